What follows belongs to an exercise in optimizing a design on an open flow for small area and a short achievable clock period; a production flow would make more cautious choices. At most, simulation tests tie the RTL to the original design; equivalence was not proved. The runs stand in the order in which they began. Some may have run side by side, so a run need not build on the results above it, and the first need not be the original design. Some runs may be left out. An edit can pass the tests and still lose a function that they never use. The RTL of runs 1 to 5 was laid out without a check of its function. Power figures rest on the tool's default switching activity, not on a simulated workload.

==> flow/design.v <==
module agree_core (
    input  logic        clk_i,
    input  logic        rst_ni,
    output logic [31:0] imem_addr_o,
    input  logic [31:0] imem_rdata_i,
    output logic [13:0] dmem_addr_o,
    output logic [3:0]  dmem_wren_o,
    output logic [31:0] dmem_wdata_o,
    input  logic [31:0] dmem_rdata_i,
    input  logic [31:0] io_sw_i,
    input  logic [3:0]  io_btn_i,
    output logic [31:0] pc_debug_o,
    output logic        insn_vld_o,
    output logic        wb_wren_o,
    output logic [4:0]  wb_rd_o,
    output logic [31:0] wb_data_o,
    output logic [31:0] io_ledr_o,
    output logic [6:0]  io_hex0_o,
                        io_hex1_o,
                        io_hex2_o,
                        io_hex3_o,
                        io_hex4_o,
                        io_hex5_o,
    output logic [31:0] io_lcd_o
);
    localparam logic [6:0] OP_LUI = 7'b0110111, OP_AUIPC = 7'b0010111, OP_JAL = 7'b1101111,
                           OP_JALR = 7'b1100111, OP_BR = 7'b1100011, OP_LD = 7'b0000011,
                           OP_ST = 7'b0100011, OP_IMM = 7'b0010011, OP_REG = 7'b0110011;
    logic [31:2] pc_f;
    logic        fd_v;
    logic [31:0] fd_ir;
    logic [31:2] fd_pc;
    logic        dx_v, dx_we, dx_ld, dx_st, dx_br, dx_jalr, dx_link, dx_pred;
    logic [4:0]  dx_rd;
    logic [2:0]  dx_f3;
    logic        dx_sub, dx_sra;
    logic        dx_s_add, dx_s_slt, dx_s_sltu, dx_s_xor, dx_s_or, dx_s_and, dx_s_sll, dx_s_srl;
    logic        dx_fa_m, dx_fa_w, dx_fb_m, dx_fb_w, dx_fs_m, dx_fs_w;
    logic [31:0] dx_a, dx_b, dx_sd;
    logic [31:2] dx_alt, dx_pc;
    logic        xm_v, xm_we, xm_ld, xm_dwe, xm_iowe;
    logic [3:0]  xm_lanes;
    logic [2:0]  xm_f3;
    logic [4:0]  xm_rd;
    logic [31:0] xm_res, xm_sd;
    logic [31:2] xm_pc;
    logic        mw_v, mw_we;
    logic [4:0]  mw_rd;
    logic [31:0] mw_data;
    logic [31:2] mw_pc;
    logic        stall, d_redir, x_redir;
    logic [31:2] d_target, x_target;
    assign imem_addr_o = {pc_f, 2'b00};
    always_ff @(posedge clk_i or negedge rst_ni) begin
        if (!rst_ni) pc_f <= '0;
        else if (x_redir) pc_f <= x_target;
        else if (!stall) pc_f <= d_redir ? d_target : pc_f + 30'd1;
    end
    always_ff @(posedge clk_i or negedge rst_ni) begin
        if (!rst_ni) fd_v <= 1'b0;
        else if (x_redir || d_redir) fd_v <= 1'b0;
        else if (!stall) fd_v <= 1'b1;
    end
    always_ff @(posedge clk_i) begin
        if (!stall) begin
            fd_ir <= imem_rdata_i;
            fd_pc <= pc_f;
        end
    end
    logic [6:0] op;
    logic [2:0] f3;
    logic [4:0] rs1, rs2, rd;
    logic       f7_zero, f7_alt;
    assign op  = fd_ir[6:0];
    assign f3  = fd_ir[14:12];
    assign rd  = fd_ir[11:7];
    assign rs1 = fd_ir[19:15];
    assign rs2 = fd_ir[24:20];
    assign f7_zero = (fd_ir[31:25] == 7'b0000000);
    assign f7_alt  = (fd_ir[31:25] == 7'b0100000);
    logic i_lui, i_auipc, i_jal, i_jalr, i_br, i_ld, i_st, i_imm, i_reg;
    assign i_lui   = (op == OP_LUI);
    assign i_auipc = (op == OP_AUIPC);
    assign i_jal   = (op == OP_JAL);
    assign i_jalr  = (op == OP_JALR);
    assign i_br    = (op == OP_BR);
    assign i_ld    = (op == OP_LD);
    assign i_st    = (op == OP_ST);
    assign i_imm   = (op == OP_IMM);
    assign i_reg   = (op == OP_REG);
    logic legal;
    always_comb begin
        legal = i_lui | i_auipc | i_jal | i_jalr | i_br | i_ld | i_st;
        if (i_reg) legal = f7_zero | f7_alt;
        if (i_imm) legal = (f3 == 3'b001) ? f7_zero : (f3 == 3'b101) ? (f7_zero | f7_alt) : 1'b1;
    end
    logic writes, uses1, uses2;
    assign writes = i_lui | i_auipc | i_jal | i_jalr | i_ld | i_imm | i_reg;
    assign uses1  = ~(i_lui | i_auipc | i_jal);
    assign uses2  = i_reg | i_br | i_st;
    logic [31:0] imm;
    always_comb begin
        if (i_st)                 imm = {{20{fd_ir[31]}}, fd_ir[31:25], fd_ir[11:7]};
        else if (i_br)            imm = {{20{fd_ir[31]}}, fd_ir[7], fd_ir[30:25], fd_ir[11:8], 1'b0};
        else if (i_jal)           imm = {{12{fd_ir[31]}}, fd_ir[19:12], fd_ir[20], fd_ir[30:21], 1'b0};
        else if (i_lui | i_auipc) imm = {fd_ir[31:12], 12'b0};
        else                      imm = {{20{fd_ir[31]}}, fd_ir[31:20]};
    end
    logic [31:0] rf_q [1:31];
    logic [31:1] rf_ok;
    logic        rf_we;
    assign rf_we = mw_v & mw_we;
    for (genvar i = 1; i < 32; i++) begin : g_rf
        always_ff @(posedge clk_i) begin
            if (rf_we && mw_rd == i) rf_q[i] <= mw_data;
        end
    end
    always_ff @(posedge clk_i or negedge rst_ni) begin
        if (!rst_ni) rf_ok <= '0;
        else if (rf_we) rf_ok[mw_rd] <= 1'b1;
    end
    logic [31:0] rv1, rv2;
    always_comb begin
        rv1 = '0;
        rv2 = '0;
        for (int i = 1; i < 32; i++) begin
            if (rs1 == i && rf_ok[i]) rv1 = rf_q[i];
            if (rs2 == i && rf_ok[i]) rv2 = rf_q[i];
        end
        if (rf_we && mw_rd == rs1) rv1 = mw_data;
        if (rf_we && mw_rd == rs2) rv2 = mw_data;
    end
    assign stall   = fd_v & dx_v & dx_ld & dx_we &
                     ((uses1 & (dx_rd == rs1)) | (uses2 & (dx_rd == rs2)));
    logic pred;
    assign pred     = i_br & fd_ir[31];
    assign d_redir  = fd_v & (i_jal | pred) & ~stall;
    assign d_target = fd_pc + imm[31:2];
    logic m1, m2, w1, w2;
    assign m1 = dx_v & dx_we & (dx_rd == rs1);
    assign m2 = dx_v & dx_we & (dx_rd == rs2);
    assign w1 = xm_v & xm_we & (xm_rd == rs1);
    assign w2 = xm_v & xm_we & (xm_rd == rs2);
    logic go;
    assign go = fd_v & ~stall & ~x_redir;
    always_ff @(posedge clk_i or negedge rst_ni) begin
        if (!rst_ni) begin
            dx_v <= 1'b0; dx_we <= 1'b0; dx_ld <= 1'b0; dx_st <= 1'b0;
            dx_br <= 1'b0; dx_jalr <= 1'b0;
        end else begin
            dx_v    <= go & legal;
            dx_we   <= go & legal & writes & (rd != 5'd0);
            dx_ld   <= go & i_ld;
            dx_st   <= go & i_st;
            dx_br   <= go & i_br;
            dx_jalr <= go & i_jalr;
        end
    end
    always_ff @(posedge clk_i) begin
        dx_rd   <= rd;
        dx_f3   <= f3;
        dx_link <= i_jal | i_jalr;
        dx_pred <= pred;
        dx_pc   <= fd_pc;
        dx_alt  <= (i_br & ~fd_ir[31]) ? d_target : pc_f;
        dx_a    <= i_auipc ? {fd_pc, 2'b00} : i_lui ? 32'd0 : rv1;
        dx_b    <= (i_reg | i_br) ? rv2 : imm;
        dx_sd   <= rv2;
        dx_fa_m <= uses1 & m1;
        dx_fa_w <= uses1 & w1 & ~m1;
        dx_fb_m <= (i_reg | i_br) & m2;
        dx_fb_w <= (i_reg | i_br) & w2 & ~m2;
        dx_fs_m <= i_st & m2;
        dx_fs_w <= i_st & w2 & ~m2;
        dx_sub  <= i_br | ((i_reg | i_imm) & (f3 == 3'b010 | f3 == 3'b011)) | (i_reg & f3 == 3'b000 & fd_ir[30]);
        dx_sra  <= fd_ir[30];
        dx_s_add  <= ~(i_reg | i_imm) | f3 == 3'b000;
        dx_s_slt  <= (i_reg | i_imm) & f3 == 3'b010;
        dx_s_sltu <= (i_reg | i_imm) & f3 == 3'b011;
        dx_s_xor  <= (i_reg | i_imm) & f3 == 3'b100;
        dx_s_or   <= (i_reg | i_imm) & f3 == 3'b110;
        dx_s_and  <= (i_reg | i_imm) & f3 == 3'b111;
        dx_s_sll  <= (i_reg | i_imm) & f3 == 3'b001;
        dx_s_srl  <= (i_reg | i_imm) & f3 == 3'b101;
    end
    logic [31:0] a, b, sd;
    assign a  = dx_fa_m ? xm_res : dx_fa_w ? mw_data : dx_a;
    assign b  = dx_fb_m ? xm_res : dx_fb_w ? mw_data : dx_b;
    assign sd = dx_fs_m ? xm_res : dx_fs_w ? mw_data : dx_sd;
    logic [31:0] sum;
    logic        cout;
    assign {cout, sum} = {1'b0, a} + {1'b0, b ^ {32{dx_sub}}} + {32'd0, dx_sub};
    logic lt, ltu, eq;
    assign ltu = ~cout;
    assign lt  = (a[31] ^ b[31]) ? a[31] : sum[31];
    assign eq  = (a == b);
    logic [31:0] sh_in, sh_out, sh_r;
    logic        sh_fill;
    always_comb begin
        for (int i = 0; i < 32; i++) sh_in[i] = dx_s_sll ? a[31-i] : a[i];
    end
    assign sh_fill = dx_sra & a[31] & ~dx_s_sll;
    assign sh_r = $signed({sh_fill, sh_in}) >>> b[4:0];
    always_comb begin
        for (int i = 0; i < 32; i++) sh_out[i] = dx_s_sll ? sh_r[31-i] : sh_r[i];
    end
    logic [31:0] res;
    assign res = ({32{dx_s_add}}  & sum)
               | ({32{dx_s_slt}}  & {31'd0, lt})
               | ({32{dx_s_sltu}} & {31'd0, ltu})
               | ({32{dx_s_xor}}  & (a ^ b))
               | ({32{dx_s_or}}   & (a | b))
               | ({32{dx_s_and}}  & (a & b))
               | ({32{dx_s_sll | dx_s_srl}} & sh_out);
    logic taken;
    always_comb begin
        case (dx_f3)
            3'b000:  taken = eq;
            3'b001:  taken = ~eq;
            3'b100:  taken = lt;
            3'b101:  taken = ~lt;
            3'b110:  taken = ltu;
            3'b111:  taken = ~ltu;
            default: taken = 1'b0;
        endcase
    end
    assign x_redir  = dx_jalr | (dx_br & (taken ^ dx_pred));
    assign x_target = dx_jalr ? sum[31:2] : dx_alt;
    logic [3:0] lanes;
    always_comb begin
        case (dx_f3[1:0])
            2'b00:   lanes = 4'b0001 << sum[1:0];
            2'b01:   lanes = sum[1] ? 4'b1100 : 4'b0011;
            default: lanes = 4'b1111;
        endcase
    end
    always_ff @(posedge clk_i or negedge rst_ni) begin
        if (!rst_ni) begin
            xm_v <= 1'b0; xm_we <= 1'b0; xm_dwe <= 1'b0; xm_iowe <= 1'b0;
        end else begin
            xm_v    <= dx_v;
            xm_we   <= dx_we;
            xm_dwe  <= dx_st & (sum[17:16] == 2'b01);
            xm_iowe <= dx_st & (sum[17:16] == 2'b10);
        end
    end
    always_ff @(posedge clk_i) begin
        xm_ld    <= dx_ld;
        xm_f3    <= dx_f3;
        xm_rd    <= dx_rd;
        xm_pc    <= dx_pc;
        xm_lanes <= lanes;
        xm_res   <= dx_link ? {dx_alt, 2'b00} : res;
        case (dx_f3[1:0])
            2'b00:   xm_sd <= {4{sd[7:0]}};
            2'b01:   xm_sd <= {2{sd[15:0]}};
            default: xm_sd <= sd;
        endcase
    end
    assign dmem_addr_o  = xm_res[15:2];
    assign dmem_wren_o  = xm_lanes & {4{xm_dwe}};
    assign dmem_wdata_o = xm_sd;
    logic [31:0] oreg [0:3];
    logic [31:0] sw_q;
    logic [3:0]  btn_q;
    for (genvar w = 0; w < 4; w++) begin : g_oreg
        for (genvar l = 0; l < 4; l++) begin : g_lane
            always_ff @(posedge clk_i or negedge rst_ni) begin
                if (!rst_ni) oreg[w][8*l +: 8] <= 8'd0;
                else if (xm_iowe && xm_lanes[l] && xm_res[3:2] == w) oreg[w][8*l +: 8] <= xm_sd[8*l +: 8];
            end
        end
    end
    always_ff @(posedge clk_i) begin
        sw_q  <= io_sw_i;
        btn_q <= io_btn_i;
    end
    assign io_ledr_o = oreg[0];
    assign io_hex0_o = oreg[1][6:0];
    assign io_hex1_o = oreg[1][14:8];
    assign io_hex2_o = oreg[1][22:16];
    assign io_hex3_o = oreg[1][30:24];
    assign io_hex4_o = oreg[2][6:0];
    assign io_hex5_o = oreg[2][14:8];
    assign io_lcd_o  = oreg[3];
    logic [31:0] ld_word, ld_data;
    logic [7:0]  ld_byte;
    logic [15:0] ld_half;
    always_comb begin
        case (xm_res[17:16])
            2'b10:   ld_word = oreg[xm_res[3:2]];
            2'b11:   ld_word = xm_res[2] ? {24'd0, 4'h4, btn_q} : sw_q;
            default: ld_word = dmem_rdata_i;
        endcase
        ld_half = xm_res[1] ? ld_word[31:16] : ld_word[15:0];
        ld_byte = xm_res[0] ? ld_half[15:8] : ld_half[7:0];
        case (xm_f3)
            3'b000:  ld_data = {{24{ld_byte[7]}}, ld_byte};
            3'b001:  ld_data = {{16{ld_half[15]}}, ld_half};
            3'b100:  ld_data = {24'd0, ld_byte};
            3'b101:  ld_data = {16'd0, ld_half};
            default: ld_data = ld_word;
        endcase
    end
    always_ff @(posedge clk_i or negedge rst_ni) begin
        if (!rst_ni) begin
            mw_v <= 1'b0; mw_we <= 1'b0;
        end else begin
            mw_v  <= xm_v;
            mw_we <= xm_we;
        end
    end
    always_ff @(posedge clk_i) begin
        mw_rd   <= xm_rd;
        mw_pc   <= xm_pc;
        mw_data <= xm_ld ? ld_data : xm_res;
    end
    assign insn_vld_o = mw_v;
    assign wb_wren_o  = mw_we;
    assign wb_rd_o    = mw_rd;
    assign wb_data_o  = mw_data;
    assign pc_debug_o = {mw_pc, 2'b00};
endmodule
==> flow/run.sh <==
#!/bin/bash
# synth_recipe.tcl (not shown) runs the flow's synth.tcl, then flattens the netlist and writes it again
# the make line also repeats each setting of config.mk as NAME=value (left out here)
make -C /OpenROAD-flow-scripts/flow DESIGN_CONFIG=/design/flow/config.mk WORK_HOME=/design/flow/orfs CLKGATE_MAP_FILE= SYNTH_SCRIPT=/design/flow/synth_recipe.tcl finish
==> flow/config.mk <==
export PLATFORM = sky130hd
export DESIGN_NAME = agree_core
export DESIGN_NICKNAME = agree_core
export VERILOG_FILES = /design/flow/design.v
export SDC_FILE = /design/flow/constraint.sdc
export NUM_CORES = 4
export LEC_CHECK = 0
export CAP_MARGIN = 20
export CORE_MARGIN = 2
export CORE_UTILIZATION = 25
export PLACE_DENSITY = 0.45
export SLEW_MARGIN = 20
==> flow/constraint.sdc <==
create_clock -name core_clock -period 11.0 [get_ports {clk_i}]
set_input_delay 2.2000 -clock core_clock [delete_from_list [all_inputs] [get_ports {clk_i}]]
set_output_delay 2.2000 -clock core_clock [all_outputs]
set_load 0.01 [all_outputs]
==> run_results.csv, run 1 <==
group,metric,value,unit
run_status,outcome,"timing/DRC/antenna clean",
synthesis,synth.ff_latch_count,1648,
sta,fin_crit,6.686,ns
floorplan,start_util,0.2509,
critical_path,critPathMaxFanout,50,
detailed_routing,wl_per_cell,37.25,um
critical_path,ff2ff_path_depth,19,
synthesis,ys_types,89,
synthesis,netlist_top_cells_area,"edfxtp_1 41%, dfxtp_1 10%, dfrtp_1 6.6%, mux2_2 3.0%, a22oi_1 2.7%",
detailed_routing,ant_nets,0,
power_and_ir_drop,power.share.sequential,0.474,
synthesis,yosysTopAreaCellShare,0.4132,
floorplan,coreArea,305300,um2
synthesis,yosysSeqAreaShare,0.5817,
sta,finalSetupViolations,0,
synthesis,synth-simple-area-share,0.08377,
sta,fin_setup_tns,0,ns
synthesis,syn_inst,6416,
synthesis,synth-edff-count,1054,
critical_path,startpoint_type,"register",
power_and_ir_drop,p_clk_frac,0.411,
sta,period_share,0.6078,
cts,ctsResizeCount,0,
min_path,holdCritPathClass,"reg2reg",
global_routing,overflow,0,
min_path,whs_path_depth,0,
critical_path,arrival,7.46,ns
cts,clock_latency,0.91,ns
power_and_ir_drop,swShare,0.2798,
synthesis,synth_top_family_by_area,"compound AO/OA/AOI/OAI gates",
power_and_ir_drop,powerDensity,172.4,nW/um2
synthesis,synth_commonest_cells,"1,054 x edfxtp_1, 418 x clkbuf_1, 392 x dfxtp_1",
detailed_routing,viasPerCell,5.869,
layout,nNetsFinal,6925,
critical_path,r2r_slack,4.31,ns
cts,path_clk_slew,0.06,ns
cts,hold_buffers,0,
synthesis,synth.yosys.warnings,3,
cts,clock_sinks,1648,
cts,cts_setup_buffers,0,
floorplan,io_pins,361,
sta,hold_viol_final,0,
flow_run,maxCapViolations,0,
critical_path,crit_path_end_kind,"register",
floorplan,fp-row-count,203,
synthesis,synthMuxAreaShare,0.07026,
global_routing,grt_antenna_before_repair,44,
layout,largest_register_ffs,992,
detailed_routing,wl,408.3,mm
sta,maxSlewViolCount,0,
sta,max_freq,149.6,MHz
synthesis,syn_area_per_cell,11.94,um2
synthesis,synth_fa_ha_area_frac,0.02303,
placement,portBuffers,356,
floorplan,die_w,557.5,um
placement,hpwl,271.7,mm
global_routing,grt_pass1_vias,61180,
power_and_ir_drop,p_sw,4421,uW
synthesis,synth_compound_area_frac,0.1860,
power_and_ir_drop,p_comb_frac,0.115,
cts,cts_tree,"done",
synthesis,ys.flop_type,"edfxtp_1",
synthesis,async_flop_share,0.1226,
placement,place_congestion,0.9510,
sta,slew_headroom,0.1892,
power_and_ir_drop,ir_drop,0.1158,mV
layout,regMostFlops,"rf_q",
critical_path,worstSetupPathType,"reg2reg",
synthesis,syn_area,76590,um2
sta,fin_worst_skew,0.07681,ns
floorplan,die_area,310800,um2
cts,clock-root-buffer,"clkbuf_16",
cts,cts_inserted_buffers,194,
detailed_routing,drt_pass1_iterations,9,
global_routing,grt_max_degree,94,
synthesis,yosysTopAreaCell,"edfxtp_1",
sta,rsz0062_at_grt,"no",
detailed_routing,drtIter0Drc,11470,
power_and_ir_drop,p_leak,0.03273,uW
detailed_routing,vias,64320,
layout,fin_util,0.3001,
layout,layout_top_registers,"rf_q (992), oreg (128)",
cts,htree_levels,4,
layout,layout-drive-gt1-share,0.1362,
floorplan,fp.dieH,557.5,um
synthesis,synthXorXnorAreaFrac,0.01772,
power_and_ir_drop,intPower,11380,uW
critical_path,crit_required,11.77,ns
layout,area_delta_synth_final,19.63,%
cts,cts_max_path_buffers,4,
synthesis,yosysMostFrequentCell,"edfxtp_1",
detailed_routing,drc,0,
global_routing,grt_pass1_wl,542.0,mm
sta,worst_pin_slew,1.201,ns
global_routing,grtUsageTotal,0.2528,
==> metrics by stage <==
step / instances / hold slack [ns] / power [uW] / cell area [um2] / worst slack, ns
global placement: 10590 / 0.3136 / 9413 / 85290 / 4.357
detailed placement: 10590 / 0.3121 / 9416 / 85300 / 4.406
floorplan: 6419 / 0.3096 / 8216 / 76610 / 5.697
finish: 10960 / 0.3219 / 15800 / 91630 / 4.314
CTS: 10940 / 0.3259 / 15880 / 91540 / 4.349
global route: 10940 / 0.3302 / 16280 / 91590 / 3.773
==> power by group through the flow <==
stage,logic [uW],registers (uW),clock network [uW]
2_1_floorplan,830,7390,0
3_3_place_gp,1800,7620,0
3_5_place_dp,1800,7610,0
4_1_cts,1810,7490,6580
5_1_grt,1950,7520,6820
6_report,1820,7490,6490
==> layout by cell type (no fill, tap or decap), drive strengths merged, types with 55 or more instances in the layout <==
| cell type | Yosys | routed |
|---|---|---|
| a21oi | 328 | 328 |
| a221oi | 233 | 233 |
| a222oi | 61 | 61 |
| a22o | 185 | 185 |
| a22oi | 272 | 272 |
| a31oi | 75 | 75 |
| and3 | 112 | 112 |
| buf | 121 | 253 |
| clkbuf | 418 | 251 |
| clkdlybuf4s50 | 0 | 355 |
| clkinv | 6 | 80 |
| dfrtp | 202 | 202 |
| dfxtp | 392 | 392 |
| edfxtp | 1054 | 1054 |
| ha | 137 | 137 |
| inv | 151 | 160 |
| mux2 | 204 | 204 |
| mux2i | 167 | 167 |
| mux4 | 62 | 62 |
| nand2 | 374 | 374 |
| nand3 | 191 | 191 |
| nand4 | 94 | 94 |
| nor2 | 346 | 346 |
| nor3 | 67 | 67 |
| o211ai | 55 | 55 |
| o21ai | 284 | 284 |
| o22ai | 104 | 104 |
| xnor2 | 103 | 103 |
==> worst paths after layout <==
| path | startpoint | end |
|---|---|---|
| max in group asynchronous | rst_ni | pc_f[30] |
| setup / recovery | dx_fb_w | dx_ld |
| hold reg to reg | xm_pc[4] | mw_pc[4] |
| setup reg to reg | dx_fb_w | dx_ld |
| hold / removal | xm_pc[4] | mw_pc[4] |
| min in group asynchronous | rst_ni | rf_ok[11] |
==> cell type report <==
type	count	area [um2]
Sequential cell	1648	44600
Multi-Input combinational cell	4075	29550
Clock buffer	251	5278
Timing Repair Buffer	608	5473
Tap cell	4100	5130
Fill cell	31080	213700
Antenna cell	18	45.04
Clock inverter	102	960.9
Inverter	157	591.8
==> cell families after synthesis <==
group,count (synthesis)
compound gates,1993
fa+ha+maj,140
flops,1648
buf+inv,696
mux,433
xor+xnor,155
simple gates,1350
other cells,1
==> metal layers <==
metal / GRT usage / share of wire / vias up
li1: - / - / 25650
met1: 0.3419 / 0.41 / 32960
met2: 0.3643 / 0.41 / 4791
met3: 0.07960 / 0.13 / 892
met4: 0.1184 / 0.054 / 16
met5: 0 / 0.00027 / -
==> worst max-delay path, stage by stage, from the launching register on <==
cell      delay [ns]
dfxtp_2         0.31
buf_4           0.47
mux2_4          0.38
mux2i_4         0.13
buf_4           0.35
o21ai_0         0.18
fa_1            0.52
a211oi_1        0.37
o21ai_0         0.29
a211oi_1        0.50
a211oi_1        0.20
or4_1           0.49
nand4b_1        0.21
mux2i_1         0.13
nand4_2         0.11
buf_4           0.49
and3_1          0.60
buf_4           0.40
nand2_2         0.15
nor3_1          0.20
==> run 2: changes to the inputs <==
==> flow/design.v (replaced) <==
module agree_rf_sel (
    input  logic [30:0] d,
    input  logic [30:0] s,
    output logic        y
);
    assign y = |(d & s);
endmodule
module agree_core (
    input  logic        clk_i,
    input  logic        rst_ni,
    output logic [31:0] imem_addr_o,
    input  logic [31:0] imem_rdata_i,
    output logic [13:0] dmem_addr_o,
    output logic [3:0]  dmem_wren_o,
    output logic [31:0] dmem_wdata_o,
    input  logic [31:0] dmem_rdata_i,
    input  logic [31:0] io_sw_i,
    input  logic [3:0]  io_btn_i,
    output logic [31:0] pc_debug_o,
    output logic        insn_vld_o,
    output logic        wb_wren_o,
    output logic [4:0]  wb_rd_o,
    output logic [31:0] wb_data_o,
    output logic [31:0] io_ledr_o,
    output logic [6:0]  io_hex0_o,
                        io_hex1_o,
                        io_hex2_o,
                        io_hex3_o,
                        io_hex4_o,
                        io_hex5_o,
    output logic [31:0] io_lcd_o
);
    localparam logic [6:0] OP_LUI = 7'b0110111, OP_AUIPC = 7'b0010111, OP_JAL = 7'b1101111,
                           OP_JALR = 7'b1100111, OP_BR = 7'b1100011, OP_LD = 7'b0000011,
                           OP_ST = 7'b0100011, OP_IMM = 7'b0010011, OP_REG = 7'b0110011;
    logic [31:2] pc_f;
    logic        fd_v;
    logic [31:0] fd_ir;
    logic [31:2] fd_pc;
    logic        dx_v, dx_we, dx_ld, dx_br, dx_dwe, dx_iowe, dx_pred;
    logic [4:0]  dx_rd;
    logic [2:0]  dx_f3;
    logic [3:0]  dx_lanes;
    logic        dx_sub, dx_sra;
    logic        dx_s_add, dx_s_slt, dx_s_sltu, dx_s_xor, dx_s_or, dx_s_and, dx_s_sll, dx_s_srl;
    logic [31:0] dx_a, dx_b;
    logic [31:2] dx_alt, dx_pc;
    logic        mw_v, mw_we;
    logic [4:0]  mw_rd;
    logic [31:0] mw_data;
    logic [31:2] mw_pc;
    logic        stall, d_redir, x_redir;
    logic [31:0] x_res;
    logic [31:0] dsum;
    assign imem_addr_o = {pc_f, 2'b00};
    always_ff @(posedge clk_i or negedge rst_ni) begin
        if (!rst_ni) pc_f <= '0;
        else if (x_redir) pc_f <= dx_alt;
        else if (!stall) pc_f <= d_redir ? dsum[31:2] : pc_f + 30'd1;
    end
    always_ff @(posedge clk_i or negedge rst_ni) begin
        if (!rst_ni) fd_v <= 1'b0;
        else if (x_redir || d_redir) fd_v <= 1'b0;
        else if (!stall) fd_v <= 1'b1;
    end
    always_ff @(posedge clk_i) begin
        if (!stall) begin
            fd_ir <= imem_rdata_i;
            fd_pc <= pc_f;
        end
    end
    logic [6:0] op;
    logic [2:0] f3;
    logic [4:0] rs1, rs2, rd;
    logic       f7_zero, f7_alt;
    assign op  = fd_ir[6:0];
    assign f3  = fd_ir[14:12];
    assign rd  = fd_ir[11:7];
    assign rs1 = fd_ir[19:15];
    assign rs2 = fd_ir[24:20];
    assign f7_zero = (fd_ir[31:25] == 7'b0000000);
    assign f7_alt  = (fd_ir[31:25] == 7'b0100000);
    logic i_lui, i_auipc, i_jal, i_jalr, i_br, i_ld, i_st, i_imm, i_reg, i_alu;
    assign i_lui   = (op == OP_LUI);
    assign i_auipc = (op == OP_AUIPC);
    assign i_jal   = (op == OP_JAL);
    assign i_jalr  = (op == OP_JALR);
    assign i_br    = (op == OP_BR);
    assign i_ld    = (op == OP_LD);
    assign i_st    = (op == OP_ST);
    assign i_imm   = (op == OP_IMM);
    assign i_reg   = (op == OP_REG);
    assign i_alu   = i_imm | i_reg;
    logic legal;
    always_comb begin
        legal = i_lui | i_auipc | i_jal | i_jalr | i_br | i_ld | i_st;
        if (i_reg) legal = f7_zero | f7_alt;
        if (i_imm) legal = (f3 == 3'b001) ? f7_zero : (f3 == 3'b101) ? (f7_zero | f7_alt) : 1'b1;
    end
    logic writes;
    assign writes = i_lui | i_auipc | i_jal | i_jalr | i_ld | i_alu;
    logic [31:0] imm;
    always_comb begin
        if (i_st)                 imm = {{20{fd_ir[31]}}, fd_ir[31:25], fd_ir[11:7]};
        else if (i_br)            imm = {{20{fd_ir[31]}}, fd_ir[7], fd_ir[30:25], fd_ir[11:8], 1'b0};
        else if (i_jal)           imm = {{12{fd_ir[31]}}, fd_ir[19:12], fd_ir[20], fd_ir[30:21], 1'b0};
        else if (i_lui | i_auipc) imm = {fd_ir[31:12], 12'b0};
        else                      imm = {{20{fd_ir[31]}}, fd_ir[31:20]};
    end
    logic [31:0] rf_q [1:31];
    logic [31:1] rf_ok, sel1, sel2;
    for (genvar i = 1; i < 32; i++) begin : g_rf
        always_ff @(posedge clk_i) begin
            if (dx_we && dx_rd == i) rf_q[i] <= x_res;
        end
        always_ff @(posedge clk_i or negedge rst_ni) begin
            if (!rst_ni) rf_ok[i] <= 1'b0;
            else if (dx_we && dx_rd == i) rf_ok[i] <= 1'b1;
        end
        assign sel1[i] = rf_ok[i] & (rs1 == i);
        assign sel2[i] = rf_ok[i] & (rs2 == i);
    end
    logic [31:0] rv1, rv2;
    for (genvar b = 0; b < 32; b++) begin : g_rd
        logic [30:0] col;
        for (genvar i = 1; i < 32; i++) begin : g_col
            assign col[i-1] = rf_q[i][b];
        end
        agree_rf_sel u_rd1 (.d(col), .s(sel1), .y(rv1[b]));
        agree_rf_sel u_rd2 (.d(col), .s(sel2), .y(rv2[b]));
    end
    logic hx1, hx2;
    assign hx1 = dx_we & (dx_rd == rs1);
    assign hx2 = dx_we & (dx_rd == rs2);
    logic [31:0] fv1, fv2;
    assign fv1 = hx1 ? x_res : rv1;
    assign fv2 = hx2 ? x_res : rv2;
    logic        use_pc, use_rs1;
    logic [31:0] dop;
    assign use_pc  = i_jal | i_br | i_auipc;
    assign use_rs1 = i_ld | i_st | i_jalr;
    assign dop  = use_pc ? {fd_pc, 2'b00} : use_rs1 ? rv1 : 32'd0;
    assign dsum = dop + imm;
    logic pred;
    assign pred    = i_br & fd_ir[31];
    assign stall   = fd_v & use_rs1 & hx1;
    assign d_redir = fd_v & (i_jal | i_jalr | pred) & ~stall;
    logic go;
    assign go = fd_v & ~stall & ~x_redir;
    logic [3:0] lanes;
    always_comb begin
        case (f3[1:0])
            2'b00:   lanes = 4'b0001 << dsum[1:0];
            2'b01:   lanes = dsum[1] ? 4'b1100 : 4'b0011;
            default: lanes = 4'b1111;
        endcase
    end
    always_ff @(posedge clk_i or negedge rst_ni) begin
        if (!rst_ni) begin
            dx_v <= 1'b0; dx_we <= 1'b0; dx_ld <= 1'b0; dx_br <= 1'b0;
            dx_dwe <= 1'b0; dx_iowe <= 1'b0;
        end else begin
            dx_v    <= go & legal;
            dx_we   <= go & legal & writes & (rd != 5'd0);
            dx_ld   <= go & i_ld;
            dx_br   <= go & i_br;
            dx_dwe  <= go & i_st & (dsum[17:16] == 2'b01);
            dx_iowe <= go & i_st & (dsum[17:16] == 2'b10);
        end
    end
    always_ff @(posedge clk_i) begin
        dx_rd    <= rd;
        dx_f3    <= f3;
        dx_lanes <= lanes;
        dx_pred  <= pred;
        dx_pc    <= fd_pc;
        dx_alt   <= (i_br & ~fd_ir[31]) ? dsum[31:2] : pc_f;
        if (i_alu | i_br)       dx_a <= fv1;
        else if (i_jal | i_jalr) dx_a <= {pc_f, 2'b00};
        else                    dx_a <= dsum;
        if (i_st) begin
            case (f3[1:0])
                2'b00:   dx_b <= {4{fv2[7:0]}};
                2'b01:   dx_b <= {2{fv2[15:0]}};
                default: dx_b <= fv2;
            endcase
        end
        else if (i_reg | i_br) dx_b <= fv2;
        else if (i_imm)        dx_b <= imm;
        else                   dx_b <= 32'd0;
        dx_sub  <= i_br | (i_alu & (f3 == 3'b010 | f3 == 3'b011)) | (i_reg & f3 == 3'b000 & fd_ir[30]);
        dx_sra  <= fd_ir[30];
        dx_s_add  <= ~i_alu | f3 == 3'b000;
        dx_s_slt  <= i_alu & f3 == 3'b010;
        dx_s_sltu <= i_alu & f3 == 3'b011;
        dx_s_xor  <= i_alu & f3 == 3'b100;
        dx_s_or   <= i_alu & f3 == 3'b110;
        dx_s_and  <= i_alu & f3 == 3'b111;
        dx_s_sll  <= i_alu & f3 == 3'b001;
        dx_s_srl  <= i_alu & f3 == 3'b101;
    end
    logic [31:0] a, b;
    assign a = dx_a;
    assign b = dx_b;
    logic [31:0] sum;
    logic        cout;
    assign {cout, sum} = {1'b0, a} + {1'b0, b ^ {32{dx_sub}}} + {32'd0, dx_sub};
    logic lt, ltu, eq;
    assign ltu = ~cout;
    assign lt  = (a[31] ^ b[31]) ? a[31] : sum[31];
    assign eq  = (a == b);
    logic [31:0] sh_in, sh_out, sh_r;
    logic        sh_fill;
    always_comb begin
        for (int i = 0; i < 32; i++) sh_in[i] = dx_s_sll ? a[31-i] : a[i];
    end
    assign sh_fill = dx_sra & a[31] & ~dx_s_sll;
    assign sh_r = $signed({sh_fill, sh_in}) >>> b[4:0];
    always_comb begin
        for (int i = 0; i < 32; i++) sh_out[i] = dx_s_sll ? sh_r[31-i] : sh_r[i];
    end
    logic [31:0] res;
    assign res = ({32{dx_s_add}}  & sum)
               | ({32{dx_s_slt}}  & {31'd0, lt})
               | ({32{dx_s_sltu}} & {31'd0, ltu})
               | ({32{dx_s_xor}}  & (a ^ b))
               | ({32{dx_s_or}}   & (a | b))
               | ({32{dx_s_and}}  & (a & b))
               | ({32{dx_s_sll | dx_s_srl}} & sh_out);
    logic taken;
    always_comb begin
        case (dx_f3)
            3'b000:  taken = eq;
            3'b001:  taken = ~eq;
            3'b100:  taken = lt;
            3'b101:  taken = ~lt;
            3'b110:  taken = ltu;
            3'b111:  taken = ~ltu;
            default: taken = 1'b0;
        endcase
    end
    assign x_redir = dx_br & (taken ^ dx_pred);
    assign dmem_addr_o  = dx_a[15:2];
    assign dmem_wren_o  = dx_lanes & {4{dx_dwe}};
    assign dmem_wdata_o = dx_b;
    logic [31:0] oreg [0:3];
    logic [31:0] sw_q;
    logic [3:0]  btn_q;
    for (genvar w = 0; w < 4; w++) begin : g_oreg
        for (genvar l = 0; l < 4; l++) begin : g_lane
            always_ff @(posedge clk_i or negedge rst_ni) begin
                if (!rst_ni) oreg[w][8*l +: 8] <= 8'd0;
                else if (dx_iowe && dx_lanes[l] && dx_a[3:2] == w) oreg[w][8*l +: 8] <= dx_b[8*l +: 8];
            end
        end
    end
    always_ff @(posedge clk_i) begin
        sw_q  <= io_sw_i;
        btn_q <= io_btn_i;
    end
    assign io_ledr_o = oreg[0];
    assign io_hex0_o = oreg[1][6:0];
    assign io_hex1_o = oreg[1][14:8];
    assign io_hex2_o = oreg[1][22:16];
    assign io_hex3_o = oreg[1][30:24];
    assign io_hex4_o = oreg[2][6:0];
    assign io_hex5_o = oreg[2][14:8];
    assign io_lcd_o  = oreg[3];
    logic [31:0] ld_word, ld_data;
    logic [7:0]  ld_byte;
    logic [15:0] ld_half;
    always_comb begin
        case (dx_a[17:16])
            2'b10:   ld_word = oreg[dx_a[3:2]];
            2'b11:   ld_word = dx_a[2] ? {24'd0, 4'h4, btn_q} : sw_q;
            default: ld_word = dmem_rdata_i;
        endcase
        ld_half = dx_a[1] ? ld_word[31:16] : ld_word[15:0];
        ld_byte = dx_a[0] ? ld_half[15:8] : ld_half[7:0];
        case (dx_f3)
            3'b000:  ld_data = {{24{ld_byte[7]}}, ld_byte};
            3'b001:  ld_data = {{16{ld_half[15]}}, ld_half};
            3'b100:  ld_data = {24'd0, ld_byte};
            3'b101:  ld_data = {16'd0, ld_half};
            default: ld_data = ld_word;
        endcase
    end
    assign x_res = dx_ld ? ld_data : res;
    always_ff @(posedge clk_i or negedge rst_ni) begin
        if (!rst_ni) begin
            mw_v <= 1'b0; mw_we <= 1'b0;
        end else begin
            mw_v  <= dx_v;
            mw_we <= dx_we;
        end
    end
    always_ff @(posedge clk_i) begin
        mw_rd   <= dx_rd;
        mw_pc   <= dx_pc;
        mw_data <= x_res;
    end
    assign insn_vld_o = mw_v;
    assign wb_wren_o  = mw_we;
    assign wb_rd_o    = mw_rd;
    assign wb_data_o  = mw_data;
    assign pc_debug_o = {mw_pc, 2'b00};
endmodule
--- a/flow/config.mk
+++ b/flow/config.mk
@@ -10,3 +10,4 @@
 export CORE_UTILIZATION = 25
 export PLACE_DENSITY = 0.45
 export SLEW_MARGIN = 20
+export SYNTH_HIERARCHICAL = 1
==> run 2 against run 1 <==
Net effect: setup slack worse by 0.16 ns; clock power is 8.9% lower; synthesized cell count is 14% lower; fmax is 2.4% lower.
==> run_results.csv, run 2 <==
group,metric,value,unit
sta,maxSlewViolCount,0,
min_path,hp-start,"dx_pc[17]",
cts,ctsResizeCount,0,
cts,cts_tree,"done",
power_and_ir_drop,p_leak,0.02998,uW
critical_path,critPathMaxFanout,26,
layout,nNetsFinal,6268,
cts,hold_buffers,0,
critical_path,rr_endpoint,"dx_a[30]",
sta,hold_viol_final,0,
sta,fin_crit,6.849,ns
synthesis,yosysTopAreaCell,"edfxtp_1",
critical_path,path_cells,"and3_1, and3_1, buf_4, a22oi_1, nand4_1, or4_1, and2_1, ha_1, fa_1, a211oi_1, o21ai_0, nand4b_1, o211ai_1, a311oi_1, o211ai_1, and3_1, mux2i_1, a21oi_1, a211oi_1, a211oi_1",
synthesis,syn_area_per_cell,12.54,um2
layout,regMostFlops,"rf_q",
cts,cts_setup_buffers,0,
sta,fin_setup_tns,0,ns
critical_path,r2r-start,"fd_ir[19]",
synthesis,synth-edff-count,1054,
cts,cts_inserted_buffers,180,
sta,period_share,0.6227,
synthesis,yosysSeqAreaShare,0.5981,
flow_run,maxCapViolations,0,
layout,layout_top_registers,"rf_q (992), oreg (128)",
layout,layout.cells.most_common_list,"1,054 x edfxtp_1, 792 x a22oi_1, 419 x nand2_1",
cts,cts_max_path_buffers,4,
global_routing,overflow,0,
floorplan,fp-row-count,193,
power_and_ir_drop,power.share.sequential,0.482,
power_and_ir_drop,intPower,10310,uW
layout,largest_register_ffs,992,
global_routing,grtUsageTotal,0.2379,
critical_path,slowest_delay,0.73,ns
min_path,hold_end,"mw_pc[17]",
global_routing,grt_pass1_vias,53580,
min_path,holdCritPathClass,"reg2reg",
global_routing,grt_pass1_wl,470.9,mm
sta,rsz0062_at_grt,"no",
layout,layout-drive-gt1-share,0.1348,
critical_path,worstSetupPathType,"reg2reg",
layout,fillers,27980,
cts,clock-root-buffer,"clkbuf_16",
layout,stdcell_count,9916,
synthesis,syn_area,69570,um2
cts,clock_latency,0.93,ns
critical_path,r2r_slack,4.15,ns
detailed_routing,viasPerCell,5.684,
floorplan,fp.dieH,531.5,um
sta,fin_worst_skew,0.1099,ns
synthesis,netlist_top_cells_area,"edfxtp_1 45%, a22oi_1 8.6%, dfxtp_1 7.2%, dfrtp_1 7.1%, ha_1 2.3%",
run_status,outcome,"timing/DRC/antenna clean",
power_and_ir_drop,p_clk_frac,0.423,
layout,layout_commonest_cell,"edfxtp_1",
detailed_routing,drtIter0Drc,7952,
min_path,whs_path_depth,0,
sta,max_freq,146.0,MHz
power_and_ir_drop,p_comb_frac,0.095,
placement,portBuffers,356,
floorplan,die_area,282500,um2
cts,path_clk_slew,0.07,ns
critical_path,worst_path_max_delay_cell,"a311oi_1",
cts,clock_sinks,1502,
detailed_routing,wl,349.7,mm
global_routing,grt_max_degree,91,
sta,slew_headroom,0.1892,
synthesis,syn_inst,5546,
synthesis,ys.flop_type,"edfxtp_1",
synthesis,yosysMostFrequentCell,"edfxtp_1",
power_and_ir_drop,swShare,0.2620,
synthesis,synth.ff_latch_count,1502,
detailed_routing,drt_pass1_iterations,9,
sta,worst_pin_slew,1.186,ns
detailed_routing,wl_per_cell,35.26,um
floorplan,start_util,0.2514,
critical_path,crit_path_end_kind,"register",
critical_path,ff2ff_path_depth,20,
floorplan,coreArea,276700,um2
placement,dp_cells,9560,
critical_path,startpoint_type,"register",
power_and_ir_drop,powerDensity,165.3,nW/um2
placement,hpwl,240.8,mm
floorplan,io_pins,361,
placement,place_congestion,0.9779,
detailed_routing,ant_nets,0,
critical_path,crit_required,11.72,ns
synthesis,ys_types,90,
detailed_routing,vias,56370,
cts,htree_levels,4,
layout,area_delta_synth_final,21.47,%
synthesis,synth.yosys.warnings,9,
synthesis,async_flop_share,0.1318,
detailed_routing,drc,0,
floorplan,die_w,531.5,um
power_and_ir_drop,p_sw,3660,uW
critical_path,arrival,7.57,ns
power_and_ir_drop,ir_drop,0.1124,mV
synthesis,yosysTopAreaCellShare,0.4549,
sta,finalSetupViolations,0,
global_routing,grt_antenna_before_repair,66,
synthesis,synth_commonest_cells,"1,054 x edfxtp_1, 796 x a22oi_1, 420 x nand2_1",
run 2: critical path: cells and delay by family (launching register included):
kind / cells / cell delay (ns)
buffers and inverters: 1 / 0.37
muxes: 1 / 0.21
and+or+nand+nor: 7 / 2.30
DFF: 1 / 0.60
AOI/OAI and AO/OA: 9 / 2.38
adders and majority gates: 2 / 0.74
run 2: how the worst max path moves through the flow:
stage,cells after the start,start,slack [ns],endpoint
detailed placement,20,fd_ir[16],4.45,dx_a[30]
global route,20,fd_ir[16],3.89,dx_a[30]
finish,20,fd_ir[19],4.15,dx_a[30]
floorplan,20,fd_ir[18],5.59,pc_f[30]
CTS,20,fd_ir[16],4.38,dx_a[30]
global placement,20,fd_ir[16],4.34,pc_f[30]
run 2: per-stage QoR:
stage                     cell area, um2  setup WS (ns)  power, uW  hold slack (ns)  utilization
after floorplan                    69580          5.590       7217           0.3096            -
after global placement             78650          4.344       8159           0.3162       0.2842
after detailed placement           78670          4.447       8164           0.3121       0.2843
after CTS                          84410          4.379      14080           0.3274       0.3050
after global routing               84440          3.895      14370           0.3326       0.3051
final                              84510          4.151      13970           0.3247       0.3054
run 2: Yosys stat by module, one instance, submodules excluded:
module / copies in the design / flip-flops and latches
agree_core: 1 / 1502
agree_rf_sel: 64 / 0
run 2: logic make-up (layout without fill, tap and decap cells):
kind of cell	after synthesis	in the layout	share of synthesized area
other cells	1	41	0.00005390
simple gates	1345	1345	0.09528
flops	1502	1502	0.5981
mux	234	234	0.04822
fa+ha+maj	129	129	0.02342
buf+inv	379	1004	0.02467
compound gates	1858	1858	0.1979
xor+xnor	98	98	0.01234
run 2: area by class of cell:
cell class                      instances  area [um2]  area share
Inverter                              119       449.2    0.005315
Tap cell                             3705        4636     0.05486
Clock inverter                         89       842.1    0.009964
Sequential cell                      1502       41620      0.4925
Antenna cell                           37       92.59    0.001096
Multi-Input combinational cell       3668       26810      0.3173
Timing Repair Buffer                  566        5152     0.06097
Clock buffer                          230        4898     0.05796
run 2: routing by layer:
metal / GRT usage / vias to the layer above / wire length [um]
li1: - / 23430 / -
met5: 0 / - / 146
met3: 0.05024 / 677 / 32000
met2: 0.3641 / 3376 / 154400
met1: 0.3128 / 28860 / 141600
met4: 0.1300 / 22 / 21560
run 2: power by group through the flow:
stage,clock network [uW],logic (uW),registers [uW]
after floorplan,0,536,6680
after global placement,0,1310,6850
after detailed placement,0,1310,6850
after CTS,6020,1320,6740
after global routing,6230,1390,6750
final,5910,1320,6740
==> run 3: changes to the inputs <==
--- a/flow/config.mk
+++ b/flow/config.mk
@@ -7,7 +7,8 @@
 export LEC_CHECK = 0
 export CAP_MARGIN = 20
 export CORE_MARGIN = 2
-export CORE_UTILIZATION = 25
-export PLACE_DENSITY = 0.45
+export CORE_UTILIZATION = 50
+export PLACE_DENSITY = 0.6
+export SETUP_SLACK_MARGIN = 5
 export SLEW_MARGIN = 20
 export SYNTH_HIERARCHICAL = 1
==> run 3 against run 2 <==
Net effect: critical path depth increased by 2; routed wire length decreased by 12%; clock-buffer cell count decreased by 18; first-iteration DRC count increased by 20%; largest cell class unchanged; via count increased by 1.9%; sequential power decreased by 0.9%; sequential share of layout area increased by 1.5 points; global-route usage increased by 19 points; clock skew decreased by 0.065 ns.
==> run_results.csv, run 3 <==
group,metric,value,unit
run_status,outcome,"timing/DRC/antenna clean",
sta,rsz0062_at_grt,"no",
sta,hold_viol_final,0,
critical_path,ff2ff_path_depth,22,
layout,area_delta_synth_final,17.77,%
synthesis,yosysTopAreaCell,"edfxtp_1",
synthesis,ys.flop_type,"edfxtp_1",
layout,largest_register_ffs,992,
layout,layout-drive-gt1-share,0.1358,
global_routing,grt_max_degree,109,
critical_path,crit_start,"fd_ir[17]",
synthesis,syn_area,69570,um2
detailed_routing,viasPerCell,7.199,
synthesis,synth.yosys.warnings,9,
global_routing,overflow,0,
layout,regArea,41620,um2
global_routing,grt_pass1_wl,419.6,mm
layout,regMostFlops,"rf_q",
sta,fin_crit,5.893,ns
placement,portBuffers,356,
critical_path,critPathMaxFanout,32,
detailed_routing,drtIter0Drc,9528,
layout,design_area,81930,um2
synthesis,synth.ff_latch_count,1502,
synthesis,syn_inst,5546,
power_and_ir_drop,powerDensity,166.1,nW/um2
sta,fin_setup_tns,0,ns
min_path,hp-start,"dx_pc[10]",
critical_path,worstSetupPathType,"reg2reg",
sta,worst_pin_slew,1.233,ns
floorplan,start_util,0.5047,
global_routing,grt_antenna_before_repair,41,
placement,place_area,76130,um2
floorplan,die_w,377.0,um
detailed_routing,drc,0,
synthesis,synth_commonest_cells,"1,054 x edfxtp_1, 796 x a22oi_1, 420 x nand2_1",
synthesis,async_flop_share,0.1318,
layout,layout_commonest_cell,"edfxtp_1",
cts,clock-root-buffer,"clkbuf_16",
critical_path,path_cells,"buf_4, and3b_1, and3_1, buf_4, a22oi_1, nand4_1, or4_4, a22o_1, ha_1, a21oi_1, o21ai_0, nand4_1, o211ai_1, buf_4, a311oi_2, buf_4, o211ai_1, and3_1, mux2i_1, o221ai_1, a21oi_1, mux2i_1",
min_path,whs_path_depth,0,
floorplan,fp-row-count,136,
detailed_routing,wl,307.3,mm
placement,hpwl,208.6,mm
synthesis,yosysMostFrequentCell,"edfxtp_1",
cts,cts_inserted_buffers,159,
power_and_ir_drop,ir_drop,0.1665,mV
sta,fin_worst_skew,0.04453,ns
cts,cts_tree,"done",
critical_path,worst_path_max_delay_cell,"or4_4",
floorplan,io_pins,361,
synthesis,syn_area_per_cell,12.54,um2
cts,clock_sinks,1502,
layout,nNetsFinal,6243,
sta,slew_headroom,0.1777,
synthesis,yosysTopAreaCellShare,0.4549,
placement,pre_cts_slack,4.419,ns
cts,path_clk_slew,0.06,ns
synthesis,ys_types,90,
global_routing,grtUsageTotal,0.4229,
sta,maxSlewViolCount,0,
critical_path,arrival,6.57,ns
synthesis,synth-edff-count,1054,
cts,clock_latency,0.82,ns
sta,worst_slack,5.107,ns
sta,finalSetupViolations,0,
detailed_routing,drt_pass1_iterations,9,
layout,multiInputGateArea,26900,um2
critical_path,crit_required,11.67,ns
cts,hold_buffers,0,
critical_path,slowest_delay,0.76,ns
critical_path,startpoint_type,"register",
cts,htree_levels,4,
min_path,holdCritPathClass,"reg2reg",
layout,fillers,11170,
critical_path,r2r-start,"fd_ir[17]",
floorplan,die_area,142100,um2
detailed_routing,wl_per_cell,38.51,um
critical_path,crit_path_end_kind,"register",
floorplan,coreArea,137800,um2
detailed_routing,ant_nets,0,
layout,layout_top_registers,"rf_q (992), oreg (128)",
flow_run,maxCapViolations,0,
synthesis,netlist_top_cells_area,"edfxtp_1 45%, a22oi_1 8.6%, dfxtp_1 7.2%, dfrtp_1 7.1%, ha_1 2.3%",
global_routing,grt_pass1_vias,52650,
layout,layout.cells.most_common_list,"1,054 x edfxtp_1, 792 x a22oi_1, 420 x nand2_1",
placement,place_congestion,1.050,
cts,cts_max_path_buffers,3,
power_and_ir_drop,p_leak,0.02987,uW
sta,period_share,0.5357,
sta,max_freq,169.7,MHz
floorplan,fp.dieH,377.0,um
critical_path,path_common_cell,"buf_4",
detailed_routing,vias,57440,
synthesis,yosysSeqAreaShare,0.5981,
[run 3: cell types whose count changed in the layout (fill, tap and decap cells not counted), sizes merged]
cell      previous run  this run
inv                123       118
diode               37        38
clkbuf             230       214
clkinv              65        60
clkinvlp             8         5
bufinv              12        20
buf                211       205
[run 3: routing by layer]
metal	track usage	vias to the layer above	routed length [um]
li1	-	23390	-
met3	0.1581	826	45150
met5	0.01338	-	232
met4	0.2188	22	19010
met2	0.5843	4491	125400
met1	0.5774	28710	117500
[run 3: critical path: cells and delay by family (launching register included)]
kind	cells	cell delay, ns
simple gates	6	2.24
compound gates	9	1.55
buf+inv	4	0.83
flops	1	0.38
fa+ha+maj	1	0.35
mux	2	0.34
[run 3: per-module statistics from Yosys, one instance, submodules excluded]
module        cells  flip-flops and latches
agree_core     4266                    1502
agree_rf_sel     20                       0
[run 3: final cells by class]
class                   instances  share of cell area
clock buffers                 212             0.05313
inverters                     119            0.005467
multi-input cells            3668              0.3284
well taps                    1794             0.02740
clock inverters                84             0.01368
diodes                         38            0.001161
repair buffers                562             0.06283
flip-flops and latches       1502              0.5080
[run 3: cell families (layout without fill, tap and decap cells)]
| group | Yosys count | after routing | synth area share |
|---|---|---|---|
| and+or+nand+nor | 1345 | 1345 | 0.09528 |
| buffers and inverters | 379 | 977 | 0.02467 |
| xor gates and xnor gates | 98 | 98 | 0.01234 |
| other | 1 | 42 | 0.00005390 |
| muxes | 234 | 234 | 0.04822 |
| adders and majority gates | 129 | 129 | 0.02342 |
| DFF | 1502 | 1502 | 0.5981 |
| AOI/OAI and AO/OA | 1858 | 1858 | 0.1979 |
[run 3: where the power goes]
part | total [uW] | internal (uW) | switching [uW]
Clock | 5650 | 3280 | 2360
Sequential | 6680 | 6400 | 277
Combinational | 1280 | 479 | 805
Total | 13600 | 10200 | 3450
[run 3: timing repair]
action	4_1_cts	5_1_grt
buffers inserted	1	11
endpoints found under the setup margin	22	32
pin swaps	3	8
endpoints found under the hold margin	0	0
resized for setup	14	20
[run 3: path summary, 6_finish.rpt]
check / slack [ns] / endpoint
setup / recovery: 5.11 / pc_f[30]
hold / removal: 0.32 / mw_pc[10]
setup reg to reg: 5.11 / pc_f[30]
hold reg to reg: 0.32 / mw_pc[10]
max in group asynchronous: 7.91 / pc_f[26]
min in group asynchronous: 1.44 / oreg[3][22]
[run 3: per-stage QoR]
stage / power, uW / instances / util / hold WS, ns
final: 13610 / 7979 / 0.5944 / 0.3224
after global routing: 13930 / 7956 / 0.5940 / 0.3317
after CTS: 13600 / 7928 / 0.5926 / 0.3254
after detailed placement: 8030 / 7631 / 0.5524 / 0.3121
after global placement: 8015 / 7629 / 0.5521 / 0.3098
after floorplan: 7217 / 5549 / - / 0.3096
==> run 4: changes to the inputs <==
--- a/flow/design.v
+++ b/flow/design.v
@@ -35,7 +35,7 @@
                            OP_ST = 7'b0100011, OP_IMM = 7'b0010011, OP_REG = 7'b0110011;
     logic [31:2] pc_f;
     logic        fd_v;
-    logic [31:0] fd_ir;
+    logic [31:0] fd_ir, fd_rv1;
     logic [31:2] fd_pc;
     logic        dx_v, dx_we, dx_ld, dx_br, dx_dwe, dx_iowe, dx_pred;
     logic [4:0]  dx_rd;
@@ -63,10 +63,14 @@
         else if (x_redir || d_redir) fd_v <= 1'b0;
         else if (!stall) fd_v <= 1'b1;
     end
+    logic [31:0] rv1_f, rv1;
     always_ff @(posedge clk_i) begin
         if (!stall) begin
-            fd_ir <= imem_rdata_i;
-            fd_pc <= pc_f;
+            fd_ir  <= imem_rdata_i;
+            fd_pc  <= pc_f;
+            fd_rv1 <= rv1_f;
+        end else begin
+            fd_rv1 <= rv1;
         end
     end
     logic [6:0] op;
@@ -109,6 +113,8 @@
     end
     logic [31:0] rf_q [1:31];
     logic [31:1] rf_ok, sel1, sel2;
+    logic [4:0]  rs1_f;
+    assign rs1_f = imem_rdata_i[19:15];
     for (genvar i = 1; i < 32; i++) begin : g_rf
         always_ff @(posedge clk_i) begin
             if (dx_we && dx_rd == i) rf_q[i] <= x_res;
@@ -117,19 +123,21 @@
             if (!rst_ni) rf_ok[i] <= 1'b0;
             else if (dx_we && dx_rd == i) rf_ok[i] <= 1'b1;
         end
-        assign sel1[i] = rf_ok[i] & (rs1 == i);
+        assign sel1[i] = rf_ok[i] & (rs1_f == i);
         assign sel2[i] = rf_ok[i] & (rs2 == i);
     end
-    logic [31:0] rv1, rv2;
+    logic [31:0] rv2;
     for (genvar b = 0; b < 32; b++) begin : g_rd
         logic [30:0] col;
         for (genvar i = 1; i < 32; i++) begin : g_col
             assign col[i-1] = rf_q[i][b];
         end
-        agree_rf_sel u_rd1 (.d(col), .s(sel1), .y(rv1[b]));
+        agree_rf_sel u_rd1 (.d(col), .s(sel1), .y(rv1_f[b]));
         agree_rf_sel u_rd2 (.d(col), .s(sel2), .y(rv2[b]));
     end
-    logic hx1, hx2;
+    logic hx1, hx2, hw1;
+    assign hw1 = mw_we & (mw_rd == rs1);
+    assign rv1 = hw1 ? mw_data : fd_rv1;
     assign hx1 = dx_we & (dx_rd == rs1);
     assign hx2 = dx_we & (dx_rd == rs2);
     logic [31:0] fv1, fv2;
==> run 4 against run 3 <==
Net effect: first-iteration DRC count decreased by 4.0%; area after synthesis increased by 2.5%; register-to-register slack improved by 0.24 ns; highest routed layer unchanged; design area increased by 2.0%.
==> run_results.csv, run 4 <==
group,metric,value,unit
critical_path,crit_start,"fd_ir[16]",
floorplan,die_w,381.6,um
layout,layout-drive-gt1-share,0.1269,
cts,clock_sinks,1534,
run_status,outcome,"timing/DRC/antenna clean",
power_and_ir_drop,p_leak,0.03035,uW
synthesis,synth_commonest_cells,"1,054 x edfxtp_1, 787 x a22oi_1, 440 x nand2_1",
layout,layout_top_registers,"rf_q (992), oreg (128)",
power_and_ir_drop,ir_drop,0.1707,mV
synthesis,synth.ff_latch_count,1534,
critical_path,worstSetupPathType,"reg2reg",
critical_path,crit_path_end_kind,"register",
critical_path,critPathMaxFanout,32,
synthesis,async_flop_share,0.1291,
synthesis,synth-edff-count,1054,
cts,clock-root-buffer,"clkbuf_16",
flow_run,maxCapViolations,0,
critical_path,r2r-start,"fd_ir[16]",
sta,period_share,0.5139,
synthesis,syn_area_per_cell,12.35,um2
layout,nNetsFinal,6435,
detailed_routing,drtIter0Drc,9151,
layout,fin_util,0.5903,
sta,hold_viol_final,0,
detailed_routing,wl_per_cell,38.84,um
synthesis,ys.flop_type,"edfxtp_1",
synthesis,syn_inst,5771,
power_and_ir_drop,powerDensity,163.8,nW/um2
detailed_routing,vias,59150,
critical_path,arrival,6.36,ns
critical_path,path_common_cell,"nor4_1",
min_path,hp-start,"dx_pc[20]",
floorplan,die_area,145600,um2
global_routing,overflow,0,
global_routing,grt_pass1_vias,54950,
min_path,whs_path_depth,0,
synthesis,synth.yosys.warnings,9,
cts,path_clk_slew,0.07,ns
layout,layout.cells.most_common_list,"1,054 x edfxtp_1, 787 x a22oi_1, 440 x nand2_1",
cts,htree_levels,4,
critical_path,crit_required,11.71,ns
global_routing,grtUsageTotal,0.4305,
synthesis,yosysTopAreaCellShare,0.4440,
synthesis,yosysMostFrequentCell,"edfxtp_1",
sta,finalSetupViolations,0,
cts,cts_setup_buffers,0,
layout,design_area,83580,um2
layout,fillers,11600,
sta,maxSlewViolCount,0,
critical_path,slowest_delay,0.68,ns
cts,cts_inserted_buffers,163,
min_path,holdCritPathClass,"reg2reg",
synthesis,ys_types,84,
sta,fin_worst_skew,0.08995,ns
sta,worst_pin_slew,1.229,ns
synthesis,syn_area,71290,um2
critical_path,ff2ff_path_depth,16,
critical_path,startpoint_type,"register",
sta,fin_crit,5.652,ns
layout,area_delta_synth_final,17.25,%
floorplan,io_pins,361,
global_routing,grt_pass1_wl,438.9,mm
global_routing,grt_max_degree,83,
detailed_routing,drt_pass1_iterations,9,
floorplan,fp-row-count,138,
synthesis,netlist_top_cells_area,"edfxtp_1 44%, a22oi_1 8.3%, dfxtp_1 7.9%, dfrtp_1 7.0%, nand2_1 2.3%",
placement,hpwl,211.9,mm
placement,portBuffers,356,
synthesis,yosysTopAreaCell,"edfxtp_1",
layout,regMostFlops,"rf_q",
layout,stdcell_count,8266,
placement,dp_cells,7926,
floorplan,fp.dieH,381.6,um
sta,max_freq,176.9,MHz
cts,cts_tree,"done",
placement,place_area,77920,um2
detailed_routing,ant_nets,0,
detailed_routing,viasPerCell,7.155,
detailed_routing,wl,321.1,mm
global_routing,grt_antenna_before_repair,40,
synthesis,yosysSeqAreaShare,0.5927,
layout,layout_commonest_cell,"edfxtp_1",
cts,clock_latency,0.84,ns
sta,rsz0062_at_grt,"yes",
sta,fin_setup_tns,0,ns
critical_path,path_cells,"xor2_1, nor4_1, and3_2, buf_6, mux2i_2, o21ai_0, ha_1, a21oi_1, nor4_1, o2111ai_1, o211ai_1, o31a_1, or4b_2, o311ai_0, o221ai_1, mux2i_1",
floorplan,coreArea,141600,um2
critical_path,worst_path_max_delay_cell,"mux2i_2",
layout,largest_register_ffs,992,
sta,slew_headroom,0.1806,
placement,place_congestion,1.072,
cts,cts_max_path_buffers,3,
floorplan,start_util,0.5035,
detailed_routing,drc,0,
==> run 4: cells by family (layout without fill, tap and decap cells) <==
| group | count (synthesis) | after routing | share of synthesized area |
|---|---|---|---|
| DFF | 1534 | 1534 | 0.5927 |
| xor gates and xnor gates | 96 | 96 | 0.01179 |
| and+or+nand+nor | 1397 | 1397 | 0.09668 |
| AOI/OAI and AO/OA | 1944 | 1944 | 0.1990 |
| adders and majority gates | 129 | 129 | 0.02285 |
| buffers and inverters | 388 | 956 | 0.02399 |
| muxes | 282 | 282 | 0.05290 |
| other | 1 | 38 | 0.00005261 |
==> run 4: metrics by stage <==
step | total power, uW | setup slack, ns | hold WS, ns
after floorplan | 7350 | 5.234 | 0.3096
after global placement | 8147 | 4.893 | 0.3100
after detailed placement | 8156 | 4.881 | 0.3121
after CTS | 13680 | 5.167 | 0.3004
after global routing | 14030 | 4.991 | 0.3041
final | 13690 | 5.348 | 0.3070
==> run 4: worst paths after layout <==
kind                       slack, ns          to
setup / recovery                5.35    pc_f[29]
hold / removal                  0.31   mw_pc[20]
setup reg to reg                5.35    pc_f[29]
hold reg to reg                 0.31   mw_pc[20]
max in group asynchronous       7.46   rf_ok[18]
min in group asynchronous       1.36  oreg[1][8]
==> run 4: metal layers <==
layer | wire length, um | global-route usage | vias to the layer above
met5 | 196 | 0.001653 | -
met4 | 28470 | 0.3166 | 30
met3 | 39060 | 0.1168 | 1034
met2 | 139700 | 0.6370 | 4563
met1 | 113600 | 0.5433 | 29390
li1 | - | - | 24130
==> run 4: final cells by class <==
cell class	count	area (um2)	area share
Sequential cell	1534	42260	0.5056
Multi-Input combinational cell	3852	27950	0.3344
Timing Repair Buffer	545	5034	0.06022
Clock buffer	221	4526	0.05415
Tap cell	1890	2365	0.02829
Clock inverter	82	954.7	0.01142
Inverter	108	405.4	0.004850
Antenna cell	34	85.08	0.001018
==> run 4: per-module statistics from Yosys (local to each module, per instance) <==
| module | cell area, um2 | times used | cells inside | flops+latches |
|---|---|---|---|---|
| agree_rf_sel | 153.9 | 64 | 20 | 0 |
| agree_core | 61440 | 1 | 4491 | 1534 |
==> run 4: what timing repair did <==
| action | 4_1_cts | 5_1_grt |
|---|---|---|
| gates resized for setup | 3 | 3 |
| setup endpoints to repair | 7 | 7 |
| hold buffers | 0 | 0 |
==> run 4: power breakdown <==
part	leakage [uW]	internal (uW)	switching, uW
clock network	0.00265	3170	2440
logic	0.0131	490	771
registers	0.0146	6520	307
total	0.0303	10200	3510
==> run 4: critical path, delay by kind of cell, from the launching register on <==
| family | cells | cell delay, ns |
|---|---|---|
| compound gates | 7 | 1.98 |
| xor+xnor | 1 | 0.19 |
| fa+ha+maj | 1 | 0.37 |
| buf+inv | 1 | 0.39 |
| flops | 1 | 0.46 |
| mux | 2 | 0.84 |
| simple gates | 4 | 1.27 |
==> run 5: changes to the inputs <==
==> flow/design.v (replaced) <==
module agree_rf_sel (
    input  logic [30:0] d,
    input  logic [30:0] s,
    output logic        y
);
    assign y = |(d & s);
endmodule
module agree_add32 (
    input  logic [31:0] a,
    input  logic [31:0] b,
    input  logic        ci,
    output logic [31:0] s,
    output logic        co
);
    logic lo;
    assign {co, s, lo} = {1'b0, a, 1'b1} + {1'b0, b, ci};
endmodule
module agree_core (
    input  logic        clk_i,
    input  logic        rst_ni,
    output logic [31:0] imem_addr_o,
    input  logic [31:0] imem_rdata_i,
    output logic [13:0] dmem_addr_o,
    output logic [3:0]  dmem_wren_o,
    output logic [31:0] dmem_wdata_o,
    input  logic [31:0] dmem_rdata_i,
    input  logic [31:0] io_sw_i,
    input  logic [3:0]  io_btn_i,
    output logic [31:0] pc_debug_o,
    output logic        insn_vld_o,
    output logic        wb_wren_o,
    output logic [4:0]  wb_rd_o,
    output logic [31:0] wb_data_o,
    output logic [31:0] io_ledr_o,
    output logic [6:0]  io_hex0_o,
                        io_hex1_o,
                        io_hex2_o,
                        io_hex3_o,
                        io_hex4_o,
                        io_hex5_o,
    output logic [31:0] io_lcd_o
);
    localparam logic [6:0] OP_LUI = 7'b0110111, OP_AUIPC = 7'b0010111, OP_JAL = 7'b1101111,
                           OP_JALR = 7'b1100111, OP_BR = 7'b1100011, OP_LD = 7'b0000011,
                           OP_ST = 7'b0100011, OP_IMM = 7'b0010011, OP_REG = 7'b0110011;
    logic [31:2] pc_f;
    logic        fd_v;
    logic [31:0] fd_ir, fd_rv1;
    logic [31:2] fd_pc;
    logic        fd_lui, fd_auipc, fd_jal, fd_jalr, fd_br, fd_ld, fd_st, fd_imm, fd_reg;
    logic        dx_v, dx_we, dx_ld, dx_br, dx_dwe, dx_iowe, dx_kill, x_we;
    logic [4:0]  dx_sh;
    logic [4:0]  dx_rd;
    logic [2:0]  dx_f3;
    logic [3:0]  dx_lanes;
    logic        dx_sub, dx_sra, dx_c_eq, dx_c_lt, dx_c_ltu, dx_inv;
    logic        dx_s_add, dx_s_slt, dx_s_sltu, dx_s_xor, dx_s_or, dx_s_and, dx_s_sll, dx_s_srl;
    logic [31:0] dx_a, dx_b;
    logic [31:2] dx_alt, dx_pc;
    logic        mw_v, mw_we;
    logic [4:0]  mw_rd;
    logic [31:0] mw_data;
    logic [31:2] mw_pc;
    logic        stall, d_redir, x_redir;
    logic [31:0] x_res, dsum;
    logic [31:0] rf_q [1:31];
    logic [31:1] rf_ok, sel1, sel2;
    logic [4:0]  rs1_f, rs2;
    logic [31:0] rv1_f, rv2;
    for (genvar i = 1; i < 32; i++) begin : g_rf
        always_ff @(posedge clk_i) begin
            if (mw_we && mw_rd == i) rf_q[i] <= mw_data;
        end
        always_ff @(posedge clk_i or negedge rst_ni) begin
            if (!rst_ni) rf_ok[i] <= 1'b0;
            else if (mw_we && mw_rd == i) rf_ok[i] <= 1'b1;
        end
        assign sel1[i] = rf_ok[i] & (rs1_f == i);
        assign sel2[i] = rf_ok[i] & (rs2 == i);
    end
    for (genvar b = 0; b < 32; b++) begin : g_rd
        logic [30:0] col;
        for (genvar i = 1; i < 32; i++) begin : g_col
            assign col[i-1] = rf_q[i][b];
        end
        agree_rf_sel u_rd1 (.d(col), .s(sel1), .y(rv1_f[b]));
        agree_rf_sel u_rd2 (.d(col), .s(sel2), .y(rv2[b]));
    end
    assign imem_addr_o = {pc_f, 2'b00};
    always_ff @(posedge clk_i or negedge rst_ni) begin
        if (!rst_ni) pc_f <= '0;
        else if (x_redir) pc_f <= dx_alt;
        else if (!stall) pc_f <= d_redir ? dsum[31:2] : pc_f + 30'd1;
    end
    always_ff @(posedge clk_i or negedge rst_ni) begin
        if (!rst_ni) fd_v <= 1'b0;
        else if (x_redir || d_redir) fd_v <= 1'b0;
        else if (!stall) fd_v <= 1'b1;
    end
    logic [31:0] fd_rv1_d;
    logic        hxf1, hwf1, hx1;
    assign rs1_f = imem_rdata_i[19:15];
    assign hxf1  = x_we & (dx_rd == rs1_f);
    assign hwf1  = mw_we & (mw_rd == rs1_f);
    always_ff @(posedge clk_i) begin
        if (!stall) begin
            fd_ir    <= imem_rdata_i;
            fd_pc    <= pc_f;
            fd_rv1   <= hxf1 ? x_res : hwf1 ? mw_data : rv1_f;
            fd_lui   <= imem_rdata_i[6:0] == OP_LUI;
            fd_auipc <= imem_rdata_i[6:0] == OP_AUIPC;
            fd_jal   <= imem_rdata_i[6:0] == OP_JAL;
            fd_jalr  <= imem_rdata_i[6:0] == OP_JALR;
            fd_br    <= imem_rdata_i[6:0] == OP_BR;
            fd_ld    <= imem_rdata_i[6:0] == OP_LD;
            fd_st    <= imem_rdata_i[6:0] == OP_ST;
            fd_imm   <= imem_rdata_i[6:0] == OP_IMM;
            fd_reg   <= imem_rdata_i[6:0] == OP_REG;
        end else begin
            fd_rv1   <= hx1 ? x_res : fd_rv1;
        end
    end
    logic [2:0] f3;
    logic [4:0] rd;
    logic       f7_zero, f7_alt;
    assign f3  = fd_ir[14:12];
    assign rd  = fd_ir[11:7];
    assign rs2 = fd_ir[24:20];
    assign f7_zero = (fd_ir[31:25] == 7'b0000000);
    assign f7_alt  = (fd_ir[31:25] == 7'b0100000);
    logic i_alu;
    assign i_alu = fd_imm | fd_reg;
    logic legal;
    always_comb begin
        legal = fd_lui | fd_auipc | fd_jal | fd_jalr | fd_br | fd_ld | fd_st;
        if (fd_reg) legal = f7_zero | f7_alt;
        if (fd_imm) legal = (f3 == 3'b001) ? f7_zero : (f3 == 3'b101) ? (f7_zero | f7_alt) : 1'b1;
    end
    logic writes;
    assign writes = fd_lui | fd_auipc | fd_jal | fd_jalr | fd_ld | i_alu;
    logic [31:0] imm;
    always_comb begin
        if (fd_st)                  imm = {{20{fd_ir[31]}}, fd_ir[31:25], fd_ir[11:7]};
        else if (fd_br)             imm = {{20{fd_ir[31]}}, fd_ir[7], fd_ir[30:25], fd_ir[11:8], 1'b0};
        else if (fd_jal)            imm = {{12{fd_ir[31]}}, fd_ir[19:12], fd_ir[20], fd_ir[30:21], 1'b0};
        else if (fd_lui | fd_auipc) imm = {fd_ir[31:12], 12'b0};
        else                        imm = {{20{fd_ir[31]}}, fd_ir[31:20]};
    end
    logic hx2, hw2;
    assign hx1 = x_we & (dx_rd == fd_ir[19:15]);
    assign hx2 = x_we & (dx_rd == rs2);
    assign hw2 = mw_we & (mw_rd == rs2);
    logic [31:0] fv1, fv2;
    assign fv1 = hx1 ? x_res : fd_rv1;
    assign fv2 = hx2 ? x_res : hw2 ? mw_data : rv2;
    logic        use_pc, use_rs1;
    logic [31:0] dop;
    assign use_pc  = fd_jal | fd_br | fd_auipc;
    assign use_rs1 = fd_ld | fd_st | fd_jalr;
    assign dop  = ({32{use_pc}} & {fd_pc, 2'b00}) | ({32{use_rs1}} & fd_rv1);
    logic dsum_co;
    agree_add32 u_dadd (.a(dop), .b(imm), .ci(1'b0), .s(dsum), .co(dsum_co));
    logic pred;
    assign pred    = fd_br & fd_ir[31];
    assign stall   = fd_v & use_rs1 & hx1;
    assign d_redir = fd_v & (fd_jal | fd_jalr | pred) & ~stall;
    logic go;
    assign go = fd_v & ~stall;
    logic [3:0] lanes;
    always_comb begin
        case (f3[1:0])
            2'b00:   lanes = 4'b0001 << dsum[1:0];
            2'b01:   lanes = dsum[1] ? 4'b1100 : 4'b0011;
            default: lanes = 4'b1111;
        endcase
    end
    logic sub;
    assign sub = fd_br | (i_alu & (f3 == 3'b010 | f3 == 3'b011)) | (fd_reg & f3 == 3'b000 & fd_ir[30]);
    logic [31:0] b_d;
    always_comb begin
        if (fd_st) begin
            case (f3[1:0])
                2'b00:   b_d = {4{fv2[7:0]}};
                2'b01:   b_d = {2{fv2[15:0]}};
                default: b_d = fv2;
            endcase
        end
        else if (fd_reg | fd_br) b_d = fv2;
        else if (fd_imm)         b_d = imm;
        else                     b_d = 32'd0;
    end
    always_ff @(posedge clk_i or negedge rst_ni) begin
        if (!rst_ni) begin
            dx_v <= 1'b0; dx_we <= 1'b0; dx_ld <= 1'b0; dx_br <= 1'b0;
            dx_dwe <= 1'b0; dx_iowe <= 1'b0; dx_kill <= 1'b0;
        end else begin
            dx_kill <= x_redir;
            dx_v    <= go & legal;
            dx_we   <= go & legal & writes & (rd != 5'd0);
            dx_ld   <= go & fd_ld;
            dx_br   <= go & fd_br;
            dx_dwe  <= go & fd_st & (dsum[17:16] == 2'b01);
            dx_iowe <= go & fd_st & (dsum[17:16] == 2'b10);
        end
    end
    always_ff @(posedge clk_i) begin
        dx_rd    <= rd;
        dx_sh    <= b_d[4:0];
        dx_f3    <= f3;
        dx_lanes <= lanes;
        dx_pc    <= fd_pc;
        dx_alt   <= (fd_br & ~fd_ir[31]) ? dsum[31:2] : pc_f;
        if (i_alu | fd_br)         dx_a <= fv1;
        else if (fd_jal | fd_jalr) dx_a <= {pc_f, 2'b00};
        else                       dx_a <= dsum;
        dx_b     <= b_d ^ {32{sub}};
        dx_c_eq  <= f3[2:1] == 2'b00;
        dx_c_lt  <= f3[2:1] == 2'b10;
        dx_c_ltu <= f3[2:1] == 2'b11;
        dx_inv   <= (f3[0] & (f3[2] | ~f3[1])) ^ pred;
        dx_sub  <= sub;
        dx_sra  <= fd_ir[30];
        dx_s_add  <= ~i_alu | f3 == 3'b000;
        dx_s_slt  <= i_alu & f3 == 3'b010;
        dx_s_sltu <= i_alu & f3 == 3'b011;
        dx_s_xor  <= i_alu & f3 == 3'b100;
        dx_s_or   <= i_alu & f3 == 3'b110;
        dx_s_and  <= i_alu & f3 == 3'b111;
        dx_s_sll  <= i_alu & f3 == 3'b001;
        dx_s_srl  <= i_alu & f3 == 3'b101;
    end
    logic [31:0] a, b;
    assign a = dx_a;
    assign b = dx_b;
    logic [31:0] sum;
    logic        cout;
    agree_add32 u_xadd (.a(a), .b(b), .ci(dx_sub), .s(sum), .co(cout));
    logic lt, ltu, eq;
    assign ltu = ~cout;
    assign lt  = (a[31] ^ ~b[31]) ? a[31] : sum[31];
    assign eq  = &(a ^ b);
    logic [31:0] sh_in, sh_out, sh_r;
    logic        sh_fill;
    always_comb begin
        for (int i = 0; i < 32; i++) sh_in[i] = dx_s_sll ? a[31-i] : a[i];
    end
    assign sh_fill = dx_sra & a[31] & ~dx_s_sll;
    assign sh_r = $signed({sh_fill, sh_in}) >>> dx_sh;
    always_comb begin
        for (int i = 0; i < 32; i++) sh_out[i] = dx_s_sll ? sh_r[31-i] : sh_r[i];
    end
    logic [31:0] res;
    assign res = ({32{dx_s_add}}  & sum)
               | ({32{dx_s_slt}}  & {31'd0, lt})
               | ({32{dx_s_sltu}} & {31'd0, ltu})
               | ({32{dx_s_xor}}  & (a ^ b))
               | ({32{dx_s_or}}   & (a | b))
               | ({32{dx_s_and}}  & (a & b))
               | ({32{dx_s_sll | dx_s_srl}} & sh_out);
    logic cond;
    assign cond    = (dx_c_eq & eq) | (dx_c_lt & lt) | (dx_c_ltu & ltu);
    assign x_redir = dx_br & ~dx_kill & (cond ^ dx_inv);
    assign x_we    = dx_we & ~dx_kill;
    assign dmem_addr_o  = dx_a[15:2];
    assign dmem_wren_o  = dx_lanes & {4{dx_dwe & ~dx_kill}};
    assign dmem_wdata_o = dx_b;
    logic [31:0] oreg [0:3];
    logic [31:0] sw_q;
    logic [3:0]  btn_q;
    for (genvar w = 0; w < 4; w++) begin : g_oreg
        for (genvar l = 0; l < 4; l++) begin : g_lane
            always_ff @(posedge clk_i or negedge rst_ni) begin
                if (!rst_ni) oreg[w][8*l +: 8] <= 8'd0;
                else if (dx_iowe && !dx_kill && dx_lanes[l] && dx_a[3:2] == w) oreg[w][8*l +: 8] <= dx_b[8*l +: 8];
            end
        end
    end
    always_ff @(posedge clk_i) begin
        sw_q  <= io_sw_i;
        btn_q <= io_btn_i;
    end
    assign io_ledr_o = oreg[0];
    assign io_hex0_o = oreg[1][6:0];
    assign io_hex1_o = oreg[1][14:8];
    assign io_hex2_o = oreg[1][22:16];
    assign io_hex3_o = oreg[1][30:24];
    assign io_hex4_o = oreg[2][6:0];
    assign io_hex5_o = oreg[2][14:8];
    assign io_lcd_o  = oreg[3];
    logic [31:0] ld_word, ld_data;
    logic [7:0]  ld_byte;
    logic [15:0] ld_half;
    always_comb begin
        case (dx_a[17:16])
            2'b10:   ld_word = oreg[dx_a[3:2]];
            2'b11:   ld_word = dx_a[2] ? {24'd0, 4'h4, btn_q} : sw_q;
            default: ld_word = dmem_rdata_i;
        endcase
        ld_half = dx_a[1] ? ld_word[31:16] : ld_word[15:0];
        ld_byte = dx_a[0] ? ld_half[15:8] : ld_half[7:0];
        case (dx_f3)
            3'b000:  ld_data = {{24{ld_byte[7]}}, ld_byte};
            3'b001:  ld_data = {{16{ld_half[15]}}, ld_half};
            3'b100:  ld_data = {24'd0, ld_byte};
            3'b101:  ld_data = {16'd0, ld_half};
            default: ld_data = ld_word;
        endcase
    end
    assign x_res = dx_ld ? ld_data : res;
    always_ff @(posedge clk_i or negedge rst_ni) begin
        if (!rst_ni) begin
            mw_v <= 1'b0; mw_we <= 1'b0;
        end else begin
            mw_v  <= dx_v & ~dx_kill;
            mw_we <= x_we;
        end
    end
    always_ff @(posedge clk_i) begin
        mw_rd   <= dx_rd;
        mw_pc   <= dx_pc;
        mw_data <= x_res;
    end
    assign insn_vld_o = mw_v;
    assign wb_wren_o  = mw_we;
    assign wb_rd_o    = mw_rd;
    assign wb_data_o  = mw_data;
    assign pc_debug_o = {mw_pc, 2'b00};
endmodule
==> run 5 against run 4 <==
Net effect: total power is 3.2% higher; utilization fell by 0.65 points; sequential cell count is 11 higher; sequential power up 1%; area after synthesis is 4.4% higher; combinational power increased by 26%; die area up 4.4%; first-iteration DRC count up 7.4%; clock skew fell by 0.030 ns; sequential share of layout area shrank 1.3 points.
==> run_results.csv, run 5 <==
group,metric,value,unit
sta,fin_worst_skew,0.05968,ns
layout,layout_commonest_cell,"edfxtp_1",
cts,htree_levels,4,
sta,slew_headroom,0.1526,
layout,layout-drive-gt1-share,0.1246,
global_routing,grt_pass1_vias,59040,
detailed_routing,wl,334.4,mm
sta,period_share,0.5129,
run_status,outcome,"timing/DRC/antenna clean",
synthesis,syn_inst,6205,
floorplan,die_w,389.9,um
sta,maxSlewViolCount,0,
critical_path,crit_path_end_kind,"register",
placement,place_area,80820,um2
floorplan,fp-row-count,141,
detailed_routing,drt_pass1_iterations,10,
sta,worst_pin_slew,1.258,ns
detailed_routing,ant_nets,0,
cts,cts_inserted_buffers,161,
flow_run,maxCapViolations,0,
synthesis,synth.yosys.warnings,9,
layout,design_area,86310,um2
sta,rsz0062_at_grt,"no",
floorplan,die_area,152000,um2
critical_path,r2r_slack,5.36,ns
cts,cts_tree,"done",
layout,fillers,12170,
cts,hold_buffers,0,
critical_path,startpoint_type,"register",
critical_path,rr_endpoint,"dx_b[8]",
layout,layout_top_registers,"rf_q (992), oreg (128)",
layout,nNetsFinal,6870,
cts,clock_latency,0.84,ns
cts,cts_setup_buffers,0,
sta,fin_setup_tns,0,ns
floorplan,start_util,0.5036,
sta,hold_viol_final,0,
placement,portBuffers,356,
critical_path,arrival,6.28,ns
global_routing,grt_pass1_wl,459.8,mm
global_routing,grt_antenna_before_repair,25,
critical_path,crit_required,11.64,ns
detailed_routing,drtIter0Drc,9827,
placement,hpwl,224.8,mm
layout,layout.cells.most_common_list,"1,056 x edfxtp_1, 800 x a22oi_1, 486 x nand2_1",
cts,clock-root-buffer,"clkbuf_16",
cts,clock_sinks,1545,
floorplan,coreArea,147800,um2
cts,cts_max_path_buffers,3,
sta,finalSetupViolations,0,
synthesis,syn_area,74450,um2
power_and_ir_drop,p_leak,0.03103,uW
critical_path,critPathMaxFanout,59,
global_routing,grtUsageTotal,0.4292,
layout,largest_register_ffs,992,
min_path,hold_end,"mw_pc[24]",
detailed_routing,viasPerCell,7.206,
min_path,hp-start,"dx_pc[24]",
layout,fin_util,0.5838,
synthesis,syn_area_per_cell,12.00,um2
cts,path_clk_slew,0.07,ns
cts,ctsResizeCount,0,
min_path,holdCritPathClass,"reg2reg",
min_path,whs_path_depth,0,
detailed_routing,drc,0,
floorplan,fp.dieH,389.9,um
detailed_routing,wl_per_cell,38.36,um
layout,regArea,42510,um2
critical_path,r2r-start,"dx_a[17]",
sta,fin_crit,5.641,ns
sta,worst_slack,5.359,ns
placement,pre_cts_slack,5.155,ns
critical_path,ff2ff_path_depth,11,
global_routing,overflow,0,
floorplan,io_pins,361,
layout,multiInputGateArea,30190,um2
sta,max_freq,177.3,MHz
global_routing,grt_max_degree,132,
placement,place_congestion,1.061,
layout,area_delta_synth_final,15.93,%
detailed_routing,vias,62820,
power_and_ir_drop,ir_drop,0.1882,mV
critical_path,worstSetupPathType,"reg2reg",
layout,regMostFlops,"rf_q",
power_and_ir_drop,powerDensity,163.8,nW/um2
## run 5: critical path: stages, from the launching register on
cell and delay (ns):
dfxtp_2 0.48, buf_4 0.61, nor3b_2 0.86, a22oi_1 0.34, nand2_1 0.28, o211ai_1 0.17, nor2_1 0.54, a32o_1 0.72
inv_1 0.30, o211ai_1 0.25, a31oi_1 0.14, xnor2_1 0.70
## run 5: how the worst max path moves through the flow
stage	startpoint	end	slack (ns)
after CTS	dx_a[3]	pc_f[26]	5.58
final	dx_a[17]	dx_b[8]	5.36
after global routing	dx_a[3]	pc_f[27]	5.30
after floorplan	imem_rdata_i[18]	fd_rv1[2]	6.24
after global placement	dmem_rdata_i[23]	dx_b[8]	5.09
after detailed placement	dmem_rdata_i[23]	dx_b[8]	5.15
## run 5: final cells by class
type | count | share of cell area
tap | 1930 | 0.02798
timing repair buffer | 583 | 0.06125
sequential | 1545 | 0.4926
antenna | 15 | 0.0004349
inverter | 115 | 0.005016
clock buffer | 221 | 0.05203
clock inverter | 78 | 0.01096
multi-input combinational | 4231 | 0.3498
## run 5: report_power, final
| part | internal (uW) | total [uW] | switching, uW |
|---|---|---|---|
| Combinational | 590 | 1590 | 997 |
| Clock | 3200 | 5640 | 2440 |
| Sequential | 6620 | 6910 | 296 |
## run 5: metrics by stage
step / std cells / hold WS (ns) / power, uW
6_report: 8718 / 0.2949 / 14140
5_1_grt: 8706 / 0.3059 / 14460
4_1_cts: 8702 / 0.2929 / 14110
3_5_place_dp: 8403 / 0.3121 / 8553
3_3_place_gp: 8402 / 0.3107 / 8542
2_1_floorplan: 6211 / 0.3096 / 7615
## run 5: metal layers
layer  share of wire  track usage
met1            0.36       0.5444
met2            0.44       0.6478
met3            0.12       0.1229
met4           0.077       0.2714
met5         0.00028            0
==> run 6: changes to the inputs <==
--- a/flow/design.v
+++ b/flow/design.v
@@ -245,7 +245,11 @@
         for (int i = 0; i < 32; i++) sh_in[i] = dx_s_sll ? a[31-i] : a[i];
     end
     assign sh_fill = dx_sra & a[31] & ~dx_s_sll;
-    assign sh_r = $signed({sh_fill, sh_in}) >>> dx_sh;
+    always_comb begin
+        sh_r = sh_in;
+        for (int k = 0; k < 5; k++)
+            if (dx_sh[k]) sh_r = (sh_r >> (1 << k)) | ({32{sh_fill}} << (32 - (1 << k)));
+    end
     always_comb begin
         for (int i = 0; i < 32; i++) sh_out[i] = dx_s_sll ? sh_r[31-i] : sh_r[i];
     end
--- a/flow/config.mk
+++ b/flow/config.mk
@@ -7,8 +7,11 @@
 export LEC_CHECK = 0
 export CAP_MARGIN = 20
 export CORE_MARGIN = 2
-export CORE_UTILIZATION = 50
-export PLACE_DENSITY = 0.6
+export CORE_UTILIZATION = 55
+export CTS_BUF_LIST = sky130_fd_sc_hd__clkbuf_16
+export CTS_CLUSTER_DIAMETER = 100
+export CTS_CLUSTER_SIZE = 20
+export PLACE_DENSITY = 0.65
 export SETUP_SLACK_MARGIN = 5
 export SLEW_MARGIN = 20
 export SYNTH_HIERARCHICAL = 1
==> run 6 against run 5 <==
Net effect: critical endpoint is now dx_b[31]; non-clock buffer count shrank 2; combinational power is essentially flat; clock-buffer cell count shrank 131.
==> run_results.csv, run 6 <==
group,metric,value,unit
critical_path,arrival,6.15,ns
run_status,outcome,"timing/DRC/antenna clean",
critical_path,crit_required,11.54,ns
layout,design_area,83360,um2
placement,place_congestion,1.083,
global_routing,grt_pass1_wl,443.1,mm
power_and_ir_drop,p_leak,0.03024,uW
critical_path,critPathMaxFanout,33,
detailed_routing,viasPerCell,7.511,
sta,worst_pin_slew,1.333,ns
cts,clock-root-buffer,"clkbuf_16",
sta,hold_viol_final,0,
layout,layout_top_registers,"rf_q (992), oreg (128)",
detailed_routing,drtIter0Drc,10410,
floorplan,io_pins,361,
synthesis,syn_inst,6061,
cts,hold_buffers,0,
sta,period_share,0.5099,
cts,cts_setup_buffers,0,
global_routing,grt_pass1_vias,58070,
synthesis,syn_area_per_cell,12.26,um2
sta,slew_headroom,0.1050,
synthesis,synth.yosys.warnings,9,
detailed_routing,ant_nets,0,
global_routing,grtUsageTotal,0.4563,
layout,fillers,10320,
cts,cts_inserted_buffers,90,
flow_run,maxCapViolations,0,
cts,ctsResizeCount,0,
floorplan,die_area,138000,um2
cts,path_clk_slew,0.09,ns
min_path,holdCritPathClass,"reg2reg",
layout,layout.cells.most_common_list,"1,056 x edfxtp_1, 797 x a22oi_1, 355 x clkdlybuf4s50_1",
floorplan,start_util,0.5552,
critical_path,crit_path_end_kind,"register",
layout,nNetsFinal,6666,
global_routing,grt_antenna_before_repair,19,
detailed_routing,wl_per_cell,39.00,um
detailed_routing,drc,0,
layout,layout-drive-gt1-share,0.1196,
synthesis,syn_area,74280,um2
sta,maxSlewViolCount,0,
global_routing,grt_max_degree,121,
cts,clock_sinks,1545,
floorplan,fp-row-count,134,
layout,layout_commonest_cell,"edfxtp_1",
floorplan,die_w,371.5,um
placement,hpwl,219.2,mm
placement,place_area,80560,um2
floorplan,coreArea,133800,um2
floorplan,fp.dieH,371.5,um
detailed_routing,vias,62240,
sta,max_freq,178.3,MHz
detailed_routing,drt_pass1_iterations,10,
sta,fin_setup_tns,0,ns
layout,largest_register_ffs,992,
cts,cts_max_path_buffers,3,
sta,fin_worst_skew,0.07066,ns
cts,cts_tree,"done",
placement,portBuffers,356,
sta,finalSetupViolations,0,
power_and_ir_drop,powerDensity,145.5,nW/um2
cts,clock_latency,0.79,ns
cts,htree_levels,3,
power_and_ir_drop,ir_drop,0.1451,mV
sta,rsz0062_at_grt,"no",
critical_path,startpoint_type,"register",
sta,fin_crit,5.609,ns
critical_path,worstSetupPathType,"reg2reg",
detailed_routing,wl,323.2,mm
layout,regMostFlops,"rf_q",
layout,area_delta_synth_final,12.23,%
global_routing,overflow,0,
[run 6: final cells by class]
class | instances | area [um2] | share of cell area
flip-flops and latches | 1545 | 42510 | 0.5099
well taps | 1768 | 2212 | 0.02654
diodes | 8 | 20.02 | 0.0002401
inverters | 120 | 451.7 | 0.005418
repair buffers | 581 | 5270 | 0.06322
clock inverters | 80 | 528.0 | 0.006334
clock buffers | 90 | 2252 | 0.02702
multi-input cells | 4095 | 30120 | 0.3613
[run 6: per-layer routing]
layer  track usage  share of wire  up-vias
li1              -              -    25110
met1        0.5654           0.34    30470
met2        0.6946           0.44     5422
met3        0.1466           0.14     1221
met4        0.2833          0.079       22
met5      0.002448        0.00064        -
[run 6: path summary, 6_finish.rpt]
check	start	endpoint	slack (ns)	cells after the start
worst max-delay path	dx_a[3]	dx_b[31]	5.39	18
worst min-delay path	dx_pc[2]	mw_pc[2]	0.33	0
worst max register to register	dx_a[3]	dx_b[31]	5.39	18
worst min register to register	dx_pc[2]	mw_pc[2]	0.33	0
max in group asynchronous	rst_ni	rf_ok[7]	8.31	2
min in group asynchronous	rst_ni	oreg[1][27]	1.41	1
[run 6: metrics by stage]
stage,worst slack [ns],std cells,util,hold WS (ns),total power (uW)
2_1_floorplan,6.234,6067,-,0.3096,7642
3_3_place_gp,5.242,8109,0.6021,0.3105,8570
3_5_place_dp,5.204,8109,0.6021,0.3121,8591
4_1_cts,5.730,8279,0.6229,0.3253,12040
5_1_grt,5.372,8280,0.6229,0.3328,12370
6_report,5.391,8287,0.6231,0.3285,12130
[run 6: power by group]
part / switching, uW / internal [uW]
Sequential: 310 / 6610
Clock: 2050 / 1540
Combinational: 1030 / 586
Total: 3390 / 8740
[run 6: worst max-delay path, stage by stage (launching register included)]
cell and delay [ns]:
dfxtp_4 0.71, ha_1 0.40, a21o_1 0.21, a21oi_1 0.19
nand2_1 0.12, o21ai_2 0.41, o21ai_0 0.28, o211ai_1 0.31
a21oi_1 0.14, xor2_1 0.22, a22oi_1 0.10, o211ai_1 0.20
a21oi_1 0.09, a32oi_1 0.20, buf_4 0.27, o21ai_0 0.11
o21ai_0 0.14, o221ai_1 0.19, xnor2_1 1.06
==> run 7: changes to the inputs <==
--- a/flow/design.v
+++ b/flow/design.v
@@ -50,6 +50,8 @@
     logic        fd_lui, fd_auipc, fd_jal, fd_jalr, fd_br, fd_ld, fd_st, fd_imm, fd_reg;
     logic        dx_v, dx_we, dx_ld, dx_br, dx_dwe, dx_iowe, dx_kill, x_we;
     logic [4:0]  dx_sh;
+    logic        dx_rg_out, dx_rg_in, dx_rg_ram, dx_l_mid1, dx_l_mid3, dx_l_byte, dx_l_word, dx_l_sgn;
+    logic [3:0]  dx_l_lo;
     logic [4:0]  dx_rd;
     logic [2:0]  dx_f3;
     logic [3:0]  dx_lanes;
@@ -208,6 +210,16 @@
         dx_sh    <= b_d[4:0];
         dx_f3    <= f3;
         dx_lanes <= lanes;
+        dx_rg_out <= fd_ld & (dsum[17:16] == 2'b10);
+        dx_rg_in  <= fd_ld & (dsum[17:16] == 2'b11);
+        dx_rg_ram <= fd_ld & ~dsum[17];
+        for (int k = 0; k < 4; k++)
+            dx_l_lo[k] <= fd_ld & (f3[1] ? (k == 0) : f3[0] ? (k == {dsum[1], 1'b0}) : (k == dsum[1:0]));
+        dx_l_mid1 <= fd_ld & (f3[1] | (f3[0] & ~dsum[1]));
+        dx_l_mid3 <= fd_ld & ~f3[1] & f3[0] & dsum[1];
+        dx_l_byte <= fd_ld & ~f3[1] & ~f3[0];
+        dx_l_word <= fd_ld & f3[1];
+        dx_l_sgn  <= fd_ld & ~f3[2] & ~f3[1];
         dx_pc    <= fd_pc;
         dx_alt   <= (fd_br & ~fd_ir[31]) ? dsum[31:2] : pc_f;
         if (i_alu | fd_br)         dx_a <= fv1;
@@ -292,25 +304,21 @@
     assign io_hex5_o = oreg[2][14:8];
     assign io_lcd_o  = oreg[3];
     logic [31:0] ld_word, ld_data;
-    logic [7:0]  ld_byte;
-    logic [15:0] ld_half;
+    logic [7:0]  ld_lo, ld_mid;
+    logic        ld_ext;
     always_comb begin
-        case (dx_a[17:16])
-            2'b10:   ld_word = oreg[dx_a[3:2]];
-            2'b11:   ld_word = dx_a[2] ? {24'd0, 4'h4, btn_q} : sw_q;
-            default: ld_word = dmem_rdata_i;
-        endcase
-        ld_half = dx_a[1] ? ld_word[31:16] : ld_word[15:0];
-        ld_byte = dx_a[0] ? ld_half[15:8] : ld_half[7:0];
-        case (dx_f3)
-            3'b000:  ld_data = {{24{ld_byte[7]}}, ld_byte};
-            3'b001:  ld_data = {{16{ld_half[15]}}, ld_half};
-            3'b100:  ld_data = {24'd0, ld_byte};
-            3'b101:  ld_data = {16'd0, ld_half};
-            default: ld_data = ld_word;
-        endcase
+        ld_word = ({32{dx_rg_ram}} & dmem_rdata_i)
+                | ({32{dx_rg_out}} & oreg[dx_a[3:2]])
+                | ({32{dx_rg_in}}  & (dx_a[2] ? {24'd0, 4'h4, btn_q} : sw_q));
+        ld_lo = '0;
+        for (int k = 0; k < 4; k++) ld_lo = ld_lo | ({8{dx_l_lo[k]}} & ld_word[8*k +: 8]);
+        ld_mid = ({8{dx_l_mid1}} & ld_word[15:8]) | ({8{dx_l_mid3}} & ld_word[31:24]);
+        ld_ext = dx_l_sgn & (dx_l_byte ? ld_lo[7] : ld_mid[7]);
+        ld_data[7:0]   = ld_lo;
+        ld_data[15:8]  = ld_mid | {8{ld_ext & dx_l_byte}};
+        ld_data[31:16] = dx_l_word ? ld_word[31:16] : {16{ld_ext}};
     end
-    assign x_res = dx_ld ? ld_data : res;
+    assign x_res = ld_data | (res & {32{~dx_ld}});
     always_ff @(posedge clk_i or negedge rst_ni) begin
         if (!rst_ni) begin
             mw_v <= 1'b0; mw_we <= 1'b0;
==> run 7 against run 6 <==
Net effect: clock skew is 0.017 ns lower; clock-buffer cell count is 3 higher; utilization barely moved; first-iteration DRC count increased by 0.12%; total power down 0.16%; sequential power up 0.6%; critical path type is now in2reg; largest cell class unchanged.
==> run_results.csv, run 7 <==
group,metric,value,unit
detailed_routing,drtIter0Drc,10420,
sta,fin_worst_skew,0.05389,ns
layout,layout.cells.most_common_list,"1,056 x edfxtp_1, 820 x a22oi_1, 451 x nand2_1",
detailed_routing,route.met3.wl,42.96,mm
detailed_routing,vias,61870,
cts,cts_inserted_buffers,90,
global_routing,grt_antenna_before_repair,21,
floorplan,coreArea,133500,um2
min_path,hold_end,"mw_pc[15]",
synthesis,synth.yosys.warnings,9,
power_and_ir_drop,p_clk_frac,0.297,
sta,fin_setup_tns,0,ns
cts,ctsResizeCount,0,
power_and_ir_drop,p_leak,0.03013,uW
cts,cts_tree,"done",
layout,layout_commonest_cell,"edfxtp_1",
detailed_routing,wl,321.2,mm
global_routing,grt_pass1_vias,57080,
layout,nNetsFinal,6703,
floorplan,die_w,370.8,um
critical_path,crit_start,"imem_rdata_i[18]",
layout,regMostFlops,"rf_q",
sta,hold_viol_final,0,
placement,place_area,80420,um2
min_path,whs_path_depth,0,
layout,largest_register_ffs,992,
power_and_ir_drop,p_comb_frac,0.128,
placement,hpwl,222.5,mm
power_and_ir_drop,power,12110,uW
power_and_ir_drop,ir_drop,0.1728,mV
critical_path,crit_path_end_kind,"register",
critical_path,critPathMaxFanout,20,
global_routing,grtUsageTotal,0.4572,
floorplan,fp.dieH,370.8,um
power_and_ir_drop,intPower,8818,uW
cts,htree_levels,3,
power_and_ir_drop,power.share.sequential,0.575,
sta,max_freq,174.5,MHz
sta,slew_headroom,0.1478,
layout,design_area,83200,um2
detailed_routing,wl_met1,110.1,mm
global_routing,overflow,0,
power_and_ir_drop,swShare,0.2717,
synthesis,syn_inst,6083,
cts,path_clk_slew,0.10,ns
detailed_routing,ant_nets,0,
floorplan,fp-row-count,134,
sta,period_share,0.5209,
sta,rsz0062_at_grt,"no",
critical_path,startpoint_type,"primary input",
power_and_ir_drop,p_sw,3290,uW
detailed_routing,wl_met2,138.7,mm
critical_path,arrival,6.32,ns
detailed_routing,viasPerCell,7.434,
min_path,holdCritPathClass,"reg2reg",
critical_path,crit_required,11.59,ns
power_and_ir_drop,powerDensity,145.5,nW/um2
detailed_routing,drt_pass1_iterations,10,
critical_path,r2r-start,"fd_ir[22]",
layout,layout_top_registers,"rf_q (992), oreg (128)",
global_routing,grt_max_degree,104,
floorplan,io_pins,361,
floorplan,start_util,0.5544,
layout,area_delta_synth_final,12.46,%
flow_run,maxCapViolations,0,
detailed_routing,topRoutingLayerUsed,"met5",
critical_path,ff2ff_path_depth,13,
detailed_routing,wl_per_cell,38.59,um
placement,portBuffers,356,
layout,layout-drive-gt1-share,0.1066,
sta,maxSlewViolCount,0,
sta,worst_pin_slew,1.258,ns
synthesis,syn_area,73980,um2
cts,cts_setup_buffers,0,
placement,pre_cts_slack,4.842,ns
cts,hold_buffers,0,
global_routing,grt_pass1_wl,441.9,mm
detailed_routing,drc,0,
sta,worst_slack,5.271,ns
min_path,hp-start,"dx_pc[15]",
critical_path,worstSetupPathType,"in2reg",
cts,clock_latency,0.79,ns
floorplan,die_area,137500,um2
cts,cts_max_path_buffers,3,
sta,finalSetupViolations,0,
sta,fin_crit,5.729,ns
sta,hold_ws,0.3231,ns
cts,clock-root-buffer,"clkbuf_16",
synthesis,syn_area_per_cell,12.16,um2
critical_path,r2r_slack,5.47,ns
placement,place_congestion,1.073,
cts,clock_sinks,1554,
critical_path,rr_endpoint,"dx_b[7]",
run_status,outcome,"timing/DRC/antenna clean",
==> run 7: per-layer routing <==
layer	track usage	up-vias
met5	0.003147	-
met4	0.3250	28
met3	0.1397	1267
met2	0.6846	5201
met1	0.5648	30220
li1	-	25150
==> run 7: power groups by stage <==
stage | registers, uW | clock network, uW | logic [uW]
2_1_floorplan | 7080 | 0 | 581
3_3_place_gp | 7070 | 0 | 1480
3_5_place_dp | 7080 | 0 | 1500
4_1_cts | 6950 | 3590 | 1500
5_1_grt | 6980 | 3790 | 1610
6_report | 6960 | 3600 | 1550
==> run 7: final cells by class <==
class                      count  area, um2
fill                       10510      50260
sequential                  1554      42690
multi-input combinational   4115      29730
timing repair buffer         590       5346
clock buffer                  93       2327
tap                         1768       2212
inverter                     119      447.9
clock inverter                76      427.9
antenna                        7      17.52
==> run 7: per-stage QoR <==
stage,utilization,std cells
2_1_floorplan,-,6089
3_3_place_gp,0.6025,8145
3_5_place_dp,0.6026,8146
4_1_cts,0.6232,8315
5_1_grt,0.6233,8318
6_report,0.6234,8322
==> run 7: how the worst max path moves through the flow <==
stage,cells past startpoint,endpoint,slack [ns]
after global placement,10,fd_rv1[2],4.90
after global routing,18,dx_b[0],5.35
after floorplan,9,fd_rv1[3],6.37
final,9,fd_rv1[2],5.27
after CTS,9,fd_rv1[2],5.60
after detailed placement,10,fd_rv1[2],4.84
==> run 7: critical path, stage by stage <==
cell             delay [ns]
clkdlybuf4s50_1        0.68
and2_0                 0.45
and3_1                 0.61
buf_4                  0.46
a22oi_1                0.21
nand4_1                0.18
or4_1                  0.56
mux2i_1                0.74
mux2i_1                0.20
==> run 8: changes to the inputs <==
--- a/flow/config.mk
+++ b/flow/config.mk
@@ -7,11 +7,11 @@
 export LEC_CHECK = 0
 export CAP_MARGIN = 20
 export CORE_MARGIN = 2
-export CORE_UTILIZATION = 55
+export CORE_UTILIZATION = 65
 export CTS_BUF_LIST = sky130_fd_sc_hd__clkbuf_16
 export CTS_CLUSTER_DIAMETER = 100
 export CTS_CLUSTER_SIZE = 20
-export PLACE_DENSITY = 0.65
+export PLACE_DENSITY = 0.72
 export SETUP_SLACK_MARGIN = 5
 export SLEW_MARGIN = 20
 export SYNTH_HIERARCHICAL = 1
==> run 8 against run 7 <==
Net effect: critical path depth stayed put; non-clock buffer count shrank 18; global-route usage is 7.7 points higher; routed wire length fell by 1.2%; total power down 0.27%; first-iteration DRC count up 30%; clock skew down 0.013 ns; final cell count shrank 3.2%; critical path type unchanged; critical endpoint is now fd_rv1[0]; largest power group unchanged; highest routed layer unchanged.
==> run_results.csv, run 8 <==
group,metric,value,unit
run_status,outcome,"timing/DRC/antenna clean",
sta,fin_crit,6.088,ns
critical_path,worstSetupPathType,"in2reg",
synthesis,synth.yosys.warnings,9,
min_path,hold_end,"mw_pc[17]",
global_routing,grt_max_degree,98,
min_path,holdCritPathClass,"reg2reg",
detailed_routing,drtIter0Drc,13570,
detailed_routing,viasPerCell,8.011,
power_and_ir_drop,p_sw,3300,uW
global_routing,gr-usage-met3,0.2367,
critical_path,ff2ff_path_depth,10,
sta,slew_headroom,0.1038,
layout,stdcell_count,8055,
flow_run,maxCapViolations,0,
layout,fillers,7265,
cts,clock-root-buffer,"clkbuf_16",
floorplan,die_w,341.4,um
placement,dp_cells,7857,
power_and_ir_drop,swShare,0.2733,
sta,hold_ws,0.3258,ns
critical_path,crit_required,11.55,ns
sta,max_freq,164.2,MHz
global_routing,grtUsageTotal,0.5342,
floorplan,io_pins,361,
critical_path,rr_endpoint,"dx_b[11]",
detailed_routing,wl_per_cell,39.38,um
layout,area_delta_synth_final,11.84,%
placement,portBuffers,356,
sta,worst_pin_slew,1.344,ns
critical_path,arrival,6.64,ns
cts,ctsResizeCount,0,
synthesis,syn_area_per_cell,12.16,um2
power_and_ir_drop,p_clk_frac,0.292,
global_routing,grt_pass1_vias,60260,
power_and_ir_drop,p_comb_frac,0.129,
sta,rsz0062_at_grt,"no",
detailed_routing,ant_nets,0,
detailed_routing,drc,0,
detailed_routing,drt_pass1_iterations,19,
power_and_ir_drop,intPower,8775,uW
cts,clock_sinks,1554,
placement,hpwl,215.3,mm
power_and_ir_drop,p_leak,0.03002,uW
cts,cts_inserted_buffers,89,
layout,layout.cells.most_common_list,"1,056 x edfxtp_1, 820 x a22oi_1, 451 x nand2_1",
floorplan,start_util,0.6567,
layout,design_area,82740,um2
floorplan,fp-row-count,123,
cts,cts_max_path_buffers,3,
floorplan,die_area,116500,um2
cts,clock_latency,0.75,ns
sta,fin_worst_skew,0.04079,ns
cts,htree_levels,3,
global_routing,overflow,0,
sta,hold_viol_final,0,
placement,place_congestion,1.181,
critical_path,crit_path_end_kind,"register",
min_path,whs_path_depth,0,
power_and_ir_drop,power.share.sequential,0.579,
power_and_ir_drop,ir_drop,0.1912,mV
synthesis,syn_inst,6083,
floorplan,coreArea,112700,um2
floorplan,fp.dieH,341.4,um
cts,cts_tree,"done",
critical_path,r2r_slack,5.05,ns
sta,finalSetupViolations,0,
layout,largest_register_ffs,992,
synthesis,syn_area,73980,um2
critical_path,critPathMaxFanout,23,
global_routing,top_usage_layer,"met2",
cts,hold_buffers,0,
layout,layout_commonest_cell,"edfxtp_1",
detailed_routing,vias,64530,
critical_path,r2r-start,"dx_sh[0]",
layout,layout_top_registers,"rf_q (992), oreg (128)",
layout,regMostFlops,"rf_q",
sta,period_share,0.5535,
cts,path_clk_slew,0.09,ns
layout,layout-drive-gt1-share,0.1060,
global_routing,grt_pass1_wl,443.7,mm
layout,fin_util,0.7345,
placement,place_area,79930,um2
global_routing,grt_use_met2,0.7625,
power_and_ir_drop,powerDensity,145.9,nW/um2
detailed_routing,wl,317.2,mm
sta,fin_setup_tns,0,ns
global_routing,grt_antenna_before_repair,39,
critical_path,startpoint_type,"primary input",
layout,nNetsFinal,6684,
sta,maxSlewViolCount,0,
cts,cts_setup_buffers,0,
min_path,hp-start,"dx_pc[17]",
global_routing,met1_usage,0.6355,
==> run 8: per-layer routing <==
| metal | share of wire | routed length [um] |
|---|---|---|
| met1 | 0.31 | 97540 |
| met2 | 0.41 | 130600 |
| met3 | 0.17 | 55020 |
| met4 | 0.11 | 33450 |
| met5 | 0.0018 | 575 |
==> run 8: area by class of cell <==
cell class	count	area [um2]	share of cell area
tap	1500	1877	0.02268
timing repair buffer	572	5190	0.06273
inverter	119	447.9	0.005414
multi-input combinational	4115	29760	0.3597
sequential	1554	42690	0.5160
clock inverter	76	444.2	0.005368
antenna	29	72.57	0.0008771
clock buffer	90	2252	0.02722
==> run 8: worst max path at each step <==
| stage | start | endpoint | slack [ns] | cells after the start |
|---|---|---|---|---|
| final | imem_rdata_i[18] | fd_rv1[0] | 4.91 | 9 |
| after global routing | imem_rdata_i[18] | fd_rv1[0] | 5.01 | 9 |
| after CTS | imem_rdata_i[18] | fd_rv1[0] | 5.35 | 9 |
| after detailed placement | imem_rdata_i[18] | fd_rv1[0] | 4.59 | 9 |
| after global placement | imem_rdata_i[18] | fd_rv1[0] | 4.68 | 9 |
| after floorplan | imem_rdata_i[16] | fd_rv1[3] | 6.37 | 9 |
==> run 8: power groups by stage <==
stage	combinational, uW	sequential (uW)	clock, uW
3_3_place_gp	1450	7080	0
5_1_grt	1590	7000	3700
2_1_floorplan	581	7080	0
4_1_cts	1480	6970	3490
3_5_place_dp	1470	7090	0
6_report	1560	6990	3530
==> run 8: critical path: stages <==
cell,delay (ns)
clkdlybuf4s50_1,0.83
and2_0,0.54
and3_1,0.61
buf_4,0.44
a22oi_1,0.23
nand4_1,0.22
or4_1,0.52
mux2i_1,0.74
mux2i_1,0.25
==> run 8: stage by stage <==
stage                     setup slack [ns]  power, uW
after floorplan                      6.373       7666
final                                4.912      12070
after global routing                 5.015      12290
after CTS                            5.346      11930
after detailed placement             4.588       8561
after global placement               4.684       8527
==> run 9: changes to the inputs <==
--- a/flow/design.v
+++ b/flow/design.v
@@ -50,8 +50,6 @@
     logic        fd_lui, fd_auipc, fd_jal, fd_jalr, fd_br, fd_ld, fd_st, fd_imm, fd_reg;
     logic        dx_v, dx_we, dx_ld, dx_br, dx_dwe, dx_iowe, dx_kill, x_we;
     logic [4:0]  dx_sh;
-    logic        dx_rg_out, dx_rg_in, dx_rg_ram, dx_l_mid1, dx_l_mid3, dx_l_byte, dx_l_word, dx_l_sgn;
-    logic [3:0]  dx_l_lo;
     logic [4:0]  dx_rd;
     logic [2:0]  dx_f3;
     logic [3:0]  dx_lanes;
@@ -92,12 +90,12 @@
     always_ff @(posedge clk_i or negedge rst_ni) begin
         if (!rst_ni) pc_f <= '0;
         else if (x_redir) pc_f <= dx_alt;
-        else if (!stall) pc_f <= d_redir ? dsum[31:2] : pc_f + 30'd1;
+        else if (stall) pc_f <= fd_pc;
+        else pc_f <= d_redir ? dsum[31:2] : pc_f + 30'd1;
     end
     always_ff @(posedge clk_i or negedge rst_ni) begin
         if (!rst_ni) fd_v <= 1'b0;
-        else if (x_redir || d_redir) fd_v <= 1'b0;
-        else if (!stall) fd_v <= 1'b1;
+        else fd_v <= ~(x_redir | d_redir | stall);
     end
     logic [31:0] fd_rv1_d;
     logic        hxf1, hwf1, hx1;
@@ -105,22 +103,18 @@
     assign hxf1  = x_we & (dx_rd == rs1_f);
     assign hwf1  = mw_we & (mw_rd == rs1_f);
     always_ff @(posedge clk_i) begin
-        if (!stall) begin
-            fd_ir    <= imem_rdata_i;
-            fd_pc    <= pc_f;
-            fd_rv1   <= hxf1 ? x_res : hwf1 ? mw_data : rv1_f;
-            fd_lui   <= imem_rdata_i[6:0] == OP_LUI;
-            fd_auipc <= imem_rdata_i[6:0] == OP_AUIPC;
-            fd_jal   <= imem_rdata_i[6:0] == OP_JAL;
-            fd_jalr  <= imem_rdata_i[6:0] == OP_JALR;
-            fd_br    <= imem_rdata_i[6:0] == OP_BR;
-            fd_ld    <= imem_rdata_i[6:0] == OP_LD;
-            fd_st    <= imem_rdata_i[6:0] == OP_ST;
-            fd_imm   <= imem_rdata_i[6:0] == OP_IMM;
-            fd_reg   <= imem_rdata_i[6:0] == OP_REG;
-        end else begin
-            fd_rv1   <= hx1 ? x_res : fd_rv1;
-        end
+        fd_ir    <= imem_rdata_i;
+        fd_pc    <= pc_f;
+        fd_rv1   <= hxf1 ? x_res : hwf1 ? mw_data : rv1_f;
+        fd_lui   <= imem_rdata_i[6:0] == OP_LUI;
+        fd_auipc <= imem_rdata_i[6:0] == OP_AUIPC;
+        fd_jal   <= imem_rdata_i[6:0] == OP_JAL;
+        fd_jalr  <= imem_rdata_i[6:0] == OP_JALR;
+        fd_br    <= imem_rdata_i[6:0] == OP_BR;
+        fd_ld    <= imem_rdata_i[6:0] == OP_LD;
+        fd_st    <= imem_rdata_i[6:0] == OP_ST;
+        fd_imm   <= imem_rdata_i[6:0] == OP_IMM;
+        fd_reg   <= imem_rdata_i[6:0] == OP_REG;
     end
     logic [2:0] f3;
     logic [4:0] rd;
@@ -210,16 +204,6 @@
         dx_sh    <= b_d[4:0];
         dx_f3    <= f3;
         dx_lanes <= lanes;
-        dx_rg_out <= fd_ld & (dsum[17:16] == 2'b10);
-        dx_rg_in  <= fd_ld & (dsum[17:16] == 2'b11);
-        dx_rg_ram <= fd_ld & ~dsum[17];
-        for (int k = 0; k < 4; k++)
-            dx_l_lo[k] <= fd_ld & (f3[1] ? (k == 0) : f3[0] ? (k == {dsum[1], 1'b0}) : (k == dsum[1:0]));
-        dx_l_mid1 <= fd_ld & (f3[1] | (f3[0] & ~dsum[1]));
-        dx_l_mid3 <= fd_ld & ~f3[1] & f3[0] & dsum[1];
-        dx_l_byte <= fd_ld & ~f3[1] & ~f3[0];
-        dx_l_word <= fd_ld & f3[1];
-        dx_l_sgn  <= fd_ld & ~f3[2] & ~f3[1];
         dx_pc    <= fd_pc;
         dx_alt   <= (fd_br & ~fd_ir[31]) ? dsum[31:2] : pc_f;
         if (i_alu | fd_br)         dx_a <= fv1;
@@ -304,21 +288,25 @@
     assign io_hex5_o = oreg[2][14:8];
     assign io_lcd_o  = oreg[3];
     logic [31:0] ld_word, ld_data;
-    logic [7:0]  ld_lo, ld_mid;
-    logic        ld_ext;
+    logic [7:0]  ld_byte;
+    logic [15:0] ld_half;
     always_comb begin
-        ld_word = ({32{dx_rg_ram}} & dmem_rdata_i)
-                | ({32{dx_rg_out}} & oreg[dx_a[3:2]])
-                | ({32{dx_rg_in}}  & (dx_a[2] ? {24'd0, 4'h4, btn_q} : sw_q));
-        ld_lo = '0;
-        for (int k = 0; k < 4; k++) ld_lo = ld_lo | ({8{dx_l_lo[k]}} & ld_word[8*k +: 8]);
-        ld_mid = ({8{dx_l_mid1}} & ld_word[15:8]) | ({8{dx_l_mid3}} & ld_word[31:24]);
-        ld_ext = dx_l_sgn & (dx_l_byte ? ld_lo[7] : ld_mid[7]);
-        ld_data[7:0]   = ld_lo;
-        ld_data[15:8]  = ld_mid | {8{ld_ext & dx_l_byte}};
-        ld_data[31:16] = dx_l_word ? ld_word[31:16] : {16{ld_ext}};
+        case (dx_a[17:16])
+            2'b10:   ld_word = oreg[dx_a[3:2]];
+            2'b11:   ld_word = dx_a[2] ? {24'd0, 4'h4, btn_q} : sw_q;
+            default: ld_word = dmem_rdata_i;
+        endcase
+        ld_half = dx_a[1] ? ld_word[31:16] : ld_word[15:0];
+        ld_byte = dx_a[0] ? ld_half[15:8] : ld_half[7:0];
+        case (dx_f3)
+            3'b000:  ld_data = {{24{ld_byte[7]}}, ld_byte};
+            3'b001:  ld_data = {{16{ld_half[15]}}, ld_half};
+            3'b100:  ld_data = {24'd0, ld_byte};
+            3'b101:  ld_data = {16'd0, ld_half};
+            default: ld_data = ld_word;
+        endcase
     end
-    assign x_res = ld_data | (res & {32{~dx_ld}});
+    assign x_res = dx_ld ? ld_data : res;
     always_ff @(posedge clk_i or negedge rst_ni) begin
         if (!rst_ni) begin
             mw_v <= 1'b0; mw_we <= 1'b0;
--- a/flow/config.mk
+++ b/flow/config.mk
@@ -7,11 +7,11 @@
 export LEC_CHECK = 0
 export CAP_MARGIN = 20
 export CORE_MARGIN = 2
-export CORE_UTILIZATION = 65
+export CORE_UTILIZATION = 55
 export CTS_BUF_LIST = sky130_fd_sc_hd__clkbuf_16
 export CTS_CLUSTER_DIAMETER = 100
 export CTS_CLUSTER_SIZE = 20
-export PLACE_DENSITY = 0.72
+export PLACE_DENSITY = 0.65
 export SETUP_SLACK_MARGIN = 5
 export SLEW_MARGIN = 20
 export SYNTH_HIERARCHICAL = 1
==> run 9 against run 8 <==
Net effect: highest routed layer unchanged; sequential power shrank 1%; fmax increased by 12%; still clean on timing, DRC and antenna; critical path type is now reg2reg; sequential share of layout area fell by 0.78 points; final cell count is 4.0% higher; clock power is essentially flat; critical endpoint is now dx_b[24]; sequential cell count is 9 lower; die area is 17% higher; hold slack improved by 0.0047 ns.
==> run_results.csv, run 9 <==
group,metric,value,unit
min_path,whs_path_depth,0,
global_routing,grt_pass1_vias,57290,
detailed_routing,viasPerCell,7.331,
detailed_routing,route.met3.wl,41.53,mm
sta,worst_pin_slew,1.219,ns
cts,cts_inserted_buffers,89,
sta,slew_headroom,0.1801,
sta,fin_setup_tns,0,ns
cts,cts_max_path_buffers,3,
run_status,outcome,"timing/DRC/antenna clean",
floorplan,die_w,369.4,um
sta,maxSlewViolCount,0,
global_routing,grt_pass1_wl,432.2,mm
detailed_routing,topRoutingLayerUsed,"met5",
layout,layout.cells.most_common_list,"992 x edfxtp_1, 788 x a22oi_1, 453 x nand2_1",
cts,htree_levels,3,
detailed_routing,wl_met2,138.7,mm
layout,largest_register_ffs,992,
critical_path,arrival,6.09,ns
layout,design_area,82400,um2
synthesis,syn_area,73450,um2
sta,fin_worst_skew,0.07302,ns
synthesis,syn_area_per_cell,11.92,um2
floorplan,coreArea,133000,um2
floorplan,start_util,0.5524,
sta,finalSetupViolations,0,
critical_path,critPathMaxFanout,26,
detailed_routing,wl_per_cell,37.20,um
placement,place_area,79580,um2
min_path,hp-start,"dx_pc[31]",
critical_path,rr_endpoint,"dx_b[24]",
detailed_routing,ant_nets,0,
floorplan,io_pins,361,
layout,layout_top_registers,"rf_q (992), oreg (128)",
layout,nNetsFinal,6752,
power_and_ir_drop,ir_drop,0.1807,mV
critical_path,r2r-start,"dx_a[1]",
cts,clock-root-buffer,"clkbuf_16",
detailed_routing,drt_pass1_iterations,9,
sta,fin_crit,5.452,ns
placement,place_congestion,1.077,
layout,layout_commonest_cell,"edfxtp_1",
cts,clock_sinks,1545,
detailed_routing,vias,61430,
sta,hold_ws,0.3305,ns
layout,multiInputGateArea,29990,um2
global_routing,grtUsageTotal,0.4447,
cts,cts_setup_buffers,0,
synthesis,syn_inst,6164,
placement,hpwl,210.0,mm
critical_path,startpoint_type,"register",
floorplan,fp-row-count,134,
sta,rsz0062_at_grt,"no",
layout,fillers,10650,
detailed_routing,drtIter0Drc,10360,
cts,hold_buffers,0,
power_and_ir_drop,p_leak,0.02966,uW
min_path,hold_end,"mw_pc[31]",
sta,period_share,0.4956,
floorplan,fp.dieH,369.4,um
critical_path,r2r_slack,5.55,ns
layout,layout-drive-gt1-share,0.1027,
global_routing,overflow,0,
layout,area_delta_synth_final,12.19,%
floorplan,die_area,136500,um2
cts,cts_tree,"done",
layout,regMostFlops,"rf_q",
placement,portBuffers,356,
sta,hold_viol_final,0,
critical_path,ff2ff_path_depth,17,
detailed_routing,wl,311.8,mm
global_routing,grt_antenna_before_repair,17,
layout,regArea,41870,um2
min_path,holdCritPathClass,"reg2reg",
sta,max_freq,183.4,MHz
cts,path_clk_slew,0.09,ns
power_and_ir_drop,powerDensity,147.3,nW/um2
cts,clock_latency,0.78,ns
flow_run,maxCapViolations,0,
critical_path,crit_path_end_kind,"register",
power_and_ir_drop,power,12130,uW
detailed_routing,wl_met1,108.4,mm
critical_path,worstSetupPathType,"reg2reg",
critical_path,crit_required,11.63,ns
cts,ctsResizeCount,0,
detailed_routing,drc,0,
synthesis,synth.yosys.warnings,9,
global_routing,grt_max_degree,86,
[run 9: how the worst max path moves through the flow]
stage,from,to,slack (ns)
after floorplan,imem_rdata_i[16],fd_rv1[4],6.18
after global placement,dmem_rdata_i[23],dx_b[15],5.18
after detailed placement,imem_rdata_i[17],fd_rv1[30],5.17
after CTS,dx_a[1],dx_b[24],5.53
after global routing,dx_a[1],dx_b[24],5.36
final,dx_a[1],dx_b[24],5.55
[run 9: layer usage]
| layer | track usage | vias up |
|---|---|---|
| li1 | - | 25260 |
| met1 | 0.5588 | 29950 |
| met2 | 0.6819 | 5062 |
| met3 | 0.1337 | 1153 |
| met4 | 0.2595 | 8 |
| met5 | 0 | - |
[run 9: report_power, final]
part / total (uW) / leakage, uW / internal, uW / switching, uW
combinational: 1680 / 0.0136 / 653 / 1030
clock: 3550 / 0.00155 / 1530 / 2010
sequential: 6900 / 0.0145 / 6590 / 317
[run 9: stage by stage]
step	setup WS (ns)	cells	util
2_1_floorplan	6.183	6170	-
3_3_place_gp	5.183	8194	0.5983
3_5_place_dp	5.168	8195	0.5985
4_1_cts	5.533	8360	0.6191
5_1_grt	5.364	8369	0.6196
6_report	5.548	8380	0.6198
[run 9: critical path, cell delays in order (launching register included)]
cell and delay [ns]:
dfxtp_1 0.31, buf_4 0.37, ha_1 0.36, o21ai_0 0.22
o21bai_1 0.13, a211oi_2 0.46, nor3_2 0.13, o21ai_1 0.24
o21ai_2 0.17, xor2_1 0.19, a22o_1 0.26, a2111oi_1 0.79
o21ai_0 0.24, a211oi_1 0.24, a22o_1 0.67, a21oi_1 0.15
o211ai_1 0.20, xnor2_1 0.17
[run 9: final cells by class]
| type | instances | share of cell area |
|---|---|---|
| Tap cell | 1768 | 0.02685 |
| Multi-Input combinational cell | 4212 | 0.3639 |
| Clock inverter | 76 | 0.006210 |
| Antenna cell | 19 | 0.0005770 |
| Timing Repair Buffer | 562 | 0.06235 |
| Inverter | 109 | 0.004965 |
| Clock buffer | 89 | 0.02703 |
| Sequential cell | 1545 | 0.5081 |
==> run 10: changes to the inputs <==
--- a/flow/config.mk
+++ b/flow/config.mk
@@ -10,7 +10,7 @@
 export CORE_UTILIZATION = 55
 export CTS_BUF_LIST = sky130_fd_sc_hd__clkbuf_16
 export CTS_CLUSTER_DIAMETER = 100
-export CTS_CLUSTER_SIZE = 20
+export CTS_CLUSTER_SIZE = 24
 export PLACE_DENSITY = 0.65
 export SETUP_SLACK_MARGIN = 5
 export SLEW_MARGIN = 20
==> run 10 against run 9 <==
Net effect: sequential cell count did not move; routed wire length fell by 0.44%; register-to-register slack got worse by 0.03 ns; sequential share of layout area rose by 0.25 points; setup slack got worse by 0.028 ns; via count fell by 0.24%; hold slack got worse by 0.0013 ns; largest power group unchanged; design area fell by 0.49%; clock power fell by 6.8%.
==> run_results.csv, run 10 <==
group,metric,value,unit
global_routing,overflow,0,
detailed_routing,drc,0,
cts,ctsResizeCount,0,
critical_path,crit_start,"dx_a[1]",
layout,stdcell_count,8352,
critical_path,crit_path_end_kind,"register",
critical_path,cp.depth,17,
sta,fin_worst_skew,0.03814,ns
sta,worst_pin_slew,1.249,ns
detailed_routing,drt_pass1_iterations,10,
synthesis,synth.yosys.warnings,9,
floorplan,fp-row-count,134,
critical_path,path_cells,"buf_4, ha_1, o21ai_0, o21bai_1, a211oi_2, nor3_2, o21ai_1, o21ai_2, xor2_1, a22o_1, a2111oi_1, o21ai_0, a211oi_1, a22o_1, a21oi_1, o211ai_1, xnor2_1",
layout,largest_register_ffs,992,
power_and_ir_drop,powerDensity,145.0,nW/um2
floorplan,coreArea,133000,um2
layout,fin_util,0.6168,
global_routing,grt_pass1_vias,57090,
layout,layout-drive-gt1-share,0.1014,
detailed_routing,wl,310.4,mm
detailed_routing,wl_met1,108.4,mm
cts,cts_setup_buffers,0,
sta,rsz0062_at_grt,"no",
detailed_routing,route.met3.wl,40.94,mm
critical_path,crit_required,11.64,ns
flow_run,maxCapViolations,0,
layout,layout_commonest_cell,"edfxtp_1",
floorplan,io_pins,361,
placement,pre_cts_slack,5.168,ns
placement,portBuffers,356,
critical_path,ff2ff_path_depth,17,
layout,nNetsFinal,6739,
sta,max_freq,182.5,MHz
layout,area_delta_synth_final,11.65,%
critical_path,crit_family,"compound AO/OA/AOI/OAI gates",
sta,worst_slack,5.520,ns
sta,period_share,0.4981,
floorplan,die_w,369.4,um
cts,clock_sinks,1545,
synthesis,syn_area,73450,um2
synthesis,syn_inst,6164,
synthesis,syn_area_per_cell,11.92,um2
sta,fin_crit,5.480,ns
detailed_routing,wl_met2,138.1,mm
run_status,outcome,"timing/DRC/antenna clean",
cts,path_clk_slew,0.11,ns
cts,clock-root-buffer,"clkbuf_16",
power_and_ir_drop,p_leak,0.02944,uW
sta,fin_setup_tns,0,ns
critical_path,r2r_slack,5.52,ns
critical_path,crit_end,"dx_b[24]",
detailed_routing,ant_nets,0,
detailed_routing,vias,61290,
sta,hold_viol_final,0,
critical_path,startpoint_type,"register",
detailed_routing,topRoutingLayerUsed,"met5",
global_routing,grt_pass1_wl,431.3,mm
critical_path,critPathMaxFanout,26,
global_routing,grt_max_degree,86,
cts,cts_max_path_buffers,3,
cts,cts_tree,"done",
cts,cts_inserted_buffers,77,
layout,layout.cells.most_common_list,"992 x edfxtp_1, 788 x a22oi_1, 453 x nand2_1",
floorplan,die_area,136500,um2
critical_path,path_buf_inv,1,
sta,slew_headroom,0.1601,
critical_path,worstSetupPathType,"reg2reg",
global_routing,grtUsageTotal,0.4439,
critical_path,rr_endpoint,"dx_b[24]",
cts,hold_buffers,0,
floorplan,start_util,0.5524,
critical_path,slowest_delay,0.77,ns
sta,maxSlewViolCount,0,
layout,layout_top_registers,"rf_q (992), oreg (128)",
placement,place_congestion,1.077,
critical_path,worst_path_max_delay_cell,"a2111oi_1",
layout,regMostFlops,"rf_q",
min_path,holdCritPathClass,"reg2reg",
cts,clock_latency,0.75,ns
critical_path,arrival,6.12,ns
global_routing,grt_antenna_before_repair,23,
critical_path,r2r-start,"dx_a[1]",
floorplan,fp.dieH,369.4,um
power_and_ir_drop,ir_drop,0.1486,mV
detailed_routing,drtIter0Drc,10200,
sta,finalSetupViolations,0,
placement,dp_cells,8195,
detailed_routing,viasPerCell,7.338,
placement,hpwl,210.0,mm
cts,htree_levels,3,
detailed_routing,wl_per_cell,37.16,um
[run 10: cell count changes in the layout (fill, tap and decap cells not counted), moves of 2 or more]
| cell | delta |
|---|---|
| inv_1 | -12 |
| clkbuf_16 | -11 |
| diode_2 | -5 |
| clkinv_8 | -4 |
| inv_16 | +4 |
| clkinv_16 | -2 |
| clkinv_2 | +2 |
[run 10: area by class of cell]
type / count / area (um2)
antenna: 14 / 35.03
clock buffer: 78 / 1952
clock inverter: 65 / 426.7
fill: 10690 / 50950
inverter: 109 / 409.1
multi-input combinational: 4212 / 29990
sequential: 1545 / 41870
tap: 1768 / 2212
timing repair buffer: 561 / 5110
[run 10: stage by stage]
stage,power (uW),instance area [um2],hold WS (ns)
floorplan,7710,73470,0.3096
global placement,8623,79550,0.3101
detailed placement,8645,79580,0.3121
CTS,11840,81960,0.3305
global route,12190,81980,0.3379
finish,11890,82000,0.3292
[run 10: layer usage]
layer | global-route usage | vias to the layer above
li1 | - | 25230
met1 | 0.5580 | 30080
met2 | 0.6775 | 4862
met3 | 0.1330 | 1097
met4 | 0.2666 | 14
met5 | 0 | -
[run 10: worst min path at each step]
stage,start,cells past startpoint,end,slack (ns)
after detailed placement,dx_pc[31],0,mw_pc[31],0.31
final,dx_pc[20],0,mw_pc[20],0.33
after floorplan,dx_pc[10],0,mw_pc[10],0.31
after global placement,dx_pc[24],0,mw_pc[24],0.31
after global routing,dx_pc[31],0,mw_pc[31],0.34
after CTS,dx_pc[31],0,mw_pc[31],0.33
[run 10: power by group]
group	switching, uW	internal (uW)	leakage [uW]
combinational	1030	652	0.0136
clock	1970	1340	0.00134
sequential	314	6590	0.0145
total	3310	8580	0.0294
==> run 11: changes to the inputs <==
--- a/flow/design.v
+++ b/flow/design.v
@@ -50,6 +50,8 @@
     logic        fd_lui, fd_auipc, fd_jal, fd_jalr, fd_br, fd_ld, fd_st, fd_imm, fd_reg;
     logic        dx_v, dx_we, dx_ld, dx_br, dx_dwe, dx_iowe, dx_kill, x_we;
     logic [4:0]  dx_sh;
+    logic        dx_rg_out, dx_rg_in, dx_rg_ram, dx_l_mid1, dx_l_mid3, dx_l_byte, dx_l_word, dx_l_sgn;
+    logic [3:0]  dx_l_lo;
     logic [4:0]  dx_rd;
     logic [2:0]  dx_f3;
     logic [3:0]  dx_lanes;
@@ -204,6 +206,16 @@
         dx_sh    <= b_d[4:0];
         dx_f3    <= f3;
         dx_lanes <= lanes;
+        dx_rg_out <= fd_ld & (dsum[17:16] == 2'b10);
+        dx_rg_in  <= fd_ld & (dsum[17:16] == 2'b11);
+        dx_rg_ram <= fd_ld & ~dsum[17];
+        for (int k = 0; k < 4; k++)
+            dx_l_lo[k] <= fd_ld & (f3[1] ? (k == 0) : f3[0] ? (k == {dsum[1], 1'b0}) : (k == dsum[1:0]));
+        dx_l_mid1 <= fd_ld & (f3[1] | (f3[0] & ~dsum[1]));
+        dx_l_mid3 <= fd_ld & ~f3[1] & f3[0] & dsum[1];
+        dx_l_byte <= fd_ld & ~f3[1] & ~f3[0];
+        dx_l_word <= fd_ld & f3[1];
+        dx_l_sgn  <= fd_ld & ~f3[2] & ~f3[1];
         dx_pc    <= fd_pc;
         dx_alt   <= (fd_br & ~fd_ir[31]) ? dsum[31:2] : pc_f;
         if (i_alu | fd_br)         dx_a <= fv1;
@@ -288,25 +300,21 @@
     assign io_hex5_o = oreg[2][14:8];
     assign io_lcd_o  = oreg[3];
     logic [31:0] ld_word, ld_data;
-    logic [7:0]  ld_byte;
-    logic [15:0] ld_half;
+    logic [7:0]  ld_lo, ld_mid;
+    logic        ld_ext;
     always_comb begin
-        case (dx_a[17:16])
-            2'b10:   ld_word = oreg[dx_a[3:2]];
-            2'b11:   ld_word = dx_a[2] ? {24'd0, 4'h4, btn_q} : sw_q;
-            default: ld_word = dmem_rdata_i;
-        endcase
-        ld_half = dx_a[1] ? ld_word[31:16] : ld_word[15:0];
-        ld_byte = dx_a[0] ? ld_half[15:8] : ld_half[7:0];
-        case (dx_f3)
-            3'b000:  ld_data = {{24{ld_byte[7]}}, ld_byte};
-            3'b001:  ld_data = {{16{ld_half[15]}}, ld_half};
-            3'b100:  ld_data = {24'd0, ld_byte};
-            3'b101:  ld_data = {16'd0, ld_half};
-            default: ld_data = ld_word;
-        endcase
+        ld_word = ({32{dx_rg_ram}} & dmem_rdata_i)
+                | ({32{dx_rg_out}} & oreg[dx_a[3:2]])
+                | ({32{dx_rg_in}}  & (dx_a[2] ? {24'd0, 4'h4, btn_q} : sw_q));
+        ld_lo = '0;
+        for (int k = 0; k < 4; k++) ld_lo = ld_lo | ({8{dx_l_lo[k]}} & ld_word[8*k +: 8]);
+        ld_mid = ({8{dx_l_mid1}} & ld_word[15:8]) | ({8{dx_l_mid3}} & ld_word[31:24]);
+        ld_ext = dx_l_sgn & (dx_l_byte ? ld_lo[7] : ld_mid[7]);
+        ld_data[7:0]   = ld_lo;
+        ld_data[15:8]  = ld_mid | {8{ld_ext & dx_l_byte}};
+        ld_data[31:16] = dx_l_word ? ld_word[31:16] : {16{ld_ext}};
     end
-    assign x_res = dx_ld ? ld_data : res;
+    assign x_res = ld_data | (res & {32{~dx_ld}});
     always_ff @(posedge clk_i or negedge rst_ni) begin
         if (!rst_ni) begin
             mw_v <= 1'b0; mw_we <= 1'b0;
--- a/flow/config.mk
+++ b/flow/config.mk
@@ -10,7 +10,7 @@
 export CORE_UTILIZATION = 55
 export CTS_BUF_LIST = sky130_fd_sc_hd__clkbuf_16
 export CTS_CLUSTER_DIAMETER = 100
-export CTS_CLUSTER_SIZE = 24
+export CTS_CLUSTER_SIZE = 20
 export PLACE_DENSITY = 0.65
 export SETUP_SLACK_MARGIN = 5
 export SLEW_MARGIN = 20
==> run 11 against run 10 <==
Net effect: still clean; via count decreased by 0.91%; sequential power about the same; utilization increased by 0.50 points; sequential cell count increased by 9; setup slack got worse by 0.35 ns; fmax decreased by 6.0%; register-to-register slack got worse by 0.35 ns; hold slack improved by 0.00097 ns; global-route usage increased by 0.38 points; final cell count decreased by 2.1%; sequential share of layout area decreased by 0.26 points; largest cell class unchanged.
==> run_results.csv, run 11 <==
group,metric,value,unit
cts,htree_levels,3,
sta,fin_worst_skew,0.04819,ns
global_routing,grt_pass1_vias,57050,
critical_path,crit_path_end_kind,"register",
synthesis,syn_area_per_cell,12.36,um2
layout,nNetsFinal,6573,
layout,largest_register_ffs,992,
sta,max_freq,171.6,MHz
floorplan,start_util,0.5533,
sta,hold_viol_final,0,
min_path,holdCritPathClass,"reg2reg",
layout,layout_top_registers,"rf_q (992), oreg (128)",
layout,layout_commonest_cell,"edfxtp_1",
sta,maxSlewViolCount,0,
floorplan,die_area,136900,um2
critical_path,path_cells,"buf_4, mux2_2, mux4_2, o32ai_1, a2111oi_0, a311oi_1, o211ai_2, buf_4, o21ai_1, a221oi_1, xnor2_1",
power_and_ir_drop,p_comb_frac,0.128,
placement,portBuffers,356,
global_routing,grt_max_degree,93,
cts,cts_tree,"done",
synthesis,syn_inst,5960,
power_and_ir_drop,power.share.sequential,0.576,
global_routing,grtUsageTotal,0.4477,
critical_path,path_common_cell,"buf_4",
cts,cts_max_path_buffers,3,
placement,hpwl,216.1,mm
detailed_routing,drtIter0Drc,9827,
power_and_ir_drop,p_clk_frac,0.297,
cts,clock_latency,0.78,ns
run_status,outcome,"timing/DRC/antenna clean",
power_and_ir_drop,p_leak,0.02997,uW
global_routing,met1_usage,0.5518,
floorplan,fp-row-count,134,
power_and_ir_drop,powerDensity,145.0,nW/um2
critical_path,slowest_delay,0.84,ns
power_and_ir_drop,swShare,0.2726,
critical_path,worst_path_max_delay_cell,"dfxtp_2",
sta,period_share,0.5298,
cts,path_clk_slew,0.09,ns
layout,regMostFlops,"rf_q",
cts,hold_buffers,0,
sta,slew_headroom,0.1044,
floorplan,die_w,369.9,um
flow_run,maxCapViolations,0,
sta,fin_crit,5.827,ns
power_and_ir_drop,ir_drop,0.1732,mV
detailed_routing,drt_pass1_iterations,10,
layout,fin_util,0.6217,
detailed_routing,ant_nets,0,
synthesis,syn_area,73650,um2
critical_path,arrival,6.44,ns
power_and_ir_drop,intPower,8731,uW
critical_path,critPathMaxFanout,54,
cts,cts_setup_buffers,0,
global_routing,top_usage_layer,"met2",
floorplan,coreArea,133100,um2
sta,hold_ws,0.3301,ns
sta,worst_pin_slew,1.329,ns
detailed_routing,viasPerCell,7.424,
critical_path,crit_family,"compound AO/OA/AOI/OAI gates",
critical_path,crit_required,11.61,ns
sta,rsz0062_at_grt,"no",
global_routing,grt_antenna_before_repair,23,
power_and_ir_drop,p_sw,3272,uW
detailed_routing,drc,0,
critical_path,path_buf_inv,2,
layout,fillers,10530,
detailed_routing,wl_per_cell,38.33,um
synthesis,synth.yosys.warnings,9,
global_routing,overflow,0,
cts,ctsResizeCount,0,
power_and_ir_drop,power,12000,uW
floorplan,fp.dieH,369.9,um
detailed_routing,vias,60730,
layout,layout.cells.most_common_list,"992 x edfxtp_1, 816 x a22oi_1, 356 x dfxtp_1",
cts,clock-root-buffer,"clkbuf_16",
layout,layout-drive-gt1-share,0.1248,
sta,finalSetupViolations,0,
global_routing,grt_use_met2,0.6902,
sta,fin_setup_tns,0,ns
critical_path,startpoint_type,"register",
placement,place_congestion,1.060,
detailed_routing,wl,313.5,mm
cts,cts_inserted_buffers,90,
floorplan,io_pins,361,
cts,clock_sinks,1554,
layout,area_delta_synth_final,12.37,%
critical_path,worstSetupPathType,"reg2reg",
global_routing,grt_pass1_wl,433.5,mm
global_routing,gr-usage-met3,0.1264,
run 11: stage by stage:
stage / cell area, um2 / worst slack, ns / cells
2_1_floorplan: 73680 / 6.192 / 5966
3_5_place_dp: 80000 / 5.128 / 8015
5_1_grt: 82750 / 5.237 / 8172
3_3_place_gp: 79990 / 5.176 / 8014
6_report: 82770 / 5.173 / 8180
4_1_cts: 82710 / 5.453 / 8171
run 11: worst paths after layout:
| check | from | to | slack [ns] | cells after the start |
|---|---|---|---|---|
| max | dx_sh[2] | dx_b[27] | 5.17 | 11 |
| min | dx_pc[18] | mw_pc[18] | 0.33 | 0 |
| max reg2reg | dx_sh[2] | dx_b[27] | 5.17 | 11 |
| min reg2reg | dx_pc[18] | mw_pc[18] | 0.33 | 0 |
| max in group asynchronous | rst_ni | mw_we | 7.23 | 3 |
| min in group asynchronous | rst_ni | oreg[1][22] | 1.43 | 1 |
run 11: area by class of cell:
cell class / instances / area [um2] / area share
clock buffer: 90 / 2252 / 0.02721
antenna: 8 / 20.02 / 0.0002419
sequential: 1554 / 42050 / 0.5080
multi-input combinational: 3996 / 30060 / 0.3632
timing repair buffer: 583 / 5285 / 0.06385
clock inverter: 66 / 457.9 / 0.005533
inverter: 115 / 431.7 / 0.005215
tap: 1768 / 2212 / 0.02673
run 11: power groups by stage:
stage | logic [uW] | registers (uW) | clock network, uW
floorplan | 600 | 7030 | 0
global placement | 1470 | 7020 | 0
detailed placement | 1480 | 7030 | 0
CTS | 1490 | 6900 | 3560
global route | 1590 | 6930 | 3760
finish | 1530 | 6910 | 3560
run 11: metal layers:
metal  share of wire  vias up
met5         0.00059        -
met4           0.084       22
met3            0.13     1179
met2            0.44     5098
met1            0.34    29760
li1                -    24670
==> run 12: changes to the inputs <==
==> flow/design.v: back to that of run 9 <==
--- a/flow/config.mk
+++ b/flow/config.mk
@@ -10,8 +10,8 @@
 export CORE_UTILIZATION = 55
 export CTS_BUF_LIST = sky130_fd_sc_hd__clkbuf_16
 export CTS_CLUSTER_DIAMETER = 100
-export CTS_CLUSTER_SIZE = 20
-export PLACE_DENSITY = 0.65
+export CTS_CLUSTER_SIZE = 28
+export PLACE_DENSITY = 0.7
 export SETUP_SLACK_MARGIN = 5
 export SLEW_MARGIN = 20
 export SYNTH_HIERARCHICAL = 1
==> run 12 against run 11 <==
Net effect: still clean on timing, DRC and antenna; setup slack improved by 0.16 ns; sequential share of layout area increased by 0.40 points; final cell count increased by 1.8%; utilization decreased by 0.67 points; fmax increased by 2.9%; sequential cell count decreased by 9; clock skew increased by 0.0097 ns.
==> run_results.csv, run 12 <==
group,metric,value,unit
cts,cts_inserted_buffers,68,
sta,worst_pin_slew,1.333,ns
layout,layout_commonest_cell,"edfxtp_1",
global_routing,grt_antenna_before_repair,30,
floorplan,die_area,136500,um2
global_routing,grt_max_degree,82,
sta,max_freq,176.5,MHz
critical_path,crit_path_end_kind,"register",
global_routing,grt_pass1_wl,428.8,mm
synthesis,synth.yosys.warnings,9,
detailed_routing,drc,0,
cts,ctsResizeCount,0,
synthesis,syn_area,73450,um2
synthesis,syn_area_per_cell,11.92,um2
min_path,hp-start,"dx_pc[21]",
detailed_routing,wl_per_cell,37.05,um
cts,clock_latency,0.73,ns
critical_path,r2r-start,"dx_a[1]",
critical_path,ff2ff_path_depth,17,
floorplan,fp-row-count,134,
global_routing,grt_pass1_vias,56470,
min_path,hold_end,"mw_pc[21]",
critical_path,crit_required,11.60,ns
min_path,whs_path_depth,0,
layout,largest_register_ffs,992,
power_and_ir_drop,intPower,8482,uW
layout,area_delta_synth_final,11.33,%
cts,cts_max_path_buffers,3,
flow_run,maxCapViolations,0,
layout,layout.cells.most_common_list,"992 x edfxtp_1, 788 x a22oi_1, 453 x nand2_1",
critical_path,rr_endpoint,"dx_b[24]",
layout,layout-drive-gt1-share,0.1007,
placement,portBuffers,356,
critical_path,startpoint_type,"register",
cts,cts_tree,"done",
power_and_ir_drop,p_leak,0.02929,uW
cts,cts_setup_buffers,0,
sta,rsz0062_at_grt,"no",
layout,multiInputGateArea,30000,um2
floorplan,coreArea,133000,um2
power_and_ir_drop,ir_drop,0.2128,mV
cts,path_clk_slew,0.12,ns
floorplan,die_w,369.4,um
synthesis,syn_inst,6164,
sta,fin_worst_skew,0.05785,ns
detailed_routing,drt_pass1_iterations,10,
layout,nNetsFinal,6731,
placement,hpwl,210.9,mm
placement,place_congestion,1.044,
layout,layout_top_registers,"rf_q (992), oreg (128)",
floorplan,io_pins,361,
cts,clock-root-buffer,"clkbuf_16",
floorplan,fp.dieH,369.4,um
global_routing,grtUsageTotal,0.4396,
sta,fin_crit,5.665,ns
sta,finalSetupViolations,0,
layout,regArea,41870,um2
power_and_ir_drop,p_sw,3269,uW
power_and_ir_drop,p_clk_frac,0.269,
detailed_routing,wl,308.6,mm
critical_path,critPathMaxFanout,26,
power_and_ir_drop,power.share.sequential,0.585,
detailed_routing,drtIter0Drc,10500,
cts,clock_sinks,1545,
detailed_routing,ant_nets,0,
cts,htree_levels,3,
sta,fin_setup_tns,0,ns
power_and_ir_drop,powerDensity,143.7,nW/um2
sta,hold_viol_final,0,
global_routing,overflow,0,
critical_path,worstSetupPathType,"reg2reg",
layout,fillers,10650,
layout,regMostFlops,"rf_q",
power_and_ir_drop,p_comb_frac,0.146,
detailed_routing,vias,61220,
min_path,holdCritPathClass,"reg2reg",
placement,pre_cts_slack,4.893,ns
floorplan,start_util,0.5524,
cts,hold_buffers,0,
detailed_routing,viasPerCell,7.351,
sta,slew_headroom,0.09982,
critical_path,r2r_slack,5.34,ns
critical_path,arrival,6.26,ns
power_and_ir_drop,swShare,0.2782,
sta,maxSlewViolCount,0,
sta,period_share,0.5150,
layout,fin_util,0.6150,
sta,worst_slack,5.335,ns
run_status,outcome,"timing/DRC/antenna clean",
## run 12: critical path, stage by stage (launching register included)
cell       delay, ns
dfxtp_1         0.33
buf_4           0.40
ha_1            0.37
o21ai_0         0.23
o21bai_1        0.13
a211oi_2        0.40
nor3_2          0.12
o21ai_1         0.26
o21ai_2         0.18
xor2_1          0.18
a22o_1          0.25
a2111oi_0       0.74
o21ai_0         0.20
a211oi_1        0.43
a22o_1          0.73
a21oi_1         0.14
o211ai_1        0.20
xnor2_1         0.20
## run 12: per-layer routing
| metal | up-vias | GRT usage | wire length [um] |
|---|---|---|---|
| met2 | 4863 | 0.6870 | 139000 |
| li1 | 25190 | - | - |
| met5 | - | 0 | 217 |
| met3 | 975 | 0.1093 | 38620 |
| met1 | 30160 | 0.5733 | 111700 |
| met4 | 26 | 0.2148 | 19090 |
## run 12: power groups by stage
stage          logic (uW)  clock network (uW)  registers, uW
2_1_floorplan         685                   0           7030
3_3_place_gp         1630                   0           7000
3_5_place_dp         1650                   0           7000
4_1_cts              1660                3160           6870
5_1_grt              1770                3350           6900
6_report             1710                3160           6880
## run 12: worst max path at each step
stage                     startpoint         to  slack, ns  cells past startpoint
finish                       dx_a[1]   dx_b[24]       5.34                     17
global route                 dx_a[1]   dx_b[24]       5.11                     17
CTS                          dx_a[1]   dx_b[24]       5.64                     17
detailed placement  imem_rdata_i[15]  fd_rv1[6]       4.89                     10
global placement    imem_rdata_i[16]  fd_rv1[6]       4.90                     10
floorplan           imem_rdata_i[16]  fd_rv1[4]       6.18                     10
## run 12: final cells by class
type,count,area share
flip-flops and latches,1545,0.5121
multi-input cells,4212,0.3669
repair buffers,562,0.06258
well taps,1768,0.02705
clock buffers,71,0.02173
inverters,109,0.005004
clock inverters,52,0.004422
diodes,9,0.0002754
## run 12: per-stage QoR
stage	instances	cell area (um2)	hold slack, ns	power [uW]
after floorplan	6170	73470	0.3096	7710
after global placement	8196	79570	0.3099	8628
after detailed placement	8196	79590	0.3121	8650
after CTS	8319	81730	0.3274	11690
after global routing	8320	81750	0.3413	12020
final	8328	81770	0.3256	11750
==> run 13: changes to the inputs <==
--- a/flow/config.mk
+++ b/flow/config.mk
@@ -10,8 +10,9 @@
 export CORE_UTILIZATION = 55
 export CTS_BUF_LIST = sky130_fd_sc_hd__clkbuf_16
 export CTS_CLUSTER_DIAMETER = 100
-export CTS_CLUSTER_SIZE = 28
-export PLACE_DENSITY = 0.7
+export CTS_CLUSTER_SIZE = 24
+export GPL_ROUTABILITY_DRIVEN = 0
+export PLACE_DENSITY = 0.65
 export SETUP_SLACK_MARGIN = 5
 export SLEW_MARGIN = 20
 export SYNTH_HIERARCHICAL = 1
==> run 13 against run 12 <==
Net effect: synthesized cell count unchanged; via count is 0.12% higher; critical path type unchanged; sequential power about the same; still clean on timing, DRC and antenna; final cell count grew 0.19%; fmax increased by 2.6%; clock power increased by 3%; first-iteration DRC count grew 0.92%; die area unchanged; clock skew is 0.0024 ns lower; hold slack worse by 0.0088 ns; clock-buffer cell count increased by 7.
==> run_results.csv, run 13 <==
group,metric,value,unit
synthesis,syn_inst,6164,
placement,pre_cts_slack,5.146,ns
critical_path,path_cells,"buf_4, ha_1, o21ai_0, o21bai_1, a211oi_2, nor3_2, o21ai_1, o21ai_2, a21oi_1, xnor2_1, a2111oi_1, o221ai_1, a31oi_1, a22oi_1, a221oi_1, a221oi_1, xnor2_1",
critical_path,path_buf_inv,1,
layout,nNetsFinal,6739,
power_and_ir_drop,power.share.sequential,0.582,
cts,cts_inserted_buffers,76,
power_and_ir_drop,powerDensity,144.4,nW/um2
cts,path_clk_slew,0.10,ns
floorplan,start_util,0.5524,
global_routing,grt_antenna_before_repair,24,
layout,layout_commonest_cell,"edfxtp_1",
detailed_routing,wl_per_cell,36.23,um
layout,multiInputGateArea,29970,um2
sta,finalSetupViolations,0,
layout,regArea,41870,um2
sta,fin_setup_tns,0,ns
min_path,whs_path_depth,0,
power_and_ir_drop,p_comb_frac,0.141,
global_routing,overflow,0,
layout,fillers,10680,
placement,portBuffers,356,
critical_path,arrival,6.12,ns
layout,largest_register_ffs,992,
detailed_routing,viasPerCell,7.346,
sta,fin_worst_skew,0.05542,ns
synthesis,synth.yosys.warnings,9,
layout,fin_util,0.6162,
detailed_routing,vias,61300,
critical_path,startpoint_type,"register",
sta,fin_crit,5.521,ns
cts,ctsResizeCount,0,
power_and_ir_drop,p_sw,3261,uW
floorplan,fp.dieH,369.4,um
layout,regMostFlops,"rf_q",
layout,area_delta_synth_final,11.54,%
power_and_ir_drop,intPower,8565,uW
layout,layout-drive-gt1-share,0.1004,
floorplan,io_pins,361,
run_status,outcome,"timing/DRC/antenna clean",
placement,hpwl,197.0,mm
power_and_ir_drop,ir_drop,0.1237,mV
floorplan,die_w,369.4,um
layout,layout.cells.most_common_list,"992 x edfxtp_1, 788 x a22oi_1, 453 x nand2_1",
critical_path,crit_path_end_kind,"register",
flow_run,maxCapViolations,0,
critical_path,crit_required,11.60,ns
placement,dp_cells,8193,
critical_path,critPathMaxFanout,26,
min_path,hp-start,"dx_pc[21]",
global_routing,grt_pass1_vias,57700,
cts,cts_max_path_buffers,3,
sta,period_share,0.5019,
critical_path,crit_start,"dx_a[1]",
critical_path,r2r-start,"dx_a[1]",
cts,htree_levels,3,
sta,slew_headroom,0.07500,
detailed_routing,drtIter0Drc,10600,
floorplan,die_area,136500,um2
floorplan,fp-row-count,134,
sta,rsz0062_at_grt,"no",
synthesis,syn_area,73450,um2
sta,max_freq,181.1,MHz
global_routing,grt_pass1_wl,420.7,mm
sta,worst_slack,5.479,ns
critical_path,cp.depth,17,
sta,hold_viol_final,0,
min_path,holdCritPathClass,"reg2reg",
layout,stdcell_count,8344,
sta,maxSlewViolCount,0,
floorplan,coreArea,133000,um2
cts,clock_latency,0.76,ns
critical_path,worstSetupPathType,"reg2reg",
cts,cts_tree,"done",
cts,clock_sinks,1545,
global_routing,grtUsageTotal,0.4318,
layout,layout_top_registers,"rf_q (992), oreg (128)",
synthesis,syn_area_per_cell,11.92,um2
critical_path,worst_path_max_delay_cell,"a2111oi_1",
sta,worst_pin_slew,1.385,ns
global_routing,grt_max_degree,101,
power_and_ir_drop,swShare,0.2758,
power_and_ir_drop,p_clk_frac,0.277,
detailed_routing,ant_nets,0,
cts,cts_setup_buffers,0,
detailed_routing,drc,0,
power_and_ir_drop,p_leak,0.02943,uW
detailed_routing,drt_pass1_iterations,13,
critical_path,ff2ff_path_depth,17,
critical_path,crit_family,"compound AO/OA/AOI/OAI gates",
cts,clock-root-buffer,"clkbuf_16",
critical_path,slowest_delay,1.02,ns
detailed_routing,wl,302.3,mm
cts,hold_buffers,0,
[run 13: final timing paths]
kind,endpoint,slack (ns)
min reg2reg,mw_pc[21],0.32
max,dx_b[26],5.48
max reg2reg,dx_b[26],5.48
min in group asynchronous,oreg[0][19],1.54
max in group asynchronous,rf_ok[10],7.37
min,mw_pc[21],0.32
[run 13: per-layer routing]
| layer | part of all wire | routed length [um] | GRT usage |
|---|---|---|---|
| met1 | 0.34 | 104000 | 0.5276 |
| met4 | 0.076 | 22920 | 0.2642 |
| met3 | 0.15 | 44700 | 0.1681 |
| met2 | 0.43 | 130500 | 0.6441 |
| met5 | 0.00076 | 231 | 0.004274 |
[run 13: power by group through the flow]
stage / Combinational, uW / Sequential, uW / Clock [uW]
after floorplan: 685 / 7030 / 0
final: 1670 / 6880 / 3270
after global routing: 1740 / 6910 / 3470
after CTS: 1610 / 6870 / 3280
after detailed placement: 1600 / 7000 / 0
after global placement: 1580 / 7000 / 0
[run 13: final cells by class]
type,count,share of cell area
sequential,1545,0.5111
multi-input combinational,4212,0.3659
timing repair buffer,562,0.06245
tap,1768,0.02700
clock buffer,78,0.02383
inverter,109,0.004994
clock inverter,61,0.004460
antenna,9,0.0002749
[run 13: per-stage QoR]
step / power, uW / instance area, um2 / hold slack, ns
2_1_floorplan: 7710 / 73470 / 0.3096
3_3_place_gp: 8579 / 79530 / 0.3096
3_5_place_dp: 8603 / 79530 / 0.3121
4_1_cts: 11760 / 81850 / 0.3134
5_1_grt: 12120 / 81910 / 0.3297
6_report: 11830 / 81920 / 0.3167

==> what the ideal ports hide <==
The flow's constraints put no driver on any port. The routed layouts listed below were extracted and timed again, unchanged, in two steps.
Step 1 assumes that a clkbuf_16 drives the clock port and a buf_2 every other input.
Step 2, shift: input delay + t, output delay - t, t = (earliest + latest rising clock arrival at the registers) / 2. This alone moves slack from input paths to output paths.
Slacks: ideal / step 1 / step 2; pairs: ideal / step 1.
run | shift t [ns] | setup WS [ns] | hold slack, ns | slew at the worst register clock pin (ns)
run 1 | 0.979 | 4.314 / 4.314 / 4.314 | 0.322 / 0.322 / 0.322 | 0.07 / 0.07
run 2 | 0.959 | 4.151 / 4.151 / 4.151 | 0.325 / 0.325 / 0.325 | 0.07 / 0.07
run 3 | 0.889 | 5.107 / 5.107 / 5.107 | 0.322 / 0.322 / 0.322 | 0.07 / 0.07
run 4 | 0.871 | 5.348 / 5.348 / 4.732 | 0.307 / 0.307 / 0.307 | 0.07 / 0.07
run 5 | 0.896 | 5.359 / 5.359 / 4.828 | 0.295 / 0.295 / 0.295 | 0.07 / 0.07
run 6 | 0.840 | 5.391 / 5.391 / 4.897 | 0.329 / 0.329 / 0.329 | 0.10 / 0.10
run 7 | 0.849 | 5.271 / 5.249 / 4.400 | 0.323 / 0.323 / 0.323 | 0.10 / 0.10
run 8 | 0.820 | 4.912 / 4.905 / 4.085 | 0.326 / 0.326 / 0.326 | 0.10 / 0.10
run 9 | 0.830 | 5.548 / 5.548 / 5.062 | 0.330 / 0.330 / 0.330 | 0.10 / 0.10
run 10 | 0.820 | 5.520 / 5.520 / 5.122 | 0.329 / 0.329 / 0.329 | 0.11 / 0.11
run 11 | 0.841 | 5.173 / 5.173 / 4.754 | 0.330 / 0.330 / 0.330 | 0.10 / 0.10
run 12 | 0.788 | 5.335 / 5.335 / 4.662 | 0.326 / 0.326 / 0.326 | 0.12 / 0.12
run 13 | 0.820 | 5.479 / 5.479 / 4.885 | 0.317 / 0.317 / 0.317 | 0.12 / 0.12
After both steps setup and hold are still met in every run listed. The setup slack of run 7, which loses most, moves by -0.022 ns with the drivers and by -0.871 ns with both steps.
